Background: an optimization exercise with open tools, aiming at small area. Do not read the settings as production practice.
At most, simulation tests tie the RTL to the original design; equivalence was not proved.
The runs stand in the order in which they began. Some may have run side by side, so a run need not build on the results above it, and the first need not be the original design.
The series may have gaps, and a smaller design here may also do less where the tests do not look.
No functional check of the RTL was part of runs 1, 3 and 5 to 7.
The clock cells of runs 7 to 14 come from the design's own scripts or RTL, not from TritonCTS.
The clock input has no modelled driver; a real chip could not lean on it and would need a root buffer or a full tree.

### flow/run.sh
#!/bin/bash
# synth_recipe.tcl (not shown) runs the flow's synth.tcl, then flattens the netlist and writes it again
# the make line also repeats each setting of config.mk as NAME=value (left out here)
make -C /OpenROAD-flow-scripts/flow DESIGN_CONFIG=/design/flow/config.mk WORK_HOME=/design/flow/orfs CLKGATE_MAP_FILE= SYNTH_SCRIPT=/design/flow/synth_recipe.tcl finish
### flow/config.mk
export PLATFORM = sky130hd
export DESIGN_NAME = VgaPong
export DESIGN_NICKNAME = VgaPong
export VERILOG_FILES = /design/flow/design.v
export SDC_FILE = /design/flow/constraint.sdc
export NUM_CORES = 4
export LEC_CHECK = 0
export CAP_MARGIN = 20
export CORE_MARGIN = 2
export CORE_UTILIZATION = 40
export SLEW_MARGIN = 20
### flow/constraint.sdc
create_clock -name core_clock -period 40.0 [get_ports {clk}]
set_input_delay 8.0000 -clock core_clock [delete_from_list [all_inputs] [get_ports {clk}]]
set_output_delay 8.0000 -clock core_clock [all_outputs]
set_load 0.01 [all_outputs]
### flow/design.v
`timescale 1ns/1ps
module VgaPong (
  output              io_h_sync,
  output              io_v_sync,
  output              io_r,
  output              io_g,
  output              io_b,
  input               io_advance,
  input               clk,
  input               reset
);
  wire                vga_sync_gen_io_h_sync;
  wire                vga_sync_gen_io_v_sync;
  wire                vga_sync_gen_io_activevideo;
  wire       [9:0]    vga_sync_gen_io_x;
  wire       [9:0]    vga_sync_gen_io_y;
  wire                vga_content_io_r;
  wire                vga_content_io_g;
  wire                vga_content_io_b;
  VgaSyncGen vga_sync_gen (
    .io_h_sync      (vga_sync_gen_io_h_sync     ),  
    .io_v_sync      (vga_sync_gen_io_v_sync     ),  
    .io_activevideo (vga_sync_gen_io_activevideo),  
    .io_x           (vga_sync_gen_io_x[9:0]     ),  
    .io_y           (vga_sync_gen_io_y[9:0]     ),  
    .clk            (clk                        ),  
    .reset          (reset                      )   
  );
  VgaContent vga_content (
    .io_x           (vga_sync_gen_io_x[9:0]     ),  
    .io_y           (vga_sync_gen_io_y[9:0]     ),  
    .io_activevideo (vga_sync_gen_io_activevideo),  
    .io_r           (vga_content_io_r           ),  
    .io_g           (vga_content_io_g           ),  
    .io_b           (vga_content_io_b           ),  
    .io_advance     (io_advance                 ),  
    .clk            (clk                        ),  
    .reset          (reset                      )   
  );
  assign io_h_sync = vga_sync_gen_io_h_sync;  
  assign io_v_sync = vga_sync_gen_io_v_sync;  
  assign io_r = vga_content_io_r;  
  assign io_g = vga_content_io_g;  
  assign io_b = vga_content_io_b;  
endmodule
module VgaContent (
  input      [9:0]    io_x,
  input      [9:0]    io_y,
  input               io_activevideo,
  output reg          io_r,
  output reg          io_g,
  output reg          io_b,
  input               io_advance,
  input               clk,
  input               reset
);
  wire       [5:0]    clock_counters_io_seconds;
  wire       [5:0]    clock_counters_io_minutes;
  wire       [3:0]    clock_counters_io_hours;
  wire                _zz_when_VgaContent_l33;
  wire       [9:0]    _zz_when_VgaContent_l33_1;
  wire       [9:0]    _zz_when_VgaContent_l33_2;
  wire                _zz_when_VgaContent_l33_3;
  wire       [9:0]    _zz_when_VgaContent_l33_4;
  wire       [9:0]    _zz_when_VgaContent_l39;
  wire       [8:0]    _zz_when_VgaContent_l39_1;
  wire       [8:0]    _zz_when_VgaContent_l39_2;
  wire       [9:0]    _zz_when_VgaContent_l45;
  wire       [8:0]    _zz_when_VgaContent_l45_1;
  wire       [8:0]    _zz_when_VgaContent_l45_2;
  wire       [9:0]    _zz_when_VgaContent_l51;
  wire       [8:0]    _zz_when_VgaContent_l51_1;
  wire       [8:0]    _zz_when_VgaContent_l51_2;
  wire                when_VgaContent_l22;
  wire                when_VgaContent_l33;
  wire                when_VgaContent_l39;
  wire                when_VgaContent_l45;
  wire                when_VgaContent_l51;
  assign _zz_when_VgaContent_l39_1 = (9'h1a4 - _zz_when_VgaContent_l39_2);
  assign _zz_when_VgaContent_l39 = {1'd0, _zz_when_VgaContent_l39_1};
  assign _zz_when_VgaContent_l39_2 = (clock_counters_io_seconds * 3'b110);
  assign _zz_when_VgaContent_l45_1 = (9'h1a4 - _zz_when_VgaContent_l45_2);
  assign _zz_when_VgaContent_l45 = {1'd0, _zz_when_VgaContent_l45_1};
  assign _zz_when_VgaContent_l45_2 = (clock_counters_io_minutes * 3'b110);
  assign _zz_when_VgaContent_l51_1 = (9'h1a4 - _zz_when_VgaContent_l51_2);
  assign _zz_when_VgaContent_l51 = {1'd0, _zz_when_VgaContent_l51_1};
  assign _zz_when_VgaContent_l51_2 = (clock_counters_io_hours * 5'h1e);
  assign _zz_when_VgaContent_l33 = (((((((((((io_y == _zz_when_VgaContent_l33_1) || (io_y == _zz_when_VgaContent_l33_2)) || (io_y == 10'h05a)) || (io_y == 10'h078)) || (io_y == 10'h096)) || (io_y == 10'h097)) || (io_y == 10'h0b4)) || (io_y == 10'h0d2)) || (io_y == 10'h0f0)) || (io_y == 10'h0f1)) || (io_y == 10'h10e));
  assign _zz_when_VgaContent_l33_3 = (io_y == 10'h12c);
  assign _zz_when_VgaContent_l33_4 = 10'h14a;
  assign _zz_when_VgaContent_l33_1 = 10'h03c;
  assign _zz_when_VgaContent_l33_2 = 10'h03d;
  ClockCounters clock_counters (
    .io_seconds (clock_counters_io_seconds[5:0]),  
    .io_minutes (clock_counters_io_minutes[5:0]),  
    .io_hours   (clock_counters_io_hours[3:0]  ),  
    .io_advance (io_advance                    ),  
    .clk        (clk                           ),  
    .reset      (reset                         )   
  );
  assign when_VgaContent_l22 = ((((io_x < 10'h00a) || (10'h275 < io_x)) || (io_y < 10'h00a)) || (10'h1d5 < io_y));  
  always @(*) begin
    if(io_activevideo) begin
      if(when_VgaContent_l22) begin
        io_r = 1'b1;  
      end else begin
        if(when_VgaContent_l33) begin
          io_r = 1'b1;  
        end else begin
          if(when_VgaContent_l39) begin
            io_r = 1'b1;  
          end else begin
            if(when_VgaContent_l45) begin
              io_r = 1'b0;  
            end else begin
              if(when_VgaContent_l51) begin
                io_r = 1'b0;  
              end else begin
                io_r = 1'b0;  
              end
            end
          end
        end
      end
    end else begin
      io_r = 1'b0;  
    end
  end
  always @(*) begin
    if(io_activevideo) begin
      if(when_VgaContent_l22) begin
        io_g = 1'b1;  
      end else begin
        if(when_VgaContent_l33) begin
          io_g = 1'b0;  
        end else begin
          if(when_VgaContent_l39) begin
            io_g = 1'b1;  
          end else begin
            if(when_VgaContent_l45) begin
              io_g = 1'b1;  
            end else begin
              if(when_VgaContent_l51) begin
                io_g = 1'b1;  
              end else begin
                io_g = 1'b0;  
              end
            end
          end
        end
      end
    end else begin
      io_g = 1'b0;  
    end
  end
  always @(*) begin
    if(io_activevideo) begin
      if(when_VgaContent_l22) begin
        io_b = 1'b1;  
      end else begin
        if(when_VgaContent_l33) begin
          io_b = 1'b0;  
        end else begin
          if(when_VgaContent_l39) begin
            io_b = 1'b1;  
          end else begin
            if(when_VgaContent_l45) begin
              io_b = 1'b0;  
            end else begin
              if(when_VgaContent_l51) begin
                io_b = 1'b0;  
              end else begin
                io_b = 1'b0;  
              end
            end
          end
        end
      end
    end else begin
      io_b = 1'b0;  
    end
  end
  assign when_VgaContent_l33 = (((10'h03c <= io_x) && (io_x < 10'h244)) && (((((((_zz_when_VgaContent_l33 || _zz_when_VgaContent_l33_3) || (io_y == _zz_when_VgaContent_l33_4)) || (io_y == 10'h14b)) || (io_y == 10'h168)) || (io_y == 10'h186)) || (io_y == 10'h1a4)) || (io_y == 10'h1a5)));  
  assign when_VgaContent_l39 = ((((10'h1a4 <= io_x) && (io_x < 10'h208)) && (io_y <= 10'h1a4)) && (_zz_when_VgaContent_l39 <= io_y));  
  assign when_VgaContent_l45 = ((((10'h10e <= io_x) && (io_x < 10'h172)) && (io_y <= 10'h1a4)) && (_zz_when_VgaContent_l45 <= io_y));  
  assign when_VgaContent_l51 = ((((10'h078 <= io_x) && (io_x < 10'h0dc)) && (io_y <= 10'h1a4)) && (_zz_when_VgaContent_l51 <= io_y));  
endmodule
module VgaSyncGen (
  output reg          io_h_sync,
  output reg          io_v_sync,
  output reg          io_activevideo,
  output reg [9:0]    io_x,
  output reg [9:0]    io_y,
  input               clk,
  input               reset
);
  wire       [9:0]    _zz_h_counter_valueNext;
  wire       [0:0]    _zz_h_counter_valueNext_1;
  wire       [9:0]    _zz_v_counter_valueNext;
  wire       [0:0]    _zz_v_counter_valueNext_1;
  reg                 h_counter_willIncrement;
  wire                h_counter_willClear;
  reg        [9:0]    h_counter_valueNext;
  reg        [9:0]    h_counter_value;
  wire                h_counter_willOverflowIfInc;
  wire                h_counter_willOverflow;
  reg                 v_counter_willIncrement;
  wire                v_counter_willClear;
  reg        [9:0]    v_counter_valueNext;
  reg        [9:0]    v_counter_value;
  wire                v_counter_willOverflowIfInc;
  wire                v_counter_willOverflow;
  wire                when_VgaSyncGen_l29;
  wire                when_VgaSyncGen_l36;
  wire                when_VgaSyncGen_l44;
  function  zz_h_counter_willIncrement(input dummy);
    begin
      zz_h_counter_willIncrement = 1'b0;  
      zz_h_counter_willIncrement = 1'b1;  
    end
  endfunction
  wire  _zz_1;
  assign _zz_h_counter_valueNext_1 = h_counter_willIncrement;
  assign _zz_h_counter_valueNext = {9'd0, _zz_h_counter_valueNext_1};
  assign _zz_v_counter_valueNext_1 = v_counter_willIncrement;
  assign _zz_v_counter_valueNext = {9'd0, _zz_v_counter_valueNext_1};
  assign _zz_1 = zz_h_counter_willIncrement(1'b0);
  always @(*) h_counter_willIncrement = _zz_1;
  assign h_counter_willClear = 1'b0;  
  assign h_counter_willOverflowIfInc = (h_counter_value == 10'h31f);  
  assign h_counter_willOverflow = (h_counter_willOverflowIfInc && h_counter_willIncrement);  
  always @(*) begin
    if(h_counter_willOverflow) begin
      h_counter_valueNext = 10'h0;  
    end else begin
      h_counter_valueNext = (h_counter_value + _zz_h_counter_valueNext);  
    end
    if(h_counter_willClear) begin
      h_counter_valueNext = 10'h0;  
    end
  end
  always @(*) begin
    v_counter_willIncrement = 1'b0;  
    if(h_counter_willOverflow) begin
      v_counter_willIncrement = 1'b1;  
    end
  end
  assign v_counter_willClear = 1'b0;  
  assign v_counter_willOverflowIfInc = (v_counter_value == 10'h20b);  
  assign v_counter_willOverflow = (v_counter_willOverflowIfInc && v_counter_willIncrement);  
  always @(*) begin
    if(v_counter_willOverflow) begin
      v_counter_valueNext = 10'h0;  
    end else begin
      v_counter_valueNext = (v_counter_value + _zz_v_counter_valueNext);  
    end
    if(v_counter_willClear) begin
      v_counter_valueNext = 10'h0;  
    end
  end
  assign when_VgaSyncGen_l29 = ((10'h010 <= h_counter_value) && (h_counter_value <= 10'h070));  
  always @(*) begin
    if(when_VgaSyncGen_l29) begin
      io_h_sync = 1'b0;  
    end else begin
      io_h_sync = 1'b1;  
    end
  end
  assign when_VgaSyncGen_l36 = ((10'h00b <= v_counter_value) && (v_counter_value <= 10'h00d));  
  always @(*) begin
    if(when_VgaSyncGen_l36) begin
      io_v_sync = 1'b0;  
    end else begin
      io_v_sync = 1'b1;  
    end
  end
  assign when_VgaSyncGen_l44 = ((10'h0a0 <= h_counter_value) && (10'h02c <= v_counter_value));  
  always @(*) begin
    if(when_VgaSyncGen_l44) begin
      io_activevideo = 1'b1;  
    end else begin
      io_activevideo = 1'b0;  
    end
  end
  always @(*) begin
    if(when_VgaSyncGen_l44) begin
      io_x = (h_counter_value - 10'h0a0);  
    end else begin
      io_x = 10'h0;  
    end
  end
  always @(*) begin
    if(when_VgaSyncGen_l44) begin
      io_y = (v_counter_value - 10'h02c);  
    end else begin
      io_y = 10'h0;  
    end
  end
  always @(posedge clk or posedge reset) begin
    if(reset) begin
      h_counter_value <= 10'h0;  
      v_counter_value <= 10'h0;  
    end else begin
      h_counter_value <= h_counter_valueNext;  
      v_counter_value <= v_counter_valueNext;  
    end
  end
endmodule
module ClockCounters (
  output     [5:0]    io_seconds,
  output     [5:0]    io_minutes,
  output     [3:0]    io_hours,
  input               io_advance,
  input               clk,
  input               reset
);
  wire       [24:0]   _zz_c_counter_valueNext;
  wire       [0:0]    _zz_c_counter_valueNext_1;
  wire       [5:0]    _zz_s_counter_valueNext;
  wire       [0:0]    _zz_s_counter_valueNext_1;
  wire       [5:0]    _zz_m_counter_valueNext;
  wire       [0:0]    _zz_m_counter_valueNext_1;
  wire       [3:0]    _zz_h_counter_valueNext;
  wire       [0:0]    _zz_h_counter_valueNext_1;
  reg                 c_counter_willIncrement;
  wire                c_counter_willClear;
  reg        [24:0]   c_counter_valueNext;
  reg        [24:0]   c_counter_value;
  wire                c_counter_willOverflowIfInc;
  wire                c_counter_willOverflow;
  reg                 s_counter_willIncrement;
  wire                s_counter_willClear;
  reg        [5:0]    s_counter_valueNext;
  reg        [5:0]    s_counter_value;
  wire                s_counter_willOverflowIfInc;
  wire                s_counter_willOverflow;
  reg                 m_counter_willIncrement;
  wire                m_counter_willClear;
  reg        [5:0]    m_counter_valueNext;
  reg        [5:0]    m_counter_value;
  wire                m_counter_willOverflowIfInc;
  wire                m_counter_willOverflow;
  reg                 h_counter_willIncrement;
  wire                h_counter_willClear;
  reg        [3:0]    h_counter_valueNext;
  reg        [3:0]    h_counter_value;
  wire                h_counter_willOverflowIfInc;
  wire                h_counter_willOverflow;
  function  zz_c_counter_willIncrement(input dummy);
    begin
      zz_c_counter_willIncrement = 1'b0;  
      zz_c_counter_willIncrement = 1'b1;  
    end
  endfunction
  wire  _zz_1;
  assign _zz_c_counter_valueNext_1 = c_counter_willIncrement;
  assign _zz_c_counter_valueNext = {24'd0, _zz_c_counter_valueNext_1};
  assign _zz_s_counter_valueNext_1 = s_counter_willIncrement;
  assign _zz_s_counter_valueNext = {5'd0, _zz_s_counter_valueNext_1};
  assign _zz_m_counter_valueNext_1 = m_counter_willIncrement;
  assign _zz_m_counter_valueNext = {5'd0, _zz_m_counter_valueNext_1};
  assign _zz_h_counter_valueNext_1 = h_counter_willIncrement;
  assign _zz_h_counter_valueNext = {3'd0, _zz_h_counter_valueNext_1};
  assign _zz_1 = zz_c_counter_willIncrement(1'b0);
  always @(*) c_counter_willIncrement = _zz_1;
  assign c_counter_willClear = 1'b0;  
  assign c_counter_willOverflowIfInc = (c_counter_value == 25'h17d783f);  
  assign c_counter_willOverflow = (c_counter_willOverflowIfInc && c_counter_willIncrement);  
  always @(*) begin
    if(c_counter_willOverflow) begin
      c_counter_valueNext = 25'h0;  
    end else begin
      c_counter_valueNext = (c_counter_value + _zz_c_counter_valueNext);  
    end
    if(c_counter_willClear) begin
      c_counter_valueNext = 25'h0;  
    end
  end
  always @(*) begin
    s_counter_willIncrement = 1'b0;  
    if(c_counter_willOverflow || io_advance) begin
      s_counter_willIncrement = 1'b1;  
    end
  end
  assign s_counter_willClear = 1'b0;  
  assign s_counter_willOverflowIfInc = (s_counter_value == 6'h3b);  
  assign s_counter_willOverflow = (s_counter_willOverflowIfInc && s_counter_willIncrement);  
  always @(*) begin
    if(s_counter_willOverflow) begin
      s_counter_valueNext = 6'h0;  
    end else begin
      s_counter_valueNext = (s_counter_value + _zz_s_counter_valueNext);  
    end
    if(s_counter_willClear) begin
      s_counter_valueNext = 6'h0;  
    end
  end
  always @(*) begin
    m_counter_willIncrement = 1'b0;  
    if(s_counter_willOverflow) begin
      m_counter_willIncrement = 1'b1;  
    end
  end
  assign m_counter_willClear = 1'b0;  
  assign m_counter_willOverflowIfInc = (m_counter_value == 6'h3b);  
  assign m_counter_willOverflow = (m_counter_willOverflowIfInc && m_counter_willIncrement);  
  always @(*) begin
    if(m_counter_willOverflow) begin
      m_counter_valueNext = 6'h0;  
    end else begin
      m_counter_valueNext = (m_counter_value + _zz_m_counter_valueNext);  
    end
    if(m_counter_willClear) begin
      m_counter_valueNext = 6'h0;  
    end
  end
  always @(*) begin
    h_counter_willIncrement = 1'b0;  
    if(m_counter_willOverflow) begin
      h_counter_willIncrement = 1'b1;  
    end
  end
  assign h_counter_willClear = 1'b0;  
  assign h_counter_willOverflowIfInc = (h_counter_value == 4'b1011);  
  assign h_counter_willOverflow = (h_counter_willOverflowIfInc && h_counter_willIncrement);  
  always @(*) begin
    if(h_counter_willOverflow) begin
      h_counter_valueNext = 4'b0000;  
    end else begin
      h_counter_valueNext = (h_counter_value + _zz_h_counter_valueNext);  
    end
    if(h_counter_willClear) begin
      h_counter_valueNext = 4'b0000;  
    end
  end
  assign io_seconds = s_counter_value;  
  assign io_minutes = m_counter_value;  
  assign io_hours = h_counter_value;  
  always @(posedge clk or posedge reset) begin
    if(reset) begin
      c_counter_value <= 25'h0;  
      s_counter_value <= 6'h0;  
      m_counter_value <= 6'h0;  
      h_counter_value <= 4'b0000;  
    end else begin
      c_counter_value <= c_counter_valueNext;  
      s_counter_value <= s_counter_valueNext;  
      m_counter_value <= m_counter_valueNext;  
      h_counter_value <= h_counter_valueNext;  
    end
  end
endmodule
==> results of run 1 <==
[per-layer routing]
metal | track usage (%) | up-vias | part of all wire (%)
li1 | - | 2205 | -
met1 | 21.84 | 2061 | 47
met2 | 26.86 | 76 | 47
met3 | 2.961 | 16 | 3.3
met4 | 8.046 | 0 | 2.3
met5 | 0 | - | 0
[layout by cell type, fill, tap and decap left out, types with 2 or more instances in the layout]
cell type | netlist | final
ha_1 | 68 | 68
nor2_1 | 63 | 63
dfrtp_1 | 61 | 61
xnor2_1 | 52 | 52
nand2_1 | 43 | 43
xor2_1 | 37 | 37
nand3_1 | 30 | 30
a21oi_1 | 30 | 30
inv_1 | 29 | 28
o21ai_0 | 24 | 24
nor3_1 | 20 | 20
nor2b_1 | 16 | 16
nand4_1 | 14 | 14
a21o_1 | 12 | 12
nand2b_1 | 9 | 9
clkbuf_16 | 0 | 9
or3_1 | 8 | 8
nor4_1 | 7 | 7
a31oi_1 | 7 | 7
fa_1 | 7 | 7
clkdlybuf4s50_1 | 0 | 7
and3_1 | 4 | 4
and4_1 | 4 | 4
and2_1 | 4 | 4
a211oi_1 | 4 | 4
a2111oi_0 | 4 | 4
o21bai_1 | 3 | 3
o211ai_1 | 3 | 3
o21ai_1 | 2 | 2
o31ai_1 | 2 | 2
a32oi_1 | 2 | 2
maj3_1 | 2 | 2
nand4b_1 | 2 | 2
o2111ai_1 | 2 | 2
a311oi_1 | 2 | 2
bufinv_16 | 0 | 2
clkinv_4 | 0 | 2
inv_6 | 0 | 2
[worst max-delay path: cells and delay by family (launching register included)]
kind | cells | cell delay (ns)
flops | 1 | 0.55
buf+inv | 3 | 0.72
xor+xnor | 3 | 0.59
compound gates | 7 | 1.08
fa+ha+maj | 4 | 1.73
simple gates | 2 | 0.22
[area by class of cell]
type | count | area [um^2]
flip-flops and latches | 61 | 1526
repair buffers | 8 | 77.57
multi-input cells | 514 | 3740
clock buffers | 10 | 229.0
fillers | 1296 | 7351
well taps | 176 | 220.2
inverters | 29 | 108.9
clock inverters | 6 | 95.09
[logic make-up after synthesis]
kind of cell             share of synthesized area (%)
AO/OA/AOI/OAI                                    13.83
AND/OR/NAND/NOR                                  21.46
multiplexers                                    0.2050
buffers and inverters                            4.123
flip-flops                                       27.79
XOR/XNOR                                         14.19
adder cells (fa/ha/maj)                          18.41
[sequential cells by signal, indices dropped and copies added (netlist names)]
| name | cells |
|---|---|
| vga_content.clock_counters.c_counter_value | 25 |
| vga_content.clock_counters.h_counter_value | 4 |
| vga_content.clock_counters.m_counter_value | 6 |
| vga_content.clock_counters.s_counter_value | 6 |
| vga_sync_gen.h_counter_value | 10 |
| vga_sync_gen.v_counter_value | 10 |
[metrics by stage]
step,hold slack (ns),std cells,area (um^2),util (%)
global route,0.5109,804,5997,44.93
floorplan,0.4380,626,5493,-
global placement,0.4553,788,5673,42.50
finish,0.4900,804,5997,44.93
CTS,0.4962,804,5997,44.93
detailed placement,0.4580,788,5673,42.50
[worst max-delay path by stage]
stage,to,startpoint
floorplan,io_g,vga_content.clock_counters.h_counter_value[2]
global placement,io_g,vga_content.clock_counters.h_counter_value[2]
detailed placement,io_g,vga_content.clock_counters.h_counter_value[2]
CTS,io_g,vga_content.clock_counters.h_counter_value[2]
global route,io_g,vga_content.clock_counters.h_counter_value[2]
finish,io_g,vga_content.clock_counters.h_counter_value[2]
==> metrics.cfg, run 1 <==
[logic_synthesis]
yosysMostFrequentCell=ha_1
synth-seq-cells=61
ys.warnings.count=3
synth_commonest_cells=ha_1, nor2_1, dfrtp_1
synth.distinct_cells=65
synth.area.top_cells=dfrtp_1, ha_1, xnor2_1
async_flop_share_pct=100.0
ys.flop_type=dfrtp_1
syn_avg_cell_area_um2=8.774
syn_inst=626
synth_enable_flop_cells=0
syn-cell-area_um2=5493
synth_largest_area_cell=dfrtp_1
netlist.area_leader.share_pct=27.79
synth-seq-area-share_pct=27.79
syn_nets=704

[setup_path]
startpoint_type=register
worst_path_most_repeated_cell=fa_1
reg2reg_from=vga_content.clock_counters.c_counter_value[6]
r2r-end=vga_content.clock_counters.h_counter_value[2]
crit_chain=fa_1 > fa_1 > inv_1 > fa_1 > inv_1 > a21o_1 > a21oi_1 > xnor2_1 > o21ai_0 > xor2_1 > xnor2_1 > ha_1 > nand4_1 > nor2_1 > a31oi_1 > a211oi_1 > o311ai_1 > a211oi_1 > clkdlybuf4s50_1
critPathMaxFanout=8
required_ns=32.00
crit_arrival_ns=5.24
worst_setup_path_end_kind=output port
crit_type=register to output port
cp_slowest_cell=clkdlybuf4s50_1
reg2regPathDepth=10
r2r_slack_ns=36.43
cpPeakStageDelay_ns=0.58

[sta]
tns_ns=0
setup_viol=0
hold_viol=0
setup_slack_ns=26.76
rsz0062_at_grt=no
drv_slew=0
max_freq_mhz=75.54
fin_skew_ns=0.007839
final_period_minus_worst_setup_slack_ns=13.24
worstMarginPinSlew_ns=0.9371
max_slew_margin_pct=37.06
period_share_pct=33.09

[floorplanning]
initial_core_util_pct=41.15
row_count=42
num_io_pins=8
die_y_um=121.2
core_area_um2=13350
die-area_um2=14690
chipWidth_um=121.2

[run]
max_cap_viol_count=0

[global_routing]
grt_pass1_vias=4227
grt_max_degree=62
grt_pass1_wl_um=19820
grt_usage_pct=16.75
antenna_found_initial=0
grt.overflow.total=0

[clocking]
cts_tree=built
ctsHoldBuffers=0
cts.path.max_buffers=2
clock_latency_ns=0.34
numCtsBuffers=9
cts.sinks=61
cts_root_buffer=clkbuf_16
htree_levels=3
clk_pin_slew_ns=0.06
postCtsSetupRepairBufs=0
cts_resized=0

[detailed_routing]
dr.pass1.iters=5
vias_per_cell=5.420
drt_wl_total_um=11430
drtIter0Drc=370
drc_errors=0
num_vias=4358
avgRoutedWirePerCell_um=14.21
drtAntennaViolNets=0

[cells_and_area]
num_antenna_cells=0
final_layout_size_suffix_gt1_share_pct=4.459
finalNetCount=701
syn_to_final_growth_pct=9.180

[hold_path]
worstHoldPathCells=1
hp-start=vga_content.clock_counters.c_counter_value[4]
hold_class=register to register
hold_path_end=vga_content.clock_counters.c_counter_value[4]

[placed_design]
place_hpwl_um=8571
gp_congestion=0.8651
dp_slack_ns=27.12
numPortBuffers=7

[outcome]
status=timing/DRC/antenna clean

Power of run 1 is not shown: the default activity estimate is doubtful for this run.
==> run 2, diff against run 1 <==
==> flow/design.v (replaced) <==
`timescale 1ns/1ps
module VgaPong (
  output              io_h_sync,
  output              io_v_sync,
  output              io_r,
  output              io_g,
  output              io_b,
  input               io_advance,
  input               clk,
  input               reset
);
  reg  [9:0]  h;
  reg         vb;
  reg  [1:0]  va;
  reg  [6:0]  vq;
  reg  [13:0] kq;
  reg  [5:0]  sec;
  reg  [5:0]  min;
  reg  [3:0]  hr;
  wire       h_end   = (h & 10'd799) == 10'd799;
  wire       l2_end  = h_end & vb;                        
  wire       va_end  = va[1];                             
  wire       f_end   = l2_end & ((vq & 7'd87) == 7'd87);  
  wire       k_end   = (kq & 14'd15624) == 14'd15624;
  wire       tick    = l2_end & k_end;
  wire       inc     = tick | io_advance;
  wire       s_end   = (sec & 6'd59) == 6'd59;
  wire       m_end   = (min & 6'd59) == 6'd59;
  wire       hr_end  = (hr & 4'd11) == 4'd11;
  always @(posedge clk or posedge reset) begin
    if (reset) begin
      h   <= 10'd0;
      vb  <= 1'b0;
      va  <= 2'd0;
      vq  <= 7'd0;
      kq  <= 14'd0;
      sec <= 6'd0;
      min <= 6'd0;
      hr  <= 4'd0;
    end else begin
      h <= h_end ? 10'd0 : h + 10'd1;
      if (h_end) vb <= ~vb;
      if (l2_end) begin
        if (f_end) begin
          va <= 2'd0;
          vq <= 7'd0;
        end else if (va_end) begin
          va <= 2'd0;
          vq <= vq + 7'd1;
        end else begin
          va <= va + 2'd1;
        end
        kq <= k_end ? 14'd0 : kq + 14'd1;
      end
      if (inc) begin
        sec <= s_end ? 6'd0 : sec + 6'd1;
        if (s_end) begin
          min <= m_end ? 6'd0 : min + 6'd1;
          if (m_end) hr <= hr_end ? 4'd0 : hr + 4'd1;
        end
      end
    end
  end
  wire [2:0] vr = {va, vb};
  function automatic ge(input integer q, input integer r);
    ge = (vq > q) || ((vq == q) && (vr >= r));
  endfunction
  wire h_sync_n = (h >= 10'd16) && (h <= 10'd112);
  wire v_sync_n = ge(1, 5) && !ge(2, 2);                  
  wire active   = (h >= 10'd160) && ge(7, 2);             
  wire frame    = (h < 10'd170) || (h > 10'd789) || !ge(9, 0) || ge(85, 4);  
  wire grid_x   = (h >= 10'd220) && (h < 10'd740);
  wire on2      = (vq == 17) || (vq == 22) || (vq == 27) || (vq == 32) || (vq == 37) ||
                  (vq == 42) || (vq == 47) || (vq == 52) || (vq == 57) || (vq == 62) ||
                  (vq == 67) || (vq == 72) || (vq == 77);
  wire on3      = (vq == 17) || (vq == 32) || (vq == 47) || (vq == 62) || (vq == 77);
  wire grid     = grid_x && (va == 2'd1) && (vb ? on3 : on2);
  wire sec_x    = (h >= 10'd580) && (h < 10'd680);
  wire min_x    = (h >= 10'd430) && (h < 10'd530);
  wire hr_x     = (h >= 10'd280) && (h < 10'd380);
  wire [5:0] hr5 = {hr, 2'b00} + {2'b00, hr};
  wire [5:0] w  = sec_x ? sec : min_x ? min : hr5;
  wire [7:0] s  = {1'b0, vq} + {2'b00, w};
  wire bar_y    = ((s > 8'd77) || ((s == 8'd77) && (vr >= 3'd2))) && !ge(77, 3);
  wire bar      = bar_y && (sec_x || min_x || hr_x);
  assign io_h_sync = !h_sync_n;
  assign io_v_sync = !v_sync_n;
  assign io_r = active && (frame || grid || (bar && sec_x));
  assign io_g = active && (frame || (!grid && bar));
  assign io_b = active && (frame || (!grid && bar && sec_x));
endmodule
==> run 2 against run 1 <==
Effect of this change:
- sequential cell count is 11 lower
- design area is 35% lower
- synthesized cell count is 30% lower
- largest cell class unchanged
- maximum frequency is 6.3% higher
- synthesized area is 33% lower
- via count is 29% lower
- global-route usage is 0.35 points higher
- still clean on timing, DRC and antenna
- register-to-register slack better by 1.0 ns
==> metrics.cfg, run 2 <==
[placed_design]
dp_cells=529  ; -33%
gp_congestion=0.8565  ; -0.99%
numPortBuffers=7  ; unchanged
place_hpwl_um=5873  ; -31%

[detailed_routing]
drc_errors=0  ; unchanged
num_vias=3092  ; -29%
avgRoutedWirePerCell_um=14.72  ; +3.6%
drt_wl_total_um=7906  ; -31%
drtAntennaViolNets=0  ; unchanged
drtIter0Drc=248  ; -33%
vias_per_cell=5.758  ; +6.2%
dr.pass1.iters=5  ; unchanged

[setup_path]
crit_arrival_ns=4.45  ; -0.79 ns
startpoint_type=register
critPathMaxFanout=13  ; +5
crit_type=register to output port
required_ns=32.00  ; about the same
worst_setup_path_end_kind=output port

[hold_path]
hold_class=register to register

[sta]
max_freq_mhz=80.30  ; +6.3%
fin_skew_ns=0.01016  ; +0.002321 ns
hold_viol=0  ; unchanged
setup_viol=0  ; unchanged
worstMarginPinSlew_ns=0.7712  ; -0.1658 ns
tns_ns=0  ; unchanged
max_slew_margin_pct=48.39  ; +11 points
drv_slew=0  ; unchanged
rsz0062_at_grt=no
period_share_pct=31.13  ; -2.0 points
final_period_minus_worst_setup_slack_ns=12.45  ; -0.7845 ns

[clocking]
ctsHoldBuffers=0  ; unchanged
cts.path.max_buffers=2  ; unchanged
htree_levels=2  ; -1
clk_pin_slew_ns=0.10  ; +0.04 ns
cts_root_buffer=clkbuf_8
clock_latency_ns=0.31  ; -0.03 ns
numCtsBuffers=5  ; -4
cts_tree=built
postCtsSetupRepairBufs=0  ; unchanged
cts.sinks=50  ; -18%
cts_resized=0  ; unchanged

[cells_and_area]
top_register=kq
finalNetCount=451  ; -36%
num_antenna_cells=0  ; unchanged
final.fill_count=882  ; -32%
reg_top3=kq (14), h (10), vq (7)
final_cells=537  ; -33%
mostFrequentLayoutCell=dfrtp_1
final_cell_mix=dfrtp_1, nand2_1, nor2_1
largest_reg_flops=14  ; -44%
final_layout_size_suffix_gt1_share_pct=5.634  ; +1.2 points
syn_to_final_growth_pct=5.810

[logic_synthesis]
synth.distinct_cells=65  ; unchanged
synth_enable_flop_cells=0  ; unchanged
syn_avg_cell_area_um2=8.446  ; -3.7%
synth_commonest_cells=dfrtp_1, nand2_1, nor2_1
netlist.area_leader.share_pct=33.98  ; +6.2 points
async_flop_share_pct=100.0  ; unchanged
syn_inst=436  ; -30%
ys.warnings.count=1  ; -2
synth_largest_area_cell=dfrtp_1
syn-cell-area_um2=3682  ; -33%
syn_nets=462  ; -34%
synth-seq-area-share_pct=33.98  ; +6.2 points
synth-seq-cells=50  ; -18%
yosysMostFrequentCell=dfrtp_1
synth.area.top_cells=dfrtp_1, ha_1, o21ai_0
ys.flop_type=dfrtp_1

[global_routing]
grt_max_degree=32  ; -48%
grt_pass1_wl_um=14230  ; -28%
antenna_found_initial=0  ; unchanged
grt_pass1_vias=2973  ; -30%
grt_usage_pct=17.09  ; +0.35 points
grt.overflow.total=0  ; unchanged

[run]
max_cap_viol_count=0  ; unchanged

[floorplanning]
initial_core_util_pct=40.62  ; -0.53 points
num_io_pins=8  ; unchanged
chipWidth_um=99.95  ; -18%
core_area_um2=9065  ; -32%
die-area_um2=9989  ; -32%
die_y_um=99.95  ; -18%
row_count=35  ; -17%

[outcome]
status=timing/DRC/antenna clean

run 2: routing by layer:
metal / global-route usage, % / vias to the layer above / routed length, um
met3: 2.507 / 6 / 254
met4: 4.636 / 0 / 66
met2: 26.72 / 50 / 3627
li1: - / 1558 / -
met5: 0 / - / 0
met1: 24.83 / 1478 / 3958
run 2: stage by stage:
stage / worst slack (ns) / hold WS [ns] / util (%) / instance area [um^2]
2_1_floorplan: 28.77 / 0.4567 / - / 3682
3_3_place_gp: 27.84 / 0.4794 / 41.61 / 3772
3_5_place_dp: 27.73 / 0.4828 / 41.84 / 3792
4_1_cts: 27.34 / 0.5065 / 42.93 / 3891
5_1_grt: 27.08 / 0.5524 / 42.98 / 3896
6_report: 27.55 / 0.5028 / 42.98 / 3896
run 2: area by class of cell:
class,count,area [um^2],share of cell area (%)
clock buffers,6,82.58,2.119
clock inverters,2,16.27,0.4175
inverters,22,82.58,2.119
multi-input cells,338,2235,57.35
flip-flops and latches,50,1251,32.11
well taps,111,138.9,3.565
repair buffers,8,90.09,2.312
run 2: final timing paths:
| kind | startpoint | endpoint | slack [ns] | cells past startpoint |
|---|---|---|---|---|
| hold / removal | kq[1] | kq[1] | 0.50 | 2 |
| max in group asynchronous | reset | h[8] | 31.47 | 3 |
| setup / recovery | h[3] | io_g | 27.55 | 15 |
| hold reg to reg | kq[1] | kq[1] | 0.50 | 2 |
| setup reg to reg | h[1] | min[2] | 37.48 | 7 |
| min in group asynchronous | reset | kq[7] | 8.00 | 2 |
run 2: critical path, cell delays in order (launching register included):
cell	delay (ns)
dfrtp_1	0.52
a2111oi_2	0.55
nand3_1	0.19
o22ai_4	0.33
mux2i_1	0.15
o21ai_0	0.18
ha_1	0.19
inv_1	0.06
fa_1	0.41
xor2_1	0.16
a21oi_1	0.11
o21ai_0	0.10
a22oi_1	0.17
o211ai_1	0.17
o31ai_1	0.27
clkdlybuf4s50_1	0.58
run 2: logic make-up after synthesis:
| family | Yosys count | synth area share [%] |
|---|---|---|
| AOI/OAI and AO/OA | 113 | 20.59 |
| xor gates and xnor gates | 23 | 5.471 |
| adders and majority gates | 23 | 8.223 |
| buffers and inverters | 48 | 5.471 |
| DFF | 50 | 33.98 |
| muxes | 8 | 2.412 |
| and+or+nand+nor | 171 | 23.85 |
Power of run 2 is not shown: the default activity estimate is doubtful for this run.
==> run 3, diff against run 2 <==
==> flow/design.v (replaced) <==
`timescale 1ns/1ps
module VgaPong (
  output              io_h_sync,
  output              io_v_sync,
  output              io_r,
  output              io_g,
  output              io_b,
  input               io_advance,
  input               clk,
  input               reset
);
  localparam [9:0] H_OFS  = 10'd224;   
  localparam [6:0] K_OFS  = 7'd3;      
  localparam [1:0] VA_OFS = 2'd1;      
  localparam [6:0] VQ_OFS = 7'd40;     
  localparam [5:0] T_OFS  = 6'd4;      
  localparam [3:0] HR_OFS = 4'd4;      
  reg  [9:0]  h;     
  reg         vb;    
  reg  [6:0]  k1;    
  reg  [6:0]  k2;
  reg  [1:0]  va;    
  reg  [6:0]  vq;    
  reg  [5:0]  sec;   
  reg  [5:0]  min;   
  reg  [3:0]  hr;    
  wire [9:0] h_s;  wire h_c;
  wire [6:0] k1_s; wire k1_c;
  wire [6:0] k2_s; wire k2_c;
  wire [1:0] va_s; wire va_c;
  wire [6:0] vq_s; wire vq_c;
  wire [5:0] sec_s; wire sec_c;
  wire [5:0] min_s; wire min_c;
  wire [3:0] hr_s; wire hr_c;
  wire l2   = h_c & vb;                  
  wire fend = l2 & (&vq);                
  wire inc  = k2_c | io_advance;         
  assign {h_c, h_s}     = {1'b0, h} + 11'd1;
  assign {k1_c, k1_s}   = {1'b0, k1} + {7'd0, l2};
  assign {k2_c, k2_s}   = {1'b0, k2} + {7'd0, k1_c};
  assign {va_c, va_s}   = {1'b0, va} + {2'd0, l2 & ~fend};
  assign {vq_c, vq_s}   = {1'b0, vq} + {7'd0, va_c | fend};
  assign {sec_c, sec_s} = {1'b0, sec} + {6'd0, inc};
  assign {min_c, min_s} = {1'b0, min} + {6'd0, sec_c};
  assign {hr_c, hr_s}   = {1'b0, hr} + {4'd0, min_c};
  always @(posedge clk or posedge reset) begin
    if (reset) begin
      h   <= H_OFS;
      vb  <= 1'b0;
      k1  <= K_OFS;
      k2  <= K_OFS;
      va  <= VA_OFS;
      vq  <= VQ_OFS;
      sec <= T_OFS;
      min <= T_OFS;
      hr  <= HR_OFS;
    end else begin
      h   <= h_s   | ({10{h_c}}  & H_OFS);
      vb  <= vb ^ h_c;
      k1  <= k1_s  | ({7{k1_c}}  & K_OFS);
      k2  <= k2_s  | ({7{k2_c}}  & K_OFS);
      va  <= va_s  | ({2{va_c}}  & VA_OFS);
      vq  <= vq_s  | ({7{vq_c}}  & VQ_OFS);
      sec <= sec_s | ({6{sec_c}} & T_OFS);
      min <= min_s | ({6{min_c}} & T_OFS);
      hr  <= hr_s  | ({4{hr_c}}  & HR_OFS);
    end
  end
  function automatic hge(input integer p);
    hge = h >= p + H_OFS;
  endfunction
  wire [2:0] vr = {va - VA_OFS, vb};
  function automatic vge(input integer q, input integer r);
    vge = (vq > q + VQ_OFS) || ((vq == q + VQ_OFS) && (vr >= r));
  endfunction
  function automatic vqis(input integer q);
    vqis = vq == q + VQ_OFS;
  endfunction
  wire h_sync_n = hge(16) && !hge(113);
  wire v_sync_n = vge(1, 5) && !vge(2, 2);                
  wire active   = hge(160) && vge(7, 2);                  
  wire frame    = !hge(170) || hge(790) || !vge(9, 0) || vge(85, 4);  
  wire grid_x   = hge(220) && !hge(740);
  wire on2      = vqis(17) || vqis(22) || vqis(27) || vqis(32) || vqis(37) ||
                  vqis(42) || vqis(47) || vqis(52) || vqis(57) || vqis(62) ||
                  vqis(67) || vqis(72) || vqis(77);
  wire on3      = vqis(17) || vqis(32) || vqis(47) || vqis(62) || vqis(77);
  wire grid     = grid_x && (va == VA_OFS + 2'd1) && (vb ? on3 : on2);
  wire sec_x    = hge(580) && !hge(680);
  wire min_x    = hge(430) && !hge(530);
  wire hr_x     = hge(280) && !hge(380);
  wire [5:0] hr5 = {hr, 2'b00} + {2'b00, hr} - 6'd16;     
  wire [5:0] w  = sec_x ? sec : min_x ? min : hr5;
  wire [7:0] s  = {1'b0, vq} + {2'b00, w} + {7'd0, va != VA_OFS};
  wire bar_y    = (s >= 8'd78 + VQ_OFS + T_OFS) && !vge(77, 3);
  wire bar      = bar_y && (sec_x || min_x || hr_x);
  assign io_h_sync = !h_sync_n;
  assign io_v_sync = !v_sync_n;
  assign io_r = active && (frame || grid || (bar && sec_x));
  assign io_g = active && (frame || (!grid && bar));
  assign io_b = active && (frame || (!grid && bar && sec_x));
endmodule
--- a/flow/config.mk
+++ b/flow/config.mk
@@ -8,4 +8,5 @@
 export CAP_MARGIN = 20
 export CORE_MARGIN = 2
 export CORE_UTILIZATION = 40
+export CTS_BUF_LIST = sky130_fd_sc_hd__clkbuf_8
 export SLEW_MARGIN = 20
==> run 3 against run 2 <==
Effect of this change:
- still clean
- synthesized area fell by 9.1%
- register-to-register slack got worse by 2.3 ns
- sequential cell count did not move
- routed wire length fell by 19%
- global-route usage fell by 1.4 points
- cell count fell by 17%
- first-iteration DRC count fell by 53%
- clock skew fell by 0.0048 ns
- sequential share of layout area rose by 3.3 points
- count of clock-buffer cells in the layout fell by 1
==> metrics.cfg, run 3 <==
[outcome]
status=timing/DRC/antenna clean

[logic_synthesis]
synth_largest_area_cell=dfrtp_1
syn_inst=344  ; -21%
syn_avg_cell_area_um2=9.733  ; +15%
ys.flop_type=dfrtp_1
synth-seq-cells=50  ; unchanged
synth.distinct_cells=53  ; -18%
synth_commonest_cells=dfrtp_1, ha_1, nand3_1
async_flop_share_pct=100.0  ; unchanged
synth_enable_flop_cells=0  ; unchanged
netlist.area_leader.share_pct=27.65  ; -6.3 points
synth-seq-area-share_pct=37.86  ; +3.9 points
synth.area.top_cells=dfrtp_1, ha_1, dfstp_2
syn-cell-area_um2=3348  ; -9.1%
ys.warnings.count=1  ; unchanged
syn_nets=380  ; -18%
yosysMostFrequentCell=dfrtp_1

[floorplanning]
initial_core_util_pct=40.96  ; +0.33 points
row_count=33  ; -5.7%
core_area_um2=8175  ; -9.8%
die_y_um=95.49  ; -4.5%
die-area_um2=9118  ; -8.7%
num_io_pins=8  ; unchanged
chipWidth_um=95.49  ; -4.5%

[clocking]
cts_resized=0  ; unchanged
cts.path.max_buffers=2  ; unchanged
ctsHoldBuffers=0  ; unchanged
numCtsBuffers=5  ; unchanged
cts_tree=built
clock_latency_ns=0.30  ; about the same
htree_levels=2  ; unchanged
cts_root_buffer=clkbuf_8
cts.sinks=50  ; unchanged
postCtsSetupRepairBufs=0  ; unchanged
clk_pin_slew_ns=0.09  ; about the same

[sta]
drv_slew=0  ; unchanged
final_period_minus_worst_setup_slack_ns=12.47  ; +0.01190 ns
max_slew_margin_pct=39.02  ; -9.4 points
worstMarginPinSlew_ns=0.9107  ; +0.1395 ns
rsz0062_at_grt=no
max_freq_mhz=80.22  ; about the same
hold_viol=0  ; unchanged
period_share_pct=31.16  ; about the same
fin_skew_ns=0.005404  ; -0.004757 ns
tns_ns=0  ; unchanged
setup_viol=0  ; unchanged

[cells_and_area]
ff_latch_area_um2=1267  ; +1.3%
finalNetCount=377  ; -16%
final_layout_size_suffix_gt1_share_pct=10.53  ; +4.9 points
multiInputGateArea_um2=1939  ; -13%
largest_reg_flops=10  ; -4
mostFrequentLayoutCell=dfrtp_1
num_antenna_cells=0  ; unchanged
final_cell_mix=dfrtp_1, ha_1, nand3_1
syn_to_final_growth_pct=6.951
top_register=h
final.fill_count=798  ; -9.5%

[placed_design]
numPortBuffers=7  ; unchanged
gp_congestion=0.9394  ; +9.7%
place_hpwl_um=4651  ; -21%

[global_routing]
grt_pass1_wl_um=11270  ; -21%
antenna_found_initial=0  ; unchanged
grt_usage_pct=15.65  ; -1.4 points
grt.overflow.total=0  ; unchanged
grt_pass1_vias=2365  ; -20%
grt_max_degree=51  ; +59%

[detailed_routing]
dr.pass1.iters=4  ; -1
drtAntennaViolNets=0  ; unchanged
avgRoutedWirePerCell_um=14.34  ; -2.6%
drtIter0Drc=116  ; -53%
drt_wl_total_um=6408  ; -19%
num_vias=2490  ; -19%
drc_errors=0  ; unchanged
vias_per_cell=5.570  ; -3.3%

[setup_path]
cp_slowest_cell=o211ai_1
crit_arrival_ns=4.47  ; +0.02 ns
startpoint_type=register
worst-path-buf-inv=2  ; unchanged
worst_path_most_repeated_cell=fa_1
crit_type=register to output port
cpPeakStageDelay_ns=0.73  ; +0.15 ns
crit_chain=o31ai_1 > nand2_1 > o211ai_1 > nor2_1 > a21oi_1 > fa_1 > inv_1 > fa_1 > nand3b_1 > mux2i_1 > o2111ai_1 > o2bb2ai_1 > o41ai_1 > clkdlybuf4s50_1
crit_family=compound AO/OA/AOI/OAI gates
required_ns=32.00  ; about the same
critPathMaxFanout=14  ; +1
worst_setup_path_end_kind=output port

[hold_path]
hold_class=register to register

[run]
max_cap_viol_count=0  ; unchanged

run 3: cell count changes after synthesis, sizes merged, moves of 6 or more:
cell    change
inv         -8
nor2       -16
dfstp      +13
dfrtp      -13
clkbuf      -8
o21ai      -31
nand4      -10
ha          +9
nand2      -20
or2         +7
nor3        -9
xnor2       +7
or3         -6
run 3: cell type report:
type	count	area share (%)
Timing Repair Buffer	8	2.166
Inverter	14	1.468
Sequential cell	50	35.39
Multi-Input combinational cell	262	54.16
Clock buffer	5	1.922
Clock inverter	3	1.223
Tap cell	105	3.669
run 3: worst register-to-register path, stage by stage (launching register included):
cell and delay, ns:
dfrtp_1 0.60, and2_1 0.23, nand2_1 0.12, or3_1 0.42, inv_1 0.10, ha_1 0.22
ha_1 0.22, nand2_1 0.06, nor2_1 0.15, and3_1 0.22, ha_1 0.23, and3_1 0.16
and3_1 0.18, or2_2 0.12, ha_1 0.18, ha_1 0.23, and3_1 0.17, ha_1 0.17
ha_1 0.22, nand2_1 0.07, nor2_1 0.13, ha_1 0.19, ha_1 0.16, nand2_1 0.05
nor2_1 0.09, nor2_1 0.05
run 3: path summary, 6_finish.rpt:
check | from | to | slack (ns) | cells after the start
max | h[3] | io_g | 27.53 | 14
min | k1[6] | k1[6] | 0.47 | 1
max reg2reg | h[3] | hr[2] | 35.20 | 25
min reg2reg | k1[6] | k1[6] | 0.47 | 1
max in group asynchronous | reset | h[4] | 31.40 | 3
min in group asynchronous | reset | k2[4] | 8.18 | 3
run 3: logic make-up (layout without fill, tap and decap cells):
| logic type | Yosys count | count (layout) | share of synthesized area, % |
|---|---|---|---|
| flip-flops | 50 | 50 | 37.86 |
| buffers and inverters | 32 | 30 | 4.223 |
| multiplexers | 8 | 8 | 2.466 |
| adder cells (fa/ha/maj) | 33 | 33 | 13.00 |
| AND/OR/NAND/NOR | 124 | 124 | 19.96 |
| XOR/XNOR | 33 | 33 | 8.632 |
| AO/OA/AOI/OAI | 64 | 64 | 13.86 |
run 3: stage by stage:
step / hold slack (ns) / util (%) / cell area, um^2 / std cells / setup slack, ns
2_1_floorplan: 0.4337 / - / 3348 / 344 / 28.61
3_3_place_gp: 0.4465 / 42.42 / 3468 / 439 / 27.99
3_5_place_dp: 0.4557 / 42.42 / 3468 / 439 / 27.87
4_1_cts: 0.4740 / 43.80 / 3581 / 447 / 27.51
5_1_grt: 0.4787 / 43.80 / 3581 / 447 / 27.07
6_report: 0.4667 / 43.80 / 3581 / 447 / 27.53
run 3: routing by layer:
layer	up-vias	track usage (%)	part of all wire [%]
met5	-	0	0
met4	0	3.452	1.0
met3	7	2.688	2.6
met2	29	25.06	47
met1	1226	22.23	49
li1	1228	-	-
Power of run 3 is not shown: the default activity estimate is doubtful for this run.
==> run 4, diff against run 3 <==
==> flow/design.v (replaced) <==
`timescale 1ns/1ps
module VgaPong (
  output              io_h_sync,
  output              io_v_sync,
  output              io_r,
  output              io_g,
  output              io_b,
  input               io_advance,
  input               clk,
  input               reset
);
  localparam [5:0] HB_OFS = 6'd14;     
  localparam [6:0] K_OFS  = 7'd3;      
  localparam [1:0] VA_OFS = 2'd1;      
  localparam [6:0] VQ_OFS = 7'd46;
  localparam [5:0] T_OFS  = 6'd4;      
  localparam [3:0] HR_OFS = 4'd4;      
  reg  [5:0]  hb;    
  reg  [3:0]  ha;    
  reg         vb;    
  reg  [6:0]  k1;    
  reg  [6:0]  k2;
  reg  [1:0]  va;    
  reg  [6:0]  vq;    
  reg  [5:0]  sec;   
  reg  [5:0]  min;   
  reg  [3:0]  hr;    
  function automatic [7:0] inc7(input [6:0] q, input ci);
    integer i; reg t;
    begin
      t = ci;
      for (i = 0; i < 7; i = i + 1) begin
        inc7[i] = q[i] ^ t;
        t = q[i] & t;
      end
      inc7[7] = t;
    end
  endfunction
  function automatic [6:0] inc6(input [5:0] q, input ci);
    integer i; reg t;
    begin
      t = ci;
      for (i = 0; i < 6; i = i + 1) begin
        inc6[i] = q[i] ^ t;
        t = q[i] & t;
      end
      inc6[6] = t;
    end
  endfunction
  function automatic [4:0] inc4(input [3:0] q, input ci);
    integer i; reg t;
    begin
      t = ci;
      for (i = 0; i < 4; i = i + 1) begin
        inc4[i] = q[i] ^ t;
        t = q[i] & t;
      end
      inc4[4] = t;
    end
  endfunction
  function automatic [2:0] inc2(input [1:0] q, input ci);
    begin
      inc2[0] = q[0] ^ ci;
      inc2[1] = q[1] ^ (q[0] & ci);
      inc2[2] = q[1] & q[0] & ci;
    end
  endfunction
  wire [6:0]  hb_n = inc6(hb, 1'b1);
  wire [4:0]  ha_n = inc4(ha, hb_n[6]);
  wire        h_c  = ha_n[4];                     
  wire        l2   = h_c & vb;                    
  wire [7:0]  k1_n = inc7(k1, l2);
  wire [7:0]  k2_n = inc7(k2, k1_n[7]);
  wire        tick = k2_n[7];                     
  wire [2:0]  va_n = inc2(va, l2);
  wire        fend = va_n[2] & vq[2] & vq[0] & ~vq[5] & ~vq[6];
  wire [7:0]  vq_n = inc7(vq, va_n[2]);
  wire [6:0]  s_n  = inc6(sec, tick | io_advance);
  wire [6:0]  m_n  = inc6(min, s_n[6]);
  wire [4:0]  hr_n = inc4(hr, m_n[6]);
  always @(posedge clk or posedge reset) begin
    if (reset) begin
      hb  <= HB_OFS;
      ha  <= 4'd0;
      vb  <= 1'b0;
      k1  <= K_OFS;
      k2  <= K_OFS;
      va  <= 2'd2 + VA_OFS;
      vq  <= VQ_OFS;
      sec <= T_OFS;
      min <= T_OFS;
      hr  <= HR_OFS;
    end else begin
      hb  <= hb_n[5:0] | ({6{hb_n[6]}} & HB_OFS);
      ha  <= ha_n[3:0];
      vb  <= vb ^ h_c;
      k1  <= k1_n[6:0] | ({7{k1_n[7]}} & K_OFS);
      k2  <= k2_n[6:0] | ({7{k2_n[7]}} & K_OFS);
      va  <= va_n[1:0] | {fend, va_n[2]};
      vq  <= vq_n[6:0] | ({7{fend}} & 7'd40);
      sec <= s_n[5:0]  | ({6{s_n[6]}}  & T_OFS);
      min <= m_n[5:0]  | ({6{m_n[6]}}  & T_OFS);
      hr  <= hr_n[3:0] | ({4{hr_n[4]}} & HR_OFS);
    end
  end
  function automatic eq7(input [6:0] x, input integer k);
    integer i; reg g;
    begin
      g = 1'b1;
      for (i = 0; i < 7; i = i + 1)
        g = g & (k[i] ? x[i] : ~x[i]);
      eq7 = g;
    end
  endfunction
  function automatic ge6(input [5:0] x, input integer k);
    integer i; reg g;
    begin
      g = 1'b1;
      for (i = 0; i < 6; i = i + 1)
        g = k[i] ? (x[i] & g) : (x[i] | g);
      ge6 = g;
    end
  endfunction
  function automatic ge7(input [6:0] x, input integer k);
    integer i; reg g;
    begin
      g = 1'b1;
      for (i = 0; i < 7; i = i + 1)
        g = k[i] ? (x[i] & g) : (x[i] | g);
      ge7 = g;
    end
  endfunction
  wire vq_hi = ~vq[6] & ~vq[5];                   
  wire [1:0] vav = va - VA_OFS;
  wire r0 = (vav == 2'd0) & ~vb;
  wire r1 = (vav == 2'd0) & vb;
  wire b10 = ge6(hb, 10 + HB_OFS);
  wire b13 = ge6(hb, 13 + HB_OFS);
  wire b16 = ge6(hb, 16 + HB_OFS);
  wire b20 = ge6(hb, 20 + HB_OFS);
  wire b30 = ge6(hb, 30 + HB_OFS);
  wire b40 = ge6(hb, 40 + HB_OFS);
  wire [15:0] a = 16'd1 << ha;
  wire h_sync_n = (a[0] & b16) | a[1] | (a[2] & ~b13);
  wire v_sync_n = eq7(vq, (2 + VQ_OFS) & 127) & (vav[1] | (vav[0] & vb));
  wire active   = (ha >= 4'd4 | (a[3] & b10)) & (vq_hi | ge7(vq, 8 + VQ_OFS));
  wire frame_y  = ~(vq_hi | ge7(vq, 9 + VQ_OFS)) | (eq7(vq, (9 + VQ_OFS) & 127) & ~vav[1]) | eq7(vq, (87 + VQ_OFS) & 127) | (eq7(vq, (86 + VQ_OFS) & 127) & (vav != 2'd0));
  wire frame    = (a[3] & ~b20) | (a[15] & b40) | frame_y;
  wire grid_x   = (a[4] & b20) | (ha >= 4'd5 & ha <= 4'd13) | (a[14] & ~b40);
  wire on0      = eq7(vq, (18 + VQ_OFS) & 127) | eq7(vq, (23 + VQ_OFS) & 127) | eq7(vq, (28 + VQ_OFS) & 127) | eq7(vq, (33 + VQ_OFS) & 127) | eq7(vq, (38 + VQ_OFS) & 127) |
                  eq7(vq, (43 + VQ_OFS) & 127) | eq7(vq, (48 + VQ_OFS) & 127) | eq7(vq, (53 + VQ_OFS) & 127) | eq7(vq, (58 + VQ_OFS) & 127) | eq7(vq, (63 + VQ_OFS) & 127) |
                  eq7(vq, (68 + VQ_OFS) & 127) | eq7(vq, (73 + VQ_OFS) & 127) | eq7(vq, (78 + VQ_OFS) & 127);
  wire on1      = eq7(vq, (18 + VQ_OFS) & 127) | eq7(vq, (33 + VQ_OFS) & 127) | eq7(vq, (48 + VQ_OFS) & 127) | eq7(vq, (63 + VQ_OFS) & 127) | eq7(vq, (78 + VQ_OFS) & 127);
  wire grid     = grid_x & ((r0 & on0) | (r1 & on1));
  wire sec_x    = (a[11] & b30) | a[12] | (a[13] & ~b30);
  wire min_x    = (a[8] & b30)  | a[9]  | (a[10] & ~b30);
  wire hr_x     = (a[5] & b30)  | a[6]  | (a[7] & ~b30);
  wire sel_s    = ha >= 4'd11;                    
  wire sel_m    = ha >= 4'd8;                     
  wire [3:0] hv = hr - HR_OFS;
  wire [5:0] h5 = {hv, 2'b00} + {2'b00, hv} + T_OFS;
  wire [5:0] w  = sel_s ? sec : sel_m ? min : h5;
  function automatic carry7(input [6:0] a, input [6:0] b);
    integer i; reg c;
    begin
      c = 1'b0;
      for (i = 0; i < 7; i = i + 1)
        c = (a[i] & b[i]) | (c & (a[i] | b[i]));
      carry7 = c;
    end
  endfunction
  wire le420    = ~(vq_hi | ge7(vq, 78 + VQ_OFS)) | (eq7(vq, (78 + VQ_OFS) & 127) & r0);
  wire bar_y    = carry7(vq, {1'b0, w}) & le420;
  wire bar      = bar_y & (sec_x | min_x | hr_x);
  wire sbar     = bar_y & sec_x;
  assign io_h_sync = ~h_sync_n;
  assign io_v_sync = ~v_sync_n;
  assign io_r = active & (frame | grid | sbar);
  assign io_g = active & (frame | (~grid & bar));
  assign io_b = active & (frame | (~grid & sbar));
endmodule
==> run 4 against run 3 <==
Effect of this change:
- die area decreased by 9.7%
- clock skew increased by 0.0041 ns
- design area decreased by 8.6%
- synthesized area decreased by 10%
- cell count decreased by 16%
- routed wire length decreased by 19%
- largest cell class unchanged
- count of clock-buffer cells in the layout increased by 1
==> metrics.cfg, run 4 <==
[logic_synthesis]
netlist.area_leader.share_pct=28.26  ; +0.61 points
synth-seq-area-share_pct=42.23  ; +4.4 points
synth_enable_flop_cells=0  ; unchanged
synth_largest_area_cell=dfrtp_1
syn_inst=274  ; -20%
syn-cell-area_um2=3010  ; -10%
synth.distinct_cells=55  ; +3.8%
syn_avg_cell_area_um2=10.99  ; +13%
synth_commonest_cells=ha_1, dfrtp_1, dfstp_2
syn_nets=331  ; -13%
ys.warnings.count=1  ; unchanged
async_flop_share_pct=100.0  ; unchanged
yosysMostFrequentCell=ha_1
ys.flop_type=dfrtp_1
synth-seq-cells=50  ; unchanged
synth.area.top_cells=dfrtp_1, ha_1, dfstp_2

[floorplanning]
num_io_pins=8  ; unchanged
initial_core_util_pct=41.50  ; +0.55 points
row_count=31  ; -6.1%
chipWidth_um=90.75  ; -5.0%
die_y_um=90.75  ; -5.0%
die-area_um2=8236  ; -9.7%
core_area_um2=7253  ; -11%

[cells_and_area]
num_antenna_cells=0  ; unchanged
syn_to_final_growth_pct=8.770
final_cell_mix=ha_1, dfrtp_1, dfstp_2
reg_top3=k1 (7), k2 (7), vq (7)
final_cell_area_um2=3274  ; -8.6%
final_layout_size_suffix_gt1_share_pct=15.47  ; +4.9 points
final_cells=377  ; -16%
mostFrequentLayoutCell=ha_1
final.fill_count=679  ; -15%
finalNetCount=334  ; -11%

[clocking]
cts_tree=built
numCtsBuffers=5  ; unchanged
postCtsSetupRepairBufs=0  ; unchanged
htree_levels=2  ; unchanged
clk_pin_slew_ns=0.09  ; about the same
cts.sinks=50  ; unchanged
cts_resized=0  ; unchanged
cts.path.max_buffers=2  ; unchanged
ctsHoldBuffers=0  ; unchanged
clock_latency_ns=0.31  ; about the same
cts_root_buffer=clkbuf_8

[global_routing]
grt_pass1_vias=1895  ; -20%
grt_max_degree=51  ; unchanged
grt_pass1_wl_um=9114  ; -19%
antenna_found_initial=0  ; unchanged
grt_usage_pct=13.73  ; -1.9 points
grt.overflow.total=0  ; unchanged

[setup_path]
crit_arrival_ns=11.82  ; +7.35 ns
required_ns=40.25  ; +8.25 ns
crit_type=input port to register
critPathMaxFanout=2  ; -12
worst_setup_path_end_kind=register
startpoint_type=input port
r2r_slack_ns=31.51  ; -3.69 ns

[sta]
rsz0062_at_grt=no
setup_viol=0  ; unchanged
worstMarginPinSlew_ns=0.8370  ; -0.07372 ns
final_period_minus_worst_setup_slack_ns=11.57  ; -0.8998 ns
tns_ns=0  ; unchanged
holdWs_ns=0.4340  ; -0.03270 ns
period_share_pct=28.91  ; -2.2 points
max_freq_mhz=86.46  ; +7.8%
fin_skew_ns=0.009457  ; +0.004053 ns
max_slew_margin_pct=44.13  ; +5.1 points
hold_viol=0  ; unchanged
drv_slew=0  ; unchanged

[detailed_routing]
drtAntennaViolNets=0  ; unchanged
drc_errors=0  ; unchanged
drtIter0Drc=87  ; -25%
num_vias=1997  ; -20%
vias_per_cell=5.297  ; -4.9%
dr.pass1.iters=4  ; unchanged
drt_wl_total_um=5185  ; -19%
avgRoutedWirePerCell_um=13.75  ; -4.1%

[placed_design]
gp_congestion=0.7669  ; -18%
dp_cells=369  ; -16%
place_hpwl_um=3731  ; -20%
dpl-instance-area_um2=3152  ; -9.1%
numPortBuffers=7  ; unchanged

[outcome]
status=timing/DRC/antenna clean

[hold_path]
hold_class=register to register

[run]
max_cap_viol_count=0  ; unchanged

==> run 4: changes by cell type after synthesis, moves of 6 or more <==
cell	previous run	this run
and3_1	9	1
ha_1	30	54
nand2_1	22	13
buf_2	11	0
xnor2_1	20	6
xor2_1	13	4
nand3_1	26	5
a21oi_1	18	12
nor2_1	22	15
==> run 4: routing by layer <==
layer / vias up / wire (um) / track usage (%)
met4: 0 / 88 / 5.385
met3: 7 / 149 / 2.838
met2: 29 / 2243 / 20.77
met5: - / 0 / 0
li1: 1004 / - / -
met1: 957 / 2703 / 19.25
==> run 4: final timing paths <==
path                                  from     end  cells past startpoint
worst max-delay path            io_advance   hr[2]                     19
min in group asynchronous            reset  sec[0]                      2
worst max register to register       hb[0]   hr[2]                     42
worst min-delay path                 hb[0]   hb[0]                      1
max in group asynchronous            reset   vq[4]                      2
worst min register to register       hb[0]   hb[0]                      1
==> run 4: final cells by class <==
class	count	area, um^2	share of cell area, %
inverter	12	46.29	1.414
sequential	50	1271	38.82
timing repair buffer	7	70.07	2.140
tap	99	123.9	3.783
multi-input combinational	201	1642	50.13
clock inverter	2	38.79	1.185
clock buffer	6	82.58	2.522
==> run 4: cell families after synthesis <==
family          share of synthesized area (%)
simple gates                            13.34
xor+xnor                                2.909
mux                                     1.039
compound gates                          14.09
flops                                   42.23
fa+ha+maj                               23.15
buf+inv                                 3.242
==> run 4: worst max-delay path, stage by stage <==
cell and delay (ns):
clkdlybuf4s50_1 0.39, or2_2 0.27, ha_1 0.18, ha_1 0.18
ha_1 0.17, ha_1 0.18, ha_1 0.17, ha_1 0.19
ha_1 0.18, ha_1 0.18, ha_1 0.18, ha_1 0.18
ha_1 0.18, ha_1 0.19, ha_1 0.18, ha_1 0.18
ha_1 0.18, ha_1 0.17, or2_2 0.28
==> run 4: metrics by stage <==
| stage | setup slack, ns | utilization, % |
|---|---|---|
| floorplan | 28.62 | - |
| global placement | 28.18 | 43.45 |
| detailed placement | 28.07 | 43.45 |
| CTS | 28.41 | 45.13 |
| global route | 28.19 | 45.14 |
| finish | 28.43 | 45.14 |
Power of run 4 is not shown: the default activity estimate is doubtful for this run.
==> run 5, diff against run 4 <==
--- a/flow/design.v
+++ b/flow/design.v
@@ -157,8 +157,24 @@
   wire hr_x     = (a[5] & b30)  | a[6]  | (a[7] & ~b30);
   wire sel_s    = ha >= 4'd11;                    
   wire sel_m    = ha >= 4'd8;                     
-  wire [3:0] hv = hr - HR_OFS;
-  wire [5:0] h5 = {hv, 2'b00} + {2'b00, hv} + T_OFS;
+  reg  [5:0] h5;
+  always @(*) begin
+    case (hr)
+      4'd4:  h5 = 6'd4;
+      4'd5:  h5 = 6'd9;
+      4'd6:  h5 = 6'd14;
+      4'd7:  h5 = 6'd19;
+      4'd8:  h5 = 6'd24;
+      4'd9:  h5 = 6'd29;
+      4'd10: h5 = 6'd34;
+      4'd11: h5 = 6'd39;
+      4'd12: h5 = 6'd44;
+      4'd13: h5 = 6'd49;
+      4'd14: h5 = 6'd54;
+      4'd15: h5 = 6'd59;
+      default: h5 = 6'bxxxxxx;
+    endcase
+  end
   wire [5:0] w  = sel_s ? sec : sel_m ? min : h5;
   function automatic carry7(input [6:0] a, input [6:0] b);
     integer i; reg c;
==> flow/flow/run.sh (new file) <==
#!/bin/bash
# Layout flow: the standard ORFS flow (standard.sh), with
#  - an area-oriented ABC script for the technology mapping in synthesis
#    (registers and the rest of synthesis unchanged),
#  - a small clock tree: few clock buffers and no dummy clock loads,
#  - minimum-size port buffers.
set -euo pipefail
W=$PWD
# synthesis script: the standard flow's, with yosys' abc pass pointed at flow/abc.script
{
  head -n 1 synth_recipe.tcl
  echo "proc abc {args} {"
  echo "  set i [lsearch -exact \$args -script]"
  echo "  if {\$i >= 0} { lset args [expr {\$i + 1}] $W/flow/abc.script }"
  echo "  yosys abc {*}\$args"
  echo "}"
  tail -n +2 synth_recipe.tcl
} > my_synth.tcl
CTS="-sink_clustering_enable -dont_use_dummy_load -repair_clock_nets -buf_list sky130_fd_sc_hd__clkbuf_8 -root_buf sky130_fd_sc_hd__clkbuf_8 -sink_clustering_size 25 -sink_clustering_max_diameter 200"
bash standard.sh finish SYNTH_SCRIPT=$W/my_synth.tcl \
  "CTS_ARGS=$CTS" \
  "BUFFER_PORTS_ARGS=-buffer_cell sky130_fd_sc_hd__buf_1" > standard.log 2>&1
==> flow/flow/abc.script (new file) <==
&get -n
&st
&syn2
&dch -f
&nf -R 1000
&st
&syn2
&dch -f
&nf -R 1000
&st
&syn2
&dch -f
&nf -R 1000
&st
&syn2
&dch -f
&nf -R 1000
&put
==> flow/standard.sh (new file) <==
#!/bin/bash
# synth_recipe.tcl (not shown) runs the flow's synth.tcl, then flattens the netlist and writes it again
# the make line also repeats each setting of config.mk as NAME=value (left out here)
make -C /OpenROAD-flow-scripts/flow DESIGN_CONFIG=/design/flow/config.mk WORK_HOME=/design/flow/orfs CLKGATE_MAP_FILE= SYNTH_SCRIPT=/design/flow/synth_recipe.tcl "${@:-finish}"
--- a/flow/config.mk
+++ b/flow/config.mk
@@ -8,5 +8,4 @@
 export CAP_MARGIN = 20
 export CORE_MARGIN = 2
 export CORE_UTILIZATION = 40
-export CTS_BUF_LIST = sky130_fd_sc_hd__clkbuf_8
 export SLEW_MARGIN = 20
removed: flow/run.sh
==> run 5 against run 4 <==
Effect of this change:
- critical path depth decreased by 5
- sequential cell count unchanged
- via count is 10% lower
- first-iteration DRC count fell by 45%
- die area shrank 10%
- cell count down 11%
- count of clock-buffer cells in the layout down 1
- clock skew increased by 0.0090 ns
- hold slack better by 0.028 ns
- register-to-register slack better by 0.15 ns
- maximum frequency up 3.8%
==> metrics.cfg, run 5 <==
[outcome]
status=timing/DRC/antenna clean

[logic_synthesis]
netlist.area_leader.share_pct=31.61  ; +3.4 points
ys.warnings.count=1  ; unchanged
synth_mux_area_share_pct=0  ; -1.0 points
synth_enable_flop_cells=0  ; unchanged
synth-seq-cells=50  ; unchanged
synth_adder_area_share_pct=24.55  ; +1.4 points
syn_avg_cell_area_um2=10.94  ; -0.42%
synth-compound-area-share_pct=11.34  ; -2.7 points
syn_nets=301  ; -9.1%
synth-seq-area-share_pct=47.23  ; +5.0 points
synth.area.top_cells=dfrtp_1, ha_1, dfstp_2
synth_commonest_cells=ha_1, dfrtp_1, nor2_1
yosysMostFrequentCell=ha_1
synth.distinct_cells=32  ; -42%
ys.flop_type=dfrtp_1
synth_largest_area_cell=dfrtp_1
synth_top_family_by_area=adder cells
yosys.area_share.simple_pct=13.39  ; +0.047 points
syn_inst=246  ; -10%
synthXorXnorAreaFrac_pct=1.953  ; -0.96 points
syn-cell-area_um2=2691  ; -11%
async_flop_share_pct=100.0  ; unchanged

[setup_path]
reg2regPathDepth=42  ; unchanged
r2r-end=hr[2]
required_ns=32.00  ; -8.25 ns
crit_arrival_ns=3.14  ; -8.68 ns
crit_type=register to output port
r2r_slack_ns=31.66  ; +0.15 ns
critPathMaxFanout=9  ; +7
reg2reg_from=hb[0]
startpoint_type=register
worst_setup_path_end_kind=output port

[detailed_routing]
avgRoutedWirePerCell_um=12.93  ; -6.0%
drt_wl_total_um=4333  ; -16%
num_vias=1797  ; -10%
drc_errors=0  ; unchanged
drtIter0Drc=48  ; -45%
drtAntennaViolNets=0  ; unchanged
dr.pass1.iters=4  ; unchanged
vias_per_cell=5.364  ; +1.3%

[global_routing]
grt_pass1_wl_um=8176  ; -10%
grt_max_degree=51  ; unchanged
grt_pass1_vias=1837  ; -3.1%
antenna_found_initial=0  ; unchanged
grt_usage_pct=13.80  ; +0.069 points
grt.overflow.total=0  ; unchanged

[clocking]
postCtsSetupRepairBufs=0  ; unchanged
ctsHoldBuffers=0  ; unchanged
cts.path.max_buffers=2  ; unchanged
cts_root_buffer=clkbuf_8
clock_latency_ns=0.30  ; about the same
htree_levels=2  ; unchanged
clk_pin_slew_ns=0.09  ; about the same
cts_tree=built
cts_resized=0  ; unchanged
numCtsBuffers=5  ; unchanged
cts.sinks=50  ; unchanged

[placed_design]
place_hpwl_um=3286  ; -12%
dp_slack_ns=28.54  ; +0.4708 ns
gp_congestion=0.8850  ; +15%
numPortBuffers=7  ; unchanged

[hold_path]
worstHoldPathCells=1  ; unchanged
hold_class=register to register
hp-start=hb[0]
hold_path_end=hb[0]

[cells_and_area]
final_cell_mix=ha_1, dfrtp_1, nor2_1
final.fill_count=598  ; -12%
fin_util_pct=44.91  ; -0.24 points
num_antenna_cells=0  ; unchanged
syn_to_final_growth_pct=7.160
finalNetCount=315  ; -5.7%
reg_top3=k1 (7), k2 (7), vq (7)
mostFrequentLayoutCell=ha_1
final_layout_size_suffix_gt1_share_pct=8.527  ; -6.9 points

[floorplanning]
die-area_um2=7400  ; -10%
chipWidth_um=86.03  ; -5.2%
die_y_um=86.03  ; -5.2%
initial_core_util_pct=41.91  ; +0.40 points
core_area_um2=6422  ; -11%
row_count=29  ; -6.5%
num_io_pins=8  ; unchanged

[sta]
max_slew_margin_pct=45.70  ; +1.6 points
fin_skew_ns=0.01843  ; +0.008973 ns
tns_ns=0  ; unchanged
rsz0062_at_grt=no
final_period_minus_worst_setup_slack_ns=11.14  ; -0.4232 ns
worstMarginPinSlew_ns=0.8136  ; -0.02344 ns
drv_slew=0  ; unchanged
max_freq_mhz=89.75  ; +3.8%
setup_viol=0  ; unchanged
period_share_pct=27.86  ; -1.1 points
setup_slack_ns=28.86  ; +0.4232 ns
hold_viol=0  ; unchanged

[run]
max_cap_viol_count=0  ; unchanged

==> run 5: cell types whose count changed in the layout (fill, tap and decap cells not counted), sizes merged, moves of 3 or more <==
cell / previous run / this run
a21oi: 12 / 15
o22ai: 0 / 8
a221oi: 4 / 1
buf: 0 / 7
nor2: 15 / 21
inv: 12 / 0
clkdlybuf4s50: 7 / 0
nor2b: 8 / 2
clkinv: 1 / 11
o21ai: 7 / 15
a41oi: 3 / 0
nand2: 14 / 17
==> run 5: worst max-delay path, cell delays in order, from the launching register on <==
cell	delay, ns
dfrtp_1	0.48
a21oi_1	0.29
nor2_1	0.09
a22oi_1	0.21
o21ai_0	0.14
o22ai_1	0.19
nor2_1	0.05
a221oi_1	0.19
o21ai_0	0.13
maj3_1	0.37
o311a_1	0.15
and3_1	0.18
nor3b_1	0.19
nor2_1	0.06
buf_1	0.13
==> run 5: worst max path at each step <==
| stage | start | to | slack, ns |
|---|---|---|---|
| floorplan | io_advance | hr[2] | 28.77 |
| global placement | io_advance | hr[2] | 28.65 |
| detailed placement | io_advance | hr[2] | 28.54 |
| CTS | ha[1] | io_r | 28.83 |
| global route | ha[1] | io_r | 28.52 |
| finish | ha[1] | io_r | 28.86 |
==> run 5: per-layer routing <==
metal  routed length, um  global-route usage (%)  vias to the layer above
li1                    -                       -                      906
met1                2155                   18.26                      871
met2                2011                   22.90                       16
met3                 128                   2.887                        4
met4                  38                   3.896                        0
met5                   0                       0                        -
==> run 5: area by class of cell <==
cell class              count  area (um^2)  share of cell area, %
clock buffers               5        68.82                  2.386
multi-input cells         185         1379                  47.81
repair buffers              7        26.28                 0.9111
well taps                  77        96.34                  3.341
inverters                  11        42.54                  1.475
flip-flops and latches     50         1271                  44.08
==> run 5: metrics by stage <==
stage | hold WS [ns] | cell area (um^2) | instances
floorplan | 0.4272 | 2691 | 246
global placement | 0.4444 | 2814 | 330
detailed placement | 0.4491 | 2814 | 330
CTS | 0.4649 | 2883 | 335
global route | 0.4668 | 2884 | 335
finish | 0.4620 | 2884 | 335
==> run 5: cells by family (layout without fill, tap and decap cells) <==
| logic type | Yosys count | after routing |
|---|---|---|
| adder cells (fa/ha/maj) | 53 | 53 |
| flip-flops | 50 | 50 |
| buffers and inverters | 11 | 23 |
| AND/OR/NAND/NOR | 74 | 74 |
| AO/OA/AOI/OAI | 52 | 52 |
| XOR/XNOR | 6 | 6 |
Power of run 5 is not shown: the default activity estimate is doubtful for this run.
==> run 6, diff against run 5 <==
--- a/flow/flow/run.sh
+++ b/flow/flow/run.sh
@@ -16,7 +16,7 @@
   echo "}"
   tail -n +2 synth_recipe.tcl
 } > my_synth.tcl
-CTS="-sink_clustering_enable -dont_use_dummy_load -repair_clock_nets -buf_list sky130_fd_sc_hd__clkbuf_8 -root_buf sky130_fd_sc_hd__clkbuf_8 -sink_clustering_size 25 -sink_clustering_max_diameter 200"
+CTS="-sink_clustering_enable -dont_use_dummy_load -repair_clock_nets -buf_list sky130_fd_sc_hd__clkbuf_16 -root_buf sky130_fd_sc_hd__clkbuf_16 -sink_clustering_size 50 -sink_clustering_max_diameter 500"
 bash standard.sh finish SYNTH_SCRIPT=$W/my_synth.tcl \
   "CTS_ARGS=$CTS" \
   "BUFFER_PORTS_ARGS=-buffer_cell sky130_fd_sc_hd__buf_1" > standard.log 2>&1
==> run 6 against run 5 <==
Effect of this change:
- cell count stayed put
- via count increased by 0.67%
- die area stayed put
- routed wire length fell by 0.51%
- non-clock buffer count did not move
- still clean
- critical path type is now input port to register
- global-route usage rose by 0.24 points
==> metrics.cfg, run 6 <==
[global_routing]
grt_usage_pct=14.05  ; +0.24 points
grt_pass1_wl_um=8293  ; +1.4%
grt.overflow.total=0  ; unchanged
grt_max_degree=51  ; unchanged
antenna_found_initial=0  ; unchanged
grt_pass1_vias=1862  ; +1.4%

[floorplanning]
core_area_um2=6422  ; unchanged
die-area_um2=7400  ; unchanged
die_y_um=86.03  ; unchanged
chipWidth_um=86.03  ; unchanged
initial_core_util_pct=41.91  ; unchanged
row_count=29  ; unchanged
num_io_pins=8  ; unchanged

[cells_and_area]
reg_top3=k1 (7), k2 (7), vq (7)
syn_to_final_growth_pct=9.252
finalNetCount=315  ; unchanged
mostFrequentLayoutCell=ha_1
num_antenna_cells=0  ; unchanged
final_layout_size_suffix_gt1_share_pct=8.527  ; unchanged
final_cell_mix=ha_1, dfrtp_1, nor2_1

[logic_synthesis]
synth.distinct_cells=32  ; unchanged
syn_avg_cell_area_um2=10.94  ; unchanged
synth_enable_flop_cells=0  ; unchanged
ys.flop_type=dfrtp_1
syn_nets=301  ; unchanged
synth_commonest_cells=ha_1, dfrtp_1, nor2_1
async_flop_share_pct=100.0  ; unchanged
syn_inst=246  ; unchanged
synth-seq-cells=50  ; unchanged
synth.area.top_cells=dfrtp_1, ha_1, dfstp_2
synth-seq-area-share_pct=47.23  ; unchanged
synth_largest_area_cell=dfrtp_1
syn-cell-area_um2=2691  ; unchanged
yosysMostFrequentCell=ha_1
ys.warnings.count=1  ; unchanged
netlist.area_leader.share_pct=31.61  ; unchanged

[clocking]
clock_latency_ns=0.29  ; about the same
ctsHoldBuffers=0  ; unchanged
postCtsSetupRepairBufs=0  ; unchanged
numCtsBuffers=5  ; unchanged
cts_root_buffer=clkbuf_16
cts_resized=0  ; unchanged
htree_levels=2  ; unchanged
cts.sinks=50  ; unchanged
clk_pin_slew_ns=0.06  ; -0.03 ns
cts.path.max_buffers=2  ; unchanged
cts_tree=built

[sta]
rsz0062_at_grt=no
hold_viol=0  ; unchanged
fin_skew_ns=0.01386  ; -0.004571 ns
setup_viol=0  ; unchanged
worstMarginPinSlew_ns=0.8099  ; -0.003639 ns
period_share_pct=27.81  ; -0.050 points
max_freq_mhz=89.91  ; +0.18%
final_period_minus_worst_setup_slack_ns=11.12  ; -0.02010 ns
tns_ns=0  ; unchanged
max_slew_margin_pct=45.94  ; +0.24 points
drv_slew=0  ; unchanged

[detailed_routing]
drc_errors=0  ; unchanged
dr.pass1.iters=4  ; unchanged
drt_wl_total_um=4311  ; -0.51%
drtAntennaViolNets=0  ; unchanged
num_vias=1809  ; +0.67%
drtIter0Drc=45  ; -6.3%
avgRoutedWirePerCell_um=12.87  ; -0.51%
vias_per_cell=5.400  ; +0.67%

[setup_path]
r2r_slack_ns=31.67  ; about the same
reg2reg_from=hb[0]
required_ns=40.21  ; +8.21 ns
crit_type=input port to register
crit_path_start=io_advance
critPathMaxFanout=2  ; -7
crit_arrival_ns=11.33  ; +8.19 ns
startpoint_type=input port
worst_setup_path_end_kind=register

[hold_path]
hp-start=hb[0]
hold_class=register to register

[placed_design]
numPortBuffers=7  ; unchanged
place_hpwl_um=3286  ; unchanged
gp_congestion=0.8850  ; unchanged

[run]
max_cap_viol_count=0  ; unchanged

[outcome]
status=timing/DRC/antenna clean

## run 6: worst paths after layout
kind / to / depth (start not counted)
worst max-delay path: hr[2] / 19
worst min-delay path: hb[0] / 1
worst max register to register: hr[2] / 42
worst min register to register: hb[0] / 1
max in group asynchronous: vq[6] / 2
min in group asynchronous: k2[4] / 2
## run 6: area by class of cell
class                           instances  area (um^2)
Timing Repair Buffer                    7        26.28
Sequential cell                        50         1271
Clock buffer                            5        125.1
Multi-Input combinational cell        185         1379
Fill cell                             589         3482
Tap cell                               77        96.34
Inverter                               11        42.54
## run 6: cell families (layout without fill, tap and decap cells)
group | Yosys count | in the layout | synth area share, %
buffers and inverters | 11 | 23 | 1.534
AND/OR/NAND/NOR | 74 | 74 | 13.39
AO/OA/AOI/OAI | 52 | 52 | 11.34
XOR/XNOR | 6 | 6 | 1.953
flip-flops | 50 | 50 | 47.23
adder cells (fa/ha/maj) | 53 | 53 | 24.55
## run 6: critical path, cell delays in order
cell and delay (ns):
buf_1 0.07, or2_0 0.19, ha_1 0.18, ha_1 0.18
ha_1 0.18, ha_1 0.17, ha_1 0.18, ha_1 0.19
ha_1 0.18, ha_1 0.17, ha_1 0.18, ha_1 0.18
ha_1 0.18, ha_1 0.19, ha_1 0.18, ha_1 0.18
ha_1 0.18, ha_1 0.17, or2_0 0.21
## run 6: metrics by stage
step                hold slack, ns  worst slack, ns  cell area (um^2)  cells  utilization, %
floorplan                   0.4272            28.77              2691    246               -
global placement            0.4444            28.65              2814    330           43.81
detailed placement          0.4491            28.54              2814    330           43.81
CTS                         0.4611            28.86              2939    335           45.76
global route                0.4629            28.55              2940    335           45.78
finish                      0.4594            28.88              2940    335           45.78
## run 6: layer usage
metal	GRT usage [%]	up-vias	routed length, um
li1	-	909	-
met5	0	-	0
met4	4.040	0	42
met2	23.11	19	2001
met1	18.20	876	2128
met3	3.754	5	139
Power of run 6 is not shown: the default activity estimate is doubtful for this run.
==> run 7, diff against run 6 <==
--- a/flow/design.v
+++ b/flow/design.v
@@ -147,10 +147,17 @@
   wire frame_y  = ~(vq_hi | ge7(vq, 9 + VQ_OFS)) | (eq7(vq, (9 + VQ_OFS) & 127) & ~vav[1]) | eq7(vq, (87 + VQ_OFS) & 127) | (eq7(vq, (86 + VQ_OFS) & 127) & (vav != 2'd0));
   wire frame    = (a[3] & ~b20) | (a[15] & b40) | frame_y;
   wire grid_x   = (a[4] & b20) | (ha >= 4'd5 & ha <= 4'd13) | (a[14] & ~b40);
-  wire on0      = eq7(vq, (18 + VQ_OFS) & 127) | eq7(vq, (23 + VQ_OFS) & 127) | eq7(vq, (28 + VQ_OFS) & 127) | eq7(vq, (33 + VQ_OFS) & 127) | eq7(vq, (38 + VQ_OFS) & 127) |
-                  eq7(vq, (43 + VQ_OFS) & 127) | eq7(vq, (48 + VQ_OFS) & 127) | eq7(vq, (53 + VQ_OFS) & 127) | eq7(vq, (58 + VQ_OFS) & 127) | eq7(vq, (63 + VQ_OFS) & 127) |
-                  eq7(vq, (68 + VQ_OFS) & 127) | eq7(vq, (73 + VQ_OFS) & 127) | eq7(vq, (78 + VQ_OFS) & 127);
-  wire on1      = eq7(vq, (18 + VQ_OFS) & 127) | eq7(vq, (33 + VQ_OFS) & 127) | eq7(vq, (48 + VQ_OFS) & 127) | eq7(vq, (63 + VQ_OFS) & 127) | eq7(vq, (78 + VQ_OFS) & 127);
+  wire [5:0] xl = vq[5:0];
+  reg d5, d15;
+  always @(*) begin
+    case (xl)
+      6'd0, 6'd15, 6'd30, 6'd45, 6'd60: begin d5 = 1'b1; d15 = 1'b1; end
+      6'd5, 6'd10, 6'd20, 6'd25, 6'd35, 6'd40, 6'd50, 6'd55: begin d5 = 1'b1; d15 = 1'b0; end
+      default: begin d5 = 1'b0; d15 = 1'b0; end
+    endcase
+  end
+  wire on0      = vq[6] & d5;
+  wire on1      = vq[6] & d15;
   wire grid     = grid_x & ((r0 & on0) | (r1 & on1));
   wire sec_x    = (a[11] & b30) | a[12] | (a[13] & ~b30);
   wire min_x    = (a[8] & b30)  | a[9]  | (a[10] & ~b30);
==> flow/flow/run.sh (replaced) <==
#!/bin/bash
# Layout flow: the standard ORFS flow (standard.sh), with
#  - technology mapping in synthesis by the best of several ABC scripts
#    (flow/synth_abc.tcl; registers and the rest of synthesis unchanged),
#  - three clock buffers in place of a clock tree (flow/pre_cts.tcl),
#  - minimum-size port buffers.
# Each tool's output goes to the ORFS logs; make's output to standard.log.
set -euo pipefail
W=$PWD
export FLOW_FLOW_DIR=$W/flow
{
  head -n 1 synth_recipe.tcl
  echo "source $W/flow/synth_abc.tcl"
  tail -n +2 synth_recipe.tcl
} > my_synth.tcl
export FLOW_CLKBUF=sky130_fd_sc_hd__clkbuf_8
export FLOW_CLK_GROUPS=3
bash standard.sh finish SYNTH_SCRIPT=$W/my_synth.tcl \
  "PRE_CTS_TCL=$W/flow/pre_cts.tcl" \
  "BUFFER_PORTS_ARGS=-buffer_cell sky130_fd_sc_hd__buf_1" > standard.log 2>&1
==> flow/flow/abc1.script (new file) <==
&get -n
&st
&syn2
&dch -f
&nf -R 1000
&st
&syn2
&dch -f
&nf -R 1000
&st
&syn2
&dch -f
&nf -R 1000
&st
&syn2
&dch -f
&nf -R 1000
&put
==> flow/flow/abc2.script (new file) <==
&get -n
&st
&deepsyn -T 20
&dch -f
&nf -R 1000
&st
&syn2
&dch -f
&nf -R 1000
&st
&syn2
&dch -f
&nf -R 1000
&st
&syn2
&dch -f
&nf -R 1000
&put
==> flow/flow/abc3.script (new file) <==
&get -n
&st
&dch
&nf -R 1000
&put
==> flow/flow/abc4.script (new file) <==
&get -n
&st
&dch
&nf
&st
&syn2
&if -g -K 6
&synch2
&nf
&st
&syn2
&if -g -K 6
&synch2
&nf
&st
&syn2
&if -g -K 6
&synch2
&nf
&st
&syn2
&if -g -K 6
&synch2
&nf
&st
&syn2
&if -g -K 6
&synch2
&nf
&put
buffer -c
topo
stime -c
upsize -c
dnsize -c
==> flow/flow/pre_cts.tcl (new file) <==
# Clock distribution: the registers are split into FLOW_CLK_GROUPS groups by
# position, and one clock buffer (FLOW_CLKBUF) at the centre of each group
# drives its clock pins. The clock port drives only these buffers.
set block [ord::get_db_block]
set dbu [$block getDbUnitsPerMicron]
set clk_net [$block findNet clk]
set sinks {}
foreach it [$clk_net getITerms] {
  set inst [$it getInst]
  set bb [$inst getBBox]
  set x [expr {([$bb xMin] + [$bb xMax]) / 2.0 / $dbu}]
  set y [expr {([$bb yMin] + [$bb yMax]) / 2.0 / $dbu}]
  lappend sinks [list $x $y "[$inst getName]/[[$it getMTerm] getName]"]
}
set n [llength $sinks]
set g $::env(FLOW_CLK_GROUPS)
# split into g groups of nearly equal size: sort by x into strips of whole
# groups, each strip sorted by y
set cols [expr {int(ceil(sqrt($g)))}]
set sorted [lsort -real -index 0 $sinks]
set groups {}
set done 0
set gdone 0
for {set c 0} {$c < $cols} {incr c} {
  set rows [expr {($g - $gdone) / ($cols - $c)}]
  set m [expr {int(round(double($n - $done) * $rows / ($g - $gdone)))}]
  set col [lsort -real -index 1 [lrange $sorted $done [expr {$done + $m - 1}]]]
  for {set r 0} {$r < $rows} {incr r} {
    set a [expr {int(round($r * double($m) / $rows))}]
    set b [expr {int(round(($r + 1) * double($m) / $rows)) - 1}]
    lappend groups [lrange $col $a $b]
  }
  incr done $m
  incr gdone $rows
}
set i 0
foreach grp $groups {
  set sx 0; set sy 0; set pins {}
  foreach s $grp {
    set sx [expr {$sx + [lindex $s 0]}]
    set sy [expr {$sy + [lindex $s 1]}]
    lappend pins [get_pins [lindex $s 2]]
  }
  set k [llength $grp]
  set cx [expr {$sx / $k}]
  set cy [expr {$sy / $k}]
  puts "clock buffer $i: $k sinks at ($cx, $cy)"
  insert_buffer -buffer_cell $::env(FLOW_CLKBUF) -net clk -load_pins $pins \
    -location [list $cx $cy] -buffer_name clkbuf_$i -net_name clknet_$i
  incr i
}
proc clock_tree_synthesis {args} {
  puts "clock_tree_synthesis skipped: clock buffers placed by pre_cts.tcl"
}
==> flow/flow/synth_abc.tcl (new file) <==
# Technology mapping: run yosys' abc pass once per script in flow/abc*.script
# and keep the mapping with the smallest total cell area.
proc abc {args} {
  set scripts [lsort [glob $::env(FLOW_FLOW_DIR)/abc*.script]]
  set si [lsearch -exact $args -script]
  set libs {}
  foreach lib $::env(LIB_FILES) { lappend libs -liberty $lib }
  yosys design -save my_preabc
  set best ""
  set best_area 0
  foreach s $scripts {
    yosys design -load my_preabc
    set a $args
    lset a [expr {$si + 1}] $s
    yosys abc {*}$a
    set st [tee -q -s result.string stat {*}$libs]
    regexp {Chip area for module [^:]*: ([0-9.]+)} $st -> area
    puts "abc script $s: area $area"
    if {$best eq "" || $area < $best_area} {
      set best $s
      set best_area $area
    }
  }
  puts "abc script chosen: $best (area $best_area)"
  yosys design -load my_preabc
  set a $args
  lset a [expr {$si + 1}] $best
  yosys abc {*}$a
}
removed: flow/flow/abc.script
==> run 7 against run 6 <==
Effect of this change:
- hold slack barely moved
- register-to-register slack got worse by 0.04 ns
- global-route usage fell by 1.6 points
- via count fell by 5.7%
- die area fell by 0.35%
- routed wire length fell by 0.26%
- first-iteration DRC count rose by 62%
- cell count fell by 3.0%
- critical path depth did not move
- sequential cell count did not move
- maximum frequency fell by 0.86%
- highest routed layer unchanged
==> metrics.cfg, run 7 <==
[logic_synthesis]
synth_enable_flop_cells=0  ; unchanged
synth-seq-area-share_pct=47.41  ; +0.18 points
synth_commonest_cells=ha_1, dfrtp_1, dfstp_2, or2_0, nand2_1
synth.area.top_cells=dfrtp_1, ha_1, dfstp_2
syn-cell-area_um2=2681  ; -0.37%
syn_nets=293  ; -2.7%
yosysMostFrequentCell=ha_1
async_flop_share_pct=100.0  ; unchanged
synth_largest_area_cell=dfrtp_1
syn_inst=238  ; -3.3%
ys.flop_type=dfrtp_1
syn_avg_cell_area_um2=11.27  ; +3.0%
netlist.area_leader.share_pct=31.73  ; +0.12 points
synth-seq-cells=50  ; unchanged
ys.warnings.count=1  ; unchanged
synth.distinct_cells=35  ; +9.4%

[floorplanning]
core_area_um2=6422  ; unchanged
die_y_um=85.88  ; -0.17%
initial_core_util_pct=41.75  ; -0.16 points
chipWidth_um=85.88  ; -0.17%
row_count=29  ; unchanged
num_io_pins=8  ; unchanged
die-area_um2=7375  ; -0.35%

[setup_path]
worst_setup_path_end_kind=register
required_ns=40.10  ; -0.11 ns
crit_type=input port to register
crit_path_start=io_advance
crit_chain=buf_1 > or2_0 > ha_1 > ha_1 > ha_1 > ha_1 > ha_1 > ha_1 > ha_1 > ha_1 > ha_1 > ha_1 > ha_1 > ha_1 > ha_1 > ha_1 > ha_1 > ha_1 > or2_0
cpPeakStageDelay_ns=0.21  ; about the same
crit_arrival_ns=11.32  ; about the same
worst-path-buf-inv=1  ; unchanged
worst_path_most_repeated_cell=ha_1
cp_slowest_cell=or2_0
startpoint_type=input port
critPathMaxFanout=2  ; unchanged
reg2reg_from=hb[0]
crit_family=adder cells

[detailed_routing]
drc_errors=0  ; unchanged
num_vias=1706  ; -5.7%
vias_per_cell=5.249  ; -2.8%
drtAntennaViolNets=0  ; unchanged
drt_wl_total_um=4300  ; -0.26%
drtIter0Drc=73  ; +62%
dr.pass1.iters=16  ; +12
avgRoutedWirePerCell_um=13.23  ; +2.8%

[sta]
rsz0062_at_grt=no
worstMarginPinSlew_ns=0.8144  ; +0.004526 ns
setup_viol=0  ; unchanged
drv_slew=0  ; unchanged
final_period_minus_worst_setup_slack_ns=11.22  ; +0.09670 ns
tns_ns=0  ; unchanged
fin_skew_ns=0.005395  ; -0.008464 ns
holdWs_ns=0.4594  ; +0.000008000 ns
period_share_pct=28.05  ; +0.24 points
max_freq_mhz=89.14  ; -0.86%
max_slew_margin_pct=45.64  ; -0.30 points
hold_viol=0  ; unchanged

[placed_design]
numPortBuffers=7  ; unchanged
gp_congestion=0.8128  ; -8.2%
dp_cells=322  ; -2.4%
place_hpwl_um=3242  ; -1.3%

[global_routing]
grt_max_degree=51  ; unchanged
antenna_found_initial=0  ; unchanged
grt_usage_pct=12.48  ; -1.6 points
grt.overflow.total=0  ; unchanged
grt_pass1_vias=1714  ; -7.9%
grt_pass1_wl_um=7845  ; -5.4%

[cells_and_area]
final.fill_count=630  ; +7.0%
final_cell_mix=ha_1, dfrtp_1, or2_0, dfstp_2, nand2_1
final_cells=325  ; -3.0%
syn_to_final_growth_pct=6.160
finalNetCount=305  ; -3.2%
mostFrequentLayoutCell=ha_1
final_layout_size_suffix_gt1_share_pct=8.065  ; -0.46 points
reg_top3=k1 (7), k2 (7), vq (7)
num_antenna_cells=0  ; unchanged

[hold_path]
hold_class=register to register
hp-start=hb[0]

[clocking]
clock_latency_ns=0.16  ; -0.13 ns
postCtsSetupRepairBufs=0  ; unchanged
clk_pin_slew_ns=0.10  ; +0.04 ns
cts_resized=0  ; unchanged
ctsHoldBuffers=0  ; unchanged

[run]
max_cap_viol_count=0  ; unchanged

[outcome]
status=timing/DRC/antenna clean

==> run 7: cell count changes in the layout (fill, tap and decap cells not counted), moves of 3 or more <==
cell	change
nor2_1	-11
o22ai_1	-3
nor2b_1	+4
or2_0	+4
clkinv_1	+3
a31oi_1	-3
o221ai_1	+3
clkbuf_8	+3
clkbuf_16	-5
nor3_1	+3
==> run 7: cell type report, clock buffers not listed <==
cell class	count	area (um^2)	area share, %
Tap cell	77	96.34	3.385
Multi-Input combinational cell	174	1358	47.69
Timing Repair Buffer	7	26.28	0.9231
Sequential cell	50	1271	44.66
Inverter	14	53.80	1.890
==> run 7: per-stage QoR <==
step / setup WS [ns] / utilization (%) / cell area (um^2)
floorplan: 28.77 / - / 2681
global placement: 28.64 / 43.66 / 2804
detailed placement: 28.56 / 43.66 / 2804
CTS: 28.57 / 44.30 / 2845
global route: 28.63 / 44.32 / 2846
finish: 28.78 / 44.32 / 2846
==> run 7: routing by layer <==
layer / global-route usage (%) / routed length (um) / vias up
met5: 0 / 0 / -
met4: 1.010 / 35 / 0
met3: 0.7700 / 76 / 4
met2: 20.86 / 1968 / 9
met1: 18.67 / 2219 / 815
li1: - / - / 878
==> run 7: logic make-up after synthesis <==
family	synth area share [%]
buf+inv	1.960
compound gates	11.85
flops	47.41
xor+xnor	1.307
fa+ha+maj	24.26
simple gates	13.21
==> run 7: path summary, 6_finish.rpt <==
check,slack [ns],cells after the start,endpoint
worst max-delay path,28.78,19,hr[2]
worst min-delay path,0.46,1,hb[0]
worst max register to register,31.63,42,hr[2]
worst min register to register,0.46,1,hb[0]
max in group asynchronous,31.58,2,hb[4]
min in group asynchronous,7.94,2,sec[3]
Power of run 7 is not shown: the default activity estimate is doubtful for this run.
==> run 8, diff against run 7 <==
--- a/flow/design.v
+++ b/flow/design.v
@@ -147,41 +147,18 @@
   wire frame_y  = ~(vq_hi | ge7(vq, 9 + VQ_OFS)) | (eq7(vq, (9 + VQ_OFS) & 127) & ~vav[1]) | eq7(vq, (87 + VQ_OFS) & 127) | (eq7(vq, (86 + VQ_OFS) & 127) & (vav != 2'd0));
   wire frame    = (a[3] & ~b20) | (a[15] & b40) | frame_y;
   wire grid_x   = (a[4] & b20) | (ha >= 4'd5 & ha <= 4'd13) | (a[14] & ~b40);
-  wire [5:0] xl = vq[5:0];
-  reg d5, d15;
-  always @(*) begin
-    case (xl)
-      6'd0, 6'd15, 6'd30, 6'd45, 6'd60: begin d5 = 1'b1; d15 = 1'b1; end
-      6'd5, 6'd10, 6'd20, 6'd25, 6'd35, 6'd40, 6'd50, 6'd55: begin d5 = 1'b1; d15 = 1'b0; end
-      default: begin d5 = 1'b0; d15 = 1'b0; end
-    endcase
-  end
-  wire on0      = vq[6] & d5;
-  wire on1      = vq[6] & d15;
+  wire on0      = eq7(vq, (18 + VQ_OFS) & 127) | eq7(vq, (23 + VQ_OFS) & 127) | eq7(vq, (28 + VQ_OFS) & 127) | eq7(vq, (33 + VQ_OFS) & 127) | eq7(vq, (38 + VQ_OFS) & 127) |
+                  eq7(vq, (43 + VQ_OFS) & 127) | eq7(vq, (48 + VQ_OFS) & 127) | eq7(vq, (53 + VQ_OFS) & 127) | eq7(vq, (58 + VQ_OFS) & 127) | eq7(vq, (63 + VQ_OFS) & 127) |
+                  eq7(vq, (68 + VQ_OFS) & 127) | eq7(vq, (73 + VQ_OFS) & 127) | eq7(vq, (78 + VQ_OFS) & 127);
+  wire on1      = eq7(vq, (18 + VQ_OFS) & 127) | eq7(vq, (33 + VQ_OFS) & 127) | eq7(vq, (48 + VQ_OFS) & 127) | eq7(vq, (63 + VQ_OFS) & 127) | eq7(vq, (78 + VQ_OFS) & 127);
   wire grid     = grid_x & ((r0 & on0) | (r1 & on1));
   wire sec_x    = (a[11] & b30) | a[12] | (a[13] & ~b30);
   wire min_x    = (a[8] & b30)  | a[9]  | (a[10] & ~b30);
   wire hr_x     = (a[5] & b30)  | a[6]  | (a[7] & ~b30);
   wire sel_s    = ha >= 4'd11;                    
   wire sel_m    = ha >= 4'd8;                     
-  reg  [5:0] h5;
-  always @(*) begin
-    case (hr)
-      4'd4:  h5 = 6'd4;
-      4'd5:  h5 = 6'd9;
-      4'd6:  h5 = 6'd14;
-      4'd7:  h5 = 6'd19;
-      4'd8:  h5 = 6'd24;
-      4'd9:  h5 = 6'd29;
-      4'd10: h5 = 6'd34;
-      4'd11: h5 = 6'd39;
-      4'd12: h5 = 6'd44;
-      4'd13: h5 = 6'd49;
-      4'd14: h5 = 6'd54;
-      4'd15: h5 = 6'd59;
-      default: h5 = 6'bxxxxxx;
-    endcase
-  end
+  wire [3:0] hv = hr - HR_OFS;
+  wire [5:0] h5 = {hv, 2'b00} + {2'b00, hv} + T_OFS;
   wire [5:0] w  = sel_s ? sec : sel_m ? min : h5;
   function automatic carry7(input [6:0] a, input [6:0] b);
     integer i; reg c;
--- a/flow/flow/run.sh
+++ b/flow/flow/run.sh
@@ -1,7 +1,8 @@
 #!/bin/bash
 # Layout flow: the standard ORFS flow (standard.sh), with
-#  - technology mapping in synthesis by the best of several ABC scripts
-#    (flow/synth_abc.tcl; registers and the rest of synthesis unchanged),
+#  - technology mapping in synthesis by the best of several ABC scripts,
+#    without full/half adder extraction (flow/synth_abc.tcl; registers and
+#    the rest of synthesis unchanged),
 #  - three clock buffers in place of a clock tree (flow/pre_cts.tcl),
 #  - minimum-size port buffers.
 # Each tool's output goes to the ORFS logs; make's output to standard.log.
==> flow/flow/abc0.script (new file) <==
&get -n
&st
&deepsyn -J 50 -S 0 -T 100
&dch -f
&nf -R 1000
&put
==> flow/flow/abc1.script (replaced) <==
&get -n
&st
&deepsyn -J 50 -S 1 -T 100
&dch -f
&nf -R 1000
&put
==> flow/flow/abc2.script (replaced) <==
&get -n
&st
&deepsyn -J 50 -S 2 -T 100
&dch -f
&nf -R 1000
&put
==> flow/flow/abc3.script (replaced) <==
&get -n
&st
&deepsyn -J 50 -S 3 -T 100
&dch -f
&nf -R 1000
&put
==> flow/flow/abc4.script (replaced) <==
&get -n
&st
&deepsyn -J 50 -S 4 -T 100
&dch -f
&nf -R 1000
&put
==> flow/flow/abc5.script (new file) <==
&get -n
&st
&deepsyn -J 50 -S 5 -T 100
&dch -f
&nf -R 1000
&put
--- a/flow/flow/synth_abc.tcl
+++ b/flow/flow/synth_abc.tcl
@@ -1,5 +1,9 @@
 # Technology mapping: run yosys' abc pass once per script in flow/abc*.script
-# and keep the mapping with the smallest total cell area.
+# and keep the mapping with the smallest total cell area. The full and half
+# adder extraction is skipped, so that abc maps the counters' logic as well.
+proc extract_fa {args} {
+  puts "extract_fa skipped"
+}
 proc abc {args} {
   set scripts [lsort [glob $::env(FLOW_FLOW_DIR)/abc*.script]]
   set si [lsearch -exact $args -script]
==> run 8 against run 7 <==
Effect of this change:
- critical path depth decreased by 6
- cell count increased by 13%
- routed wire length increased by 13%
- synthesized area decreased by 4.7%
- hold slack improved by 0.023 ns
- register-to-register slack improved by 2.5 ns
- critical path type is now register to output port
- critical endpoint is now io_g
- largest cell class is now sequential cells
==> metrics.cfg, run 8 <==
[outcome]
status=timing/DRC/antenna clean

[logic_synthesis]
ys.warnings.count=1  ; unchanged
syn-cell-area_um2=2556  ; -4.7%
synth.area.top_cells=dfrtp_1, dfstp_2, nor2_1
synth.distinct_cells=33  ; -5.7%
syn_inst=280  ; +18%
yosysMostFrequentCell=nor2_1
ys.flop_type=dfrtp_1
async_flop_share_pct=100.0  ; unchanged
synth_commonest_cells=nor2_1, dfrtp_1, nand2_1
netlist.area_leader.share_pct=33.28  ; +1.6 points
synth_largest_area_cell=dfrtp_1
syn_nets=283  ; -3.4%
synth-seq-cells=50  ; unchanged
synth_enable_flop_cells=0  ; unchanged
synth-seq-area-share_pct=49.73  ; +2.3 points
syn_avg_cell_area_um2=9.129  ; -19%

[clocking]
clock_latency_ns=0.16  ; about the same
postCtsSetupRepairBufs=0  ; unchanged
ctsHoldBuffers=0  ; unchanged
clk_pin_slew_ns=0.10  ; about the same
cts_resized=0  ; unchanged

[run]
max_cap_viol_count=0  ; unchanged

[cells_and_area]
final_layout_size_suffix_gt1_share_pct=6.897  ; -1.2 points
mostFrequentLayoutCell=nor2_1
syn_to_final_growth_pct=6.461
reg_top3=k1 (7), k2 (7), vq (7)
num_antenna_cells=0  ; unchanged
finalNetCount=295  ; -3.3%
final_cell_mix=nor2_1, dfrtp_1, nand2_1

[detailed_routing]
dr.pass1.iters=4  ; -12
num_vias=1994  ; +17%
wl_met2_um=2198  ; +12%
highest_layer=met4
drtAntennaViolNets=0  ; unchanged
avgRoutedWirePerCell_um=13.19  ; -0.30%
drt_wl_total_um=4841  ; +13%
vias_per_cell=5.433  ; +3.5%
wl_met1_um=2440  ; +10%
wl_met3_um=110  ; +45%
drc_errors=0  ; unchanged
drtIter0Drc=90  ; +23%

[setup_path]
r2r_slack_ns=34.16  ; +2.53 ns
reg2regPathDepth=21  ; -50%
crit_family=compound AO/OA/AOI/OAI gates
critPathMaxFanout=8  ; +6
startpoint_type=register
crit_arrival_ns=2.55  ; -8.77 ns
worst-path-buf-inv=1  ; unchanged
crit_chain=nand2_1 > nand2b_1 > nand2_1 > o22ai_1 > nor2_1 > a22o_1 > o221ai_1 > a21o_1 > a21oi_1 > a21oi_1 > nor2_1 > a41o_1 > buf_1
r2r-end=hr[3]
cpPeakStageDelay_ns=0.48  ; +0.27 ns
worst_setup_path_end_kind=output port
cp_slowest_cell=dfrtp_1
reg2reg_from=hb[1]
crit_type=register to output port
required_ns=32.00  ; -8.10 ns

[floorplanning]
chipWidth_um=83.94  ; -2.3%
die_y_um=83.94  ; -2.3%
die-area_um2=7046  ; -4.5%
initial_core_util_pct=40.72  ; -1.0 points
core_area_um2=6277  ; -2.3%
num_io_pins=8  ; unchanged
row_count=29  ; unchanged

[global_routing]
grt_pass1_wl_um=8804  ; +12%
grt_max_degree=51  ; unchanged
grt.overflow.total=0  ; unchanged
grt_usage_pct=14.46  ; +2.0 points
grt_pass1_vias=1944  ; +13%
antenna_found_initial=0  ; unchanged

[sta]
max_slew_margin_pct=43.70  ; -1.9 points
tns_ns=0  ; unchanged
worstMarginPinSlew_ns=0.8436  ; +0.02912 ns
setup_viol=0  ; unchanged
fin_skew_ns=0.007054  ; +0.001659 ns
hold_viol=0  ; unchanged
final_period_minus_worst_setup_slack_ns=10.55  ; -0.6652 ns
drv_slew=0  ; unchanged
rsz0062_at_grt=no
period_share_pct=26.38  ; -1.7 points
max_freq_mhz=94.75  ; +6.3%

[hold_path]
worstHoldPathCells=1  ; unchanged
hold_path_end=k2[4]
hold_class=register to register
hp-start=k2[4]

[placed_design]
place_hpwl_um=3529  ; +8.8%
numPortBuffers=7  ; unchanged
gp_congestion=0.8430  ; +3.7%

## run 8: cell count changes in the layout (fill, tap and decap cells not counted), sizes merged, moves of 4 or more
cell,delta
o21ai,-4
or2,-15
clkinv,-6
xor2,+8
and2,+4
a31oi,+6
a21oi,+15
nand2,+16
and3,+10
nor2,+37
nand3,+5
xnor2,+15
ha,-52
## run 8: cell families (layout without fill, tap and decap cells)
group / after synthesis / in the layout / share of synthesized area (%)
xor+xnor: 27 / 27 / 9.251
buf+inv: 8 / 18 / 1.175
compound gates: 68 / 68 / 16.59
simple gates: 127 / 127 / 23.25
flops: 50 / 50 / 49.73
## run 8: routing by layer
layer  GRT usage, %  up-vias
li1               -     1018
met4          2.639        0
met2          24.44       24
met5              0        -
met1          20.82      943
met3         0.7913        9
## run 8: metrics by stage
step	hold slack (ns)	cell area (um^2)	setup WS, ns	std cells	util (%)
global route	0.5072	2721	29.18	367	43.35
CTS	0.4732	2720	29.62	367	43.33
floorplan	0.4457	2556	29.96	280	-
detailed placement	0.4696	2679	29.63	364	42.67
finish	0.4823	2721	29.45	367	43.35
global placement	0.4684	2679	29.67	364	42.67
## run 8: how the worst max path moves through the flow
stage | startpoint | to | slack [ns] | depth (start not counted)
3_5_place_dp | ha[1] | io_g | 29.63 | 13
6_report | ha[0] | io_g | 29.45 | 13
4_1_cts | ha[1] | io_g | 29.62 | 13
3_3_place_gp | ha[0] | io_g | 29.67 | 13
5_1_grt | ha[1] | io_g | 29.18 | 13
2_1_floorplan | ha[0] | io_g | 29.96 | 12
## run 8: area by class of cell, clock buffers not listed
class                           count  area (um^2)
Sequential cell                    50         1271
Fill cell                         639         3556
Inverter                            8        31.28
Tap cell                           77        96.34
Multi-Input combinational cell    222         1255
Timing Repair Buffer                7        26.28
## run 8: worst reg2reg max path, delay by kind of cell, from the launching register on
family,cells,cell delay [ns]
compound gates,1,0.14
xor+xnor,1,0.16
flops,1,0.60
simple gates,19,4.84
Power of run 8 is not shown: the default activity estimate is doubtful for this run.
==> run 9, diff against run 8 <==
--- a/flow/design.v
+++ b/flow/design.v
@@ -15,16 +15,24 @@
   localparam [6:0] VQ_OFS = 7'd46;
   localparam [5:0] T_OFS  = 6'd4;      
   localparam [3:0] HR_OFS = 4'd4;      
-  reg  [5:0]  hb;    
+  reg  [5:0] hb_r;
+  wire [5:0]  hb = hb_r ^ HB_OFS;    
   reg  [3:0]  ha;    
   reg         vb;    
-  reg  [6:0]  k1;    
-  reg  [6:0]  k2;
-  reg  [1:0]  va;    
-  reg  [6:0]  vq;    
-  reg  [5:0]  sec;   
-  reg  [5:0]  min;   
-  reg  [3:0]  hr;    
+  reg  [6:0] k1_r;
+  wire [6:0]  k1 = k1_r ^ K_OFS;    
+  reg  [6:0] k2_r;
+  wire [6:0]  k2 = k2_r ^ K_OFS;
+  reg  [1:0] va_r;
+  wire [1:0]  va = va_r ^ (2'd2 + VA_OFS);    
+  reg  [6:0] vq_r;
+  wire [6:0]  vq = vq_r ^ VQ_OFS;    
+  reg  [5:0] sec_r;
+  wire [5:0]  sec = sec_r ^ T_OFS;   
+  reg  [5:0] min_r;
+  wire [5:0]  min = min_r ^ T_OFS;   
+  reg  [3:0] hr_r;
+  wire [3:0]  hr = hr_r ^ HR_OFS;    
   function automatic [7:0] inc7(input [6:0] q, input ci);
     integer i; reg t;
     begin
@@ -80,27 +88,27 @@
   wire [4:0]  hr_n = inc4(hr, m_n[6]);
   always @(posedge clk or posedge reset) begin
     if (reset) begin
-      hb  <= HB_OFS;
+      hb_r  <= 6'd0;
       ha  <= 4'd0;
       vb  <= 1'b0;
-      k1  <= K_OFS;
-      k2  <= K_OFS;
-      va  <= 2'd2 + VA_OFS;
-      vq  <= VQ_OFS;
-      sec <= T_OFS;
-      min <= T_OFS;
-      hr  <= HR_OFS;
+      k1_r  <= 7'd0;
+      k2_r  <= 7'd0;
+      va_r  <= 2'd0;
+      vq_r  <= 7'd0;
+      sec_r <= 6'd0;
+      min_r <= 6'd0;
+      hr_r  <= 4'd0;
     end else begin
-      hb  <= hb_n[5:0] | ({6{hb_n[6]}} & HB_OFS);
+      hb_r  <= (hb_n[5:0] | ({6{hb_n[6]}} & HB_OFS)) ^ HB_OFS;
       ha  <= ha_n[3:0];
       vb  <= vb ^ h_c;
-      k1  <= k1_n[6:0] | ({7{k1_n[7]}} & K_OFS);
-      k2  <= k2_n[6:0] | ({7{k2_n[7]}} & K_OFS);
-      va  <= va_n[1:0] | {fend, va_n[2]};
-      vq  <= vq_n[6:0] | ({7{fend}} & 7'd40);
-      sec <= s_n[5:0]  | ({6{s_n[6]}}  & T_OFS);
-      min <= m_n[5:0]  | ({6{m_n[6]}}  & T_OFS);
-      hr  <= hr_n[3:0] | ({4{hr_n[4]}} & HR_OFS);
+      k1_r  <= (k1_n[6:0] | ({7{k1_n[7]}} & K_OFS)) ^ K_OFS;
+      k2_r  <= (k2_n[6:0] | ({7{k2_n[7]}} & K_OFS)) ^ K_OFS;
+      va_r  <= (va_n[1:0] | {fend, va_n[2]}) ^ (2'd2 + VA_OFS);
+      vq_r  <= (vq_n[6:0] | ({7{fend}} & 7'd40)) ^ VQ_OFS;
+      sec_r <= (s_n[5:0]  | ({6{s_n[6]}}  & T_OFS)) ^ T_OFS;
+      min_r <= (m_n[5:0]  | ({6{m_n[6]}}  & T_OFS)) ^ T_OFS;
+      hr_r  <= (hr_n[3:0] | ({4{hr_n[4]}} & HR_OFS)) ^ HR_OFS;
     end
   end
   function automatic eq7(input [6:0] x, input integer k);
==> flow/flow/abc6.script (new file) <==
&get -n
&st
&deepsyn -J 50 -S 6 -T 100
&dch -f
&nf -R 1000
&put
==> flow/flow/abc7.script (new file) <==
&get -n
&st
&deepsyn -J 50 -S 7 -T 100
&dch -f
&nf -R 1000
&put
==> flow/flow/abc8.script (new file) <==
&get -n
&st
&deepsyn -J 50 -S 8 -T 100
&dch -f
&nf -R 1000
&put
==> flow/flow/abc9.script (new file) <==
&get -n
&st
&deepsyn -J 50 -S 9 -T 100
&dch -f
&nf -R 1000
&put
==> run 9 against run 8 <==
Effect of this change:
- hold slack improved by 0.015 ns
- maximum frequency fell by 8.5%
- sequential share of layout area fell by 0.22 points
- first-iteration DRC count rose by 53%
- highest routed layer unchanged
==> metrics.cfg, run 9 <==
[logic_synthesis]
synth-seq-area-share_pct=49.48  ; -0.25 points
ys.warnings.count=1  ; unchanged
synth_commonest_cells=dfrtp_1, nor2_1, a21oi_1, nand2_1, o21ai_0
synth.area.top_cells=dfrtp_1, xor2_1, nor2_1
syn_inst=274  ; -2.1%
synth_largest_area_cell=dfrtp_1
synth-seq-cells=50  ; unchanged
syn_nets=277  ; -2.1%
yosysMostFrequentCell=dfrtp_1
async_flop_share_pct=100.0  ; unchanged
synth_enable_flop_cells=0  ; unchanged
syn-cell-area_um2=2529  ; -1.1%
syn_avg_cell_area_um2=9.229  ; +1.1%
ys.flop_type=dfrtp_1
synth.distinct_cells=39  ; +18%
netlist.area_leader.share_pct=49.48  ; +16 points

[setup_path]
crit_type=register to output port
r2r_slack_ns=34.51  ; +0.35 ns
cpPeakStageDelay_ns=0.57  ; +0.09 ns
worst-path-buf-inv=1  ; unchanged
critPathMaxFanout=12  ; +4
startpoint_type=register
r2r-end=hr_r[3]
worst_path_most_repeated_cell=o21ai_0
crit_family=compound AO/OA/AOI/OAI gates
crit_path_start=ha[1]
worst_setup_path_end_kind=output port
crit_arrival_ns=3.53  ; +0.98 ns
cp_slowest_cell=dfrtp_1
reg2reg_from=hb_r[3]
required_ns=32.00  ; about the same
reg2regPathDepth=23  ; +9.5%
crit_chain=nand2_1 > nand2b_1 > o221a_1 > o21ai_0 > a211oi_1 > o21ai_0 > maj3_1 > maj3_1 > o21ai_0 > a21oi_1 > a2111oi_0 > o21a_1 > or2_0 > buf_1

[global_routing]
antenna_found_initial=0  ; unchanged
grt_pass1_vias=1873  ; -3.7%
grt_max_degree=51  ; unchanged
grt_pass1_wl_um=8694  ; -1.2%
grt_usage_pct=14.25  ; -0.21 points
grt.overflow.total=0  ; unchanged

[sta]
drv_slew=0  ; unchanged
worstMarginPinSlew_ns=0.8539  ; +0.01032 ns
max_freq_mhz=86.71  ; -8.5%
setup_viol=0  ; unchanged
hold_viol=0  ; unchanged
fin_skew_ns=0.01769  ; +0.01064 ns
max_slew_margin_pct=43.01  ; -0.69 points
setup_slack_ns=28.47  ; -0.9795 ns
rsz0062_at_grt=no
tns_ns=0  ; unchanged
final_period_minus_worst_setup_slack_ns=11.53  ; +0.9795 ns
period_share_pct=28.83  ; +2.4 points

[cells_and_area]
final_layout_size_suffix_gt1_share_pct=1.408  ; -5.5 points
syn_to_final_growth_pct=6.432  ; about the same
final_cell_mix=dfrtp_1, nor2_1, nand2_1, a21oi_1, o21ai_0
final_cell_area_um2=2691  ; -1.1%
final.fill_count=602  ; -5.8%
final_cells=359  ; -2.2%
num_antenna_cells=0  ; unchanged
mostFrequentLayoutCell=dfrtp_1
reg_top3=k1_r (7), k2_r (7), vq_r (7)
finalNetCount=289  ; -2.0%

[hold_path]
hp-start=k2_r[2]
hold_class=register to register
worstHoldPathCells=1  ; unchanged
hold_path_end=k2_r[2]

[outcome]
status=timing/DRC/antenna clean

[clocking]
postCtsSetupRepairBufs=0  ; unchanged
ctsHoldBuffers=0  ; unchanged
clock_latency_ns=0.17  ; about the same
cts_resized=0  ; unchanged
clk_pin_slew_ns=0.12  ; +0.02 ns

[placed_design]
place_hpwl_um=3459  ; -2.0%
dp_slack_ns=28.67  ; -0.9653 ns
gp_congestion=0.7574  ; -10%
numPortBuffers=7  ; unchanged
dp_cells=356  ; -2.2%
dpl-instance-area_um2=2649  ; -1.1%

[detailed_routing]
drt_wl_total_um=5006  ; +3.4%
dr.pass1.iters=5  ; +1
drc_errors=0  ; unchanged
num_vias=1994  ; unchanged
avgRoutedWirePerCell_um=13.94  ; +5.7%
vias_per_cell=5.554  ; +2.2%
drtIter0Drc=138  ; +53%
drtAntennaViolNets=0  ; unchanged

[floorplanning]
initial_core_util_pct=41.96  ; +1.2 points
row_count=28  ; -3.4%
num_io_pins=8  ; unchanged
die_y_um=83.51  ; -0.51%
core_area_um2=6026  ; -4.0%
die-area_um2=6974  ; -1.0%
chipWidth_um=83.51  ; -0.51%

[run]
max_cap_viol_count=0  ; unchanged

run 9: cell count changes after synthesis, moves of 3 or more:
| cell | change |
|---|---|
| nor2_1 | -4 |
| o21ai_0 | +13 |
| nor2b_1 | -4 |
| xor2_1 | +11 |
| nand2_1 | -8 |
| a31oi_1 | -3 |
| xnor2_1 | -9 |
| a221o_1 | -3 |
| a21oi_1 | -5 |
| dfstp_2 | -16 |
| dfrtp_1 | +16 |
run 9: worst max-delay path by stage:
stage / endpoint / slack, ns / cells past startpoint
global route: io_r / 28.08 / 14
finish: io_r / 28.47 / 14
detailed placement: io_r / 28.67 / 14
CTS: io_r / 28.67 / 14
global placement: io_r / 28.82 / 14
floorplan: io_r / 28.65 / 13
run 9: cell type report, clock buffers not listed:
type | instances | area (um^2) | area share, %
inverter | 7 | 27.53 | 1.023
multi-input combinational | 217 | 1251 | 46.49
sequential | 50 | 1251 | 46.49
tap | 75 | 93.84 | 3.487
timing repair buffer | 7 | 26.28 | 0.9763
run 9: per-layer routing:
metal / GRT usage, % / wire, um
met4: 1.466 / 53
met5: 0 / 0
met3: 1.088 / 195
met1: 20.86 / 2426
met2: 24.12 / 2330
run 9: per-stage QoR:
step                util, %  hold WS [ns]
global route          44.66        0.5286
global placement      43.96        0.4690
finish                44.66        0.4974
CTS                   44.64        0.4808
floorplan                 -        0.4550
detailed placement    43.96        0.4791
run 9: logic make-up after synthesis:
family                   after synthesis  share of synthesized area, %
AND/OR/NAND/NOR                      113                         21.03
multiplexers                           1                        0.3959
flip-flops                            50                         49.48
XOR/XNOR                              29                         10.04
AO/OA/AOI/OAI                         72                         17.22
adder cells (fa/ha/maj)                2                        0.7917
buffers and inverters                  7                         1.039
Power of run 9 is not shown: the default activity estimate is doubtful for this run.
==> run 10, diff against run 9 <==
--- a/flow/config.mk
+++ b/flow/config.mk
@@ -7,5 +7,6 @@
 export LEC_CHECK = 0
 export CAP_MARGIN = 20
 export CORE_MARGIN = 2
-export CORE_UTILIZATION = 40
+export CORE_UTILIZATION = 65
+export PLACE_DENSITY = 0.75
 export SLEW_MARGIN = 20
==> run 10 against run 9 <==
Effect of this change:
- critical path depth stayed put
- via count up 0.75%
- register-to-register slack hardly changed
- design area is 1.3% lower
- sequential cell count is the same
==> metrics.cfg, run 10 <==
[cells_and_area]
mostFrequentLayoutCell=dfrtp_1
multiInputGateArea_um2=1251  ; unchanged
reg_top3=k1_r (7), k2_r (7), vq_r (7)
final_layout_size_suffix_gt1_share_pct=1.408  ; unchanged
finalNetCount=289  ; unchanged
syn_to_final_growth_pct=5.097
final_cell_mix=dfrtp_1, nor2_1, nand2_1, a21oi_1, o21ai_0
final.fill_count=289  ; -52%
ff_latch_area_um2=1251  ; unchanged
num_antenna_cells=0  ; unchanged

[sta]
final_period_minus_worst_setup_slack_ns=11.50  ; -0.03370 ns
tns_ns=0  ; unchanged
drv_slew=0  ; unchanged
fin_skew_ns=0.01928  ; +0.001582 ns
worstMarginPinSlew_ns=0.8289  ; -0.02498 ns
max_slew_margin_pct=44.68  ; +1.7 points
period_share_pct=28.75  ; -0.084 points
max_freq_mhz=86.96  ; +0.29%
setup_viol=0  ; unchanged
hold_viol=0  ; unchanged
rsz0062_at_grt=no

[logic_synthesis]
syn_inst=274  ; unchanged
synth_largest_area_cell=dfrtp_1
syn-cell-area_um2=2529  ; unchanged
synth.distinct_cells=39  ; unchanged
async_flop_share_pct=100.0  ; unchanged
ys.flop_type=dfrtp_1
netlist.area_leader.share_pct=49.48  ; unchanged
synth-seq-area-share_pct=49.48  ; unchanged
synth-seq-cells=50  ; unchanged
yosysMostFrequentCell=dfrtp_1
synth_enable_flop_cells=0  ; unchanged
synth.area.top_cells=dfrtp_1, xor2_1, nor2_1
syn_avg_cell_area_um2=9.229  ; unchanged
ys.warnings.count=1  ; unchanged
syn_nets=277  ; unchanged
synth_commonest_cells=dfrtp_1, nor2_1, a21oi_1, nand2_1, o21ai_0

[setup_path]
crit_path_start=ha[1]
startpoint_type=register
crit_arrival_ns=3.50  ; -0.03 ns
r2r_slack_ns=34.50  ; about the same
reg2regPathDepth=23  ; unchanged
required_ns=32.00  ; about the same
reg2reg_from=hb_r[3]
crit_type=register to output port
r2r-end=hr_r[3]
critPathMaxFanout=12  ; unchanged
worst_setup_path_end_kind=output port

[floorplanning]
die-area_um2=4405  ; -37%
row_count=22  ; -21%
num_io_pins=8  ; unchanged
core_area_um2=3689  ; -39%
die_y_um=66.37  ; -21%
initial_core_util_pct=68.55  ; +27 points
chipWidth_um=66.37  ; -21%

[clocking]
ctsHoldBuffers=0  ; unchanged
postCtsSetupRepairBufs=0  ; unchanged
cts_resized=0  ; unchanged
clk_pin_slew_ns=0.11  ; about the same
clock_latency_ns=0.17  ; about the same

[outcome]
status=timing/DRC/antenna clean

[hold_path]
hold_path_end=k2_r[2]
worstHoldPathCells=1  ; unchanged
hold_class=register to register
hp-start=k2_r[2]

[detailed_routing]
drc_errors=0  ; unchanged
drtAntennaViolNets=0  ; unchanged
drtIter0Drc=181  ; +31%
drt_wl_total_um=4743  ; -5.3%
vias_per_cell=6.051  ; +8.9%
num_vias=2009  ; +0.75%
avgRoutedWirePerCell_um=14.29  ; +2.5%
dr.pass1.iters=4  ; -1

[global_routing]
grt_pass1_wl_um=8231  ; -5.3%
grt.overflow.total=0  ; unchanged
grt_max_degree=51  ; unchanged
antenna_found_initial=0  ; unchanged
grt_usage_pct=23.16  ; +8.9 points
grt_pass1_vias=1822  ; -2.7%

[placed_design]
place_hpwl_um=3349  ; -3.2%
numPortBuffers=7  ; unchanged
gp_congestion=0.8436  ; +11%

[run]
max_cap_viol_count=0  ; unchanged

-- run 10: cell counts after synthesis --
Identical to the previous run, type by type.
-- run 10: kinds of logic after synthesis --
family	count (synthesis)	synth area share, %
DFF	50	49.48
buffers and inverters	7	1.039
muxes	1	0.3959
and+or+nand+nor	113	21.03
adders and majority gates	2	0.7917
AOI/OAI and AO/OA	72	17.22
xor gates and xnor gates	29	10.04
-- run 10: layout make-up, clock buffers not listed --
type                    count  area share (%)
flip-flops and latches     50           47.08
multi-input cells         217           47.08
well taps                  48           2.260
inverters                   7           1.036
repair buffers              7          0.9887
-- run 10: worst max-delay path by stage --
stage / endpoint / slack, ns
5_1_grt: io_r / 28.22
4_1_cts: io_r / 28.72
3_5_place_dp: io_r / 28.72
3_3_place_gp: io_r / 28.82
2_1_floorplan: io_r / 28.65
6_report: io_r / 28.50
-- run 10: per-stage QoR --
stage          utilization, %  instance area, um^2  hold slack (ns)  worst slack (ns)  instances
2_1_floorplan               -                 2529           0.4550             28.65        274
3_3_place_gp            70.90                 2615           0.4703             28.82        329
3_5_place_dp            70.90                 2615           0.4788             28.72        329
4_1_cts                 72.01                 2656           0.4805             28.72        332
5_1_grt                 72.05                 2658           0.5178             28.22        332
6_report                72.05                 2658           0.4927             28.50        332
-- run 10: per-layer routing --
layer / track usage, % / routed length (um) / vias to the layer above
li1: - / - / 1003
met1: 36.30 / 2371 / 955
met2: 36.75 / 2161 / 41
met3: 1.022 / 129 / 10
met4: 3.061 / 80 / 0
met5: 0 / 0 / -
-- run 10: critical path: stages (launching register included) --
cell and delay (ns):
dfrtp_1 0.55, nand2_1 0.11, nand2b_1 0.22, o221a_1 0.21, o21ai_0 0.10, a211oi_1 0.23, o21ai_0 0.12, maj3_1 0.36
maj3_1 0.34, o21ai_0 0.08, a21oi_1 0.08, a2111oi_0 0.43, o21a_1 0.21, or2_0 0.13, buf_1 0.16
Power of run 10 is not shown: the default activity estimate is doubtful for this run.
==> run 11, diff against run 10 <==
--- a/flow/design.v
+++ b/flow/design.v
@@ -16,8 +16,9 @@
   localparam [5:0] T_OFS  = 6'd4;      
   localparam [3:0] HR_OFS = 4'd4;      
   reg  [5:0] hb_r;
-  wire [5:0]  hb = hb_r ^ HB_OFS;    
-  reg  [3:0]  ha;    
+  wire [5:0]  hb = hb_r ^ (6'd20 + HB_OFS);  
+  reg  [3:0]  ha_r;
+  wire [3:0]  ha = ha_r ^ 4'd15;  
   reg         vb;    
   reg  [6:0] k1_r;
   wire [6:0]  k1 = k1_r ^ K_OFS;    
@@ -75,7 +76,7 @@
   endfunction
   wire [6:0]  hb_n = inc6(hb, 1'b1);
   wire [4:0]  ha_n = inc4(ha, hb_n[6]);
-  wire        h_c  = ha_n[4];                     
+  wire        h_c  = (&ha) & (hb == 6'd19 + HB_OFS);  
   wire        l2   = h_c & vb;                    
   wire [7:0]  k1_n = inc7(k1, l2);
   wire [7:0]  k2_n = inc7(k2, k1_n[7]);
@@ -89,7 +90,7 @@
   always @(posedge clk or posedge reset) begin
     if (reset) begin
       hb_r  <= 6'd0;
-      ha  <= 4'd0;
+      ha_r <= 4'd0;
       vb  <= 1'b0;
       k1_r  <= 7'd0;
       k2_r  <= 7'd0;
@@ -99,8 +100,8 @@
       min_r <= 6'd0;
       hr_r  <= 4'd0;
     end else begin
-      hb_r  <= (hb_n[5:0] | ({6{hb_n[6]}} & HB_OFS)) ^ HB_OFS;
-      ha  <= ha_n[3:0];
+      hb_r  <= (hb_n[5:0] | ({6{hb_n[6]}} & HB_OFS)) ^ (6'd20 + HB_OFS);
+      ha_r <= ha_n[3:0] ^ 4'd15;
       vb  <= vb ^ h_c;
       k1_r  <= (k1_n[6:0] | ({7{k1_n[7]}} & K_OFS)) ^ K_OFS;
       k2_r  <= (k2_n[6:0] | ({7{k2_n[7]}} & K_OFS)) ^ K_OFS;
@@ -143,28 +144,28 @@
   wire r0 = (vav == 2'd0) & ~vb;
   wire r1 = (vav == 2'd0) & vb;
   wire b10 = ge6(hb, 10 + HB_OFS);
-  wire b13 = ge6(hb, 13 + HB_OFS);
-  wire b16 = ge6(hb, 16 + HB_OFS);
   wire b20 = ge6(hb, 20 + HB_OFS);
   wire b30 = ge6(hb, 30 + HB_OFS);
+  wire b33 = ge6(hb, 33 + HB_OFS);
+  wire b36 = ge6(hb, 36 + HB_OFS);
   wire b40 = ge6(hb, 40 + HB_OFS);
   wire [15:0] a = 16'd1 << ha;
-  wire h_sync_n = (a[0] & b16) | a[1] | (a[2] & ~b13);
+  wire h_sync_n = (a[15] & b36) | a[0] | (a[1] & ~b33);
   wire v_sync_n = eq7(vq, (2 + VQ_OFS) & 127) & (vav[1] | (vav[0] & vb));
-  wire active   = (ha >= 4'd4 | (a[3] & b10)) & (vq_hi | ge7(vq, 8 + VQ_OFS));
+  wire active   = ((a[2] & b30) | (ha >= 4'd3 & ha <= 4'd14) | (a[15] & ~b20)) & (vq_hi | ge7(vq, 8 + VQ_OFS));
   wire frame_y  = ~(vq_hi | ge7(vq, 9 + VQ_OFS)) | (eq7(vq, (9 + VQ_OFS) & 127) & ~vav[1]) | eq7(vq, (87 + VQ_OFS) & 127) | (eq7(vq, (86 + VQ_OFS) & 127) & (vav != 2'd0));
-  wire frame    = (a[3] & ~b20) | (a[15] & b40) | frame_y;
-  wire grid_x   = (a[4] & b20) | (ha >= 4'd5 & ha <= 4'd13) | (a[14] & ~b40);
+  wire frame    = (a[2] & ~b40) | (a[15] & b10) | frame_y;
+  wire grid_x   = (a[3] & b40) | (ha >= 4'd4 & ha <= 4'd13) | (a[14] & ~b10);
   wire on0      = eq7(vq, (18 + VQ_OFS) & 127) | eq7(vq, (23 + VQ_OFS) & 127) | eq7(vq, (28 + VQ_OFS) & 127) | eq7(vq, (33 + VQ_OFS) & 127) | eq7(vq, (38 + VQ_OFS) & 127) |
                   eq7(vq, (43 + VQ_OFS) & 127) | eq7(vq, (48 + VQ_OFS) & 127) | eq7(vq, (53 + VQ_OFS) & 127) | eq7(vq, (58 + VQ_OFS) & 127) | eq7(vq, (63 + VQ_OFS) & 127) |
                   eq7(vq, (68 + VQ_OFS) & 127) | eq7(vq, (73 + VQ_OFS) & 127) | eq7(vq, (78 + VQ_OFS) & 127);
   wire on1      = eq7(vq, (18 + VQ_OFS) & 127) | eq7(vq, (33 + VQ_OFS) & 127) | eq7(vq, (48 + VQ_OFS) & 127) | eq7(vq, (63 + VQ_OFS) & 127) | eq7(vq, (78 + VQ_OFS) & 127);
   wire grid     = grid_x & ((r0 & on0) | (r1 & on1));
-  wire sec_x    = (a[11] & b30) | a[12] | (a[13] & ~b30);
-  wire min_x    = (a[8] & b30)  | a[9]  | (a[10] & ~b30);
-  wire hr_x     = (a[5] & b30)  | a[6]  | (a[7] & ~b30);
-  wire sel_s    = ha >= 4'd11;                    
-  wire sel_m    = ha >= 4'd8;                     
+  wire sec_x    = a[11] | a[12];
+  wire min_x    = a[8] | a[9];
+  wire hr_x     = a[5] | a[6];
+  wire sel_s    = ha >= 4'd10;                    
+  wire sel_m    = ha >= 4'd7;                     
   wire [3:0] hv = hr - HR_OFS;
   wire [5:0] h5 = {hv, 2'b00} + {2'b00, hv} + T_OFS;
   wire [5:0] w  = sel_s ? sec : sel_m ? min : h5;
==> flow/flow/abc0.script (replaced) <==
&get -n
&st
&deepsyn -J 150 -S 0 -T 200
&dch -f
&nf -R 1000
&put
==> flow/flow/abc1.script (replaced) <==
&get -n
&st
&deepsyn -J 150 -S 1 -T 200
&dch -f
&nf -R 1000
&put
==> flow/flow/abc2.script (replaced) <==
&get -n
&st
&deepsyn -J 150 -S 2 -T 200
&dch -f
&nf -R 1000
&put
==> flow/flow/abc3.script (replaced) <==
&get -n
&st
&deepsyn -J 150 -S 3 -T 200
&dch -f
&nf -R 1000
&put
==> flow/flow/abc4.script (replaced) <==
&get -n
&st
&deepsyn -J 150 -S 4 -T 200
&dch -f
&nf -R 1000
&put
==> flow/flow/abc5.script (replaced) <==
&get -n
&st
&deepsyn -J 150 -S 5 -T 200
&dch -f
&nf -R 1000
&put
==> flow/flow/abc6.script (replaced) <==
&get -n
&st
&deepsyn -J 150 -S 6 -T 200
&dch -f
&nf -R 1000
&put
==> flow/flow/abc7.script (replaced) <==
&get -n
&st
&deepsyn -J 150 -S 7 -T 200
&dch -f
&nf -R 1000
&put
==> flow/flow/abc8.script (replaced) <==
&get -n
&st
&deepsyn -J 150 -S 8 -T 200
&dch -f
&nf -R 1000
&put
==> flow/flow/abc9.script (replaced) <==
&get -n
&st
&deepsyn -J 150 -S 9 -T 200
&dch -f
&nf -R 1000
&put
--- a/flow/config.mk
+++ b/flow/config.mk
@@ -7,6 +7,5 @@
 export LEC_CHECK = 0
 export CAP_MARGIN = 20
 export CORE_MARGIN = 2
-export CORE_UTILIZATION = 65
-export PLACE_DENSITY = 0.75
+export CORE_UTILIZATION = 40
 export SLEW_MARGIN = 20
==> run 11 against run 10 <==
Effect of this change:
- still clean on timing, DRC and antenna
- synthesized area down 0.79%
- clock skew up 0.0022 ns
- cell count up 6.6%
- sequential cell count unchanged
- worst setup slack better by 0.36 ns
- synthesized cell count down 1.8%
- global-route usage down 9.6 points
- routed wire length up 0.27%
- critical path depth unchanged
- critical endpoint unchanged
==> metrics.cfg, run 11 <==
[setup_path]
crit_family=compound AO/OA/AOI/OAI gates
crit_arrival_ns=3.14  ; -0.36 ns
startpoint_type=register
critPathMaxFanout=9  ; -3
worst-path-buf-inv=1  ; unchanged
cpPeakStageDelay_ns=0.51  ; -0.04 ns
crit_type=register to output port
reg2reg_from=ha_r[1]
worst_setup_path_end_kind=output port
required_ns=32.00  ; about the same
r2r-end=hr_r[3]
cp_slowest_cell=dfrtp_1
reg2regPathDepth=20  ; -13%
r2r_slack_ns=34.21  ; -0.29 ns
crit_chain=nand2_1 > nand2_1 > o21bai_1 > maj3_1 > a21oi_1 > o21ai_0 > o22ai_1 > a21oi_1 > a2111oi_0 > nor2_1 > nor3_1 > o21a_1 > or2_0 > buf_1

[global_routing]
grt_pass1_wl_um=8121  ; -1.3%
grt_usage_pct=13.59  ; -9.6 points
grt_pass1_vias=1677  ; -8.0%
antenna_found_initial=0  ; unchanged
grt_max_degree=51  ; unchanged
grt.overflow.total=0  ; unchanged

[sta]
drv_slew=0  ; unchanged
setup_viol=0  ; unchanged
max_slew_margin_pct=41.86  ; -2.8 points
final_period_minus_worst_setup_slack_ns=11.14  ; -0.3592 ns
rsz0062_at_grt=no
fin_skew_ns=0.02146  ; +0.002181 ns
tns_ns=0  ; unchanged
hold_viol=0  ; unchanged
setup_slack_ns=28.86  ; +0.3592 ns
max_freq_mhz=89.76  ; +3.2%
worstMarginPinSlew_ns=0.8710  ; +0.04213 ns
period_share_pct=27.85  ; -0.90 points

[detailed_routing]
drc_errors=0  ; unchanged
drt_wl_total_um=4756  ; +0.27%
num_vias=1904  ; -5.2%
drtIter0Drc=152  ; -16%
vias_per_cell=5.379  ; -11%
avgRoutedWirePerCell_um=13.44  ; -6.0%
drtAntennaViolNets=0  ; unchanged
dr.pass1.iters=4  ; unchanged

[logic_synthesis]
yosysMostFrequentCell=dfrtp_1
synth.area.top_cells=dfrtp_1, xor2_1, xnor2_1
ys.flop_type=dfrtp_1
synth-seq-area-share_pct=49.88  ; +0.39 points
synth.distinct_cells=37  ; -5.1%
syn_inst=269  ; -1.8%
ys.warnings.count=1  ; unchanged
syn-cell-area_um2=2509  ; -0.79%
synth_commonest_cells=dfrtp_1, nor2_1, nand2_1
synth-seq-cells=50  ; unchanged
synth_largest_area_cell=dfrtp_1
syn_nets=272  ; -1.8%
synth_enable_flop_cells=0  ; unchanged
async_flop_share_pct=100.0  ; unchanged
syn_avg_cell_area_um2=9.326  ; +1.1%
netlist.area_leader.share_pct=49.88  ; +0.39 points

[cells_and_area]
mostFrequentLayoutCell=dfrtp_1
finalNetCount=284  ; -1.7%
reg_top3=k1_r (7), k2_r (7), vq_r (7)
syn_to_final_growth_pct=6.484
num_antenna_cells=0  ; unchanged
final_cell_mix=dfrtp_1, nor2_1, nand2_1
final_layout_size_suffix_gt1_share_pct=1.434  ; +0.025 points

[floorplanning]
num_io_pins=8  ; unchanged
chipWidth_um=83.20  ; +25%
die_y_um=83.20  ; +25%
row_count=28  ; +27%
core_area_um2=5991  ; +62%
die-area_um2=6921  ; +57%
initial_core_util_pct=41.88  ; -27 points

[clocking]
ctsHoldBuffers=0  ; unchanged
clock_latency_ns=0.17  ; about the same
postCtsSetupRepairBufs=0  ; unchanged
clk_pin_slew_ns=0.11  ; about the same
cts_resized=0  ; unchanged

[placed_design]
numPortBuffers=7  ; unchanged
gp_congestion=0.8206  ; -2.7%
place_hpwl_um=3364  ; +0.45%
dp_slack_ns=29.08  ; +0.3617 ns

[hold_path]
hold_class=register to register
hp-start=k1_r[4]
worstHoldPathCells=1  ; unchanged
hold_path_end=k1_r[4]

[run]
max_cap_viol_count=0  ; unchanged

[outcome]
status=timing/DRC/antenna clean

## run 11: changes by cell type after synthesis, moves of 4 or more
cell / before / now
nor2b_1: 0 / 4
a21oi_1: 23 / 18
nor3_1: 8 / 12
nand2_1: 23 / 28
nor2_1: 43 / 32
xnor2_1: 9 / 15
and3_1: 8 / 3
## run 11: area by class of cell, clock buffers not listed
cell class	instances	area, um^2
inverters	7	27.53
multi-input cells	212	1231
fillers	574	3319
flip-flops and latches	50	1251
well taps	75	93.84
repair buffers	7	26.28
## run 11: per-stage QoR
stage               hold slack [ns]  util, %  cells  instance area [um^2]
floorplan                    0.4550        -    269                  2509
global placement             0.4709    43.88    351                  2629
detailed placement           0.4751    43.88    351                  2629
CTS                          0.4806    44.57    354                  2670
global route                 0.5086    44.59    354                  2671
finish                       0.4910    44.59    354                  2671
## run 11: kinds of logic (layout without fill, tap and decap cells)
group                    count (synthesis)  after routing  share of synthesized area, %
flip-flops                              50             50                         49.88
buffers and inverters                    7             17                         1.048
AO/OA/AOI/OAI                           72             72                         17.36
AND/OR/NAND/NOR                        106            106                         19.80
adder cells (fa/ha/maj)                  1              1                        0.3990
XOR/XNOR                                33             33                         11.52
## run 11: worst max-delay path by stage
stage	slack (ns)	startpoint	cells past startpoint	endpoint
after floorplan	29.22	ha_r[1]	13	io_r
after detailed placement	29.08	ha_r[3]	14	io_r
after global placement	29.22	ha_r[3]	14	io_r
after CTS	29.07	ha_r[3]	14	io_r
after global routing	28.48	ha_r[3]	14	io_r
final	28.86	ha_r[1]	14	io_r
## run 11: metal layers
metal | share of wire, % | vias to the layer above | global-route usage [%] | wire, um
met1 | 54 | 892 | 22.32 | 2556
met2 | 42 | 25 | 20.53 | 2020
met3 | 2.6 | 5 | 0.6958 | 126
li1 | - | 982 | - | -
met4 | 1.1 | 0 | 1.192 | 52
met5 | 0 | - | 0 | 0
Power of run 11 is not shown: the default activity estimate is doubtful for this run.
==> run 12, diff against run 11 <==
==> flow/flow/abc00.script (new file) <==
&get -n
&st
&deepsyn -J 150 -S 0 -T 300
&dch -f
&nf -R 1000
&put
==> flow/flow/abc01.script (new file) <==
&get -n
&st
&deepsyn -J 150 -S 1 -T 300
&dch -f
&nf -R 1000
&put
==> flow/flow/abc02.script (new file) <==
&get -n
&st
&deepsyn -J 150 -S 2 -T 300
&dch -f
&nf -R 1000
&put
==> flow/flow/abc03.script (new file) <==
&get -n
&st
&deepsyn -J 150 -S 3 -T 300
&dch -f
&nf -R 1000
&put
==> flow/flow/abc04.script (new file) <==
&get -n
&st
&deepsyn -J 150 -S 4 -T 300
&dch -f
&nf -R 1000
&put
==> flow/flow/abc05.script (new file) <==
&get -n
&st
&deepsyn -J 150 -S 5 -T 300
&dch -f
&nf -R 1000
&put
==> flow/flow/abc06.script (new file) <==
&get -n
&st
&deepsyn -J 150 -S 6 -T 300
&dch -f
&nf -R 1000
&put
==> flow/flow/abc07.script (new file) <==
&get -n
&st
&deepsyn -J 150 -S 7 -T 300
&dch -f
&nf -R 1000
&put
==> flow/flow/abc08.script (new file) <==
&get -n
&st
&deepsyn -J 150 -S 8 -T 300
&dch -f
&nf -R 1000
&put
==> flow/flow/abc09.script (new file) <==
&get -n
&st
&deepsyn -J 150 -S 9 -T 300
&dch -f
&nf -R 1000
&put
==> flow/flow/abc10.script (new file) <==
&get -n
&st
&deepsyn -J 50 -S 0 -T 300
&dch -f
&nf -R 1000
&put
==> flow/flow/abc11.script (new file) <==
&get -n
&st
&deepsyn -J 50 -S 1 -T 300
&dch -f
&nf -R 1000
&put
==> flow/flow/abc12.script (new file) <==
&get -n
&st
&deepsyn -J 50 -S 2 -T 300
&dch -f
&nf -R 1000
&put
==> flow/flow/abc13.script (new file) <==
&get -n
&st
&deepsyn -J 50 -S 3 -T 300
&dch -f
&nf -R 1000
&put
==> flow/flow/abc14.script (new file) <==
&get -n
&st
&deepsyn -J 50 -S 4 -T 300
&dch -f
&nf -R 1000
&put
==> flow/flow/abc15.script (new file) <==
&get -n
&st
&deepsyn -J 50 -S 5 -T 300
&dch -f
&nf -R 1000
&put
==> flow/flow/abc16.script (new file) <==
&get -n
&st
&deepsyn -J 50 -S 6 -T 300
&dch -f
&nf -R 1000
&put
==> flow/flow/abc17.script (new file) <==
&get -n
&st
&deepsyn -J 50 -S 7 -T 300
&dch -f
&nf -R 1000
&put
==> flow/flow/abc18.script (new file) <==
&get -n
&st
&deepsyn -J 50 -S 8 -T 300
&dch -f
&nf -R 1000
&put
==> flow/flow/abc19.script (new file) <==
&get -n
&st
&deepsyn -J 50 -S 9 -T 300
&dch -f
&nf -R 1000
&put
--- a/flow/flow/pre_cts.tcl
+++ b/flow/flow/pre_cts.tcl
@@ -33,6 +33,39 @@
   incr done $m
   incr gdone $rows
 }
+# refine: balanced k-means (each group holds at most ceil(n/g) sinks)
+set cap [expr {int(ceil(double($n) / $g))}]
+for {set iter 0} {$iter < 20} {incr iter} {
+  set centers {}
+  foreach grp $groups {
+    set sx 0; set sy 0
+    foreach s $grp { set sx [expr {$sx + [lindex $s 0]}]; set sy [expr {$sy + [lindex $s 1]}] }
+    lappend centers [list [expr {$sx / [llength $grp]}] [expr {$sy / [llength $grp]}]]
+  }
+  set cand {}
+  set si 0
+  foreach s $sinks {
+    set gi 0
+    foreach c $centers {
+      set d [expr {abs([lindex $s 0] - [lindex $c 0]) + abs([lindex $s 1] - [lindex $c 1])}]
+      lappend cand [list $d $si $gi]
+      incr gi
+    }
+    incr si
+  }
+  set cand [lsort -real -index 0 $cand]
+  set taken [lrepeat $n 0]
+  set size [lrepeat $g 0]
+  set new [lrepeat $g {}]
+  foreach c $cand {
+    lassign $c d si gi
+    if {[lindex $taken $si] || [lindex $size $gi] >= $cap} { continue }
+    lset taken $si 1
+    lset size $gi [expr {[lindex $size $gi] + 1}]
+    lset new $gi [concat [lindex $new $gi] [list [lindex $sinks $si]]]
+  }
+  set groups $new
+}
 set i 0
 foreach grp $groups {
   set sx 0; set sy 0; set pins {}
removed: flow/flow/abc0.script
removed: flow/flow/abc1.script
removed: flow/flow/abc2.script
removed: flow/flow/abc3.script
removed: flow/flow/abc4.script
removed: flow/flow/abc5.script
removed: flow/flow/abc6.script
removed: flow/flow/abc7.script
removed: flow/flow/abc8.script
removed: flow/flow/abc9.script
==> run 12 against run 11 <==
Effect of this change:
- still clean
- synthesized cell count is the same
- critical path depth stayed put
- die area did not move
- global-route usage increased by 0.32 points
- hold slack improved by 0.0028 ns
- cell count unchanged
- register-to-register slack worse by 0.03 ns
- critical path type unchanged
- largest cell class unchanged
- highest routed layer unchanged
==> metrics.cfg, run 12 <==
[outcome]
status=timing/DRC/antenna clean

[placed_design]
dp_slack_ns=29.08  ; unchanged
place_hpwl_um=3364  ; unchanged
numPortBuffers=7  ; unchanged
gp_congestion=0.8206  ; unchanged
dpl-instance-area_um2=2629  ; unchanged

[sta]
setup_viol=0  ; unchanged
fin_skew_ns=0.01943  ; -0.002027 ns
worstMarginPinSlew_ns=0.8682  ; -0.002809 ns
holdWs_ns=0.4938  ; +0.002813 ns
max_freq_mhz=89.89  ; +0.14%
tns_ns=0  ; unchanged
max_slew_margin_pct=42.12  ; +0.25 points
setup_slack_ns=28.88  ; +0.01530 ns
final_period_minus_worst_setup_slack_ns=11.13  ; -0.01530 ns
drv_slew=0  ; unchanged
rsz0062_at_grt=no
period_share_pct=27.81  ; -0.038 points
hold_viol=0  ; unchanged

[detailed_routing]
drt_wl_total_um=4774  ; +0.38%
drtAntennaViolNets=0  ; unchanged
avgRoutedWirePerCell_um=13.49  ; +0.38%
num_vias=1895  ; -0.47%
drc_errors=0  ; unchanged
drtIter0Drc=184  ; +21%
vias_per_cell=5.353  ; -0.47%
dr.pass1.iters=4  ; unchanged

[setup_path]
required_ns=32.00  ; about the same
crit_type=register to output port
worst-path-stages=14  ; unchanged
crit_path_start=ha_r[1]
startpoint_type=register
crit_arrival_ns=3.13  ; about the same
r2r-end=hr_r[3]
cpPeakStageDelay_ns=0.50  ; about the same
r2r_slack_ns=34.18  ; -0.03 ns
worst_setup_path_end_kind=output port
critPathMaxFanout=9  ; unchanged
crit_chain=nand2_1 > nand2_1 > o21bai_1 > maj3_1 > a21oi_1 > o21ai_0 > o22ai_1 > a21oi_1 > a2111oi_0 > nor2_1 > nor3_1 > o21a_1 > or2_0 > buf_1
worst-path-buf-inv=1  ; unchanged
cp_slowest_cell=dfrtp_1
reg2regPathDepth=20  ; unchanged
crit_family=compound AO/OA/AOI/OAI gates
reg2reg_from=ha_r[1]
setup.worst_path.end=io_r

[logic_synthesis]
netlist.area_leader.share_pct=49.88  ; unchanged
syn_inst=269  ; unchanged
ys.flop_type=dfrtp_1
synth-seq-area-share_pct=49.88  ; unchanged
syn_avg_cell_area_um2=9.326  ; unchanged
yosysMostFrequentCell=dfrtp_1
synth_commonest_cells=dfrtp_1, nor2_1, nand2_1
syn_nets=272  ; unchanged
yosys.area_share.simple_pct=19.80  ; unchanged
synth.area.top_cells=dfrtp_1, xor2_1, xnor2_1
async_flop_share_pct=100.0  ; unchanged
synth_largest_area_cell=dfrtp_1
synth_mux_area_share_pct=0  ; unchanged
ys.warnings.count=1  ; unchanged
synth_top_family_by_area=simple AND/OR/NAND/NOR gates
syn-cell-area_um2=2509  ; unchanged
synth-compound-area-share_pct=17.36  ; unchanged
synthXorXnorAreaFrac_pct=11.52  ; unchanged
synth.distinct_cells=37  ; unchanged
synth_enable_flop_cells=0  ; unchanged
synth-seq-cells=50  ; unchanged
synth_adder_area_share_pct=0.3990  ; unchanged

[global_routing]
grt_pass1_wl_um=8238  ; +1.4%
grt.overflow.total=0  ; unchanged
grt_pass1_vias=1682  ; +0.30%
grt_usage_pct=13.91  ; +0.32 points
antenna_found_initial=0  ; unchanged
grt_max_degree=51  ; unchanged

[cells_and_area]
multiInputGateArea_um2=1231  ; unchanged
num_antenna_cells=0  ; unchanged
syn_to_final_growth_pct=6.484  ; unchanged
reg_top3=k1_r (7), k2_r (7), vq_r (7)
finalNetCount=284  ; unchanged
ff_latch_area_um2=1251  ; unchanged
final_layout_size_suffix_gt1_share_pct=1.434  ; unchanged
final.fill_count=578  ; +0.70%
final_cell_area_um2=2671  ; unchanged
mostFrequentLayoutCell=dfrtp_1
final_cell_mix=dfrtp_1, nor2_1, nand2_1

[floorplanning]
num_io_pins=8  ; unchanged
row_count=28  ; unchanged
die-area_um2=6921  ; unchanged
chipWidth_um=83.20  ; unchanged
die_y_um=83.20  ; unchanged
initial_core_util_pct=41.88  ; unchanged
core_area_um2=5991  ; unchanged

[clocking]
ctsHoldBuffers=0  ; unchanged
clk_pin_slew_ns=0.12  ; about the same
postCtsSetupRepairBufs=0  ; unchanged
cts_resized=0  ; unchanged
clock_latency_ns=0.17  ; about the same

[run]
max_cap_viol_count=0  ; unchanged

[hold_path]
hold_class=register to register

## run 12: cell counts in the layout (fill, tap and decap cells not counted)
Identical to the previous run, type by type.
## run 12: cells by family after synthesis
kind of cell,count (synthesis)
AND/OR/NAND/NOR,106
flip-flops,50
adder cells (fa/ha/maj),1
XOR/XNOR,33
buffers and inverters,7
AO/OA/AOI/OAI,72
## run 12: worst min path at each step
stage / startpoint / endpoint / cells after the start
4_1_cts: k1_r[6] / k1_r[0] / 1
6_report: k2_r[5] / k2_r[5] / 1
3_5_place_dp: k1_r[4] / k1_r[4] / 1
2_1_floorplan: k1_r[3] / k1_r[3] / 2
3_3_place_gp: k1_r[4] / k1_r[4] / 1
5_1_grt: k2_r[2] / k2_r[2] / 1
## run 12: layer usage
layer	GRT usage [%]	share of wire [%]	vias to the layer above
li1	-	-	981
met1	23.03	53	891
met2	20.67	43	20
met3	1.093	2.8	3
met4	0.8942	0.92	0
met5	0	0	-
## run 12: metrics by stage
stage,utilization [%],std cells
after global placement,43.88,351
after floorplan,-,269
after CTS,44.57,354
after detailed placement,43.88,351
final,44.59,354
after global routing,44.59,354
## run 12: final cells by class, clock buffers not listed
cell class	instances	area share, %
inverters	7	1.030
multi-input cells	212	46.09
flip-flops and latches	50	46.84
well taps	75	3.513
repair buffers	7	0.9836
Power of run 12 is not shown: the default activity estimate is doubtful for this run.
==> run 13, diff against run 12 <==
--- a/flow/design.v
+++ b/flow/design.v
@@ -18,7 +18,7 @@
   reg  [5:0] hb_r;
   wire [5:0]  hb = hb_r ^ (6'd20 + HB_OFS);  
   reg  [3:0]  ha_r;
-  wire [3:0]  ha = ha_r ^ 4'd15;  
+  wire [3:0]  ha = ha_r ^ 4'd0;  
   reg         vb;    
   reg  [6:0] k1_r;
   wire [6:0]  k1 = k1_r ^ K_OFS;    
@@ -76,7 +76,7 @@
   endfunction
   wire [6:0]  hb_n = inc6(hb, 1'b1);
   wire [4:0]  ha_n = inc4(ha, hb_n[6]);
-  wire        h_c  = (&ha) & (hb == 6'd19 + HB_OFS);  
+  wire        h_c  = (ha == 4'd0) & (hb == 6'd19 + HB_OFS);  
   wire        l2   = h_c & vb;                    
   wire [7:0]  k1_n = inc7(k1, l2);
   wire [7:0]  k2_n = inc7(k2, k1_n[7]);
@@ -101,7 +101,7 @@
       hr_r  <= 4'd0;
     end else begin
       hb_r  <= (hb_n[5:0] | ({6{hb_n[6]}} & HB_OFS)) ^ (6'd20 + HB_OFS);
-      ha_r <= ha_n[3:0] ^ 4'd15;
+      ha_r <= ha_n[3:0] ^ 4'd0;
       vb  <= vb ^ h_c;
       k1_r  <= (k1_n[6:0] | ({7{k1_n[7]}} & K_OFS)) ^ K_OFS;
       k2_r  <= (k2_n[6:0] | ({7{k2_n[7]}} & K_OFS)) ^ K_OFS;
@@ -149,13 +149,14 @@
   wire b33 = ge6(hb, 33 + HB_OFS);
   wire b36 = ge6(hb, 36 + HB_OFS);
   wire b40 = ge6(hb, 40 + HB_OFS);
-  wire [15:0] a = 16'd1 << ha;
+  wire [15:0] a0 = 16'd1 << ha;
+  wire [15:0] a = {a0, a0} >> 1;    
   wire h_sync_n = (a[15] & b36) | a[0] | (a[1] & ~b33);
   wire v_sync_n = eq7(vq, (2 + VQ_OFS) & 127) & (vav[1] | (vav[0] & vb));
-  wire active   = ((a[2] & b30) | (ha >= 4'd3 & ha <= 4'd14) | (a[15] & ~b20)) & (vq_hi | ge7(vq, 8 + VQ_OFS));
+  wire active   = ((a[2] & b30) | (|a[14:3]) | (a[15] & ~b20)) & (vq_hi | ge7(vq, 8 + VQ_OFS));
   wire frame_y  = ~(vq_hi | ge7(vq, 9 + VQ_OFS)) | (eq7(vq, (9 + VQ_OFS) & 127) & ~vav[1]) | eq7(vq, (87 + VQ_OFS) & 127) | (eq7(vq, (86 + VQ_OFS) & 127) & (vav != 2'd0));
   wire frame    = (a[2] & ~b40) | (a[15] & b10) | frame_y;
-  wire grid_x   = (a[3] & b40) | (ha >= 4'd4 & ha <= 4'd13) | (a[14] & ~b10);
+  wire grid_x   = (a[3] & b40) | (|a[13:4]) | (a[14] & ~b10);
   wire on0      = eq7(vq, (18 + VQ_OFS) & 127) | eq7(vq, (23 + VQ_OFS) & 127) | eq7(vq, (28 + VQ_OFS) & 127) | eq7(vq, (33 + VQ_OFS) & 127) | eq7(vq, (38 + VQ_OFS) & 127) |
                   eq7(vq, (43 + VQ_OFS) & 127) | eq7(vq, (48 + VQ_OFS) & 127) | eq7(vq, (53 + VQ_OFS) & 127) | eq7(vq, (58 + VQ_OFS) & 127) | eq7(vq, (63 + VQ_OFS) & 127) |
                   eq7(vq, (68 + VQ_OFS) & 127) | eq7(vq, (73 + VQ_OFS) & 127) | eq7(vq, (78 + VQ_OFS) & 127);
@@ -164,8 +165,8 @@
   wire sec_x    = a[11] | a[12];
   wire min_x    = a[8] | a[9];
   wire hr_x     = a[5] | a[6];
-  wire sel_s    = ha >= 4'd10;                    
-  wire sel_m    = ha >= 4'd7;                     
+  wire sel_s    = |a[15:10];                    
+  wire sel_m    = |a[15:7];                     
   wire [3:0] hv = hr - HR_OFS;
   wire [5:0] h5 = {hv, 2'b00} + {2'b00, hv} + T_OFS;
   wire [5:0] w  = sel_s ? sec : sel_m ? min : h5;
--- a/flow/flow/run.sh
+++ b/flow/flow/run.sh
@@ -3,7 +3,9 @@
 #  - technology mapping in synthesis by the best of several ABC scripts,
 #    without full/half adder extraction (flow/synth_abc.tcl; registers and
 #    the rest of synthesis unchanged),
-#  - three clock buffers in place of a clock tree (flow/pre_cts.tcl),
+#  - three clock buffers in place of a clock tree, one per group of nearby
+#    registers, each upsized if its clock pin slew comes out high
+#    (flow/pre_cts.tcl),
 #  - minimum-size port buffers.
 # Each tool's output goes to the ORFS logs; make's output to standard.log.
 set -euo pipefail
@@ -16,6 +18,8 @@
 } > my_synth.tcl
 export FLOW_CLKBUF=sky130_fd_sc_hd__clkbuf_8
 export FLOW_CLK_GROUPS=3
+export FLOW_CLKBUF_BIG=sky130_fd_sc_hd__clkbuf_16
+export FLOW_CLK_SLEW_PS=118
 bash standard.sh finish SYNTH_SCRIPT=$W/my_synth.tcl \
   "PRE_CTS_TCL=$W/flow/pre_cts.tcl" \
   "BUFFER_PORTS_ARGS=-buffer_cell sky130_fd_sc_hd__buf_1" > standard.log 2>&1
--- a/flow/flow/pre_cts.tcl
+++ b/flow/flow/pre_cts.tcl
@@ -82,6 +82,30 @@
     -location [list $cx $cy] -buffer_name clkbuf_$i -net_name clknet_$i
   incr i
 }
+# Check the clock pin slews with placement parasitics; while the worst is
+# above FLOW_CLK_SLEW_PS, give the buffer that drives it the larger cell
+# FLOW_CLKBUF_BIG.
+set_propagated_clock [all_clocks]
+for {set k 0} {$k < [llength $groups]} {incr k} {
+  estimate_parasitics -placement
+  set worst 0
+  set worst_pin ""
+  foreach p [get_pins -hierarchical */CLK] {
+    set sl [get_property $p slew_max]
+    if {$sl > $worst} { set worst $sl; set worst_pin $p }
+  }
+  set worst_ps [expr {$worst * 1000.0}]
+  if {$worst_ps <= $::env(FLOW_CLK_SLEW_PS)} { break }
+  set net [get_nets -of_objects $worst_pin]
+  set drv [get_pins -of_objects $net -filter "direction==output"]
+  set buf [get_property [get_cells -of_objects $drv] name]
+  set inst [$block findInst $buf]
+  if {$inst eq "NULL" || [[$inst getMaster] getName] eq $::env(FLOW_CLKBUF_BIG)} { break }
+  puts [format "clock pin slew %.1f ps: %s becomes %s" $worst_ps $buf $::env(FLOW_CLKBUF_BIG)]
+  replace_cell $buf $::env(FLOW_CLKBUF_BIG)
+}
+puts [format "worst clock pin slew (placement estimate): %.1f ps" $worst_ps]
+unset_propagated_clock [all_clocks]
 proc clock_tree_synthesis {args} {
   puts "clock_tree_synthesis skipped: clock buffers placed by pre_cts.tcl"
 }
==> run 13 against run 12 <==
Effect of this change:
- via count decreased by 0.58%
- worst setup slack improved by 0.45 ns
- first-iteration DRC count decreased by 29%
- still clean on timing, DRC and antenna
- design area decreased by 0.33%
- critical path type unchanged
- hold slack got worse by 0.010 ns
- clock skew decreased by 0.012 ns
- maximum frequency increased by 4.2%
- synthesized cell count decreased by 1.1%
- sequential share of layout area increased by 0.15 points
- register-to-register slack got worse by 0.50 ns
- sequential cell count unchanged
- die area decreased by 0.77%
==> metrics.cfg, run 13 <==
[outcome]
status=timing/DRC/antenna clean

[floorplanning]
core_area_um2=5956  ; -0.58%
row_count=28  ; unchanged
chipWidth_um=82.88  ; -0.38%
initial_core_util_pct=41.79  ; -0.090 points
die_y_um=82.88  ; -0.38%
num_io_pins=8  ; unchanged
die-area_um2=6868  ; -0.77%

[logic_synthesis]
synth_commonest_cells=dfrtp_1, nor2_1, nand2_1
syn_avg_cell_area_um2=9.356  ; +0.32%
netlist.area_leader.share_pct=50.28  ; +0.40 points
syn-cell-area_um2=2489  ; -0.80%
syn_inst=266  ; -1.1%
synth.distinct_cells=35  ; -5.4%
async_flop_share_pct=100.0  ; unchanged
synth.area.top_cells=dfrtp_1, xnor2_1, o21ai_0
ys.flop_type=dfrtp_1
synth_largest_area_cell=dfrtp_1
syn_nets=269  ; -1.1%
yosysMostFrequentCell=dfrtp_1
synth-seq-area-share_pct=50.28  ; +0.40 points
ys.warnings.count=1  ; unchanged
synth-seq-cells=50  ; unchanged
synth_enable_flop_cells=0  ; unchanged

[sta]
worstMarginPinSlew_ns=0.8477  ; -0.02051 ns
setup_viol=0  ; unchanged
rsz0062_at_grt=no
max_slew_margin_pct=43.42  ; +1.3 points
hold_viol=0  ; unchanged
setup_slack_ns=29.32  ; +0.4486 ns
max_freq_mhz=93.66  ; +4.2%
fin_skew_ns=0.007669  ; -0.01176 ns
final_period_minus_worst_setup_slack_ns=10.68  ; -0.4486 ns
period_share_pct=26.69  ; -1.1 points
tns_ns=0  ; unchanged
drv_slew=0  ; unchanged

[detailed_routing]
vias_per_cell=5.368  ; +0.27%
dr.pass1.iters=4  ; unchanged
drt_wl_total_um=4820  ; +0.96%
drtAntennaViolNets=0  ; unchanged
num_vias=1884  ; -0.58%
drc_errors=0  ; unchanged
avgRoutedWirePerCell_um=13.73  ; +1.8%
drtIter0Drc=131  ; -29%

[clocking]
cts_resized=0  ; unchanged
postCtsSetupRepairBufs=0  ; unchanged
ctsHoldBuffers=0  ; unchanged
clock_latency_ns=0.16  ; about the same
clk_pin_slew_ns=0.10  ; -0.02 ns

[setup_path]
cp_slowest_cell=dfrtp_1
reg2regPathDepth=24  ; +20%
r2r-end=hr_r[3]
worst_path_most_repeated_cell=nand2_1
crit_arrival_ns=2.68  ; -0.45 ns
startpoint_type=register
worst_setup_path_end_kind=output port
crit_chain=nor2_1 > nand2b_1 > nand2_1 > o221ai_1 > nand2_1 > a22oi_1 > a21oi_1 > a221oi_1 > o21ai_0 > o31ai_1 > and2_0 > buf_1
critPathMaxFanout=8  ; -1
reg2reg_from=hb_r[2]
required_ns=32.00  ; about the same
cpPeakStageDelay_ns=0.47  ; -0.03 ns
crit_type=register to output port
r2r_slack_ns=33.68  ; -0.50 ns

[cells_and_area]
finalNetCount=281  ; -1.1%
final_cell_area_um2=2663  ; -0.33%
final.fill_count=583  ; +0.87%
final_cell_mix=dfrtp_1, nor2_1, nand2_1
reg_top3=k1_r (7), k2_r (7), vq_r (7)
final_layout_size_suffix_gt1_share_pct=1.449  ; +0.016 points
fin_util_pct=44.71  ; +0.12 points
num_antenna_cells=0  ; unchanged
mostFrequentLayoutCell=dfrtp_1
syn_to_final_growth_pct=6.988

[hold_path]
hold_class=register to register
hp-start=min_r[0]
hold_path_end=min_r[0]
worstHoldPathCells=1  ; unchanged

[global_routing]
grt_usage_pct=14.39  ; +0.49 points
grt.overflow.total=0  ; unchanged
antenna_found_initial=0  ; unchanged
grt_pass1_vias=1777  ; +5.6%
grt_max_degree=51  ; unchanged
grt_pass1_wl_um=8721  ; +5.9%

[placed_design]
numPortBuffers=7  ; unchanged
dp_slack_ns=29.50  ; +0.4186 ns
gp_congestion=0.8613  ; +5.0%
dpl-instance-area_um2=2609  ; -0.76%
place_hpwl_um=3432  ; +2.0%

[run]
max_cap_viol_count=0  ; unchanged

-- run 13: changes by cell type after synthesis, sizes merged, moves of 2 or more --
cell    previous run  this run
clkinv             7        10
nor2              32        29
a21oi             18        20
a221oi             0         2
nor3              12         8
xor2              18        13
nor4               2         4
a31oi              5         1
a32oi              2         0
xnor2             15        18
and3               3         5
and2               3         5
o21ai             25        23
a211oi             0         2
-- run 13: through the flow --
step	std cells	hold slack, ns
after floorplan	266	0.4458
after global placement	348	0.4668
after detailed placement	348	0.4715
after CTS	351	0.4731
after global routing	351	0.4924
final	351	0.4837
-- run 13: per-layer routing --
metal	vias to the layer above	global-route usage [%]	wire length [um]
li1	966	-	-
met1	888	22.90	2564
met2	25	21.85	2089
met3	5	1.093	108
met4	0	2.086	58
met5	-	0	0
-- run 13: worst max path at each step --
stage,endpoint,slack [ns],depth (start not counted),startpoint
after global routing,io_b,28.97,12,ha_r[3]
final,io_b,29.32,12,ha_r[3]
after CTS,io_b,29.50,12,ha_r[3]
after floorplan,io_b,29.94,11,ha_r[3]
after global placement,io_b,29.62,12,ha_r[3]
after detailed placement,io_b,29.50,12,ha_r[3]
-- run 13: area by class of cell, clock buffers not listed --
type / instances / area, um^2 / share of cell area, %
inverters: 10 / 38.79 / 1.457
multi-input cells: 206 / 1200 / 45.07
flip-flops and latches: 50 / 1251 / 46.99
well taps: 75 / 93.84 / 3.524
repair buffers: 7 / 26.28 / 0.9868
-- run 13: cells by family after synthesis --
family	count (synthesis)	synth area share, %
flip-flops	50	50.28
XOR/XNOR	31	10.91
multiplexers	1	0.4022
buffers and inverters	10	1.508
AO/OA/AOI/OAI	72	17.65
AND/OR/NAND/NOR	102	19.26
-- run 13: critical path, delay by kind of cell (launching register included) --
family	cells	cell delay, ns
flip-flops	1	0.47
buffers and inverters	1	0.15
AND/OR/NAND/NOR	5	0.93
AO/OA/AOI/OAI	6	0.98
Power of run 13 is not shown: the default activity estimate is doubtful for this run.
==> run 14, diff against run 13 <==
--- a/flow/flow/run.sh
+++ b/flow/flow/run.sh
@@ -4,8 +4,9 @@
 #    without full/half adder extraction (flow/synth_abc.tcl; registers and
 #    the rest of synthesis unchanged),
 #  - three clock buffers in place of a clock tree, one per group of nearby
-#    registers, each upsized if its clock pin slew comes out high
-#    (flow/pre_cts.tcl),
+#    registers; of several groupings the one with the lowest clock pin slew
+#    is built, and a buffer is upsized if that slew is still high
+#    (flow/pre_cts.tcl, clk_groups.tcl, clk_eval.tcl; logs in clk_eval/),
 #  - minimum-size port buffers.
 # Each tool's output goes to the ORFS logs; make's output to standard.log.
 set -euo pipefail
@@ -19,7 +20,7 @@
 export FLOW_CLKBUF=sky130_fd_sc_hd__clkbuf_8
 export FLOW_CLK_GROUPS=3
 export FLOW_CLKBUF_BIG=sky130_fd_sc_hd__clkbuf_16
-export FLOW_CLK_SLEW_PS=118
+export FLOW_CLK_SLEW_PS=120
 bash standard.sh finish SYNTH_SCRIPT=$W/my_synth.tcl \
   "PRE_CTS_TCL=$W/flow/pre_cts.tcl" \
   "BUFFER_PORTS_ARGS=-buffer_cell sky130_fd_sc_hd__buf_1" > standard.log 2>&1
==> flow/flow/clk_eval.tcl (new file) <==
# Child process: the worst clock pin slew for one grouping of the design in
# FLOW_CLK_ODB. Prints "CLK_EVAL <ps>".
read_db $::env(FLOW_CLK_ODB)
foreach lib $::env(LIB_FILES) { read_liberty $lib }
read_sdc $::env(FLOW_CLK_SDC)
source $::env(PLATFORM_DIR)/setRC.tcl
source $::env(FLOW_FLOW_DIR)/clk_groups.tcl
clk_insert [clk_groups $::env(FLOW_CLK_GROUPS) $::env(FLOW_CLK_EXTRA)] $::env(FLOW_CLKBUF)
puts "CLK_EVAL [lindex [clk_worst_slew] 0]"
==> flow/flow/clk_groups.tcl (new file) <==
# Clock distribution helpers: the registers are split into groups by
# position, and one clock buffer at the centre of each group drives its
# clock pins, so that the clock port drives only these buffers.

# Groups of clock sinks {x y pin}: strips of nearly equal size, refined by
# k-means in which a group holds at most ceil(n/g) + extra sinks.
proc clk_groups {g extra} {
  set block [ord::get_db_block]
  set dbu [$block getDbUnitsPerMicron]
  set sinks {}
  foreach it [[$block findNet clk] getITerms] {
    set bb [[$it getInst] getBBox]
    set x [expr {([$bb xMin] + [$bb xMax]) / 2.0 / $dbu}]
    set y [expr {([$bb yMin] + [$bb yMax]) / 2.0 / $dbu}]
    lappend sinks [list $x $y "[[$it getInst] getName]/[[$it getMTerm] getName]"]
  }
  set n [llength $sinks]
  set cols [expr {int(ceil(sqrt($g)))}]
  set sorted [lsort -real -index 0 $sinks]
  set groups {}
  set done 0
  set gdone 0
  for {set c 0} {$c < $cols} {incr c} {
    set rows [expr {($g - $gdone) / ($cols - $c)}]
    set m [expr {int(round(double($n - $done) * $rows / ($g - $gdone)))}]
    set col [lsort -real -index 1 [lrange $sorted $done [expr {$done + $m - 1}]]]
    for {set r 0} {$r < $rows} {incr r} {
      set a [expr {int(round($r * double($m) / $rows))}]
      set b [expr {int(round(($r + 1) * double($m) / $rows)) - 1}]
      lappend groups [lrange $col $a $b]
    }
    incr done $m
    incr gdone $rows
  }
  set cap [expr {int(ceil(double($n) / $g)) + $extra}]
  for {set iter 0} {$iter < 20} {incr iter} {
    set centers {}
    foreach grp $groups {
      set sx 0; set sy 0
      foreach s $grp { set sx [expr {$sx + [lindex $s 0]}]; set sy [expr {$sy + [lindex $s 1]}] }
      lappend centers [list [expr {$sx / [llength $grp]}] [expr {$sy / [llength $grp]}]]
    }
    set cand {}
    set si 0
    foreach s $sinks {
      set gi 0
      foreach c $centers {
        set d [expr {abs([lindex $s 0] - [lindex $c 0]) + abs([lindex $s 1] - [lindex $c 1])}]
        lappend cand [list $d $si $gi]
        incr gi
      }
      incr si
    }
    set cand [lsort -real -index 0 $cand]
    set taken [lrepeat $n 0]
    set size [lrepeat $g 0]
    set new [lrepeat $g {}]
    foreach c $cand {
      lassign $c d si gi
      if {[lindex $taken $si] || [lindex $size $gi] >= $cap} { continue }
      lset taken $si 1
      lset size $gi [expr {[lindex $size $gi] + 1}]
      lset new $gi [concat [lindex $new $gi] [list [lindex $sinks $si]]]
    }
    set groups $new
  }
  return $groups
}

# Insert one buffer of type cell per group, at the group's centre.
proc clk_insert {groups cell} {
  set i 0
  foreach grp $groups {
    set sx 0; set sy 0; set pins {}
    foreach s $grp {
      set sx [expr {$sx + [lindex $s 0]}]
      set sy [expr {$sy + [lindex $s 1]}]
      lappend pins [get_pins [lindex $s 2]]
    }
    set k [llength $grp]
    set cx [expr {$sx / $k}]
    set cy [expr {$sy / $k}]
    puts "clock buffer $i: $k sinks at ($cx, $cy)"
    insert_buffer -buffer_cell $cell -net clk -load_pins $pins \
      -location [list $cx $cy] -buffer_name clkbuf_$i -net_name clknet_$i
    incr i
  }
}

# Worst register clock pin slew (ps) with placement parasitics, and its pin.
proc clk_worst_slew {} {
  set_propagated_clock [all_clocks]
  estimate_parasitics -placement
  set worst 0
  set worst_pin ""
  foreach p [get_pins -hierarchical */CLK] {
    set sl [get_property $p slew_max]
    if {$sl > $worst} { set worst $sl; set worst_pin $p }
  }
  unset_propagated_clock [all_clocks]
  return [list [expr {$worst * 1000.0}] $worst_pin]
}
==> flow/flow/pre_cts.tcl (replaced) <==
# Clock distribution in place of clock tree synthesis: FLOW_CLK_GROUPS
# buffers (FLOW_CLKBUF), each driving a group of nearby registers. Several
# groupings are tried, each in a separate openroad process on a copy of the
# design, and the one with the lowest clock pin slew (placement parasitics)
# is built. While the slew is still above FLOW_CLK_SLEW_PS, the buffer that
# drives the worst pin becomes FLOW_CLKBUF_BIG.
source $::env(FLOW_FLOW_DIR)/clk_groups.tcl
set tmp [file dirname $::env(FLOW_FLOW_DIR)]/clk_eval
file mkdir $tmp
write_db $tmp/design.odb
write_sdc $tmp/design.sdc
set best_extra 0
set best_ps 1e9
foreach extra {0 1 2 3} {
  set ps 1e9
  if {[catch {
    exec env FLOW_CLK_ODB=$tmp/design.odb FLOW_CLK_SDC=$tmp/design.sdc \
      FLOW_CLK_EXTRA=$extra [info nameofexecutable] -no_init -exit $::env(FLOW_FLOW_DIR)/clk_eval.tcl \
      >& $tmp/eval_$extra.log
    set f [open $tmp/eval_$extra.log]
    set out [read $f]
    close $f
    regexp {CLK_EVAL ([0-9.]+)} $out -> ps
  } err]} {
    puts "clock grouping $extra: evaluation failed: $err"
  }
  puts "clock grouping $extra: worst clock pin slew $ps ps"
  if {$ps < $best_ps} { set best_ps $ps; set best_extra $extra }
}
puts "clock grouping chosen: $best_extra"
set block [ord::get_db_block]
clk_insert [clk_groups $::env(FLOW_CLK_GROUPS) $best_extra] $::env(FLOW_CLKBUF)
for {set k 0} {$k < $::env(FLOW_CLK_GROUPS)} {incr k} {
  lassign [clk_worst_slew] worst_ps worst_pin
  if {$worst_ps <= $::env(FLOW_CLK_SLEW_PS)} { break }
  set net [get_nets -of_objects $worst_pin]
  set drv [get_pins -of_objects $net -filter "direction==output"]
  set buf [get_property [get_cells -of_objects $drv] name]
  set inst [$block findInst $buf]
  if {$inst eq "NULL" || [[$inst getMaster] getName] eq $::env(FLOW_CLKBUF_BIG)} { break }
  puts [format "clock pin slew %.1f ps: %s becomes %s" $worst_ps $buf $::env(FLOW_CLKBUF_BIG)]
  replace_cell $buf $::env(FLOW_CLKBUF_BIG)
}
puts [format "worst clock pin slew (placement estimate): %.1f ps" [lindex [clk_worst_slew] 0]]
proc clock_tree_synthesis {args} {
  puts "clock_tree_synthesis skipped: clock buffers placed by pre_cts.tcl"
}
==> run 14 against run 13 <==
Effect of this change:
- global-route usage shrank 0.11 points
- synthesized cell count is the same
- die area is the same
- sequential share of layout area grew 0.20 points
- via count shrank 0.11%
- critical path depth is the same
- first-iteration DRC count shrank 9.2%
- clock skew grew 0.00057 ns
- register-to-register slack lost 0.02 ns
- routed wire length shrank 0.60%
- worst setup slack lost 0.0048 ns
==> metrics.cfg, run 14 <==
[outcome]
status=timing/DRC/antenna clean

[setup_path]
cpPeakStageDelay_ns=0.48  ; about the same
startpoint_type=register
worst_path_most_repeated_cell=nand2_1
cp_slowest_cell=dfrtp_1
crit_type=register to output port
worst_setup_path_end_kind=output port
crit_arrival_ns=2.68  ; about the same
crit_chain=nor2_1 > nand2b_1 > nand2_1 > o221ai_1 > nand2_1 > a22oi_1 > a21oi_1 > a221oi_1 > o21ai_0 > o31ai_1 > and2_0 > buf_1
critPathMaxFanout=8  ; unchanged
required_ns=32.00  ; about the same

[hold_path]
hold_class=register to register

[logic_synthesis]
synth_adder_area_share_pct=0  ; unchanged
netlist.area_leader.share_pct=50.28  ; unchanged
yosys.area_share.simple_pct=19.26  ; unchanged
synthXorXnorAreaFrac_pct=10.91  ; unchanged
async_flop_share_pct=100.0  ; unchanged
yosysMostFrequentCell=dfrtp_1
synth-seq-area-share_pct=50.28  ; unchanged
ys.flop_type=dfrtp_1
synth_enable_flop_cells=0  ; unchanged
synth_top_family_by_area=simple AND/OR/NAND/NOR gates
syn_inst=266  ; unchanged
synth-seq-cells=50  ; unchanged
syn_nets=269  ; unchanged
synth_largest_area_cell=dfrtp_1
ys.warnings.count=1  ; unchanged
syn_avg_cell_area_um2=9.356  ; unchanged
syn-cell-area_um2=2489  ; unchanged
synth-compound-area-share_pct=17.65  ; unchanged
synth.area.top_cells=dfrtp_1, xnor2_1, o21ai_0
synth.distinct_cells=35  ; unchanged
synth_mux_area_share_pct=0.4022  ; unchanged
synth_commonest_cells=dfrtp_1, nor2_1, nand2_1

[clocking]
postCtsSetupRepairBufs=0  ; unchanged
cts_resized=0  ; unchanged
clk_pin_slew_ns=0.10  ; about the same
clock_latency_ns=0.16  ; about the same
ctsHoldBuffers=0  ; unchanged

[floorplanning]
die_y_um=82.88  ; unchanged
core_area_um2=5956  ; unchanged
initial_core_util_pct=41.79  ; unchanged
die-area_um2=6868  ; unchanged
num_io_pins=8  ; unchanged
chipWidth_um=82.88  ; unchanged
row_count=28  ; unchanged

[cells_and_area]
finalNetCount=281  ; unchanged
syn_to_final_growth_pct=6.536
final_layout_size_suffix_gt1_share_pct=1.449  ; unchanged
reg_top3=k1_r (7), k2_r (7), vq_r (7)
num_antenna_cells=0  ; unchanged
mostFrequentLayoutCell=dfrtp_1
final_cell_mix=dfrtp_1, nor2_1, nand2_1

[sta]
max_freq_mhz=93.62  ; about the same
fin_skew_ns=0.008236  ; +0.0005673 ns
setup_slack_ns=29.32  ; -0.004800 ns
worstMarginPinSlew_ns=0.8457  ; -0.002015 ns
max_slew_margin_pct=43.55  ; +0.13 points
drv_slew=0  ; unchanged
hold_viol=0  ; unchanged
period_share_pct=26.70  ; about the same
final_period_minus_worst_setup_slack_ns=10.68  ; +0.004800 ns
setup_viol=0  ; unchanged
rsz0062_at_grt=no
tns_ns=0  ; unchanged

[global_routing]
grt_usage_pct=14.29  ; -0.11 points
grt_pass1_wl_um=8673  ; -0.55%
grt_max_degree=51  ; unchanged
grt_pass1_vias=1769  ; -0.45%
antenna_found_initial=0  ; unchanged
grt.overflow.total=0  ; unchanged

[detailed_routing]
drt_wl_total_um=4791  ; -0.60%
drc_errors=0  ; unchanged
num_vias=1882  ; -0.11%
vias_per_cell=5.362  ; -0.11%
avgRoutedWirePerCell_um=13.65  ; -0.60%
drtIter0Drc=119  ; -9.2%
drtAntennaViolNets=0  ; unchanged
dr.pass1.iters=4  ; unchanged

[placed_design]
place_hpwl_um=3432  ; unchanged
numPortBuffers=7  ; unchanged
dp_slack_ns=29.50  ; unchanged
gp_congestion=0.8613  ; unchanged

[run]
max_cap_viol_count=0  ; unchanged

## run 14: cell counts after synthesis
Identical to the previous run, type by type.
## run 14: worst max-delay path: cells and delay by family, from the launching register on
| kind | cells | cell delay, ns |
|---|---|---|
| DFF | 1 | 0.48 |
| and+or+nand+nor | 5 | 0.92 |
| AOI/OAI and AO/OA | 6 | 0.97 |
| buffers and inverters | 1 | 0.15 |
## run 14: cells by family after synthesis
| logic type | count (synthesis) |
|---|---|
| AO/OA/AOI/OAI | 72 |
| XOR/XNOR | 31 |
| buffers and inverters | 10 |
| flip-flops | 50 |
| multiplexers | 1 |
| AND/OR/NAND/NOR | 102 |
## run 14: cell type report, clock buffers not listed
type / instances / area [um^2]
fillers: 580 / 3304
flip-flops and latches: 50 / 1251
multi-input cells: 206 / 1200
well taps: 75 / 93.84
inverters: 10 / 38.79
repair buffers: 7 / 26.28
## run 14: per-stage QoR
| stage | area, um^2 | cells | hold WS (ns) | util (%) |
|---|---|---|---|---|
| 2_1_floorplan | 2489 | 266 | 0.4458 | - |
| 3_3_place_gp | 2609 | 348 | 0.4668 | 43.80 |
| 3_5_place_dp | 2609 | 348 | 0.4715 | 43.80 |
| 4_1_cts | 2650 | 351 | 0.4731 | 44.50 |
| 5_1_grt | 2651 | 351 | 0.4932 | 44.52 |
| 6_report | 2651 | 351 | 0.4813 | 44.52 |
## run 14: final timing paths
check,from,endpoint,slack (ns),cells past startpoint
setup / recovery,ha_r[3],io_b,29.32,12
hold / removal,min_r[0],min_r[0],0.48,1
setup reg to reg,hb_r[2],hr_r[3],33.66,24
hold reg to reg,min_r[0],min_r[0],0.48,1
max in group asynchronous,reset,hr_r[1],31.55,2
min in group asynchronous,reset,k2_r[3],7.94,2
## run 14: layer usage
metal | up-vias | global-route usage (%) | wire length [um]
met5 | - | 0 | 0
met4 | 0 | 2.086 | 64
met3 | 5 | 1.093 | 130
met2 | 20 | 22.14 | 2149
met1 | 890 | 22.33 | 2446
li1 | 967 | - | -
Power of run 14 is not shown: the default activity estimate is doubtful for this run.

afterwards: timing with drivers on the ports:
The flow's constraints put no driver on any port. The routed layouts listed below were extracted and timed again, unchanged, in two steps. Step 1 (the two cells are an assumption about what drives the block):
set clk [get_ports {clk}]
set_driving_cell -lib_cell sky130_fd_sc_hd__clkbuf_16 $clk
set_driving_cell -lib_cell sky130_fd_sc_hd__buf_2 [delete_from_list [all_inputs] $clk]
Step 2 moves the port delays by t, midway between the first and last clock arrival at a register: inputs arrive t later, outputs are due t later. That takes back most of the time a late clock gives input paths. a / b / c = ideal ports / drivers / drivers and shift; a / b = the first two.
run | t (ns) | setup slack, ns | worst setup path at the end
run 1 | 0.377 | 26.762 / 26.723 / 27.100 | register to output
run 2 | 0.338 | 27.547 / 27.515 / 27.853 | register to output
run 3 | 0.331 | 27.535 / 27.502 / 27.833 | register to output
run 4 | 0.338 | 28.435 / 28.423 / 28.105 | input to register
run 5 | 0.319 | 28.858 / 28.831 / 28.581 | input to register
run 6 | 0.310 | 28.878 / 28.850 / 28.578 | input to register
run 7 | 0.202 | 28.781 / 28.807 / 28.605 | input to register
run 8 | 0.204 | 29.446 / 29.400 / 29.603 | register to output
run 9 | 0.215 | 28.467 / 28.413 / 28.628 | register to output
run 10 | 0.206 | 28.501 / 28.453 / 28.659 | register to output
run 11 | 0.205 | 28.860 / 28.812 / 29.017 | register to output
run 12 | 0.215 | 28.875 / 28.824 / 29.039 | register to output
run 13 | 0.204 | 29.324 / 29.271 / 29.475 | register to output
run 14 | 0.208 | 29.319 / 29.271 / 29.479 | register to output
After both steps setup and hold are still met in every run listed. The setup slack of run 4, which loses most, moves by -0.012 ns with the drivers and by -0.330 ns with both steps.
